From an optimization exercise on the open Yosys and OpenROAD flow, aimed at small area and a short achievable clock period; shortcuts taken in it are not production practice. RTL that was checked went through simulation tests only; none was proved equivalent to the original. The runs stand in the order in which they began. Some may have run side by side, so a run need not build on the results above it, and the first need not be the original design. The series may have gaps, and a smaller design here may also do less where the tests do not look. No functional check of the RTL was part of runs 1, 3 to 9, 20, 24, 27 and 28. No driver is modelled on the clock port, so clock power and skew are understated where the tree is cut down; a real chip needs a root buffer or a tree. Power and IR drop assume default switching activity.

### design.v
module SPI_RAM(din,clk,rst_n,rx_valid,dout,tx_valid);
input [9:0] din;
input clk,rst_n,rx_valid;
output reg [7:0] dout;
output reg tx_valid;
parameter MEM_DEPTH=256;
parameter ADDR_SIZE=8;
reg [ADDR_SIZE-1:0] wr_addr;
reg [ADDR_SIZE-1:0] rd_addr;
reg [7:0] mem [MEM_DEPTH-1:0];
integer i;
always@(posedge clk or negedge rst_n)begin
    if(!rst_n)begin
        dout<=0;
        tx_valid<=0;
        wr_addr<=0;
        rd_addr<=0;
    end
    else if(rx_valid) begin
        case(din[9:8])
        'b00: wr_addr <= din[7:0];
        'b01: mem[wr_addr] <= din[7:0];
        'b10: rd_addr <= din[7:0];
        'b11: begin 
            dout<= mem[rd_addr];
            tx_valid <= 1;
        end
    endcase
    end
    else 
        tx_valid <= 0;
end
endmodule
module SPI_Slave(MOSI,clk,SS_n,tx_data,tx_valid,rst_n,MISO,rx_valid,rx_data);
    input MOSI,clk,SS_n;
    input [7:0] tx_data;
    input tx_valid,rst_n;
    output reg MISO,rx_valid;
    output reg [9:0] rx_data;
parameter IDLE     = 3'b000;
parameter CHK_CMD  = 3'b001;
parameter WRITE    = 3'b010;
parameter READ_DATA= 3'b011;
parameter READ_ADD = 3'b100;
reg [2:0] cs, ns;
reg read_ctrl;            
reg is_read_cmd;          
reg [3:0] bit_count;    
reg [9:0] rx_buffer;
reg flag;
always @(posedge clk) begin
    if (!rst_n) 
        cs <= IDLE;
    else 
        cs <= ns;
end
always @(*) begin
    case (cs)
        IDLE: begin
            ns = (!SS_n) ? CHK_CMD : IDLE;
        end
        CHK_CMD: begin
            if (SS_n) 
                ns = IDLE;
            else begin
                if(is_read_cmd)
                    ns = ((!read_ctrl) ? READ_ADD : READ_DATA);
                else 
                    ns = WRITE;
            end
        end
        WRITE: begin
            if (SS_n) 
                ns = IDLE;
            else if (bit_count < 10) 
                ns = cs;
            else 
                ns = IDLE;
        end
        READ_ADD: begin
            if (SS_n) 
                ns = IDLE;
            else if (bit_count < 10) 
                ns = cs;
            else 
                ns = IDLE ;
        end
        READ_DATA: begin
            if (SS_n) 
                ns = IDLE;
            else if (bit_count < 10) 
                ns = cs;
            else 
                ns = IDLE;
        end
        default: ns = IDLE;
    endcase
end
always @(posedge clk) begin
    if (!rst_n) begin
        rx_valid    <= 1'b0;
        rx_data     <= 10'b0;
        rx_buffer   <= 10'b0;
        MISO        <= 1'b0;
        bit_count   <= 4'b0;
        read_ctrl   <= 1'b0;
        is_read_cmd <= 1'b0;
        flag        <= 1'b0;
    end 
    else begin
        rx_valid <= 1'b0;
        if(tx_valid)
            flag<=1;
        case (cs)
            IDLE: begin
                bit_count <= 4'b0;
                MISO      <= 1'b0;
                rx_valid  <= 1'b0;
            end
            CHK_CMD: begin
                if (!SS_n) begin
                    is_read_cmd <= MOSI; 
                    bit_count   <= 4'b0;   
                end
            end
            WRITE: begin
                if (!SS_n) begin
                    if (bit_count < 10) begin
                        rx_buffer[9-bit_count] <= MOSI;
                        if (bit_count == 9) begin
                            rx_data<= rx_buffer;
                            rx_valid <= 1'b1;
                        end
                        else 
                            rx_valid <= 1'b0;
                        bit_count <= bit_count + 1;  
                    end
                end
            end
            READ_ADD: begin
                if (!SS_n && (bit_count < 10)) begin
                    rx_data[9-bit_count] <= MOSI;
                    if (bit_count == 9) begin  
                        rx_valid <= 1'b1;
                        read_ctrl <= 1'b1;
                         bit_count<=0;
                    end
                    else
                       rx_valid<=0;                    
                    bit_count <= bit_count + 1;
                end
            end
            READ_DATA: begin
                if (!SS_n && (bit_count < 10)) begin
                    rx_data[9-bit_count] <= MOSI;
                    if (flag && (bit_count < 8)) 
                        MISO <= tx_data[7-bit_count];
                    else 
                        MISO <= 1'b0;  
                    if (bit_count == 9) begin 
                        read_ctrl <= 1'b0;
                        flag<=0; 
                    end                    
                    bit_count <= bit_count + 1;
                end
                else
                    bit_count<=0;
            end
        endcase
    end
end
endmodule
module TopModule(MOSI,clk,SS_n,rst_n,MISO);
    input MOSI,clk,SS_n,rst_n;
    output MISO;
    wire [9:0] rx_data;
    wire rx_valid,tx_valid;
    wire [7:0] tx_data;
    SPI_Slave spi_slave (MOSI,clk,SS_n,tx_data,tx_valid,rst_n,MISO,rx_valid,rx_data);
    SPI_RAM ram(rx_data,clk,rst_n,rx_valid,tx_data,tx_valid);
endmodule
### run.sh
#!/bin/bash
# synth_recipe.tcl (not shown) runs the flow's synth.tcl, then flattens the netlist and writes it again
# the make line also repeats each setting of config.mk as NAME=value (left out here)
make -C /OpenROAD-flow-scripts/flow DESIGN_CONFIG=/design/flow/config.mk WORK_HOME=/design/flow/orfs CLKGATE_MAP_FILE= SYNTH_SCRIPT=/design/flow/synth_recipe.tcl finish
### config.mk
export PLATFORM = sky130hd
export DESIGN_NAME = TopModule
export DESIGN_NICKNAME = TopModule
export VERILOG_FILES = /design/flow/design.v
export SDC_FILE = /design/flow/constraint.sdc
export NUM_CORES = 8
export LEC_CHECK = 0
export CAP_MARGIN = 30
export CORE_MARGIN = 2
export CORE_UTILIZATION = 40
export SETUP_SLACK_MARGIN = 0.5
export SLEW_MARGIN = 20
### constraint.sdc
create_clock -name core_clock -period 7.0 [get_ports {clk}]
set_input_delay 1.4000 -clock core_clock [delete_from_list [all_inputs] [get_ports {clk}]]
set_output_delay 1.4000 -clock core_clock [all_outputs]
set_load 0.01 [all_outputs]
==> results of run 1 <==
[stage by stage]
step,instances,worst slack [ns],cell area [um2],util,hold WS (ns)
2_1_floorplan,5062,2.72,81000,-,0.440
3_3_place_gp,7726,1.05,86800,0.430,0.461
3_5_place_dp,7826,1.73,88600,0.439,0.456
4_1_cts,8237,1.72,95800,0.475,0.465
5_1_grt,8293,1.60,96400,0.478,0.483
6_report,8353,1.23,96600,0.479,0.464
[placed cells by master, fill, tap and decap left out, types with 127 or more instances in the layout]
cell type,Yosys,final
a22oi_1,451,449
a32oi_1,155,151
buf_4,12,382
clkbuf_16,0,223
edfxtp_1,2048,2048
nand3_1,339,332
nand4_1,127,127
nor2_1,407,224
nor2_2,1,136
o22ai_1,183,175
[registers in the layout, summed over array words and instances, names as in the netlist]
signal	cells
ram.mem	2048
spi_slave.rx_buffer	10
spi_slave.rx_data	10
ram.dout	8
ram.rd_addr	8
ram.wr_addr	8
spi_slave.bit_count	4
spi_slave.cs	3
ram.tx_valid	1
spi_slave.MISO	1
spi_slave.flag	1
spi_slave.is_read_cmd	1
spi_slave.read_ctrl	1
spi_slave.rx_valid	1
[cell type report]
type                            instances  area, um2  area share
Sequential cell                      2105      62800       0.650
Multi-Input combinational cell       2557      17800       0.184
Clock buffer                          259       5690      0.0590
Timing Repair Buffer                  524       5160      0.0534
Tap cell                             2672       3340      0.0346
Clock inverter                        152       1560      0.0161
Antenna cell                           73        183     0.00189
Inverter                               11       41.3    0.000428
[critical path, stage by stage (launching register included)]
cell and delay (ns):
dfrtp_2 0.96, buf_4 0.39, nor2_1 0.11, nand2_1 0.94, buf_4 0.33, o22ai_1 0.26, nor4_1 0.90, nand2_1 0.50
nor4_2 0.53, nand4b_1 0.43, o221a_2 0.26
[routing by layer]
| layer | up-vias | GRT usage | part of all wire |
|---|---|---|---|
| met5 | - | 0.0625 | 0.0032 |
| met4 | 64 | 0.470 | 0.11 |
| met3 | 2313 | 0.339 | 0.18 |
| met2 | 9126 | 0.729 | 0.38 |
| met1 | 34800 | 0.645 | 0.32 |
| li1 | 21800 | - | - |
[path summary, 6_finish.rpt]
kind / from / endpoint / slack, ns / cells after the start
setup / recovery: ram.rd_addr[2] / ram.dout[5] / 1.23 / 10
setup reg to reg: ram.rd_addr[2] / ram.dout[5] / 1.23 / 10
hold / removal: spi_slave.rx_buffer[8] / spi_slave.rx_buffer[8] / 0.46 / 2
min in group asynchronous: rst_n / ram.rd_addr[4] / 0.71 / 2
hold reg to reg: spi_slave.rx_buffer[8] / spi_slave.rx_buffer[8] / 0.46 / 2
max in group asynchronous: rst_n / ram.wr_addr[6] / 5.78 / 2
[kinds of logic after synthesis]
kind of cell | count (synthesis) | share of synthesized area
AOI/OAI and AO/OA | 1200 | 0.113
adders and majority gates | 13 | 0.00201
xor gates and xnor gates | 7 | 0.000757
buffers and inverters | 400 | 0.0217
DFF | 2105 | 0.775
and+or+nand+nor | 1305 | 0.0829
muxes | 32 | 0.00454
==> flow_metrics.py, run 1 <==
metrics = {
    "status": {
        "status": "complete, no violations",
    },
    "synth": {
        "synth_edf_count": 2048,
        "synth.net_count": 5079,
        "ys_types": 77,
        "synth_seq_cells": 2105,
        "netlist_instances": 5062,
        "yosysTopAreaCellShare": 0.760,
        "synth_area_um2": 81000,
        "avgSynthCellArea_um2": 16.0,
        "async_reset_ff_frac": 0.0119,
        "synth_top_cells_by_area": "edfxtp_1, a22oi_1, nand3_1, nor2_1, a32oi_1",
        "synth.most_common_cell": "edfxtp_1",
        "ys.flop_type": "edfxtp_1",
        "synthTopCellsByCount": "edfxtp_1, a22oi_1, nor2_1",
        "ys_warn_count": 3,
        "yosys.area.top_type": "edfxtp_1",
        "ys_seq_area_frac": 0.775,
    },
    "cells_and_area": {
        "num-fill-cells": 17200,
        "syn_to_final_growth_pct": 19.3,
        "drive_gt1_frac": 0.211,
        "finalNetCount": 5436,
    },
    "routing": {
        "drt-wirelength-per-cell_um": 70.3,
        "drc": 0,
        "ant_nets": 0,
        "routed_wl_um": 587000,
        "drt_iter0_markers": 17700,
        "vias": 68100,
        "vias_per_cell": 8.15,
        "dr.pass1.iters": 11,
    },
    "cts": {
        "cts_tree": "done",
        "cts_buffers": 220,
        "post_cts_buffers": 0,
        "cts.clk_slew.worst_paths_ns": 0.06,
        "clockBufferDepth": 3,
        "clock_latency_ns": 0.93,
        "cts_resized": 0,
        "cts_hold_buf": 0,
        "htree_levels": 4,
        "clockRootBuffer": "clkbuf_16",
        "cts_sinks": 2105,
    },
    "setup_path": {
        "cp.required_ns": 7.79,
        "critPathMaxFanout": 39,
        "arrival_ns": 6.56,
        "cp-end-kind": "register",
        "cp-start-kind": "register",
        "critical_path_class": "register to register",
    },
    "die": {
        "die_y_um": 454,
        "die_area_um2": 206000,
        "die_w_um": 454,
        "rows": 165,
        "core-area_um2": 202000,
        "ios": 5,
        "start_util": 0.401,
    },
    "grt": {
        "grt_pass1_wl_um": 715000,
        "grtUsageTotal": 0.562,
        "first_global_vias": 57000,
        "grt_overflow": 0,
        "antenna_found_initial": 95,
        "grt_max_degree": 131,
    },
    "sta": {
        "slew_viol_final": 0,
        "max_freq_mhz": 173,
        "rsz0062_at_grt": "no",
        "period_share": 0.824,
        "hold_viol_final": 0,
        "relSlewSlack": 0.0638,
        "setup_viol": 0,
        "fin_crit_ns": 5.77,
        "fin_skew_ns": 0.0727,
        "worst_slew_pin_slew_ns": 1.40,
        "finalSetupTns_ns": 0,
    },
    "place": {
        "gp_congestion": 1.17,
        "io_buffers": 4,
        "dp_hpwl_um": 405000,
    },
    "run": {
        "max-cap-violations": 0,
    },
    "hold_path": {
        "min_path_type": "register to register",
    },
}
Power of run 1 is not shown: the default activity estimate is doubtful for this run.
==> inputs of run 2 (changes only) <==
==> design.v (replaced) <==
module SPI_RAM(din,clk,rst_n,rx_valid,dout);
input [9:0] din;
input clk,rst_n,rx_valid;
output reg [7:0] dout;
reg [2:0] ph;             
reg [7:0] wr_addr;
reg wz;                   
reg [7:0] rd_addr;
reg wp;                   
reg wpz;                  
reg [7:0] wdata;
reg [7:0] rs;             
wire [7:0] wt = wpz ? 8'd0 : wr_addr;
wire wnow = wp && (ph == wt[2:0]);
wire [7:0] tap [0:31];
genvar r;
generate
    for (r = 0; r < 32; r = r + 1) begin : ring
        reg [63:0] q;     
        wire we = wnow && (wt[7:3] == r);
        always @(posedge clk)
            q <= {q[55:0], we ? wdata : q[63:56]};
        assign tap[r] = q[7:0];
    end
endgenerate
wire deliver = rx_valid && rst_n;
always @(posedge clk)
    ph <= ph + 3'd1;
always @(posedge clk) begin
    if (deliver && din[9:8] == 2'b01) begin
        wp    <= 1'b1;
        wpz   <= wz;
        wdata <= din[7:0];
    end else if (wnow)
        wp <= 1'b0;
    if (rx_valid && din[9:8] == 2'b00)
        wr_addr <= din[7:0];
    if (!rst_n)
        wz <= 1'b1;
    else if (rx_valid && din[9:8] == 2'b00)
        wz <= 1'b0;
    if (!rst_n)
        rd_addr <= 8'd0;
    else if (rx_valid && din[9:8] == 2'b10)
        rd_addr <= din[7:0];
    if (ph - 3'd1 == rd_addr[2:0])
        rs <= tap[rd_addr[7:3]];
    if (deliver && din[9:8] == 2'b11)
        dout <= rs;
end
endmodule
module SPI_Slave(MOSI,clk,SS_n,tx_data,rst_n,MISO,rx_valid,rx_data);
    input MOSI,clk,SS_n,rst_n;
    input [7:0] tx_data;
    output reg MISO,rx_valid;
    output [9:0] rx_data;
localparam IDLE  = 3'd0;
localparam CHK   = 3'd1;
localparam WRITE = 3'd2;
localparam RDATA = 3'd3;
localparam RADD  = 3'd4;
reg [2:0] cs;
reg [3:0] bit_count;
reg read_ctrl;            
reg is_read_cmd;          
reg flag;                 
reg b0;                   
reg [9:0] sh;             
wire wpath = (cs == WRITE);
assign rx_data = {sh[9:1], wpath ? b0 : sh[0]};
wire cap = rx_valid & rx_data[9] & rx_data[8];
always @(posedge clk)
    sh <= {sh[8:0], MOSI};
always @(posedge clk) begin
    if (!rst_n) begin
        cs          <= IDLE;
        rx_valid    <= 1'b0;
        MISO        <= 1'b0;
        read_ctrl   <= 1'b0;
        is_read_cmd <= 1'b0;
        flag        <= 1'b0;
        b0          <= 1'b0;
    end else begin
        rx_valid <= 1'b0;
        if (rx_valid && wpath)
            b0 <= sh[0];
        if (cap)
            flag <= 1'b1;
        case (cs)
            IDLE: begin
                MISO <= 1'b0;
                if (!SS_n) cs <= CHK;
            end
            CHK: begin
                if (SS_n)
                    cs <= IDLE;
                else begin
                    is_read_cmd <= MOSI;
                    cs <= is_read_cmd ? (read_ctrl ? RDATA : RADD) : WRITE;
                end
            end
            WRITE, RADD: begin
                if (SS_n || bit_count == 4'd10)
                    cs <= IDLE;
                else if (bit_count == 4'd9) begin
                    rx_valid <= 1'b1;
                    if (cs == RADD) read_ctrl <= 1'b1;
                end
            end
            RDATA: begin
                if (SS_n || bit_count == 4'd10)
                    cs <= IDLE;
                else begin
                    MISO <= flag && !bit_count[3] && tx_data[~bit_count[2:0]];
                    if (bit_count == 4'd9) begin
                        read_ctrl <= 1'b0;
                        flag <= 1'b0;
                    end
                end
            end
            default: cs <= IDLE;
        endcase
    end
end
always @(posedge clk) begin
    if (cs == CHK)
        bit_count <= 4'd0;
    else
        bit_count <= bit_count + 4'd1;
end
endmodule
module TopModule(MOSI,clk,SS_n,rst_n,MISO);
    input MOSI,clk,SS_n,rst_n;
    output MISO;
    wire [9:0] rx_data;
    wire rx_valid;
    wire [7:0] tx_data;
    SPI_Slave spi_slave (MOSI,clk,SS_n,tx_data,rst_n,MISO,rx_valid,rx_data);
    SPI_RAM ram(rx_data,clk,rst_n,rx_valid,tx_data);
endmodule
==> run 2 against run 1 <==
Effect of this change:
- still clean on timing, DRC and antenna
- clock skew down 0.043 ns
- synthesized area decreased by 39%
- final area fell by 40%
- synthesized cell count shrank 41%
- core utilization decreased by 0.99 points
- register-to-register slack better by 2.5 ns
- critical endpoint is now ram.rs[1]
==> flow_metrics.py, run 2 <==
metrics = {
    "cts": {
        "clockRootBuffer": "clkbuf_16",
        "clockBufferDepth": 3,
        "cts_buffers": 187,
        "htree_levels": 4,
        "clock_latency_ns": 0.77,
        "cts_sinks": 2117,
        "post_cts_buffers": 0,
        "cts.clk_slew.worst_paths_ns": 0.06,
        "cts_resized": 0,
        "cts_tree": "done",
        "cts_hold_buf": 0,
    },
    "routing": {
        "drc": 0,
        "dr.pass1.iters": 5,
        "ant_nets": 0,
        "drt-wirelength-per-cell_um": 20.1,
        "vias": 21600,
        "vias_per_cell": 4.39,
        "drt_iter0_markers": 1403,
        "routed_wl_um": 98500,
    },
    "sta": {
        "fin_crit_ns": 3.30,
        "worst_slew_pin_slew_ns": 1.02,
        "hold_viol_final": 0,
        "finalSetupTns_ns": 0,
        "hold_slack_ns": 0.300,
        "rsz0062_at_grt": "no",
        "slew_viol_final": 0,
        "max_freq_mhz": 303,
        "fin_skew_ns": 0.0294,
        "relSlewSlack": 0.305,
        "period_share": 0.472,
        "setup_viol": 0,
    },
    "synth": {
        "ys_seq_area_frac": 0.859,
        "avgSynthCellArea_um2": 16.6,
        "synthTopCellsByCount": "dfxtp_1, mux2_2, nand3_1",
        "synth_seq_cells": 2117,
        "synth.net_count": 2995,
        "async_reset_ff_frac": 0,
        "ys.flop_type": "dfxtp_1",
        "synth_edf_count": 33,
        "synth.most_common_cell": "dfxtp_1",
        "synth_top_cells_by_area": "dfxtp_1, mux2_2, edfxtp_1, and3_1, nand3_1",
        "synth_area_um2": 49700,
        "yosys.area.top_type": "dfxtp_1",
        "yosysTopAreaCellShare": 0.839,
        "netlist_instances": 2986,
        "ys_warn_count": 2,
        "ys_types": 71,
    },
    "grt": {
        "first_global_vias": 20900,
        "grtUsageTotal": 0.155,
        "grt_pass1_wl_um": 142000,
        "grt_overflow": 0,
        "antenna_found_initial": 6,
        "grt_max_degree": 61,
    },
    "cells_and_area": {
        "final_common_cell": "dfxtp_1",
        "top_register": "ram.ring.q",
        "finalNetCount": 3129,
        "layout_common_cells": "dfxtp_1, mux2_2, clkbuf_16",
        "fin_area_um2": 57900,
        "utilization": 0.469,
        "syn_to_final_growth_pct": 16.5,
        "largest_register_ffs": 2048,
        "reg.largest.list": "ram.ring.q: 2048 flops, spi_slave.sh: 10 flops",
        "drive_gt1_frac": 0.196,
    },
    "setup_path": {
        "rr_worst_depth": 6,
        "arrival_ns": 3.81,
        "slowest_stage": "a2111oi_0",
        "cp-end-kind": "register",
        "critPathMaxFanout": 60,
        "crit_buf_inv": 1,
        "cp.required_ns": 7.50,
        "cp_cell_sequence": "buf_4 -> and3b_1 -> and2_1 -> a2111oi_0 -> nand4_1 -> o32a_1",
        "rrSetupSlack_ns": 3.70,
        "slowest_delay_ns": 0.92,
        "critical_path_class": "register to register",
        "worstReg2RegStart": "ram.rd_addr[6]",
        "cp-start-kind": "register",
        "reg2reg_to": "ram.rs[1]",
        "cp_top_family": "compound AO/OA/AOI/OAI gates",
    },
    "die": {
        "rows": 129,
        "ios": 5,
        "core-area_um2": 123000,
        "die_w_um": 357,
        "die_area_um2": 127000,
        "start_util": 0.403,
        "die_y_um": 357,
    },
    "place": {
        "dp_hpwl_um": 63900,
        "placed_area_um2": 51600,
        "gp_congestion": 0.923,
        "io_buffers": 4,
    },
    "run": {
        "max-cap-violations": 0,
    },
    "status": {
        "status": "complete, no violations",
    },
    "hold_path": {
        "min_path_type": "register to register",
        "hp-start": "ram.ring[29].q[43]",
        "min_path_cells": 0,
        "holdPathEnd": "ram.ring[29].q[51]",
    },
}
[run 2: changes by cell type in the layout (fill, tap and decap cells not counted), moves of 244 or more]
cell and delta:
a22oi_1 -432, mux2_2 +244, nand3_1 -271, edfxtp_1 -2015, buf_4 -358, dfxtp_1 +2057
[run 2: how the worst max path moves through the flow]
stage                              start      endpoint  slack, ns  cells after the start
final                     ram.rd_addr[6]     ram.rs[1]       3.70                      6
after CTS                 ram.rd_addr[6]     ram.rs[2]       3.80                      6
after detailed placement  ram.rd_addr[6]     ram.rs[2]       3.81                      6
after global routing      ram.rd_addr[6]     ram.rs[1]       3.66                      6
after global placement    ram.rd_addr[3]     ram.rs[1]       3.83                      5
after floorplan                    rst_n  ram.wdata[0]       4.70                      2
[run 2: cell families (layout without fill, tap and decap cells)]
family                   Yosys count  in the layout  share of synthesized area
AO/OA/AOI/OAI                    129            129                     0.0199
XOR/XNOR                           9              9                    0.00159
adder cells (fa/ha/maj)            5              5                    0.00126
buffers and inverters            100            381                    0.00992
flip-flops                      2117           2117                      0.859
multiplexers                     292            292                     0.0660
other                              0              2                          0
AND/OR/NAND/NOR                  334            334                     0.0422
[run 2: final cells by class]
| type | instances | area [um2] |
|---|---|---|
| inverter | 13 | 48.8 |
| antenna | 2 | 5.00 |
| clock inverter | 54 | 682 |
| tap | 1637 | 2050 |
| clock buffer | 282 | 5580 |
| timing repair buffer | 32 | 265 |
| fill | 10500 | 65600 |
| sequential | 2117 | 42700 |
| multi-input combinational | 769 | 6560 |
[run 2: per-stage QoR]
step / worst slack (ns) / cells
after floorplan: 4.70 / 2986
after global placement: 3.83 / 4564
after detailed placement: 3.81 / 4568
after CTS: 3.80 / 4904
after global routing: 3.66 / 4904
final: 3.70 / 4906
[run 2: layer usage]
layer,GRT usage,part of all wire
met1,0.226,0.50
met3,0.0304,0.044
met2,0.231,0.43
met4,0.0548,0.027
met5,0,0
Power of run 2 is not shown: the default activity estimate is doubtful for this run.
==> inputs of run 3 (changes only) <==
--- a/design.v
+++ b/design.v
@@ -4,3 +4,3 @@
 output reg [7:0] dout;
-reg [2:0] ph;             
+reg [3:0] cnt;            
 reg [7:0] wr_addr;
@@ -12,4 +12,6 @@
 reg [7:0] rs;             
+reg wr, wr_n;             
 wire [7:0] wt = wpz ? 8'd0 : wr_addr;
-wire wnow = wp && (ph == wt[2:0]);
+wire [7:0] wd = wdata ^ {8{~cnt[3]}};
+wire [3:0] cntm1 = cnt - 4'd1;
 wire [7:0] tap [0:31];
@@ -19,5 +21,7 @@
         reg [63:0] q;     
-        wire we = wnow && (wt[7:3] == r);
+        wire sel = (wt[7:3] == r);
+        wire a = sel & wr;
+        wire b = ~sel | wr_n;
         always @(posedge clk)
-            q <= {q[55:0], we ? wdata : q[63:56]};
+            q <= {q[55:0], ~((q[63:56] | {8{a}}) & (wd | {8{b}}))};
         assign tap[r] = q[7:0];
@@ -26,11 +30,16 @@
 wire deliver = rx_valid && rst_n;
+wire put = deliver && din[9:8] == 2'b01;
+wire wp_nx = put | (wp & ~wr);
+wire wpz_nx = put ? wz : wpz;
+wire [2:0] wt_nx = wpz_nx ? 3'd0 : wr_addr[2:0];
+wire wr_nx = wp_nx && (cnt[2:0] + 3'd1 == wt_nx);
 always @(posedge clk)
-    ph <= ph + 3'd1;
+    cnt <= cnt + 4'd1;
 always @(posedge clk) begin
-    if (deliver && din[9:8] == 2'b01) begin
-        wp    <= 1'b1;
-        wpz   <= wz;
+    wp   <= wp_nx;
+    wpz  <= wpz_nx;
+    wr   <= wr_nx;
+    wr_n <= ~wr_nx;
+    if (put)
         wdata <= din[7:0];
-    end else if (wnow)
-        wp <= 1'b0;
     if (rx_valid && din[9:8] == 2'b00)
@@ -45,4 +54,4 @@
         rd_addr <= din[7:0];
-    if (ph - 3'd1 == rd_addr[2:0])
-        rs <= tap[rd_addr[7:3]];
+    if (cntm1[2:0] == rd_addr[2:0])
+        rs <= tap[rd_addr[7:3]] ^ {8{cntm1[3]}};
     if (deliver && din[9:8] == 2'b11)
--- a/config.mk
+++ b/config.mk
@@ -10,3 +10,3 @@
 export CORE_UTILIZATION = 40
-export SETUP_SLACK_MARGIN = 0.5
+export SETUP_SLACK_MARGIN = 4.5
 export SLEW_MARGIN = 20
==> run 3 against run 2 <==
Effect of this change:
- final cell count up 1.3%
- first-iteration DRC count up 29%
- via count up 5.8%
- synthesized cell count up 1.5%
- sequential cell count up 3
- still clean
- clock skew up 0.012 ns
- non-clock buffer count up 23
- sequential share of layout area up 0.79 points
- wire length up 14%
==> flow_metrics.py, run 3 <==
metrics = {
    "status": {
        "status": "complete, no violations",
    },
    "cells_and_area": {
        "largest_register_ffs": 2048,
        "reg.largest.list": "ram.ring.q: 2048 flops, spi_slave.sh: 10 flops",
        "finalNetCount": 3208,
        "multiInputGateArea_um2": 5470,
        "top_register": "ram.ring.q",
        "final_common_cell": "dfxtp_1",
        "drive_gt1_frac": 0.133,
        "seq_area_um2": 42800,
        "syn_to_final_growth_pct": 18.5,
        "layout_common_cells": "dfxtp_1, o22ai_1, clkbuf_16",
        "num-fill-cells": 10200,
    },
    "sta": {
        "fin_skew_ns": 0.0412,
        "hold_viol_final": 0,
        "max_freq_mhz": 384,
        "slew_viol_final": 0,
        "finalSetupTns_ns": 0,
        "worst_slew_pin_slew_ns": 1.06,
        "fin_crit_ns": 2.60,
        "rsz0062_at_grt": "yes",
        "period_share": 0.372,
        "relSlewSlack": 0.291,
        "setup_viol": 0,
    },
    "grt": {
        "grt_max_degree": 45,
        "antenna_found_initial": 9,
        "first_global_vias": 21900,
        "grt_overflow": 0,
        "grt_pass1_wl_um": 158000,
        "grtUsageTotal": 0.178,
    },
    "synth": {
        "ys.flop_type": "dfxtp_1",
        "synthTopCellsByCount": "dfxtp_1, o22ai_1, nor2_1",
        "synth_seq_cells": 2120,
        "synth_top_cells_by_area": "dfxtp_1, o22ai_1, edfxtp_1, nor2_1, nand3_1",
        "synth_area_um2": 48400,
        "synth_edf_count": 32,
        "yosysTopAreaCellShare": 0.863,
        "ys_warn_count": 2,
        "synth.net_count": 3040,
        "ys_types": 73,
        "ys_seq_area_frac": 0.883,
        "synth.most_common_cell": "dfxtp_1",
        "avgSynthCellArea_um2": 16.0,
        "async_reset_ff_frac": 0,
        "yosys.area.top_type": "dfxtp_1",
        "netlist_instances": 3031,
    },
    "hold_path": {
        "min_path_type": "register to register",
    },
    "cts": {
        "cts.clk_slew.worst_paths_ns": 0.07,
        "clock_latency_ns": 0.78,
        "cts_buffers": 185,
        "htree_levels": 4,
        "cts_sinks": 2120,
        "clockRootBuffer": "clkbuf_16",
        "clockBufferDepth": 3,
        "cts_tree": "done",
    },
    "routing": {
        "vias_per_cell": 4.59,
        "drc": 0,
        "routed_wl_um": 112000,
        "vias": 22800,
        "dr.pass1.iters": 5,
        "drt_iter0_markers": 1806,
        "drt-wirelength-per-cell_um": 22.5,
        "ant_nets": 0,
    },
    "die": {
        "die_w_um": 352,
        "start_util": 0.404,
        "die_area_um2": 124000,
        "die_y_um": 352,
        "rows": 127,
        "core-area_um2": 120000,
        "ios": 5,
    },
    "place": {
        "gp_congestion": 0.951,
        "dp_hpwl_um": 73600,
        "io_buffers": 4,
    },
    "setup_path": {
        "cp_top_family": "flip-flops",
        "arrival_ns": 1.20,
        "critPathMaxFanout": 2,
        "cp-start-kind": "register",
        "slowest_stage": "dfxtp_2",
        "cp-end-kind": "output pin",
        "slowest_delay_ns": 0.32,
        "crit_buf_inv": 1,
        "cp.required_ns": 5.60,
        "critical_path_class": "register to output pin",
        "cp_cell_sequence": "buf_6",
    },
    "run": {
        "max-cap-violations": 0,
    },
}
==> run 3: cell types whose count changed after synthesis, moves of 7 or more <==
cell and change:
nand3_1 -9, nand3_4 -9, a32oi_1 +8, nand2_1 +33
buf_2 -7, mux2_2 -253, nand3_2 -17, nor3_1 +13
a22o_1 +8, and3_1 -22, xnor2_1 +13, o22ai_1 +259
nor2_1 +43
==> run 3: layer usage <==
metal	up-vias	part of all wire	track usage
met2	620	0.43	0.264
met4	2	0.036	0.0720
met5	-	0.000089	0
met1	11300	0.49	0.256
li1	10700	-	-
met3	186	0.048	0.0327
==> run 3: final timing paths <==
kind	from	end	slack [ns]	cells after the start
setup / recovery	spi_slave.MISO	MISO	4.40	1
hold / removal	ram.ring[15].q[31]	ram.ring[15].q[39]	0.30	0
setup reg to reg	ram.rd_addr[7]	ram.rs[3]	4.50	8
hold reg to reg	ram.ring[15].q[31]	ram.ring[15].q[39]	0.30	0
==> run 3: kinds of logic (layout without fill, tap and decap cells) <==
family	Yosys count	in the layout	synth area share
compound gates	386	386	0.0542
xor+xnor	26	26	0.00470
fa+ha+maj	6	6	0.00150
buf+inv	89	414	0.00915
flops	2120	2120	0.883
mux	34	34	0.00788
other cells	0	3	0
simple gates	370	370	0.0394
==> run 3: cell type report <==
class,count,area share
antenna,3,0.000131
multi-input combinational,822,0.0953
inverter,15,0.000981
timing repair buffer,55,0.00933
clock buffer,267,0.0968
clock inverter,77,0.0167
tap,1612,0.0352
sequential,2120,0.746
==> run 3: what timing repair did <==
item / CTS / global route
endpoints found under the setup margin: 9 / 37
cloned: 1 / 0
pin swaps: 1 / 4
resized for setup: 43 / 20
setup buffers: 9 / 9
hold buffers: 0 / 0
==> run 3: per-stage QoR <==
step | setup slack, ns | hold WS (ns) | area [um2] | cells | util
after detailed placement | 3.73 | 0.312 | 50400 | 4605 | 0.421
after floorplan | 4.49 | 0.310 | 48400 | 3031 | -
after CTS | 4.35 | 0.295 | 57200 | 4959 | 0.477
after global routing | 4.35 | 0.307 | 57400 | 4968 | 0.478
final | 4.40 | 0.300 | 57400 | 4971 | 0.478
after global placement | 3.66 | 0.309 | 50400 | 4599 | 0.420
Power of run 3 is not shown: the default activity estimate is doubtful for this run.
==> inputs of run 4 (changes only) <==
--- a/config.mk
+++ b/config.mk
@@ -10,3 +10,3 @@
 export CORE_UTILIZATION = 40
-export SETUP_SLACK_MARGIN = 4.5
+export SETUP_SLACK_MARGIN = 0.5
 export SLEW_MARGIN = 20
==> run 4 against run 3 <==
Effect of this change:
- still clean
- sequential cell count did not move
- core utilization fell by 0.38 points
- register-to-register slack got worse by 0.80 ns
- wire length fell by 1.8%
- via count fell by 0.43%
- die area did not move
- clock-buffer cell count fell by 14
- worst hold slack improved by 0.0019 ns
- sequential share of layout area rose by 0.58 points
- clock skew barely moved
==> flow_metrics.py, run 4 <==
metrics = {
    "synth": {
        "synth.most_common_cell": "dfxtp_1",
        "muxShareOfSynthArea": 0.00788,
        "avgSynthCellArea_um2": 16.0,
        "synth_seq_cells": 2120,
        "synth_edf_count": 32,
        "ys_seq_area_frac": 0.883,
        "yosysTopAreaCellShare": 0.863,
        "synth.net_count": 3040,
        "synth_top_family_by_area": "compound AO/OA/AOI/OAI gates",
        "ys.flop_type": "dfxtp_1",
        "netlist_instances": 3031,
        "synthSimpleGateAreaFrac": 0.0394,
        "synth_fa_ha_area_frac": 0.00150,
        "ys_warn_count": 2,
        "synth_area_um2": 48400,
        "synth_compound_area_frac": 0.0542,
        "async_reset_ff_frac": 0,
        "ys_types": 73,
        "synthXorXnorAreaFrac": 0.00470,
        "yosys.area.top_type": "dfxtp_1",
        "synthTopCellsByCount": "dfxtp_1, o22ai_1, nor2_1",
        "synth_top_cells_by_area": "dfxtp_1, o22ai_1, edfxtp_1, nor2_1, nand3_1",
    },
    "cts": {
        "clock_latency_ns": 0.77,
        "cts_buffers": 184,
        "cts_sinks": 2120,
        "post_cts_buffers": 0,
        "cts_tree": "done",
        "clockBufferDepth": 3,
        "cts_resized": 0,
        "clockRootBuffer": "clkbuf_16",
        "cts.clk_slew.worst_paths_ns": 0.06,
        "cts_hold_buf": 0,
        "htree_levels": 4,
    },
    "sta": {
        "setup_viol": 0,
        "fin_skew_ns": 0.0411,
        "slew_viol_final": 0,
        "relSlewSlack": 0.308,
        "hold_viol_final": 0,
        "period_share": 0.471,
        "max_freq_mhz": 303,
        "rsz0062_at_grt": "no",
        "worst_slew_pin_slew_ns": 1.01,
        "finalSetupTns_ns": 0,
        "fin_crit_ns": 3.30,
    },
    "die": {
        "die_y_um": 352,
        "ios": 5,
        "die_w_um": 352,
        "rows": 127,
        "die_area_um2": 124000,
        "core-area_um2": 120000,
        "start_util": 0.404,
    },
    "cells_and_area": {
        "final_common_cell": "dfxtp_1",
        "layout_common_cells": "dfxtp_1, o22ai_1, clkbuf_16",
        "seq_area_um2": 42800,
        "largest_register_ffs": 2048,
        "drive_gt1_frac": 0.114,
        "reg.largest.list": "ram.ring.q: 2048 flops, spi_slave.sh: 10 flops",
        "multiInputGateArea_um2": 5300,
        "syn_to_final_growth_pct": 17.6,
        "finalNetCount": 3186,
        "top_register": "ram.ring.q",
        "num-fill-cells": 10100,
    },
    "grt": {
        "first_global_vias": 21700,
        "grtUsageTotal": 0.174,
        "grt.busiest_layer": "met2",
        "gr-usage-met2": 0.258,
        "grt_max_degree": 61,
        "grt.met1_usage": 0.251,
        "grt_pass1_wl_um": 154000,
        "grt_overflow": 0,
        "met3_usage": 0.0336,
        "antenna_found_initial": 7,
    },
    "routing": {
        "drt_iter0_markers": 1806,
        "dr.pass1.iters": 6,
        "drc": 0,
        "ant_nets": 0,
        "routed_wl_um": 110000,
        "drt-wirelength-per-cell_um": 22.2,
        "vias": 22700,
        "vias_per_cell": 4.59,
    },
    "setup_path": {
        "critical_path_class": "register to register",
        "cp-end-kind": "register",
        "crit_buf_inv": 1,
        "cp-start-kind": "register",
        "cp_cell_sequence": "buf_4 -> nand2_1 -> nor3_1 -> a221oi_1 -> nand4_1 -> o31ai_1 -> xor2_1",
        "slowest_stage": "nor3_1",
        "cp.required_ns": 7.46,
        "critPathMaxFanout": 42,
        "cp_top_family": "simple AND/OR/NAND/NOR gates",
        "arrival_ns": 3.75,
        "slowest_delay_ns": 0.85,
    },
    "hold_path": {
        "min_path_type": "register to register",
    },
    "status": {
        "status": "complete, no violations",
    },
    "place": {
        "dp_hpwl_um": 72300,
        "io_buffers": 4,
        "gp_congestion": 0.939,
    },
    "run": {
        "max-cap-violations": 0,
    },
}
[run 4: cell count changes in the layout (fill, tap and decap cells not counted), moves of 4 or more]
| cell | delta |
|---|---|
| buf_12 | -6 |
| clkinvlp_4 | -6 |
| clkbuf_1 | +6 |
| nor3_2 | -4 |
| nor2_1 | +5 |
| bufinv_16 | +11 |
| nor3_1 | +6 |
| a2111oi_0 | +6 |
| clkbuf_8 | -17 |
| buf_4 | -11 |
| a2111oi_2 | -6 |
[run 4: logic make-up (layout without fill, tap and decap cells)]
kind of cell               after synthesis  in the layout
xor gates and xnor gates                26             26
AOI/OAI and AO/OA                      386            386
muxes                                   34             34
adders and majority gates                6              6
buffers and inverters                   89            387
other                                    0              1
DFF                                   2120           2120
and+or+nand+nor                        370            370
[run 4: layout make-up]
class                           count  area share
Clock inverter                     85      0.0217
Timing Repair Buffer               34     0.00475
Clock buffer                      253      0.0926
Inverter                           15    0.000989
Multi-Input combinational cell    822      0.0931
Tap cell                         1612      0.0354
Antenna cell                        1   0.0000440
Sequential cell                  2120       0.751
[run 4: worst register-to-register path, stage by stage (launching register included)]
cell	delay [ns]
dfxtp_2	0.35
buf_4	0.49
nand2_1	0.49
nor3_1	0.86
a221oi_1	0.36
nand4_1	0.18
o31ai_1	0.12
xor2_1	0.16
[run 4: per-stage QoR]
step,hold slack (ns),setup slack [ns],util,std cells,instance area [um2]
after floorplan,0.310,4.45,-,3031,48400
after global placement,0.309,3.61,0.420,4600,50400
after detailed placement,0.312,3.66,0.420,4603,50400
after CTS,0.288,3.78,0.474,4941,56900
after global routing,0.295,3.63,0.474,4941,56900
final,0.301,3.70,0.474,4942,56900
[run 4: layer usage]
| metal | vias up | share of wire | routed length [um] |
|---|---|---|---|
| li1 | 10700 | - | - |
| met1 | 11300 | 0.48 | 53300 |
| met2 | 590 | 0.43 | 47200 |
| met3 | 187 | 0.051 | 5580 |
| met4 | 0 | 0.035 | 3820 |
| met5 | - | 0 | 0 |
[run 4: worst paths after layout]
kind                                         start            endpoint  slack (ns)  depth (start not counted)
worst max-delay path                ram.rd_addr[4]           ram.rs[3]        3.70                          7
worst max register to register      ram.rd_addr[4]           ram.rs[3]        3.70                          7
worst min-delay path            ram.ring[15].q[40]  ram.ring[15].q[48]        0.30                          0
worst min register to register  ram.ring[15].q[40]  ram.ring[15].q[48]        0.30                          0
Power of run 4 is not shown: the default activity estimate is doubtful for this run.
==> inputs of run 5 (changes only) <==
--- a/config.mk
+++ b/config.mk
@@ -9,4 +9,5 @@
 export CORE_MARGIN = 2
-export CORE_UTILIZATION = 40
-export SETUP_SLACK_MARGIN = 0.5
+export CORE_UTILIZATION = 65
+export PLACE_DENSITY = 0.75
+export SETUP_SLACK_MARGIN = 4.5
 export SLEW_MARGIN = 20
==> run 5 against run 4 <==
Effect of this change:
- sequential share of layout area is 0.63 points higher
- clock skew increased by 0.026 ns
- final area is 0.79% lower
- wire length increased by 19%
- sequential cell count unchanged
- worst hold slack worse by 0.032 ns
- largest cell class unchanged
- highest routed layer is now met5
==> flow_metrics.py, run 5 <==
metrics = {
    "die": {
        "start_util": 0.654,
        "rows": 100,
        "ios": 5,
        "core-area_um2": 74100,
        "die_area_um2": 76700,
        "die_y_um": 277,
        "die_w_um": 277,
    },
    "routing": {
        "dr.pass1.iters": 5,
        "drc": 0,
        "routed_wl_um": 131000,
        "vias": 24300,
        "ant_nets": 0,
        "drt-wirelength-per-cell_um": 30.4,
        "drt_iter0_markers": 1919,
        "vias_per_cell": 5.65,
    },
    "sta": {
        "slew_viol_final": 0,
        "worst_slew_pin_slew_ns": 0.936,
        "fin_crit_ns": 2.62,
        "period_share": 0.375,
        "setup_viol": 0,
        "setup_slack_ns": 4.38,
        "rsz0062_at_grt": "yes",
        "max_freq_mhz": 381,
        "hold_viol_final": 0,
        "finalSetupTns_ns": 0,
        "fin_skew_ns": 0.0667,
        "relSlewSlack": 0.373,
    },
    "synth": {
        "synth_top_cells_by_area": "dfxtp_1, o22ai_1, edfxtp_1, nor2_1, nand3_1",
        "ys.flop_type": "dfxtp_1",
        "ys_warn_count": 2,
        "async_reset_ff_frac": 0,
        "synth_edf_count": 32,
        "yosysTopAreaCellShare": 0.863,
        "synth.most_common_cell": "dfxtp_1",
        "synthTopCellsByCount": "dfxtp_1, o22ai_1, nor2_1",
        "synth_seq_cells": 2120,
        "netlist_instances": 3031,
        "avgSynthCellArea_um2": 16.0,
        "synth.net_count": 3040,
        "yosys.area.top_type": "dfxtp_1",
        "ys_seq_area_frac": 0.883,
        "synth_area_um2": 48400,
        "ys_types": 73,
    },
    "setup_path": {
        "cp_cell_sequence": "buf_6",
        "slowest_stage": "dfxtp_2",
        "critical_path_class": "register to output pin",
        "arrival_ns": 1.22,
        "worstReg2RegStart": "ram.wpz",
        "slowest_delay_ns": 0.32,
        "cp-end-kind": "output pin",
        "crit_start": "spi_slave.MISO",
        "crit_buf_inv": 1,
        "cp-start-kind": "register",
        "cp.required_ns": 5.60,
        "critPathMaxFanout": 2,
        "cp_top_family": "flip-flops",
    },
    "grt": {
        "antenna_found_initial": 4,
        "grt_pass1_wl_um": 186000,
        "first_global_vias": 25400,
        "grt_max_degree": 41,
        "grt_overflow": 0,
        "grtUsageTotal": 0.343,
    },
    "cells_and_area": {
        "final_common_cell": "dfxtp_1",
        "reg.largest.list": "ram.ring.q: 2048 flops, spi_slave.sh: 10 flops",
        "largest_register_ffs": 2048,
        "top_register": "ram.ring.q",
        "finalNetCount": 3197,
        "layout_common_cells": "dfxtp_1, o22ai_1, clkbuf_16",
        "syn_to_final_growth_pct": 16.6,
        "drive_gt1_frac": 0.132,
    },
    "cts": {
        "cts.clk_slew.worst_paths_ns": 0.06,
        "cts_buffers": 174,
        "cts_sinks": 2120,
        "clockRootBuffer": "clkbuf_16",
        "cts_tree": "done",
        "clockBufferDepth": 3,
        "htree_levels": 4,
        "clock_latency_ns": 0.80,
    },
    "hold_path": {
        "hp-start": "ram.ring[21].q[55]",
        "min_path_type": "register to register",
    },
    "run": {
        "max-cap-violations": 0,
    },
    "place": {
        "dp_hpwl_um": 77600,
        "gp_congestion": 1.00,
        "place_ws_ns": 3.57,
        "io_buffers": 4,
    },
    "status": {
        "status": "complete, no violations",
    },
}
## run 5: cell count changes in the layout (fill, tap and decap cells not counted), moves of 5 or more
| cell | previous run | this run |
|---|---|---|
| clkinv_2 | 35 | 27 |
| clkbuf_8 | 32 | 44 |
| buf_4 | 27 | 32 |
| inv_6 | 8 | 1 |
| nor3_1 | 27 | 21 |
| nor2_1 | 88 | 66 |
| dfxtp_4 | 0 | 5 |
| a2111oi_0 | 9 | 3 |
| clkbuf_16 | 188 | 177 |
| nor2_2 | 2 | 23 |
## run 5: repair_timing
item / in CTS / in global routing
pin swaps: 2 / 6
gates cloned: 2 / 3
endpoints found under the setup margin: 134 / 62
hold buffers: 0 / 0
resized for setup: 55 / 36
buffers inserted: 9 / 4
hold endpoints to repair: 0 / 0
## run 5: layer usage
| layer | track usage | part of all wire |
|---|---|---|
| met1 | 0.458 | 0.42 |
| met3 | 0.0702 | 0.065 |
| met2 | 0.547 | 0.47 |
| met4 | 0.157 | 0.051 |
| met5 | 0 | 0.00030 |
## run 5: final cells by class
type                            count  area [um2]
Tap cell                          969        1210
Timing Repair Buffer               53         572
Multi-Input combinational cell    824        5570
Fill cell                        3820       17600
Clock buffer                      251        5130
Inverter                           15        56.3
Clock inverter                     68        1150
Antenna cell                        3        7.51
Sequential cell                  2120       42800
## run 5: cells by family (layout without fill, tap and decap cells)
logic type,after synthesis,count (layout),share of synthesized area
simple gates,370,372,0.0394
compound gates,386,386,0.0542
other cells,0,3,0
fa+ha+maj,6,6,0.00150
xor+xnor,26,26,0.00470
flops,2120,2120,0.883
mux,34,34,0.00788
buf+inv,89,387,0.00915
## run 5: stage by stage
stage | area [um2] | hold WS [ns] | cells | utilization
2_1_floorplan | 48400 | 0.310 | 3031 | -
3_3_place_gp | 49600 | 0.310 | 3959 | 0.670
3_5_place_dp | 49600 | 0.312 | 3962 | 0.670
4_1_cts | 56200 | 0.259 | 4292 | 0.759
5_1_grt | 56500 | 0.262 | 4300 | 0.762
6_report | 56500 | 0.270 | 4303 | 0.762
## run 5: final timing paths
check                       endpoint  slack, ns  cells past startpoint
hold / removal    ram.ring[21].q[63]       0.27                      0
hold reg to reg   ram.ring[21].q[63]       0.27                      0
setup / recovery                MISO       4.38                      1
setup reg to reg   ram.ring[21].q[6]       4.42                      4
Power of run 5 is not shown: the default activity estimate is doubtful for this run.
==> inputs of run 6 (changes only) <==
--- a/config.mk
+++ b/config.mk
@@ -9,4 +9,5 @@
 export CORE_MARGIN = 2
-export CORE_UTILIZATION = 65
-export PLACE_DENSITY = 0.75
+export CORE_UTILIZATION = 40
+export CTS_BUF_LIST = sky130_fd_sc_hd__clkbuf_8
+export CTS_CLUSTER_SIZE = 20
 export SETUP_SLACK_MARGIN = 4.5
==> run 6 against run 5 <==
Effect of this change:
- still clean
- clock skew increased by 0.015 ns
- maximum frequency is 4.4% lower
- first-iteration DRC count grew 0.57%
- final area grew 1.4%
- critical path type unchanged
- largest cell class unchanged
==> flow_metrics.py, run 6 <==
metrics = {
    "cells_and_area": {
        "fin_cells": 5165,
        "utilization": 0.477,
        "final_common_cell": "dfxtp_1",
        "layout_common_cells": "dfxtp_1, clkbuf_8, o22ai_1",
        "finalNetCount": 3342,
        "largest_register_ffs": 2048,
        "syn_to_final_growth_pct": 18.3,
        "reg.largest.list": "ram.ring.q: 2048 flops, spi_slave.sh: 10 flops",
        "top_register": "ram.ring.q",
        "drive_gt1_frac": 0.165,
    },
    "routing": {
        "drt_iter0_markers": 1930,
        "vias_per_cell": 4.55,
        "ant_nets": 0,
        "dr_wl_met3_um": 6280,
        "wl_met2_um": 48400,
        "wl_met1_um": 54300,
        "drc": 0,
        "drt-wirelength-per-cell_um": 21.9,
        "routed_wl_um": 113000,
        "highest_layer": "met5",
        "vias": 23500,
        "dr.pass1.iters": 5,
    },
    "synth": {
        "synth_compound_area_frac": 0.0542,
        "yosys.area.top_type": "dfxtp_1",
        "ys_seq_area_frac": 0.883,
        "ys_warn_count": 2,
        "synth.net_count": 3040,
        "yosysTopAreaCellShare": 0.863,
        "synth_edf_count": 32,
        "ys_types": 73,
        "async_reset_ff_frac": 0,
        "netlist_instances": 3031,
        "synthSimpleGateAreaFrac": 0.0394,
        "synthTopCellsByCount": "dfxtp_1, o22ai_1, nor2_1",
        "synth_top_family_by_area": "compound AO/OA/AOI/OAI gates",
        "synth_area_um2": 48400,
        "synth_seq_cells": 2120,
        "synth.most_common_cell": "dfxtp_1",
        "avgSynthCellArea_um2": 16.0,
        "muxShareOfSynthArea": 0.00788,
        "ys.flop_type": "dfxtp_1",
        "synth_top_cells_by_area": "dfxtp_1, o22ai_1, edfxtp_1, nor2_1, nand3_1",
        "synth_fa_ha_area_frac": 0.00150,
        "synthXorXnorAreaFrac": 0.00470,
    },
    "place": {
        "gp_congestion": 0.951,
        "place_ws_ns": 3.73,
        "io_buffers": 4,
        "dpl.cell_count": 4605,
        "dp_hpwl_um": 73600,
    },
    "cts": {
        "cts.clk_slew.worst_paths_ns": 0.06,
        "cts_buffers": 326,
        "clockRootBuffer": "clkbuf_8",
        "cts_sinks": 2120,
        "htree_levels": 5,
        "cts_hold_buf": 0,
        "clockBufferDepth": 4,
        "clock_latency_ns": 0.94,
        "cts_tree": "done",
    },
    "die": {
        "ios": 5,
        "start_util": 0.404,
        "rows": 127,
        "die_w_um": 352,
        "die_y_um": 352,
        "core-area_um2": 120000,
        "die_area_um2": 124000,
    },
    "grt": {
        "grtUsageTotal": 0.181,
        "grt_max_degree": 45,
        "grt_overflow": 0,
        "grt_pass1_wl_um": 161000,
        "antenna_found_initial": 10,
        "first_global_vias": 23100,
    },
    "sta": {
        "rsz0062_at_grt": "yes",
        "fin_crit_ns": 2.74,
        "period_share": 0.392,
        "fin_skew_ns": 0.0814,
        "worst_slew_pin_slew_ns": 0.922,
        "setup_viol": 0,
        "hold_viol_final": 0,
        "max_freq_mhz": 365,
        "relSlewSlack": 0.384,
        "slew_viol_final": 0,
        "finalSetupTns_ns": 0,
        "setup_slack_ns": 4.26,
    },
    "setup_path": {
        "crit_buf_inv": 1,
        "critical_path_class": "register to output pin",
        "slowest_stage": "dfxtp_2",
        "critPathMaxFanout": 2,
        "cp-end-kind": "output pin",
        "cp-start-kind": "register",
        "slowest_delay_ns": 0.32,
        "cp_top_family": "flip-flops",
        "cp.required_ns": 5.60,
        "cp_cell_sequence": "buf_6",
        "arrival_ns": 1.34,
    },
    "run": {
        "max-cap-violations": 0,
    },
    "hold_path": {
        "min_path_type": "register to register",
    },
    "status": {
        "status": "complete, no violations",
    },
}
## run 6: what timing repair did
action,CTS,global route
pin swaps,2,5
resized for setup,45,32
gates cloned,1,0
endpoints found under the setup margin,10,34
buffers inserted,7,4
## run 6: layer usage
metal	vias up	track usage
met2	728	0.266
met3	219	0.0425
met4	2	0.0785
met5	-	0
li1	11000	-
met1	11600	0.254
## run 6: worst paths after layout
path                 startpoint                 end  slack, ns  cells past startpoint
max              spi_slave.MISO                MISO       4.26                      1
min          ram.ring[22].q[33]  ram.ring[22].q[41]       0.25                      0
max reg2reg      ram.rd_addr[5]           ram.rs[1]       4.46                      7
min reg2reg  ram.ring[22].q[33]  ram.ring[22].q[41]       0.25                      0
## run 6: worst reg2reg max path, delay by kind of cell (launching register included)
family / cells / cell delay (ns)
AND/OR/NAND/NOR: 3 / 1.06
AO/OA/AOI/OAI: 2 / 0.60
flip-flops: 1 / 0.33
XOR/XNOR: 1 / 0.12
buffers and inverters: 1 / 0.18
## run 6: area by class of cell
type                    count  area [um2]
diodes                      3        7.51
clock buffers             406        5590
clock inverters           139         801
fillers                 10200       62700
inverters                  15        56.3
multi-input cells         822        5530
flip-flops and latches   2120       42800
well taps                1612        2020
repair buffers             48         512
## run 6: logic make-up (layout without fill, tap and decap cells)
family / Yosys count / after routing
flops: 2120 / 2120
compound gates: 386 / 386
simple gates: 370 / 370
buf+inv: 89 / 608
mux: 34 / 34
xor+xnor: 26 / 26
fa+ha+maj: 6 / 6
other cells: 0 / 3
## run 6: through the flow
stage / hold WS [ns] / instance area (um2)
CTS: 0.248 / 57100
finish: 0.246 / 57300
floorplan: 0.310 / 48400
global placement: 0.309 / 50400
global route: 0.247 / 57300
detailed placement: 0.312 / 50400
Power of run 6 is not shown: the default activity estimate is doubtful for this run.
==> inputs of run 7 (changes only) <==
--- a/config.mk
+++ b/config.mk
@@ -10,4 +10,4 @@
 export CORE_UTILIZATION = 40
-export CTS_BUF_LIST = sky130_fd_sc_hd__clkbuf_8
-export CTS_CLUSTER_SIZE = 20
+export CTS_BUF_LIST = sky130_fd_sc_hd__clkbuf_16 sky130_fd_sc_hd__clkbuf_8 sky130_fd_sc_hd__clkbuf_4
+export CTS_CLUSTER_SIZE = 30
 export SETUP_SLACK_MARGIN = 4.5
==> run 7 against run 6 <==
Effect of this change:
- register-to-register slack gained 0.02 ns
- critical path type unchanged
- synthesized area did not move
- still clean
- maximum frequency increased by 5.5%
- largest cell class unchanged
==> flow_metrics.py, run 7 <==
metrics = {
    "routing": {
        "dr.pass1.iters": 5,
        "vias_per_cell": 4.57,
        "routed_wl_um": 112000,
        "drc": 0,
        "ant_nets": 0,
        "drt-wirelength-per-cell_um": 22.5,
        "vias": 22700,
        "drt_iter0_markers": 1898,
    },
    "sta": {
        "slew_viol_final": 0,
        "relSlewSlack": 0.302,
        "rsz0062_at_grt": "yes",
        "worst_slew_pin_slew_ns": 1.04,
        "max_freq_mhz": 385,
        "hold_viol_final": 0,
        "fin_crit_ns": 2.60,
        "setup_viol": 0,
        "fin_skew_ns": 0.0373,
        "hold_slack_ns": 0.302,
        "period_share": 0.371,
        "finalSetupTns_ns": 0,
    },
    "synth": {
        "synth_seq_cells": 2120,
        "synth_edf_count": 32,
        "async_reset_ff_frac": 0,
        "ys_warn_count": 2,
        "yosys.area.top_type": "dfxtp_1",
        "ys_types": 73,
        "synthTopCellsByCount": "dfxtp_1, o22ai_1, nor2_1",
        "ys_seq_area_frac": 0.883,
        "synth.net_count": 3040,
        "synth.most_common_cell": "dfxtp_1",
        "yosysTopAreaCellShare": 0.863,
        "avgSynthCellArea_um2": 16.0,
        "ys.flop_type": "dfxtp_1",
        "synth_area_um2": 48400,
        "synth_top_cells_by_area": "dfxtp_1, o22ai_1, edfxtp_1, nor2_1, nand3_1",
        "netlist_instances": 3031,
    },
    "grt": {
        "grt_overflow": 0,
        "antenna_found_initial": 9,
        "first_global_vias": 21900,
        "grt_max_degree": 45,
        "grtUsageTotal": 0.178,
        "grt_pass1_wl_um": 158000,
    },
    "cts": {
        "cts_tree": "done",
        "cts_buffers": 185,
        "cts_hold_buf": 0,
        "cts.clk_slew.worst_paths_ns": 0.06,
        "clock_latency_ns": 0.78,
        "htree_levels": 4,
        "clockRootBuffer": "clkbuf_16",
        "cts_sinks": 2120,
        "clockBufferDepth": 3,
    },
    "cells_and_area": {
        "layout_common_cells": "dfxtp_1, o22ai_1, clkbuf_16",
        "syn_to_final_growth_pct": 18.7,
        "num-fill-cells": 10100,
        "top_register": "ram.ring.q",
        "finalNetCount": 3208,
        "largest_register_ffs": 2048,
        "final_common_cell": "dfxtp_1",
        "utilization": 0.479,
        "reg.largest.list": "ram.ring.q: 2048 flops, spi_slave.sh: 10 flops",
        "drive_gt1_frac": 0.141,
    },
    "setup_path": {
        "rr_worst_depth": 7,
        "crit_buf_inv": 1,
        "cp.required_ns": 5.60,
        "slowest_delay_ns": 0.32,
        "path_depth": 1,
        "cp_cell_sequence": "buf_6",
        "critical_path_class": "register to output pin",
        "cp_top_family": "flip-flops",
        "slowest_stage": "dfxtp_2",
        "cp-end-kind": "output pin",
        "cp-start-kind": "register",
        "critPathMaxFanout": 2,
        "arrival_ns": 1.20,
    },
    "hold_path": {
        "min_path_cells": 0,
        "min_path_type": "register to register",
    },
    "die": {
        "die_y_um": 352,
        "die_w_um": 352,
        "core-area_um2": 120000,
        "rows": 127,
        "start_util": 0.404,
        "ios": 5,
        "die_area_um2": 124000,
    },
    "run": {
        "max-cap-violations": 0,
    },
    "place": {
        "gp_congestion": 0.951,
        "io_buffers": 4,
        "dp_hpwl_um": 73600,
    },
    "status": {
        "status": "complete, no violations",
    },
}
==> run 7: cell counts after synthesis <==
No cell type changed its count.
==> run 7: per-layer routing <==
metal | vias up | global-route usage | wire length [um]
met5 | - | 0 | 10
li1 | 10700 | - | -
met1 | 11200 | 0.256 | 54400
met3 | 183 | 0.0340 | 5600
met4 | 2 | 0.0705 | 3920
met2 | 616 | 0.265 | 48000
==> run 7: cells by family (layout without fill, tap and decap cells) <==
| family | after synthesis | in the layout | share of synthesized area |
|---|---|---|---|
| other | 0 | 2 | 0 |
| buffers and inverters | 89 | 414 | 0.00915 |
| muxes | 34 | 34 | 0.00788 |
| xor gates and xnor gates | 26 | 26 | 0.00470 |
| AOI/OAI and AO/OA | 386 | 386 | 0.0542 |
| adders and majority gates | 6 | 6 | 0.00150 |
| and+or+nand+nor | 370 | 370 | 0.0394 |
| DFF | 2120 | 2120 | 0.883 |
==> run 7: timing repair <==
action                                  CTS  global route
pin swaps                                 1             4
resized for setup                        43            20
gates cloned                              1             0
buffers inserted                          9             9
endpoints found under the setup margin    9            37
==> run 7: per-stage QoR <==
stage	worst slack (ns)	cells	instance area (um2)
5_1_grt	4.35	4968	57500
6_report	4.40	4970	57500
4_1_cts	4.35	4959	57300
2_1_floorplan	4.49	3031	48400
3_5_place_dp	3.73	4605	50400
3_3_place_gp	3.66	4599	50400
==> run 7: worst paths after layout <==
check	from	to	slack, ns
max	spi_slave.MISO	MISO	4.40
min	ram.ring[16].q[52]	ram.ring[16].q[60]	0.30
max reg2reg	ram.rd_addr[4]	ram.rs[4]	4.48
min reg2reg	ram.ring[16].q[52]	ram.ring[16].q[60]	0.30
==> run 7: area by class of cell <==
cell class / instances / area (um2) / area share
clock buffers: 267 / 5660 / 0.0984
well taps: 1612 / 2020 / 0.0351
multi-input cells: 822 / 5470 / 0.0951
clock inverters: 77 / 960 / 0.0167
flip-flops and latches: 2120 / 42800 / 0.744
repair buffers: 55 / 536 / 0.00932
inverters: 15 / 56.3 / 0.000980
diodes: 2 / 5.00 / 0.0000871
Power of run 7 is not shown: the default activity estimate is doubtful for this run.
==> inputs of run 8 (changes only) <==
--- a/config.mk
+++ b/config.mk
@@ -10,4 +10,4 @@
 export CORE_UTILIZATION = 40
-export CTS_BUF_LIST = sky130_fd_sc_hd__clkbuf_16 sky130_fd_sc_hd__clkbuf_8 sky130_fd_sc_hd__clkbuf_4
-export CTS_CLUSTER_SIZE = 30
+export CTS_CLUSTER_DIAMETER = 60
+export CTS_CLUSTER_SIZE = 25
 export SETUP_SLACK_MARGIN = 4.5
==> run 8 against run 7 <==
Effect of this change:
- highest routed layer is now met4
- final area down 5.6%
- clock-buffer cell count down 146
- core utilization down 2.7 points
- critical path depth unchanged
- first-iteration DRC count down 1.2%
- die area unchanged
- sequential share of layout area up 4.5 points
- clock skew up 0.0028 ns
- still clean on timing, DRC and antenna
- largest cell class unchanged
- via count down 3.2%
- critical endpoint unchanged
==> flow_metrics.py, run 8 <==
metrics = {
    "status": {
        "status": "complete, no violations",
    },
    "synth": {
        "avgSynthCellArea_um2": 16.0,
        "ys.flop_type": "dfxtp_1",
        "synth.most_common_cell": "dfxtp_1",
        "ys_warn_count": 2,
        "netlist_instances": 3031,
        "ys_seq_area_frac": 0.883,
        "ys_types": 73,
        "yosys.area.top_type": "dfxtp_1",
        "synth_area_um2": 48400,
        "synthTopCellsByCount": "dfxtp_1, o22ai_1, nor2_1",
        "yosysTopAreaCellShare": 0.863,
        "async_reset_ff_frac": 0,
        "synth_seq_cells": 2120,
        "synth.net_count": 3040,
        "synth_top_cells_by_area": "dfxtp_1, o22ai_1, edfxtp_1, nor2_1, nand3_1",
        "synth_edf_count": 32,
    },
    "grt": {
        "grt.busiest_layer": "met2",
        "grt_overflow": 0,
        "antenna_found_initial": 8,
        "grt_max_degree": 45,
        "met3_usage": 0.0280,
        "grt_pass1_wl_um": 153000,
        "grtUsageTotal": 0.173,
        "grt.met1_usage": 0.252,
        "first_global_vias": 20800,
        "gr-usage-met2": 0.258,
    },
    "place": {
        "dp_hpwl_um": 73600,
        "io_buffers": 4,
        "gp_congestion": 0.951,
        "place_ws_ns": 3.73,
    },
    "die": {
        "core-area_um2": 120000,
        "start_util": 0.404,
        "die_w_um": 352,
        "die_y_um": 352,
        "ios": 5,
        "die_area_um2": 124000,
        "rows": 127,
    },
    "routing": {
        "drt-wirelength-per-cell_um": 22.8,
        "dr.pass1.iters": 5,
        "vias_per_cell": 4.60,
        "drc": 0,
        "drt_iter0_markers": 1876,
        "routed_wl_um": 109000,
        "vias": 22000,
        "ant_nets": 0,
    },
    "sta": {
        "hold_viol_final": 0,
        "max_freq_mhz": 392,
        "finalSetupTns_ns": 0,
        "slew_viol_final": 0,
        "setup_viol": 0,
        "relSlewSlack": 0.292,
        "rsz0062_at_grt": "yes",
        "period_share": 0.364,
        "fin_skew_ns": 0.0402,
        "worst_slew_pin_slew_ns": 1.06,
        "setup_slack_ns": 4.45,
        "fin_crit_ns": 2.55,
    },
    "hold_path": {
        "min_path_type": "register to register",
        "holdPathEnd": "ram.ring[26].q[58]",
        "hp-start": "ram.ring[26].q[50]",
        "min_path_cells": 0,
    },
    "cts": {
        "clockRootBuffer": "clkbuf_16",
        "cts_buffers": 108,
        "cts_tree": "done",
        "cts_sinks": 2120,
        "cts.clk_slew.worst_paths_ns": 0.09,
        "clockBufferDepth": 3,
        "htree_levels": 3,
        "clock_latency_ns": 0.72,
    },
    "cells_and_area": {
        "reg.largest.list": "ram.ring.q: 2048 flops, spi_slave.sh: 10 flops",
        "syn_to_final_growth_pct": 12.0,
        "top_register": "ram.ring.q",
        "multiInputGateArea_um2": 5550,
        "finalNetCount": 3127,
        "drive_gt1_frac": 0.0924,
        "layout_common_cells": "dfxtp_1, o22ai_1, clkbuf_16",
        "seq_area_um2": 42800,
        "final_common_cell": "dfxtp_1",
        "num-fill-cells": 10500,
        "largest_register_ffs": 2048,
    },
    "setup_path": {
        "rr_worst_depth": 7,
        "critPathMaxFanout": 2,
        "slowest_delay_ns": 0.33,
        "worstReg2RegStart": "ram.rd_addr[4]",
        "cp-end-kind": "output pin",
        "cp_top_family": "flip-flops",
        "critical_path_class": "register to output pin",
        "cp_cell_sequence": "buf_6",
        "arrival_ns": 1.15,
        "crit_buf_inv": 1,
        "cp-start-kind": "register",
        "cp.required_ns": 5.60,
        "rrSetupSlack_ns": 4.48,
        "slowest_stage": "dfxtp_2",
        "reg2reg_to": "ram.rs[1]",
    },
    "run": {
        "max-cap-violations": 0,
    },
}
-- run 8: cell counts after synthesis --
No cell type changed its count.
-- run 8: per-layer routing --
metal  part of all wire  routed length, um  vias up
met3              0.049               5370      172
met4              0.036               3980        0
li1                   -                  -    10400
met5                  0                  0        -
met1               0.49              53200    10900
met2               0.43              46700      494
-- run 8: stage by stage --
stage | std cells | area, um2 | utilization | hold slack (ns)
2_1_floorplan | 3031 | 48400 | - | 0.310
3_3_place_gp | 4599 | 50400 | 0.420 | 0.309
3_5_place_dp | 4605 | 50400 | 0.421 | 0.312
4_1_cts | 4773 | 54000 | 0.450 | 0.306
5_1_grt | 4782 | 54200 | 0.452 | 0.301
6_report | 4783 | 54200 | 0.452 | 0.308
-- run 8: layout make-up --
type | instances | area share
Inverter | 15 | 0.00104
Multi-Input combinational cell | 822 | 0.102
Antenna cell | 1 | 0.0000462
Timing Repair Buffer | 51 | 0.00948
Clock inverter | 41 | 0.00900
Clock buffer | 121 | 0.0520
Tap cell | 1612 | 0.0372
Sequential cell | 2120 | 0.789
-- run 8: what timing repair did --
| action | 4_1_cts | 5_1_grt |
|---|---|---|
| hold buffers | 0 | 0 |
| cloned | 0 | 1 |
| setup buffers | 6 | 8 |
| pin swaps | 2 | 4 |
| endpoints found under the setup margin | 10 | 34 |
| resized for setup | 50 | 30 |
-- run 8: worst max path at each step --
stage               cells after the start        end  slack [ns]            from
finish                                  1       MISO        4.45  spi_slave.MISO
global route                            1       MISO        4.39  spi_slave.MISO
CTS                                     1       MISO        4.39  spi_slave.MISO
detailed placement                      7  ram.rs[5]        3.73  ram.rd_addr[6]
global placement                        7  ram.rs[5]        3.66  ram.rd_addr[7]
floorplan                               6     ram.wr        4.49           rst_n
-- run 8: logic make-up after synthesis --
kind of cell / after synthesis / synth area share
flip-flops: 2120 / 0.883
AO/OA/AOI/OAI: 386 / 0.0542
AND/OR/NAND/NOR: 370 / 0.0394
buffers and inverters: 89 / 0.00915
multiplexers: 34 / 0.00788
XOR/XNOR: 26 / 0.00470
adder cells (fa/ha/maj): 6 / 0.00150
Power of run 8 is not shown: the default activity estimate is doubtful for this run.
==> inputs of run 9 (changes only) <==
--- a/config.mk
+++ b/config.mk
@@ -10,4 +10,4 @@
 export CORE_UTILIZATION = 40
-export CTS_CLUSTER_DIAMETER = 60
-export CTS_CLUSTER_SIZE = 25
+export CTS_CLUSTER_DIAMETER = 80
+export CTS_CLUSTER_SIZE = 30
 export SETUP_SLACK_MARGIN = 4.5
==> run 9 against run 8 <==
Effect of this change:
- still clean
- critical path depth increased by 7
- worst setup slack got worse by 0.013 ns
- sequential share of layout area grew 1.2 points
- core utilization shrank 0.67 points
- final cell count is 1.1% lower
- synthesized area unchanged
- worst hold slack improved by 0.0034 ns
- first-iteration DRC count grew 9.1%
- via count decreased by 0.37%
- global-route usage shrank 0.098 points
- sequential cell count did not move
- critical path type is now register to register
==> flow_metrics.py, run 9 <==
metrics = {
    "synth": {
        "synth.net_count": 3040,
        "yosysTopAreaCellShare": 0.863,
        "netlist_instances": 3031,
        "yosys.area.top_type": "dfxtp_1",
        "ys_types": 73,
        "avgSynthCellArea_um2": 16.0,
        "ys_seq_area_frac": 0.883,
        "synth.most_common_cell": "dfxtp_1",
        "async_reset_ff_frac": 0,
        "synth_seq_cells": 2120,
        "ys.flop_type": "dfxtp_1",
        "synth_top_cells_by_area": "dfxtp_1, o22ai_1, edfxtp_1, nor2_1, nand3_1",
        "synth_edf_count": 32,
        "synthTopCellsByCount": "dfxtp_1, o22ai_1, nor2_1",
        "ys_warn_count": 2,
        "synth_area_um2": 48400,
    },
    "cells_and_area": {
        "largest_register_ffs": 2048,
        "drive_gt1_frac": 0.0773,
        "syn_to_final_growth_pct": 10.3,
        "top_register": "ram.ring.q",
        "finalNetCount": 3104,
        "layout_common_cells": "dfxtp_1, o22ai_1, clkbuf_16",
        "reg.largest.list": "ram.ring.q: 2048 flops, spi_slave.sh: 10 flops",
        "final_common_cell": "dfxtp_1",
    },
    "die": {
        "start_util": 0.404,
        "core-area_um2": 120000,
        "rows": 127,
        "die_y_um": 352,
        "ios": 5,
        "die_w_um": 352,
        "die_area_um2": 124000,
    },
    "place": {
        "io_buffers": 4,
        "dp_hpwl_um": 73600,
        "gp_congestion": 0.951,
    },
    "setup_path": {
        "cp.required_ns": 7.43,
        "critPathMaxFanout": 22,
        "critical_path_class": "register to register",
        "arrival_ns": 2.99,
        "cp-start-kind": "register",
        "cp-end-kind": "register",
    },
    "cts": {
        "cts_buffers": 85,
        "clock_latency_ns": 0.70,
        "cts_hold_buf": 0,
        "cts.clk_slew.worst_paths_ns": 0.11,
        "clockBufferDepth": 3,
        "cts_tree": "done",
        "clockRootBuffer": "clkbuf_16",
        "htree_levels": 3,
        "cts_sinks": 2120,
    },
    "routing": {
        "drt_iter0_markers": 2046,
        "vias": 21900,
        "dr.pass1.iters": 5,
        "vias_per_cell": 4.63,
        "ant_nets": 0,
        "drc": 0,
        "routed_wl_um": 110000,
        "drt-wirelength-per-cell_um": 23.2,
    },
    "grt": {
        "grt.busiest_layer": "met2",
        "first_global_vias": 20500,
        "antenna_found_initial": 10,
        "gr-usage-met2": 0.258,
        "grt.met1_usage": 0.252,
        "grt_pass1_wl_um": 152000,
        "grt_overflow": 0,
        "met3_usage": 0.0264,
        "grt_max_degree": 45,
        "grtUsageTotal": 0.172,
    },
    "sta": {
        "relSlewSlack": 0.262,
        "finalSetupTns_ns": 0,
        "hold_viol_final": 0,
        "period_share": 0.366,
        "slew_viol_final": 0,
        "max_freq_mhz": 390,
        "fin_skew_ns": 0.0283,
        "fin_crit_ns": 2.56,
        "worst_slew_pin_slew_ns": 1.10,
        "rsz0062_at_grt": "yes",
        "setup_viol": 0,
    },
    "run": {
        "max-cap-violations": 0,
    },
    "status": {
        "status": "complete, no violations",
    },
    "hold_path": {
        "min_path_type": "register to register",
    },
}
==> run 9: changes by cell type in the layout (fill, tap and decap cells not counted), sizes merged <==
cell      delta
clkinvlp     -4
buf          -1
bufinv       +1
inv         -10
clkbuf      -27
clkinv      -13
diode        +1
==> run 9: worst paths after layout <==
| kind | startpoint | to | slack [ns] | depth (start not counted) |
|---|---|---|---|---|
| setup / recovery | ram.rd_addr[4] | ram.rs[6] | 4.44 | 8 |
| hold / removal | ram.ring[23].q[30] | ram.ring[23].q[38] | 0.31 | 0 |
| setup reg to reg | ram.rd_addr[4] | ram.rs[6] | 4.44 | 8 |
| hold reg to reg | ram.ring[23].q[30] | ram.ring[23].q[38] | 0.31 | 0 |
==> run 9: repair_timing <==
item	4_1_cts	5_1_grt
cloned	0	2
endpoints found under the hold margin	0	0
buffers inserted	12	1
resized for setup	52	30
pin swaps	3	4
setup endpoints to repair	12	39
==> run 9: critical path: stages (launching register included) <==
cell and delay, ns:
dfxtp_2 0.48, buf_12 0.23, nor3b_2 0.13, buf_6 0.17, and3_1 0.19, a2111oi_2 0.37
nand4_1 0.31, o31ai_2 0.28, xor2_1 0.10
==> run 9: layout make-up <==
class / count / area, um2
timing repair buffer: 51 / 527
clock inverter: 15 / 258
sequential: 2120 / 42800
clock buffer: 93 / 2220
inverter: 15 / 56.3
antenna: 2 / 5.00
multi-input combinational: 822 / 5560
tap: 1612 / 2020
fill: 10600 / 66600
==> run 9: logic make-up after synthesis <==
kind of cell | share of synthesized area
XOR/XNOR | 0.00470
multiplexers | 0.00788
AO/OA/AOI/OAI | 0.0542
AND/OR/NAND/NOR | 0.0394
adder cells (fa/ha/maj) | 0.00150
buffers and inverters | 0.00915
flip-flops | 0.883
==> run 9: per-stage QoR <==
stage / std cells / hold WS [ns] / area (um2) / utilization / setup slack [ns]
global route: 4728 / 0.313 / 53400 / 0.445 / 4.42
detailed placement: 4605 / 0.312 / 50400 / 0.421 / 3.73
CTS: 4725 / 0.314 / 53200 / 0.444 / 4.42
finish: 4730 / 0.311 / 53400 / 0.445 / 4.44
global placement: 4599 / 0.309 / 50400 / 0.420 / 3.66
floorplan: 3031 / 0.310 / 48400 / - / 4.49
==> run 9: per-layer routing <==
layer	up-vias	wire [um]
met2	487	46500
li1	10400	-
met3	164	4780
met1	10900	54400
met5	-	10
met4	2	3950
Power of run 9 is not shown: the default activity estimate is doubtful for this run.
==> inputs of run 10 (changes only) <==
--- a/design.v
+++ b/design.v
@@ -9,9 +9,8 @@
 reg wp;                   
-reg wpz;                  
 reg [7:0] wdata;
+reg [7:0] rm;             
 reg [7:0] rs;             
 reg wr, wr_n;             
-wire [7:0] wt = wpz ? 8'd0 : wr_addr;
 wire [7:0] wd = wdata ^ {8{~cnt[3]}};
-wire [3:0] cntm1 = cnt - 4'd1;
+wire [3:0] cntm2 = cnt - 4'd2;
 wire [7:0] tap [0:31];
@@ -21,3 +20,3 @@
         reg [63:0] q;     
-        wire sel = (wt[7:3] == r);
+        wire sel = (wr_addr[7:3] == r);
         wire a = sel & wr;
@@ -32,5 +31,3 @@
 wire wp_nx = put | (wp & ~wr);
-wire wpz_nx = put ? wz : wpz;
-wire [2:0] wt_nx = wpz_nx ? 3'd0 : wr_addr[2:0];
-wire wr_nx = wp_nx && (cnt[2:0] + 3'd1 == wt_nx);
+wire wr_nx = wp_nx && (cnt[2:0] + 3'd1 == wr_addr[2:0]);
 always @(posedge clk)
@@ -39,3 +36,2 @@
     wp   <= wp_nx;
-    wpz  <= wpz_nx;
     wr   <= wr_nx;
@@ -46,2 +42,4 @@
         wr_addr <= din[7:0];
+    else if (wz && !wp)
+        wr_addr <= 8'd0;
     if (!rst_n)
@@ -54,4 +52,5 @@
         rd_addr <= din[7:0];
-    if (cntm1[2:0] == rd_addr[2:0])
-        rs <= tap[rd_addr[7:3]] ^ {8{cntm1[3]}};
+    rm <= tap[rd_addr[7:3]];
+    if (cntm2[2:0] == rd_addr[2:0])
+        rs <= rm ^ {8{cntm2[3]}};
     if (deliver && din[9:8] == 2'b11)
--- a/config.mk
+++ b/config.mk
@@ -10,4 +10,4 @@
 export CORE_UTILIZATION = 40
-export CTS_CLUSTER_DIAMETER = 80
-export CTS_CLUSTER_SIZE = 30
+export CTS_CLUSTER_DIAMETER = 60
+export CTS_CLUSTER_SIZE = 25
 export SETUP_SLACK_MARGIN = 4.5
==> run 10 against run 9 <==
Effect of this change:
- worst hold slack lost 0.0072 ns
- largest cell class unchanged
- register-to-register slack gained 0.02 ns
- non-clock buffer count fell by 9
- still clean on timing, DRC and antenna
- final area rose by 1.3%
- first-iteration DRC count shrank 18%
- wire length down 18%
- critical endpoint is now MISO
- global-route usage is 3.1 points lower
- die area is 0.65% higher
- core utilization hardly changed
- worst setup slack improved by 0.019 ns
==> flow_metrics.py, run 10 <==
metrics = {
    "setup_path": {
        "critPathMaxFanout": 2,
        "cp_cell_sequence": "buf_6",
        "crit_buf_inv": 1,
        "arrival_ns": 1.15,
        "slowest_stage": "dfxtp_2",
        "cp_top_family": "flip-flops",
        "cp-start-kind": "register",
        "rrSetupSlack_ns": 4.46,
        "slowest_delay_ns": 0.33,
        "critical_path_class": "register to output pin",
        "cp-end-kind": "output pin",
        "cp.required_ns": 5.60,
    },
    "sta": {
        "max_freq_mhz": 393,
        "slew_viol_final": 0,
        "fin_skew_ns": 0.0331,
        "finalSetupTns_ns": 0,
        "worst_slew_pin_slew_ns": 0.956,
        "setup_viol": 0,
        "relSlewSlack": 0.361,
        "fin_crit_ns": 2.55,
        "period_share": 0.364,
        "hold_viol_final": 0,
        "rsz0062_at_grt": "yes",
    },
    "cts": {
        "clockRootBuffer": "clkbuf_16",
        "cts_tree": "done",
        "clockBufferDepth": 3,
        "clock_latency_ns": 0.71,
        "cts_sinks": 2127,
        "cts_hold_buf": 0,
        "cts.clk_slew.worst_paths_ns": 0.09,
        "htree_levels": 3,
        "cts_buffers": 103,
    },
    "grt": {
        "grtUsageTotal": 0.141,
        "grt_overflow": 0,
        "grt_pass1_wl_um": 131000,
        "grt_max_degree": 54,
        "first_global_vias": 20400,
        "antenna_found_initial": 1,
    },
    "die": {
        "die_area_um2": 125000,
        "start_util": 0.401,
        "ios": 5,
        "die_w_um": 353,
        "rows": 128,
        "die_y_um": 353,
        "core-area_um2": 121000,
    },
    "place": {
        "dp_hpwl_um": 57200,
        "io_buffers": 4,
        "gp_congestion": 0.892,
    },
    "synth": {
        "ys.flop_type": "dfxtp_1",
        "synth_edf_count": 32,
        "ys_types": 64,
        "synth_area_um2": 48700,
        "ys_seq_area_frac": 0.880,
        "synthTopCellsByCount": "dfxtp_1, o22ai_1, nor2_1",
        "synth_compound_area_frac": 0.0488,
        "synthXorXnorAreaFrac": 0.00503,
        "synth.net_count": 3062,
        "synth_seq_cells": 2127,
        "avgSynthCellArea_um2": 16.0,
        "async_reset_ff_frac": 0,
        "yosysTopAreaCellShare": 0.861,
        "synth_top_cells_by_area": "dfxtp_1, o22ai_1, edfxtp_1, mux2i_1, nand3_1",
        "synth.most_common_cell": "dfxtp_1",
        "yosys.area.top_type": "dfxtp_1",
        "muxShareOfSynthArea": 0.0158,
        "netlist_instances": 3052,
        "synth_fa_ha_area_frac": 0.00154,
        "synthSimpleGateAreaFrac": 0.0386,
        "synth_top_family_by_area": "compound AO/OA/AOI/OAI gates",
        "ys_warn_count": 2,
    },
    "routing": {
        "routed_wl_um": 89700,
        "drt_iter0_markers": 1680,
        "dr.pass1.iters": 5,
        "drc": 0,
        "wl_met1_um": 43700,
        "wl_met2_um": 38300,
        "drt-wirelength-per-cell_um": 18.7,
        "ant_nets": 0,
        "vias_per_cell": 4.47,
        "dr_wl_met3_um": 4170,
        "vias": 21400,
        "highest_layer": "met4",
    },
    "cells_and_area": {
        "seq_area_um2": 42900,
        "layout_common_cells": "dfxtp_1, o22ai_1, clkbuf_16",
        "finalNetCount": 3124,
        "final_common_cell": "dfxtp_1",
        "largest_register_ffs": 2048,
        "drive_gt1_frac": 0.0785,
        "syn_to_final_growth_pct": 11.0,
        "top_register": "ram.ring.q",
        "num-fill-cells": 10700,
        "multiInputGateArea_um2": 5550,
        "n_antenna_cell": 0,
        "reg.largest.list": "ram.ring.q: 2048 flops, spi_slave.sh: 10 flops",
    },
    "status": {
        "status": "complete, no violations",
    },
    "hold_path": {
        "min_path_type": "register to register",
    },
    "run": {
        "max-cap-violations": 0,
    },
}
-- run 10: layer usage --
metal | vias up | global-route usage
met3 | 171 | 0.0255
met5 | - | 0
met2 | 496 | 0.213
met1 | 10400 | 0.201
met4 | 0 | 0.0560
li1 | 10400 | -
-- run 10: repair_timing --
| action | CTS | global route |
|---|---|---|
| gates resized for setup | 30 | 17 |
| buffers inserted | 0 | 7 |
| setup endpoints to repair | 59 | 50 |
| cloned | 0 | 0 |
-- run 10: layout make-up --
type                       count  share of cell area
clock buffer                 117              0.0498
timing repair buffer          42             0.00722
multi-input combinational    828               0.103
clock inverter                35             0.00858
inverter                      12            0.000833
sequential                  2127               0.793
tap                         1625              0.0376
-- run 10: kinds of logic (layout without fill, tap and decap cells) --
kind of cell	count (synthesis)	count (layout)
buf+inv	97	206
fa+ha+maj	6	6
simple gates	356	356
flops	2127	2127
compound gates	370	370
mux	68	68
xor+xnor	28	28
-- run 10: stage by stage --
stage | instance area [um2] | instances | util | setup WS (ns) | hold slack, ns
floorplan | 48700 | 3052 | - | 4.48 | 0.310
global placement | 50600 | 4618 | 0.417 | 3.55 | 0.309
detailed placement | 50600 | 4622 | 0.417 | 3.47 | 0.312
CTS | 53900 | 4774 | 0.444 | 4.38 | 0.317
global route | 54100 | 4786 | 0.446 | 4.40 | 0.319
finish | 54100 | 4786 | 0.446 | 4.45 | 0.304
-- run 10: final timing paths --
kind                           start            endpoint  depth (start not counted)
hold reg to reg   ram.ring[17].q[31]  ram.ring[17].q[39]                          0
hold / removal    ram.ring[17].q[31]  ram.ring[17].q[39]                          0
setup / recovery      spi_slave.MISO                MISO                          1
setup reg to reg      ram.rd_addr[3]           ram.rm[6]                          8
Power of run 10 is not shown: the default activity estimate is doubtful for this run.
==> inputs of run 11 (changes only) <==
==> flow/run.sh (new file) <==
#!/bin/bash
# The standard layout (standard.sh), with the clock tree built from smaller
# sink clusters and without dummy loads. make's output goes to make.log; each
# ORFS step keeps its own log under orfs/logs/.
set -euo pipefail
export CTS_ARGS="-sink_clustering_enable -repair_clock_nets -dont_use_dummy_load -buf_list {sky130_fd_sc_hd__clkbuf_16 sky130_fd_sc_hd__clkbuf_8 sky130_fd_sc_hd__clkbuf_4} -root_buf sky130_fd_sc_hd__clkbuf_16 -sink_clustering_buffer sky130_fd_sc_hd__clkbuf_16 -sink_buffer_max_cap_derate 1.0 -sink_clustering_size 30 -sink_clustering_max_diameter 80"
bash standard.sh finish > make.log 2>&1
==> standard.sh (new file) <==
#!/bin/bash
# synth_recipe.tcl (not shown) runs the flow's synth.tcl, then flattens the netlist and writes it again
# the make line also repeats each setting of config.mk as NAME=value (left out here)
make -C /OpenROAD-flow-scripts/flow DESIGN_CONFIG=/design/flow/config.mk WORK_HOME=/design/flow/orfs CLKGATE_MAP_FILE= SYNTH_SCRIPT=/design/flow/synth_recipe.tcl "${@:-finish}"
--- a/config.mk
+++ b/config.mk
@@ -10,4 +10,2 @@
 export CORE_UTILIZATION = 40
-export CTS_CLUSTER_DIAMETER = 60
-export CTS_CLUSTER_SIZE = 25
 export SETUP_SLACK_MARGIN = 4.5
removed: run.sh
==> run 11 against run 10 <==
Effect of this change:
- still clean on timing, DRC and antenna
- global-route usage decreased by 0.11 points
- clock-buffer cell count decreased by 35
- register-to-register slack got worse by 0.03 ns
- critical path depth increased by 6
- die area unchanged
- sequential share of layout area increased by 1.7 points
- via count decreased by 0.61%
- synthesized cell count unchanged
- critical path type is now register to register
- critical endpoint is now ram.rm[6]
- highest routed layer unchanged
==> flow_metrics.py, run 11 <==
metrics = {
    "die": {
        "die_w_um": 353,
        "die_y_um": 353,
        "rows": 128,
        "die_area_um2": 125000,
        "core-area_um2": 121000,
        "start_util": 0.401,
        "ios": 5,
    },
    "grt": {
        "grt_max_degree": 54,
        "grtUsageTotal": 0.140,
        "antenna_found_initial": 2,
        "grt_pass1_wl_um": 130000,
        "grt_overflow": 0,
        "first_global_vias": 20100,
    },
    "hold_path": {
        "min_path_cells": 0,
        "min_path_type": "register to register",
    },
    "cts": {
        "clock_latency_ns": 0.70,
        "htree_levels": 3,
        "clockRootBuffer": "clkbuf_16",
        "cts.clk_slew.worst_paths_ns": 0.11,
        "cts_sinks": 2127,
        "cts_tree": "done",
        "clockBufferDepth": 3,
        "cts_buffers": 82,
        "cts_hold_buf": 0,
    },
    "setup_path": {
        "arrival_ns": 3.15,
        "critPathMaxFanout": 32,
        "cp.required_ns": 7.57,
        "rr_worst_depth": 7,
        "cp-end-kind": "register",
        "cp-start-kind": "register",
        "critical_path_class": "register to register",
    },
    "routing": {
        "drt-wirelength-per-cell_um": 18.9,
        "drc": 0,
        "vias": 21300,
        "vias_per_cell": 4.51,
        "drt_iter0_markers": 1666,
        "routed_wl_um": 89100,
        "ant_nets": 0,
        "dr.pass1.iters": 7,
    },
    "synth": {
        "ys_warn_count": 2,
        "synth.net_count": 3062,
        "synth.most_common_cell": "dfxtp_1",
        "yosys.area.top_type": "dfxtp_1",
        "avgSynthCellArea_um2": 16.0,
        "synth_edf_count": 32,
        "ys_seq_area_frac": 0.880,
        "synth_seq_cells": 2127,
        "netlist_instances": 3052,
        "synth_top_cells_by_area": "dfxtp_1, o22ai_1, edfxtp_1, mux2i_1, nand3_1",
        "synthTopCellsByCount": "dfxtp_1, o22ai_1, nor2_1",
        "yosysTopAreaCellShare": 0.861,
        "async_reset_ff_frac": 0,
        "ys.flop_type": "dfxtp_1",
        "ys_types": 64,
        "synth_area_um2": 48700,
    },
    "sta": {
        "slew_viol_final": 0,
        "max_freq_mhz": 388,
        "fin_crit_ns": 2.57,
        "worst_slew_pin_slew_ns": 0.953,
        "rsz0062_at_grt": "yes",
        "relSlewSlack": 0.363,
        "setup_viol": 0,
        "hold_slack_ns": 0.247,
        "fin_skew_ns": 0.106,
        "finalSetupTns_ns": 0,
        "period_share": 0.368,
        "hold_viol_final": 0,
    },
    "run": {
        "max-cap-violations": 0,
    },
    "status": {
        "status": "complete, no violations",
    },
    "cells_and_area": {
        "syn_to_final_growth_pct": 8.69,
        "n_antenna_cell": 0,
        "layout_common_cells": "dfxtp_1, o22ai_1, clkbuf_16",
        "drive_gt1_frac": 0.0596,
        "reg.largest.list": "ram.ring.q: 2048 flops, spi_slave.sh: 10 flops",
        "fin_area_um2": 53000,
        "largest_register_ffs": 2048,
        "top_register": "ram.ring.q",
        "finalNetCount": 3101,
        "final_common_cell": "dfxtp_1",
    },
    "place": {
        "io_buffers": 4,
        "placed_area_um2": 50600,
        "gp_congestion": 0.892,
        "dp_hpwl_um": 57200,
    },
}
==> run 11: cell counts after synthesis <==
No cell type changed its count.
==> run 11: worst paths after layout <==
| check | slack, ns | startpoint | end |
|---|---|---|---|
| worst max-delay path | 4.43 | ram.rd_addr[7] | ram.rm[6] |
| worst min-delay path | 0.25 | ram.ring[4].q[17] | ram.ring[4].q[25] |
| worst max register to register | 4.43 | ram.rd_addr[7] | ram.rm[6] |
| worst min register to register | 0.25 | ram.ring[4].q[17] | ram.ring[4].q[25] |
==> run 11: stage by stage <==
stage               instances  worst slack, ns   util
floorplan                3052             4.48      -
global placement         4618             3.55  0.417
detailed placement       4622             3.47  0.417
CTS                      4705             4.37  0.435
global route             4714             4.38  0.436
finish                   4714             4.43  0.436
==> run 11: per-layer routing <==
metal	track usage	vias up	wire length, um
li1	-	10300	-
met1	0.203	10400	43800
met2	0.211	468	38200
met3	0.0233	163	3820
met4	0.0519	0	3290
met5	0	-	0
==> run 11: critical path: stages (launching register included) <==
cell and delay [ns]:
dfxtp_4 0.57, buf_12 0.29, mux2i_2 0.41, a2bb2oi_1 0.29
nand4_1 0.14, a2111oi_0 0.47, buf_4 0.22, a21oi_1 0.06
==> run 11: cells by family (layout without fill, tap and decap cells) <==
logic type,after synthesis,count (layout),share of synthesized area
XOR/XNOR,28,28,0.00503
AND/OR/NAND/NOR,356,356,0.0386
buffers and inverters,97,134,0.00991
multiplexers,68,68,0.0158
flip-flops,2127,2127,0.880
adder cells (fa/ha/maj),6,6,0.00154
AO/OA/AOI/OAI,370,370,0.0488
==> run 11: area by class of cell <==
class                      count  area [um2]
inverter                      12        45.0
fill                       10800       68400
multi-input combinational    828        5560
clock buffer                  82        2050
sequential                  2127       42900
timing repair buffer          40         364
tap                         1625        2030
==> run 11: what timing repair did <==
action | in CTS | in global routing
setup buffers | 1 | 4
resized for setup | 28 | 20
endpoints found under the hold margin | 0 | 0
endpoints found under the setup margin | 69 | 57
Power of run 11 is not shown: the default activity estimate is doubtful for this run.
==> inputs of run 12 (changes only) <==
--- a/config.mk
+++ b/config.mk
@@ -10,3 +10,3 @@
 export CORE_UTILIZATION = 40
-export SETUP_SLACK_MARGIN = 4.5
+export SETUP_SLACK_MARGIN = 5.0
 export SLEW_MARGIN = 20
==> run 12 against run 11 <==
Effect of this change:
- largest cell class unchanged
- critical path depth decreased by 6
- core utilization increased by 0.99 points
- wire length increased by 6.6%
- maximum frequency increased by 2.5%
- final area increased by 2.3%
- synthesized cell count unchanged
- final cell count increased by 0.87%
- highest routed layer unchanged
- register-to-register slack improved by 0.56 ns
- global-route usage increased by 0.63 points
- via count increased by 1.9%
- first-iteration DRC count increased by 23%
==> flow_metrics.py, run 12 <==
metrics = {
    "status": {
        "status": "complete, no violations",
    },
    "synth": {
        "synth_top_cells_by_area": "dfxtp_1, o22ai_1, edfxtp_1, mux2i_1, nand3_1",
        "synthTopCellsByCount": "dfxtp_1, o22ai_1, nor2_1",
        "yosysTopAreaCellShare": 0.861,
        "synth.most_common_cell": "dfxtp_1",
        "yosys.area.top_type": "dfxtp_1",
        "synth.net_count": 3062,
        "synth_seq_cells": 2127,
        "ys.flop_type": "dfxtp_1",
        "netlist_instances": 3052,
        "synth_area_um2": 48700,
        "ys_warn_count": 2,
        "async_reset_ff_frac": 0,
        "ys_types": 64,
        "synth_edf_count": 32,
        "ys_seq_area_frac": 0.880,
        "avgSynthCellArea_um2": 16.0,
    },
    "cts": {
        "htree_levels": 3,
        "clockBufferDepth": 3,
        "cts_buffers": 83,
        "cts.clk_slew.worst_paths_ns": 0.10,
        "cts_sinks": 2127,
        "cts_tree": "done",
        "clock_latency_ns": 0.68,
        "cts_hold_buf": 0,
        "clockRootBuffer": "clkbuf_16",
    },
    "run": {
        "max-cap-violations": 0,
    },
    "grt": {
        "antenna_found_initial": 1,
        "grt_overflow": 0,
        "grt_pass1_wl_um": 135000,
        "grtUsageTotal": 0.146,
        "grt_max_degree": 56,
        "first_global_vias": 20500,
    },
    "place": {
        "place_ws_ns": 3.79,
        "placed_area_um2": 50700,
        "gp_congestion": 0.885,
        "io_buffers": 4,
        "dp_hpwl_um": 59600,
    },
    "die": {
        "die_area_um2": 125000,
        "rows": 128,
        "ios": 5,
        "core-area_um2": 121000,
        "die_w_um": 353,
        "die_y_um": 353,
        "start_util": 0.401,
    },
    "routing": {
        "vias_per_cell": 4.56,
        "ant_nets": 0,
        "drc": 0,
        "routed_wl_um": 95000,
        "drt_iter0_markers": 2047,
        "drt-wirelength-per-cell_um": 20.0,
        "dr.pass1.iters": 6,
        "vias": 21700,
    },
    "cells_and_area": {
        "layout_common_cells": "dfxtp_1, o22ai_1, clkbuf_16",
        "reg.largest.list": "ram.ring.q: 2048 flops, spi_slave.sh: 10 flops",
        "final_common_cell": "dfxtp_1",
        "drive_gt1_frac": 0.104,
        "n_antenna_cell": 0,
        "syn_to_final_growth_pct": 11.1,
        "fin_area_um2": 54200,
        "finalNetCount": 3142,
        "largest_register_ffs": 2048,
        "top_register": "ram.ring.q",
    },
    "sta": {
        "hold_slack_ns": 0.231,
        "period_share": 0.359,
        "fin_crit_ns": 2.51,
        "max_freq_mhz": 398,
        "setup_slack_ns": 4.49,
        "relSlewSlack": 0.319,
        "fin_skew_ns": 0.0936,
        "setup_viol": 0,
        "worst_slew_pin_slew_ns": 1.02,
        "hold_viol_final": 0,
        "rsz0062_at_grt": "yes",
        "slew_viol_final": 0,
        "finalSetupTns_ns": 0,
    },
    "setup_path": {
        "critical_path_class": "register to output pin",
        "cp.required_ns": 5.60,
        "cp_top_family": "flip-flops",
        "slowest_stage": "dfxtp_2",
        "cp-end-kind": "output pin",
        "cp_cell_sequence": "buf_6",
        "slowest_delay_ns": 0.34,
        "crit_buf_inv": 1,
        "cp-start-kind": "register",
        "critPathMaxFanout": 2,
        "arrival_ns": 1.11,
    },
    "hold_path": {
        "min_path_type": "register to register",
    },
}
[run 12: changes by cell type in the layout (fill, tap and decap cells not counted), moves of 12 or more]
cell,delta
nand2_2,+17
buf_4,+16
nand2_1,-17
nor2_1,-26
nor2_4,+21
o21ai_0,-12
[run 12: kinds of logic after synthesis]
logic type	synth area share
fa+ha+maj	0.00154
compound gates	0.0488
buf+inv	0.00991
simple gates	0.0386
mux	0.0158
flops	0.880
xor+xnor	0.00503
[run 12: per-layer routing]
layer | up-vias | wire [um] | track usage
met1 | 10500 | 46400 | 0.213
li1 | 10400 | - | -
met2 | 600 | 40000 | 0.220
met3 | 229 | 4250 | 0.0195
met5 | - | 0 | 0
met4 | 0 | 4350 | 0.0603
[run 12: area by class of cell]
cell class / count / area, um2
Multi-Input combinational cell: 829 / 6170
Tap cell: 1625 / 2030
Clock buffer: 83 / 2080
Sequential cell: 2127 / 42900
Fill cell: 10700 / 67200
Timing Repair Buffer: 79 / 928
Inverter: 12 / 45.0
[run 12: what timing repair did]
| action | 4_1_cts | 5_1_grt |
|---|---|---|
| setup endpoints to repair | 303 | 156 |
| gates cloned | 2 | 7 |
| setup buffers | 26 | 15 |
| gates resized for setup | 142 | 76 |
| pin swaps | 5 | 36 |
[run 12: metrics by stage]
step / util / instances
finish: 0.446 / 4755
global route: 0.446 / 4755
CTS: 0.441 / 4732
detailed placement: 0.417 / 4621
global placement: 0.417 / 4613
floorplan: - / 3052
[run 12: final timing paths]
kind                 startpoint            endpoint  slack [ns]  cells after the start
max              spi_slave.MISO                MISO        4.49                      1
min          ram.ring[23].q[16]  ram.ring[23].q[24]        0.23                      0
max reg2reg      ram.rd_addr[6]           ram.rm[0]        4.99                      9
min reg2reg  ram.ring[23].q[16]  ram.ring[23].q[24]        0.23                      0
Power of run 12 is not shown: the default activity estimate is doubtful for this run.
==> inputs of run 13 (changes only) <==
==> run.sh (new file) <==
#!/bin/bash
# synth_recipe.tcl (not shown) runs the flow's synth.tcl, then flattens the netlist and writes it again
# the make line also repeats each setting of config.mk as NAME=value (left out here)
make -C /OpenROAD-flow-scripts/flow DESIGN_CONFIG=/design/flow/config.mk WORK_HOME=/design/flow/orfs CLKGATE_MAP_FILE= SYNTH_SCRIPT=/design/flow/synth_recipe.tcl finish
--- a/config.mk
+++ b/config.mk
@@ -10,2 +10,4 @@
 export CORE_UTILIZATION = 40
+export CTS_CLUSTER_DIAMETER = 60
+export CTS_CLUSTER_SIZE = 25
 export SETUP_SLACK_MARGIN = 5.0
removed: flow/run.sh
removed: standard.sh
==> run 13 against run 12 <==
Effect of this change:
- still clean on timing, DRC and antenna
- clock skew down 0.058 ns
- core utilization rose by 1.3 points
- worst setup slack worse by 0.039 ns
- global-route usage is 0.14 points higher
- critical path depth did not move
- maximum frequency fell by 1.5%
- final area is 2.8% higher
- worst hold slack better by 0.072 ns
- clock-buffer cell count grew 34
- largest cell class unchanged
==> flow_metrics.py, run 13 <==
metrics = {
    "status": {
        "status": "complete, no violations",
    },
    "setup_path": {
        "rrSetupSlack_ns": 4.88,
        "cp-start-kind": "register",
        "cp-end-kind": "output pin",
        "cp.required_ns": 5.60,
        "cp_top_family": "flip-flops",
        "slowest_delay_ns": 0.34,
        "path_depth": 1,
        "endpoint": "MISO",
        "critPathMaxFanout": 2,
        "crit_buf_inv": 1,
        "crit_start": "spi_slave.MISO",
        "worstReg2RegStart": "ram.rd_addr[7]",
        "critical_path_class": "register to output pin",
        "rr_worst_depth": 8,
        "cp_cell_sequence": "buf_6",
        "arrival_ns": 1.15,
        "slowest_stage": "dfxtp_2",
        "reg2reg_to": "ram.rm[2]",
    },
    "die": {
        "core-area_um2": 121000,
        "rows": 128,
        "die_y_um": 353,
        "die_area_um2": 125000,
        "die_w_um": 353,
        "ios": 5,
        "start_util": 0.401,
    },
    "synth": {
        "ys_types": 64,
        "async_reset_ff_frac": 0,
        "synth.net_count": 3062,
        "netlist_instances": 3052,
        "synthTopCellsByCount": "dfxtp_1, o22ai_1, nor2_1",
        "yosysTopAreaCellShare": 0.861,
        "avgSynthCellArea_um2": 16.0,
        "synth_area_um2": 48700,
        "ys_warn_count": 2,
        "ys.flop_type": "dfxtp_1",
        "synth_top_cells_by_area": "dfxtp_1, o22ai_1, edfxtp_1, mux2i_1, nand3_1",
        "synth.most_common_cell": "dfxtp_1",
        "synth_seq_cells": 2127,
        "ys_seq_area_frac": 0.880,
        "yosys.area.top_type": "dfxtp_1",
        "synth_edf_count": 32,
    },
    "cells_and_area": {
        "final_common_cell": "dfxtp_1",
        "top_register": "ram.ring.q",
        "seq_area_um2": 42900,
        "multiInputGateArea_um2": 6200,
        "finalNetCount": 3173,
        "layout_common_cells": "dfxtp_1, o22ai_1, clkbuf_16",
        "largest_register_ffs": 2048,
        "fin_area_um2": 55700,
        "num-fill-cells": 10500,
        "reg.largest.list": "ram.ring.q: 2048 flops, spi_slave.sh: 10 flops",
        "drive_gt1_frac": 0.126,
        "syn_to_final_growth_pct": 14.3,
        "n_antenna_cell": 0,
    },
    "routing": {
        "routed_wl_um": 96200,
        "drc": 0,
        "drt_iter0_markers": 1966,
        "drt-wirelength-per-cell_um": 19.9,
        "vias": 22100,
        "ant_nets": 0,
        "dr.pass1.iters": 5,
        "vias_per_cell": 4.58,
    },
    "cts": {
        "cts_buffers": 105,
        "clockBufferDepth": 3,
        "clockRootBuffer": "clkbuf_16",
        "htree_levels": 3,
        "cts_sinks": 2127,
        "cts.clk_slew.worst_paths_ns": 0.09,
        "clock_latency_ns": 0.73,
        "cts_hold_buf": 0,
        "cts_tree": "done",
    },
    "place": {
        "gp_congestion": 0.885,
        "placed_area_um2": 50700,
        "dp_hpwl_um": 59600,
        "io_buffers": 4,
    },
    "sta": {
        "finalSetupTns_ns": 0,
        "hold_slack_ns": 0.303,
        "rsz0062_at_grt": "yes",
        "relSlewSlack": 0.529,
        "slew_viol_final": 0,
        "fin_skew_ns": 0.0353,
        "fin_crit_ns": 2.55,
        "hold_viol_final": 0,
        "worst_slew_pin_slew_ns": 0.703,
        "max_freq_mhz": 392,
        "period_share": 0.364,
        "setup_viol": 0,
    },
    "grt": {
        "grtUsageTotal": 0.148,
        "grt.met1_usage": 0.215,
        "first_global_vias": 20800,
        "grt_overflow": 0,
        "grt_max_degree": 55,
        "grt_pass1_wl_um": 136000,
        "gr-usage-met2": 0.224,
        "met3_usage": 0.0208,
        "grt.busiest_layer": "met2",
        "antenna_found_initial": 1,
    },
    "run": {
        "max-cap-violations": 0,
    },
    "hold_path": {
        "min_path_type": "register to register",
    },
}
==> run 13: cell counts after synthesis <==
No cell type changed its count.
==> run 13: per-layer routing <==
| layer | part of all wire | routed length, um |
|---|---|---|
| met5 | 0 | 0 |
| met4 | 0.035 | 3410 |
| met3 | 0.051 | 4870 |
| met2 | 0.43 | 41300 |
| met1 | 0.48 | 46600 |
==> run 13: how the worst min path moves through the flow <==
| stage | to | slack, ns | cells past startpoint | start |
|---|---|---|---|---|
| floorplan | ram.ring[0].q[16] | 0.31 | 0 | ram.ring[0].q[8] |
| global placement | ram.ring[21].q[41] | 0.31 | 0 | ram.ring[21].q[33] |
| detailed placement | ram.ring[13].q[62] | 0.31 | 0 | ram.ring[13].q[54] |
| CTS | ram.ring[8].q[28] | 0.30 | 0 | ram.ring[8].q[20] |
| global route | ram.ring[8].q[28] | 0.32 | 0 | ram.ring[8].q[20] |
| finish | ram.ring[8].q[28] | 0.30 | 0 | ram.ring[8].q[20] |
==> run 13: cell families after synthesis <==
kind of cell,Yosys count,synth area share
xor gates and xnor gates,28,0.00503
and+or+nand+nor,356,0.0386
adders and majority gates,6,0.00154
AOI/OAI and AO/OA,370,0.0488
DFF,2127,0.880
buffers and inverters,97,0.00991
muxes,68,0.0158
==> run 13: layout make-up <==
cell class	count	area share
flip-flops and latches	2127	0.771
inverters	12	0.000809
multi-input cells	828	0.111
clock buffers	117	0.0491
repair buffers	89	0.0200
clock inverters	41	0.0117
well taps	1625	0.0365
==> run 13: metrics by stage <==
step                setup slack, ns  instances   util
floorplan                      4.85       3052      -
global placement               3.83       4613  0.417
detailed placement             3.79       4621  0.417
CTS                            4.41       4807  0.452
global route                   4.40       4839  0.459
finish                         4.45       4839  0.459
==> run 13: repair_timing <==
| action | in CTS | in global routing |
|---|---|---|
| endpoints found under the setup margin | 300 | 204 |
| cloned | 1 | 10 |
| buffers inserted | 27 | 21 |
| gates resized for setup | 155 | 83 |
| pin swaps | 7 | 34 |
Power of run 13 is not shown: the default activity estimate is doubtful for this run.
==> inputs of run 14 (changes only) <==
==> flow/run.sh (new file) <==
#!/bin/bash
# The standard layout (standard.sh) with two changes:
#  - synthesis maps the logic with an area-oriented ABC script (abc.script
#    here, in place of ORFS's abc_speed.script); every other synthesis step,
#    and so every register, is the standard synthesis's;
#  - the clock tree is built from larger sink clusters, without dummy loads.
# Each make run writes its output to a log here; each ORFS step keeps its
# own log under orfs/logs/.
set -euo pipefail
here=$(pwd)
rm -rf "$here/scripts_abc"
cp -r "$FLOW_HOME/scripts" "$here/scripts_abc"
cp "$here/flow/abc.script" "$here/scripts_abc/abc_speed.script"
bash standard.sh "SCRIPTS_DIR=$here/scripts_abc" synth > synth.log 2>&1
export CTS_ARGS="-sink_clustering_enable -repair_clock_nets -dont_use_dummy_load -buf_list {sky130_fd_sc_hd__clkbuf_16 sky130_fd_sc_hd__clkbuf_8 sky130_fd_sc_hd__clkbuf_4} -root_buf sky130_fd_sc_hd__clkbuf_16 -sink_clustering_buffer sky130_fd_sc_hd__clkbuf_16 -sink_buffer_max_cap_derate 1.0 -sink_clustering_size 30 -sink_clustering_max_diameter 80"
bash standard.sh finish > make.log 2>&1
==> flow/abc.script (new file) <==
&get -n
&st
&syn2
&dch -f
&nf -a -R 100
&st
&syn2
&dch -f
&nf -a -R 100
&put
buffer -c
topo
stime -c
upsize -c
dnsize -c
==> standard.sh (new file) <==
#!/bin/bash
# synth_recipe.tcl (not shown) runs the flow's synth.tcl, then flattens the netlist and writes it again
# the make line also repeats each setting of config.mk as NAME=value (left out here)
make -C /OpenROAD-flow-scripts/flow DESIGN_CONFIG=/design/flow/config.mk WORK_HOME=/design/flow/orfs CLKGATE_MAP_FILE= SYNTH_SCRIPT=/design/flow/synth_recipe.tcl "${@:-finish}"
--- a/config.mk
+++ b/config.mk
@@ -10,5 +10,3 @@
 export CORE_UTILIZATION = 40
-export CTS_CLUSTER_DIAMETER = 60
-export CTS_CLUSTER_SIZE = 25
-export SETUP_SLACK_MARGIN = 5.0
+export SETUP_SLACK_MARGIN = 4.8
 export SLEW_MARGIN = 20
removed: run.sh
==> run 14 against run 13 <==
Effect of this change:
- sequential cell count did not move
- largest cell class unchanged
- highest routed layer unchanged
- final area fell by 6.3%
- core utilization is 1.7 points lower
- register-to-register slack got worse by 0.15 ns
- sequential share of layout area rose by 5.2 points
- critical path depth unchanged
- critical endpoint unchanged
==> flow_metrics.py, run 14 <==
metrics = {
    "sta": {
        "finalSetupTns_ns": 0,
        "setup_viol": 0,
        "period_share": 0.352,
        "fin_crit_ns": 2.47,
        "rsz0062_at_grt": "yes",
        "fin_skew_ns": 0.0781,
        "slew_viol_final": 0,
        "worst_slew_pin_slew_ns": 1.05,
        "relSlewSlack": 0.300,
        "hold_viol_final": 0,
        "setup_slack_ns": 4.53,
        "max_freq_mhz": 405,
    },
    "place": {
        "dp_hpwl_um": 55900,
        "placed_area_um2": 49600,
        "io_buffers": 4,
        "place_ws_ns": 3.83,
        "gp_congestion": 0.873,
    },
    "cells_and_area": {
        "layout_common_cells": "dfxtp_1, o22ai_1, clkbuf_16",
        "drive_gt1_frac": 0.0768,
        "reg.largest.list": "ram.ring.q: 2048 flops, spi_slave.sh: 10 flops",
        "fin_area_um2": 52200,
        "largest_register_ffs": 2048,
        "num-fill-cells": 10300,
        "finalNetCount": 2966,
        "utilization": 0.442,
        "final_common_cell": "dfxtp_1",
        "top_register": "ram.ring.q",
        "n_antenna_cell": 0,
        "syn_to_final_growth_pct": 9.64,
    },
    "synth": {
        "synth.most_common_cell": "dfxtp_1",
        "ys_seq_area_frac": 0.901,
        "synth_edf_count": 32,
        "ys_types": 47,
        "ys_warn_count": 2,
        "synth_area_um2": 47600,
        "synthTopCellsByCount": "dfxtp_1, o22ai_1, nor2_1",
        "synth.net_count": 2895,
        "synth_seq_cells": 2127,
        "ys.flop_type": "dfxtp_1",
        "yosysTopAreaCellShare": 0.881,
        "yosys.area.top_type": "dfxtp_1",
        "netlist_instances": 2885,
        "synth_top_cells_by_area": "dfxtp_1, o22ai_1, edfxtp_1, a221oi_1, a22o_1",
        "async_reset_ff_frac": 0,
        "avgSynthCellArea_um2": 16.5,
    },
    "setup_path": {
        "slowest_stage": "dfxtp_2",
        "slowest_delay_ns": 0.33,
        "crit_buf_inv": 1,
        "cp.required_ns": 5.60,
        "rr_worst_depth": 3,
        "worstReg2RegStart": "ram.wr",
        "cp-start-kind": "register",
        "cp-end-kind": "output pin",
        "critPathMaxFanout": 2,
        "reg2reg_to": "ram.ring[16].q[4]",
        "rrSetupSlack_ns": 4.73,
        "cp_top_family": "flip-flops",
        "critical_path_class": "register to output pin",
        "arrival_ns": 1.07,
        "cp_cell_sequence": "buf_6",
    },
    "grt": {
        "antenna_found_initial": 2,
        "grt_max_degree": 33,
        "first_global_vias": 18900,
        "grtUsageTotal": 0.137,
        "grt_pass1_wl_um": 123000,
        "grt_overflow": 0,
    },
    "routing": {
        "drt-wirelength-per-cell_um": 18.9,
        "dr.pass1.iters": 6,
        "vias_per_cell": 4.51,
        "vias": 20200,
        "drt_iter0_markers": 1687,
        "routed_wl_um": 84800,
        "drc": 0,
        "ant_nets": 0,
    },
    "die": {
        "die_w_um": 349,
        "die_area_um2": 122000,
        "rows": 126,
        "die_y_um": 349,
        "core-area_um2": 118000,
        "ios": 5,
        "start_util": 0.403,
    },
    "hold_path": {
        "holdPathEnd": "ram.ring[25].q[52]",
        "hp-start": "ram.ring[25].q[44]",
        "min_path_type": "register to register",
        "min_path_cells": 0,
    },
    "cts": {
        "clockRootBuffer": "clkbuf_16",
        "clockBufferDepth": 3,
        "cts_buffers": 83,
        "cts_sinks": 2127,
        "htree_levels": 3,
        "cts_tree": "done",
        "cts.clk_slew.worst_paths_ns": 0.10,
        "clock_latency_ns": 0.67,
    },
    "run": {
        "max-cap-violations": 0,
    },
    "status": {
        "status": "complete, no violations",
    },
}
run 14: kinds of logic (layout without fill, tap and decap cells):
logic type	count (synthesis)	count (layout)	synth area share
AOI/OAI and AO/OA	411	411	0.0604
and+or+nand+nor	253	253	0.0252
buffers and inverters	56	125	0.00510
DFF	2127	2127	0.901
muxes	4	4	0.00137
adders and majority gates	6	6	0.00158
xor gates and xnor gates	28	28	0.00515
run 14: worst max path at each step:
stage	from	to	slack (ns)	depth (start not counted)
final	spi_slave.MISO	MISO	4.53	1
after global routing	spi_slave.MISO	MISO	4.50	1
after detailed placement	rst_n	spi_slave.flag	3.83	5
after CTS	spi_slave.MISO	MISO	4.49	1
after floorplan	SS_n	spi_slave.MISO	4.74	4
after global placement	rst_n	spi_slave.flag	3.83	5
run 14: metal layers:
metal,track usage,wire (um)
met1,0.209,43900
met2,0.195,34700
met3,0.0258,4050
met4,0.0453,2140
met5,0,0
run 14: layout make-up:
| type | instances | area, um2 | area share |
|---|---|---|---|
| Sequential cell | 2127 | 42900 | 0.822 |
| Multi-Input combinational cell | 702 | 4990 | 0.0955 |
| Clock buffer | 83 | 2080 | 0.0398 |
| Tap cell | 1536 | 1920 | 0.0368 |
| Timing Repair Buffer | 32 | 258 | 0.00494 |
| Inverter | 10 | 37.5 | 0.000719 |
run 14: worst reg2reg max path: stages, from the launching register on:
cell and delay, ns:
dfxtp_1 0.40, nand2_1 0.61, nor2_1 0.91, o22ai_1 0.20
run 14: through the flow:
stage          cells  hold slack, ns
2_1_floorplan   2885           0.310
3_3_place_gp    4396           0.310
3_5_place_dp    4398           0.312
4_1_cts         4484           0.236
5_1_grt         4490           0.247
6_report        4490           0.237
run 14: timing repair:
item	CTS	global route
setup endpoints to repair	91	95
buffers inserted	3	4
pin swaps	1	0
hold buffers	0	0
resized for setup	71	38
gates cloned	0	0
Power of run 14 is not shown: the default activity estimate is doubtful for this run.
==> inputs of run 15 (changes only) <==
--- a/config.mk
+++ b/config.mk
@@ -10,3 +10,3 @@
 export CORE_UTILIZATION = 40
-export SETUP_SLACK_MARGIN = 4.8
+export SETUP_SLACK_MARGIN = 4.6
 export SLEW_MARGIN = 20
==> run 15 against run 14 <==
Effect of this change:
- still clean
- clock-buffer cell count is 2 lower
- final cell count is 0.29% lower
- wire length is 1.5% lower
- maximum frequency hardly changed
- clock skew is 0.010 ns lower
- final area is 0.73% lower
- global-route usage is 0.20 points lower
- critical path depth stayed put
- synthesized area stayed put
- critical path type unchanged
- critical endpoint unchanged
- highest routed layer unchanged
==> flow_metrics.py, run 15 <==
metrics = {
    "sta": {
        "fin_crit_ns": 2.47,
        "setup_viol": 0,
        "hold_viol_final": 0,
        "relSlewSlack": 0.289,
        "finalSetupTns_ns": 0,
        "slew_viol_final": 0,
        "fin_skew_ns": 0.0681,
        "worst_slew_pin_slew_ns": 1.06,
        "max_freq_mhz": 405,
        "rsz0062_at_grt": "yes",
        "period_share": 0.353,
    },
    "routing": {
        "drt-wirelength-per-cell_um": 18.7,
        "vias_per_cell": 4.53,
        "ant_nets": 0,
        "drt_iter0_markers": 1661,
        "vias": 20300,
        "dr.pass1.iters": 5,
        "routed_wl_um": 83600,
        "drc": 0,
    },
    "synth": {
        "synth_compound_area_frac": 0.0604,
        "async_reset_ff_frac": 0,
        "synth.most_common_cell": "dfxtp_1",
        "synth_top_cells_by_area": "dfxtp_1, o22ai_1, edfxtp_1, a221oi_1, a22o_1",
        "muxShareOfSynthArea": 0.00137,
        "synth_top_family_by_area": "compound AO/OA/AOI/OAI gates",
        "synthTopCellsByCount": "dfxtp_1, o22ai_1, nor2_1",
        "synth.net_count": 2895,
        "ys_seq_area_frac": 0.901,
        "ys_types": 47,
        "synth_seq_cells": 2127,
        "netlist_instances": 2885,
        "yosysTopAreaCellShare": 0.881,
        "ys.flop_type": "dfxtp_1",
        "synthXorXnorAreaFrac": 0.00515,
        "yosys.area.top_type": "dfxtp_1",
        "synth_fa_ha_area_frac": 0.00158,
        "avgSynthCellArea_um2": 16.5,
        "ys_warn_count": 2,
        "synth_edf_count": 32,
        "synthSimpleGateAreaFrac": 0.0252,
        "synth_area_um2": 47600,
    },
    "setup_path": {
        "cp_top_family": "flip-flops",
        "rrSetupSlack_ns": 4.63,
        "critical_path_class": "register to output pin",
        "crit_buf_inv": 1,
        "cp-end-kind": "output pin",
        "cp_cell_sequence": "buf_6",
        "arrival_ns": 1.07,
        "slowest_delay_ns": 0.33,
        "slowest_stage": "dfxtp_2",
        "critPathMaxFanout": 2,
        "cp-start-kind": "register",
        "cp.required_ns": 5.60,
    },
    "cts": {
        "htree_levels": 3,
        "cts_tree": "done",
        "cts_sinks": 2127,
        "clock_latency_ns": 0.66,
        "cts_buffers": 81,
        "cts.clk_slew.worst_paths_ns": 0.10,
        "cts_hold_buf": 0,
        "clockBufferDepth": 3,
        "clockRootBuffer": "clkbuf_16",
    },
    "die": {
        "die_y_um": 349,
        "rows": 126,
        "die_w_um": 349,
        "core-area_um2": 118000,
        "die_area_um2": 122000,
        "start_util": 0.403,
        "ios": 5,
    },
    "cells_and_area": {
        "n_antenna_cell": 0,
        "top_register": "ram.ring.q",
        "finalNetCount": 2953,
        "drive_gt1_frac": 0.0595,
        "reg.largest.list": "ram.ring.q: 2048 flops, spi_slave.sh: 10 flops",
        "largest_register_ffs": 2048,
        "final_common_cell": "dfxtp_1",
        "syn_to_final_growth_pct": 8.84,
        "layout_common_cells": "dfxtp_1, o22ai_1, nor2_1",
    },
    "place": {
        "io_buffers": 4,
        "gp_congestion": 0.848,
        "dp_hpwl_um": 55200,
    },
    "status": {
        "status": "complete, no violations",
    },
    "grt": {
        "grtUsageTotal": 0.135,
        "grt_overflow": 0,
        "antenna_found_initial": 1,
        "first_global_vias": 18800,
        "grt_pass1_wl_um": 122000,
        "grt_max_degree": 33,
    },
    "hold_path": {
        "min_path_type": "register to register",
    },
    "run": {
        "max-cap-violations": 0,
    },
}
run 15: cell counts after synthesis:
No cell type changed its count.
run 15: cell families after synthesis:
family	after synthesis
muxes	4
and+or+nand+nor	253
AOI/OAI and AO/OA	411
xor gates and xnor gates	28
adders and majority gates	6
buffers and inverters	56
DFF	2127
run 15: metal layers:
metal  up-vias  track usage  part of all wire
met5         -            0                 0
met4         0       0.0418             0.027
met3       130       0.0253             0.047
met2       428        0.192              0.41
met1      9926        0.207              0.52
li1       9802            -                 -
run 15: what timing repair did:
| item | in CTS | in global routing |
|---|---|---|
| buffers inserted | 0 | 1 |
| endpoints found under the setup margin | 25 | 28 |
| pin swaps | 1 | 1 |
| gates resized for setup | 33 | 22 |
run 15: stage by stage:
stage | hold slack (ns) | std cells | cell area (um2) | utilization | setup slack, ns
after CTS | 0.290 | 4473 | 51700 | 0.438 | 4.49
after detailed placement | 0.312 | 4392 | 49500 | 0.419 | 3.64
after floorplan | 0.310 | 2885 | 47600 | - | 4.61
after global placement | 0.310 | 4391 | 49500 | 0.419 | 3.60
final | 0.288 | 4477 | 51800 | 0.439 | 4.53
after global routing | 0.281 | 4477 | 51800 | 0.439 | 4.48
run 15: area by class of cell:
| type | count | area (um2) |
|---|---|---|
| Fill cell | 10300 | 66300 |
| Clock buffer | 81 | 2030 |
| Inverter | 10 | 37.5 |
| Multi-Input combinational cell | 702 | 4760 |
| Sequential cell | 2127 | 42900 |
| Timing Repair Buffer | 21 | 165 |
| Tap cell | 1536 | 1920 |
run 15: worst paths after layout:
kind | start | endpoint | depth (start not counted)
setup / recovery | spi_slave.MISO | MISO | 1
hold reg to reg | ram.ring[1].q[52] | ram.ring[1].q[60] | 0
setup reg to reg | ram.rd_addr[4] | ram.rm[2] | 6
hold / removal | ram.ring[1].q[52] | ram.ring[1].q[60] | 0
Power of run 15 is not shown: the default activity estimate is doubtful for this run.
==> inputs of run 16 (changes only) <==
--- a/config.mk
+++ b/config.mk
@@ -7,3 +7,3 @@
 export LEC_CHECK = 0
-export CAP_MARGIN = 30
+export CAP_MARGIN = 0
 export CORE_MARGIN = 2
@@ -11,2 +11,2 @@
 export SETUP_SLACK_MARGIN = 4.6
-export SLEW_MARGIN = 20
+export SLEW_MARGIN = 0
==> run 16 against run 15 <==
Effect of this change:
- sequential share of layout area hardly changed
- maximum frequency is 0.40% higher
- final cell count hardly changed
- first-iteration DRC count is 1.1% lower
- core utilization hardly changed
- largest cell class unchanged
==> flow_metrics.py, run 16 <==
metrics = {
    "status": {
        "status": "complete, no violations",
    },
    "synth": {
        "synth_edf_count": 32,
        "synth_seq_cells": 2127,
        "synth_top_cells_by_area": "dfxtp_1, o22ai_1, edfxtp_1, a221oi_1, a22o_1",
        "ys_types": 47,
        "async_reset_ff_frac": 0,
        "yosysTopAreaCellShare": 0.881,
        "ys.flop_type": "dfxtp_1",
        "ys_warn_count": 2,
        "yosys.area.top_type": "dfxtp_1",
        "ys_seq_area_frac": 0.901,
        "synth_area_um2": 47600,
        "avgSynthCellArea_um2": 16.5,
        "synthTopCellsByCount": "dfxtp_1, o22ai_1, nor2_1",
        "synth.net_count": 2895,
        "synth.most_common_cell": "dfxtp_1",
        "netlist_instances": 2885,
    },
    "sta": {
        "hold_slack_ns": 0.283,
        "fin_crit_ns": 2.46,
        "rsz0062_at_grt": "yes",
        "slew_viol_final": 0,
        "setup_viol": 0,
        "fin_skew_ns": 0.0753,
        "relSlewSlack": 0.273,
        "finalSetupTns_ns": 0,
        "hold_viol_final": 0,
        "period_share": 0.351,
        "max_freq_mhz": 407,
        "worst_slew_pin_slew_ns": 1.08,
    },
    "hold_path": {
        "min_path_type": "register to register",
    },
    "grt": {
        "grt_pass1_wl_um": 123000,
        "gr-usage-met2": 0.194,
        "grt_max_degree": 33,
        "grt.met1_usage": 0.207,
        "grtUsageTotal": 0.136,
        "first_global_vias": 18900,
        "met3_usage": 0.0243,
        "grt.busiest_layer": "met1",
        "antenna_found_initial": 1,
        "grt_overflow": 0,
    },
    "place": {
        "dp_hpwl_um": 55200,
        "gp_congestion": 0.848,
        "placed_area_um2": 49500,
        "io_buffers": 4,
    },
    "setup_path": {
        "reg2reg_to": "ram.ring[1].q[3]",
        "critical_path_class": "register to output pin",
        "cp_top_family": "flip-flops",
        "crit_buf_inv": 1,
        "cp-end-kind": "output pin",
        "rr_worst_depth": 3,
        "cp.required_ns": 5.60,
        "path_depth": 1,
        "slowest_delay_ns": 0.33,
        "rrSetupSlack_ns": 4.61,
        "crit_start": "spi_slave.MISO",
        "critPathMaxFanout": 2,
        "slowest_stage": "dfxtp_2",
        "cp_cell_sequence": "buf_6",
        "worstReg2RegStart": "ram.wr_addr[7]",
        "cp-start-kind": "register",
        "endpoint": "MISO",
        "arrival_ns": 1.06,
    },
    "cells_and_area": {
        "utilization": 0.439,
        "fin_area_um2": 51800,
        "n_antenna_cell": 0,
        "layout_common_cells": "dfxtp_1, o22ai_1, clkbuf_16",
        "finalNetCount": 2952,
        "top_register": "ram.ring.q",
        "num-fill-cells": 10300,
        "syn_to_final_growth_pct": 8.84,
        "drive_gt1_frac": 0.0612,
        "largest_register_ffs": 2048,
        "final_common_cell": "dfxtp_1",
        "reg.largest.list": "ram.ring.q: 2048 flops, spi_slave.sh: 10 flops",
    },
    "routing": {
        "vias": 20300,
        "ant_nets": 0,
        "vias_per_cell": 4.53,
        "dr.pass1.iters": 5,
        "drt_iter0_markers": 1643,
        "drt-wirelength-per-cell_um": 18.7,
        "drc": 0,
        "routed_wl_um": 83700,
    },
    "cts": {
        "clock_latency_ns": 0.66,
        "cts_hold_buf": 0,
        "cts_buffers": 81,
        "cts_sinks": 2127,
        "cts.clk_slew.worst_paths_ns": 0.10,
        "clockRootBuffer": "clkbuf_16",
        "cts_tree": "done",
        "htree_levels": 3,
        "clockBufferDepth": 3,
    },
    "die": {
        "die_w_um": 349,
        "start_util": 0.403,
        "ios": 5,
        "die_area_um2": 122000,
        "die_y_um": 349,
        "core-area_um2": 118000,
        "rows": 126,
    },
    "run": {
        "max-cap-violations": 0,
    },
}
run 16: area by class of cell:
class                      count  area (um2)  share of cell area
sequential                  2127       42900               0.828
clock buffer                  81        2030              0.0391
tap                         1536        1920              0.0371
timing repair buffer          20         156             0.00302
inverter                      10        37.5            0.000724
multi-input combinational    702        4760              0.0920
run 16: what timing repair did:
item,CTS,global route
pin swaps,1,1
setup endpoints to repair,25,69
gates resized for setup,36,25
buffers inserted,0,3
run 16: worst min path at each step:
stage | from | to | cells past startpoint
6_report | ram.ring[12].q[10] | ram.ring[12].q[18] | 0
2_1_floorplan | ram.ring[0].q[8] | ram.ring[0].q[16] | 0
3_3_place_gp | ram.ring[30].q[37] | ram.ring[30].q[45] | 0
3_5_place_dp | ram.ring[6].q[51] | ram.ring[6].q[59] | 0
4_1_cts | ram.ring[1].q[11] | ram.ring[1].q[19] | 0
5_1_grt | ram.ring[1].q[53] | ram.ring[1].q[61] | 0
run 16: logic make-up (layout without fill, tap and decap cells):
family,count (synthesis),in the layout,synth area share
DFF,2127,2127,0.901
AOI/OAI and AO/OA,411,411,0.0604
and+or+nand+nor,253,253,0.0252
buffers and inverters,56,111,0.00510
xor gates and xnor gates,28,28,0.00515
adders and majority gates,6,6,0.00158
muxes,4,4,0.00137
run 16: per-layer routing:
metal  wire [um]  vias to the layer above
met5           0                        -
met4        2240                        0
met3        3910                      138
met2       34300                      417
met1       43200                     9904
li1            -                     9795
run 16: through the flow:
step                      std cells  setup WS, ns
final                          4476          4.54
after detailed placement       4392          3.62
after global placement         4391          3.60
after CTS                      4473          4.49
after floorplan                2885          4.61
after global routing           4476          4.48
Power of run 16 is not shown: the default activity estimate is doubtful for this run.
==> inputs of run 17 (changes only) <==
--- a/config.mk
+++ b/config.mk
@@ -7,6 +7,7 @@
 export LEC_CHECK = 0
-export CAP_MARGIN = 0
+export CAP_MARGIN = 30
 export CORE_MARGIN = 2
-export CORE_UTILIZATION = 40
+export CORE_UTILIZATION = 70
+export PLACE_DENSITY = 0.8
 export SETUP_SLACK_MARGIN = 4.6
-export SLEW_MARGIN = 0
+export SLEW_MARGIN = 20
==> run 17 against run 16 <==
Effect of this change:
- global-route usage increased by 13 points
- critical path depth did not move
- die area decreased by 42%
- worst hold slack worse by 0.028 ns
- final area fell by 1.6%
- synthesized area did not move
- via count up 7.1%
- first-iteration DRC count grew 35%
- largest cell class unchanged
==> flow_metrics.py, run 17 <==
metrics = {
    "setup_path": {
        "crit_buf_inv": 1,
        "cp-end-kind": "output pin",
        "critPathMaxFanout": 2,
        "slowest_stage": "dfxtp_2",
        "cp_top_family": "flip-flops",
        "rr_worst_depth": 3,
        "reg2reg_to": "ram.ring[12].q[3]",
        "critical_path_class": "register to output pin",
        "worstReg2RegStart": "ram.wr_addr[7]",
        "cp.required_ns": 5.60,
        "rrSetupSlack_ns": 4.51,
        "arrival_ns": 1.10,
        "cp-start-kind": "register",
        "slowest_delay_ns": 0.34,
        "cp_cell_sequence": "buf_6",
    },
    "cells_and_area": {
        "final_common_cell": "dfxtp_1",
        "syn_to_final_growth_pct": 7.09,
        "drive_gt1_frac": 0.0581,
        "largest_register_ffs": 2048,
        "layout_common_cells": "dfxtp_1, o22ai_1, clkbuf_16",
        "fin_area_um2": 51000,
        "num-fill-cells": 3560,
        "reg.largest.list": "ram.ring.q: 2048 flops, spi_slave.sh: 10 flops",
        "finalNetCount": 2954,
        "utilization": 0.758,
        "top_register": "ram.ring.q",
    },
    "routing": {
        "drc": 0,
        "vias": 21700,
        "dr.pass1.iters": 6,
        "ant_nets": 0,
        "vias_per_cell": 5.68,
        "routed_wl_um": 93600,
        "drt-wirelength-per-cell_um": 24.5,
        "drt_iter0_markers": 2210,
    },
    "synth": {
        "yosysTopAreaCellShare": 0.881,
        "synth.most_common_cell": "dfxtp_1",
        "ys_seq_area_frac": 0.901,
        "async_reset_ff_frac": 0,
        "netlist_instances": 2885,
        "ys_warn_count": 2,
        "synth_top_cells_by_area": "dfxtp_1, o22ai_1, edfxtp_1, a221oi_1, a22o_1",
        "synth_seq_cells": 2127,
        "synth_area_um2": 47600,
        "ys_types": 47,
        "synth.net_count": 2895,
        "ys.flop_type": "dfxtp_1",
        "avgSynthCellArea_um2": 16.5,
        "yosys.area.top_type": "dfxtp_1",
        "synth_edf_count": 32,
        "synthTopCellsByCount": "dfxtp_1, o22ai_1, nor2_1",
    },
    "die": {
        "rows": 95,
        "start_util": 0.708,
        "ios": 5,
        "die_w_um": 265,
        "die_y_um": 265,
        "die_area_um2": 70100,
        "core-area_um2": 67300,
    },
    "grt": {
        "first_global_vias": 21700,
        "grtUsageTotal": 0.264,
        "grt_max_degree": 33,
        "antenna_found_initial": 2,
        "grt_pass1_wl_um": 136000,
        "grt_overflow": 0,
    },
    "status": {
        "status": "complete, no violations",
    },
    "cts": {
        "cts_sinks": 2127,
        "htree_levels": 3,
        "cts_hold_buf": 0,
        "clockRootBuffer": "clkbuf_16",
        "cts_tree": "done",
        "clockBufferDepth": 3,
        "clock_latency_ns": 0.65,
        "cts_buffers": 81,
        "cts.clk_slew.worst_paths_ns": 0.10,
    },
    "sta": {
        "worst_slew_pin_slew_ns": 1.09,
        "fin_skew_ns": 0.0695,
        "relSlewSlack": 0.275,
        "max_freq_mhz": 401,
        "fin_crit_ns": 2.50,
        "slew_viol_final": 0,
        "finalSetupTns_ns": 0,
        "setup_viol": 0,
        "rsz0062_at_grt": "yes",
        "period_share": 0.357,
        "hold_slack_ns": 0.255,
        "hold_viol_final": 0,
    },
    "place": {
        "io_buffers": 4,
        "placed_area_um2": 48700,
        "gp_congestion": 0.960,
        "dp_hpwl_um": 57700,
    },
    "hold_path": {
        "holdPathEnd": "ram.ring[30].q[29]",
        "min_path_type": "register to register",
        "min_path_cells": 0,
        "hp-start": "ram.ring[30].q[21]",
    },
    "run": {
        "max-cap-violations": 0,
    },
}
## run 17: repair_timing
action                                  in CTS  in global routing
endpoints found under the setup margin      30                 99
pin swaps                                    0                  3
setup buffers                                2                  3
resized for setup                           23                 34
cloned                                       0                  0
## run 17: final cells by class
| type | count | area (um2) | share of cell area |
|---|---|---|---|
| Sequential cell | 2127 | 42900 | 0.842 |
| Multi-Input combinational cell | 702 | 4740 | 0.0929 |
| Clock buffer | 81 | 2030 | 0.0398 |
| Tap cell | 873 | 1090 | 0.0214 |
| Timing Repair Buffer | 22 | 175 | 0.00344 |
| Inverter | 10 | 37.5 | 0.000736 |
| Antenna cell | 1 | 2.50 | 0.0000491 |
## run 17: worst max-delay path by stage
stage / to / slack, ns / cells after the start / from
after floorplan: spi_slave.MISO / 4.61 / 4 / SS_n
after global placement: spi_slave.flag / 3.79 / 5 / rst_n
after detailed placement: spi_slave.flag / 3.76 / 5 / rst_n
after CTS: MISO / 4.47 / 1 / spi_slave.MISO
after global routing: MISO / 4.46 / 1 / spi_slave.MISO
final: MISO / 4.50 / 1 / spi_slave.MISO
## run 17: stage by stage
step                      instances  worst slack, ns
final                          3816             4.50
after detailed placement       3727             3.76
after floorplan                2885             4.61
after CTS                      3810             4.47
after global placement         3726             3.79
after global routing           3815             4.46
## run 17: kinds of logic (layout without fill, tap and decap cells)
kind of cell               Yosys count  in the layout  synth area share
AOI/OAI and AO/OA                  411            411            0.0604
adders and majority gates            6              6           0.00158
other                                0              1                 0
buffers and inverters               56            113           0.00510
xor gates and xnor gates            28             28           0.00515
muxes                                4              4           0.00137
DFF                               2127           2127             0.901
and+or+nand+nor                    253            253            0.0252
## run 17: per-layer routing
metal | wire, um | up-vias | GRT usage
li1 | - | 9782 | -
met1 | 39900 | 10600 | 0.364
met2 | 43100 | 987 | 0.416
met3 | 5760 | 276 | 0.0418
met4 | 4880 | 0 | 0.124
met5 | 0 | - | 0
Power of run 17 is not shown: the default activity estimate is doubtful for this run.
==> inputs of run 18 (changes only) <==
--- a/config.mk
+++ b/config.mk
@@ -9,4 +9,4 @@
 export CORE_MARGIN = 2
-export CORE_UTILIZATION = 70
-export PLACE_DENSITY = 0.8
+export CORE_UTILIZATION = 55
+export PLACE_DENSITY = 0.7
 export SETUP_SLACK_MARGIN = 4.6
==> run 18 against run 17 <==
Effect of this change:
- still clean
- sequential share of layout area fell by 0.53 points
- worst hold slack improved by 0.030 ns
- synthesized area did not move
- final cell count rose by 7.2%
- sequential cell count did not move
- final area rose by 0.63%
- worst setup slack improved by 0.0026 ns
- first-iteration DRC count fell by 27%
- global-route usage fell by 7.4 points
- clock skew fell by 0.015 ns
- synthesized cell count did not move
- die area rose by 27%
==> flow_metrics.py, run 18 <==
metrics = {
    "sta": {
        "rsz0062_at_grt": "yes",
        "worst_slew_pin_slew_ns": 1.01,
        "hold_viol_final": 0,
        "period_share": 0.356,
        "fin_crit_ns": 2.49,
        "setup_viol": 0,
        "max_freq_mhz": 401,
        "relSlewSlack": 0.325,
        "fin_skew_ns": 0.0544,
        "finalSetupTns_ns": 0,
        "slew_viol_final": 0,
    },
    "routing": {
        "wl_met2_um": 37800,
        "dr.pass1.iters": 5,
        "drt_iter0_markers": 1608,
        "highest_layer": "met4",
        "drc": 0,
        "vias": 20800,
        "ant_nets": 0,
        "routed_wl_um": 85600,
        "drt-wirelength-per-cell_um": 20.9,
        "vias_per_cell": 5.09,
        "wl_met1_um": 40100,
        "dr_wl_met3_um": 4650,
    },
    "setup_path": {
        "reg2reg_to": "ram.rm[0]",
        "cp.required_ns": 5.60,
        "rrSetupSlack_ns": 4.52,
        "crit_buf_inv": 1,
        "cp_top_family": "flip-flops",
        "cp-end-kind": "output pin",
        "cp_cell_sequence": "buf_6",
        "cp-start-kind": "register",
        "arrival_ns": 1.09,
        "slowest_delay_ns": 0.33,
        "critPathMaxFanout": 2,
        "rr_worst_depth": 6,
        "slowest_stage": "dfxtp_2",
        "worstReg2RegStart": "ram.rd_addr[6]",
        "critical_path_class": "register to output pin",
    },
    "hold_path": {
        "min_path_type": "register to register",
        "holdPathEnd": "ram.ring[27].q[58]",
        "min_path_cells": 0,
        "hp-start": "ram.ring[27].q[50]",
    },
    "cts": {
        "cts_hold_buf": 0,
        "clock_latency_ns": 0.66,
        "cts_buffers": 81,
        "clockBufferDepth": 3,
        "cts.clk_slew.worst_paths_ns": 0.10,
        "htree_levels": 3,
        "cts_sinks": 2127,
        "clockRootBuffer": "clkbuf_16",
        "cts_tree": "done",
    },
    "synth": {
        "async_reset_ff_frac": 0,
        "yosys.area.top_type": "dfxtp_1",
        "ys_warn_count": 2,
        "ys.flop_type": "dfxtp_1",
        "yosysTopAreaCellShare": 0.881,
        "synth.most_common_cell": "dfxtp_1",
        "synth.net_count": 2895,
        "synthTopCellsByCount": "dfxtp_1, o22ai_1, nor2_1",
        "ys_types": 47,
        "synth_top_cells_by_area": "dfxtp_1, o22ai_1, edfxtp_1, a221oi_1, a22o_1",
        "synth_seq_cells": 2127,
        "ys_seq_area_frac": 0.901,
        "avgSynthCellArea_um2": 16.5,
        "netlist_instances": 2885,
        "synth_area_um2": 47600,
        "synth_edf_count": 32,
    },
    "cells_and_area": {
        "largest_register_ffs": 2048,
        "n_antenna_cell": 0,
        "top_register": "ram.ring.q",
        "num-fill-cells": 6244,
        "finalNetCount": 2957,
        "layout_common_cells": "dfxtp_1, o22ai_1, nor2_1",
        "final_common_cell": "dfxtp_1",
        "syn_to_final_growth_pct": 7.76,
        "reg.largest.list": "ram.ring.q: 2048 flops, spi_slave.sh: 10 flops",
        "drive_gt1_frac": 0.0567,
    },
    "place": {
        "dp_hpwl_um": 56200,
        "gp_congestion": 0.934,
        "io_buffers": 4,
    },
    "die": {
        "die_y_um": 298,
        "die_w_um": 298,
        "core-area_um2": 85400,
        "die_area_um2": 88900,
        "rows": 107,
        "start_util": 0.557,
        "ios": 5,
    },
    "grt": {
        "first_global_vias": 20500,
        "grtUsageTotal": 0.190,
        "grt_overflow": 0,
        "grt_max_degree": 31,
        "grt_pass1_wl_um": 127000,
        "antenna_found_initial": 1,
    },
    "status": {
        "status": "complete, no violations",
    },
    "run": {
        "max-cap-violations": 0,
    },
}
==> run 18: cell counts after synthesis <==
Identical to the previous run, type by type.
==> run 18: logic make-up (layout without fill, tap and decap cells) <==
logic type               count (synthesis)  count (layout)  synth area share
adder cells (fa/ha/maj)                  6               6           0.00158
multiplexers                             4               4           0.00137
buffers and inverters                   56             116           0.00510
XOR/XNOR                                28              28           0.00515
AO/OA/AOI/OAI                          411             411            0.0604
flip-flops                            2127            2127             0.901
AND/OR/NAND/NOR                        253             253            0.0252
==> run 18: area by class of cell <==
type | instances | area, um2 | share of cell area
Tap cell | 1144 | 1430 | 0.0279
Multi-Input combinational cell | 702 | 4700 | 0.0916
Inverter | 10 | 37.5 | 0.000732
Sequential cell | 2127 | 42900 | 0.836
Clock buffer | 81 | 2030 | 0.0395
Timing Repair Buffer | 25 | 200 | 0.00390
==> run 18: worst max path at each step <==
stage,start,to,slack [ns],cells after the start
finish,spi_slave.MISO,MISO,4.51,1
global route,spi_slave.MISO,MISO,4.48,1
CTS,spi_slave.MISO,MISO,4.45,1
detailed placement,rst_n,spi_slave.flag,3.75,5
global placement,rst_n,spi_slave.flag,3.79,5
floorplan,SS_n,spi_slave.MISO,4.61,4
==> run 18: metal layers <==
metal | GRT usage | vias to the layer above
met1 | 0.274 | 10200
met4 | 0.0695 | 0
met5 | 0 | -
met2 | 0.293 | 623
met3 | 0.0288 | 173
li1 | - | 9814
==> run 18: what timing repair did <==
| action | 4_1_cts | 5_1_grt |
|---|---|---|
| endpoints found under the setup margin | 26 | 43 |
| pin swaps | 0 | 2 |
| setup buffers | 2 | 0 |
| gates resized for setup | 17 | 31 |
==> run 18: metrics by stage <==
| stage | setup WS [ns] | util | instances | hold slack, ns | instance area [um2] |
|---|---|---|---|---|---|
| after detailed placement | 3.75 | 0.574 | 4004 | 0.312 | 49100 |
| final | 4.51 | 0.601 | 4089 | 0.284 | 51300 |
| after CTS | 4.45 | 0.599 | 4087 | 0.288 | 51200 |
| after global placement | 3.79 | 0.574 | 4001 | 0.310 | 49000 |
| after floorplan | 4.61 | - | 2885 | 0.310 | 47600 |
| after global routing | 4.48 | 0.601 | 4089 | 0.296 | 51300 |
Power of run 18 is not shown: the default activity estimate is doubtful for this run.
==> inputs of run 19 (changes only) <==
==> design.v (replaced) <==
module SPI_RAM(din,clk,rst_n,rx_valid,dout);
input [9:0] din;
input clk,rst_n,rx_valid;
output reg [7:0] dout;
reg [3:0] cnt;            
reg [7:0] wr_addr;
reg wz;                   
reg [7:0] rd_addr;
reg wp;                   
reg [7:0] wdata;
reg [7:0] rm;             
reg [7:0] rs;             
reg wr, wr_n;             
wire [7:0] wd = wdata ^ {8{~cnt[3]}};
wire [3:0] cntm2 = cnt - 4'd2;
wire [7:0] tap [0:31];
genvar r;
generate
    for (r = 0; r < 32; r = r + 1) begin : ring
        reg [63:0] q;     
        wire sel = (wr_addr[7:3] == r);
        wire a = sel & wr;
        wire b = ~sel | wr_n;
        always @(posedge clk)
            q <= {q[55:0], ~((q[63:56] | {8{a}}) & (wd | {8{b}}))};
        assign tap[r] = q[7:0];
    end
endgenerate
wire put = rx_valid && din[9:8] == 2'b01;
wire at1 = (cnt[2:0] + 3'd1 == wr_addr[2:0]);
wire wp_nx = (rst_n & put) | (wp & ~wr);
wire wr_nx = (rst_n & put & at1) | (wp & ~wr & at1);
always @(posedge clk)
    cnt <= cnt + 4'd1;
always @(posedge clk) begin
    wp   <= wp_nx;
    wr   <= wr_nx;
    wr_n <= ~wr_nx;
    if (put)
        wdata <= din[7:0];
    if (rx_valid && din[9:8] == 2'b00)
        wr_addr <= din[7:0];
    else if (wz && !wp)
        wr_addr <= 8'd0;
    wz <= ~rst_n | (wz & ~(rx_valid && din[9:8] == 2'b00));
    rd_addr <= {8{rst_n}} & ((rx_valid && din[9:8] == 2'b10) ? din[7:0] : rd_addr);
    rm <= tap[rd_addr[7:3]];
    if (cntm2[2:0] == rd_addr[2:0])
        rs <= rm ^ {8{cntm2[3]}};
    if (rx_valid && din[9:8] == 2'b11)
        dout <= rs;
end
endmodule
module SPI_Slave(MOSI,clk,SS_n,tx_data,rst_n,MISO,rx_valid,rx_data);
    input MOSI,clk,SS_n,rst_n;
    input [7:0] tx_data;
    output reg MISO,rx_valid;
    output [9:0] rx_data;
localparam IDLE  = 3'd0;
localparam CHK   = 3'd1;
localparam WRITE = 3'd2;
localparam RDATA = 3'd3;
localparam RADD  = 3'd4;
reg [2:0] cs;
reg [3:0] bit_count;
reg read_ctrl;            
reg is_read_cmd;          
reg flag;                 
reg b0;                   
reg [9:0] sh;             
wire idle  = (cs == IDLE);
wire chk   = (cs == CHK);
wire wpath = (cs == WRITE);
wire rdata = (cs == RDATA);
wire radd  = (cs == RADD);
wire bc9   = (bit_count == 4'd9);
wire bc10  = (bit_count == 4'd10);
assign rx_data = {sh[9:1], wpath ? b0 : sh[0]};
wire cap = rx_valid & rx_data[9] & rx_data[8];
reg [2:0] cs_go;
always @* begin
    case (cs)
        IDLE:  cs_go = CHK;
        CHK:   cs_go = is_read_cmd ? (read_ctrl ? RDATA : RADD) : WRITE;
        WRITE, RADD, RDATA: cs_go = bc10 ? IDLE : cs;
        default: cs_go = IDLE;
    endcase
end
wire miso_go   = ~idle & ((rdata & ~bc10) ? (flag & ~bit_count[3] & tx_data[~bit_count[2:0]]) : MISO);
wire miso_hold = ~idle & MISO;
wire rc_go     = (radd & bc9) | (read_ctrl & ~(rdata & bc9));
wire fl_keep   = flag | cap;
wire fl_go     = fl_keep & ~(rdata & bc9);
wire rv_go     = (wpath | radd) & bc9;
always @(posedge clk)
    sh <= {sh[8:0], MOSI};
always @(posedge clk) begin
    cs          <= (rst_n & ~SS_n) ? cs_go : IDLE;
    MISO        <= rst_n & (SS_n ? miso_hold : miso_go);
    read_ctrl   <= rst_n & (SS_n ? read_ctrl : rc_go);
    flag        <= rst_n & (SS_n ? fl_keep : fl_go);
    rx_valid    <= rst_n & ~SS_n & rv_go;
    is_read_cmd <= rst_n & ((chk & ~SS_n) ? MOSI : is_read_cmd);
    b0          <= rst_n & ((rx_valid & wpath) ? sh[0] : b0);
end
always @(posedge clk) begin
    if (chk)
        bit_count <= 4'd0;
    else
        bit_count <= bit_count + 4'd1;
end
endmodule
module TopModule(MOSI,clk,SS_n,rst_n,MISO);
    input MOSI,clk,SS_n,rst_n;
    output MISO;
    wire [9:0] rx_data;
    wire rx_valid;
    wire [7:0] tx_data;
    SPI_Slave spi_slave (MOSI,clk,SS_n,tx_data,rst_n,MISO,rx_valid,rx_data);
    SPI_RAM ram(rx_data,clk,rst_n,rx_valid,tx_data);
endmodule
--- a/flow/run.sh
+++ b/flow/run.sh
@@ -1,3 +1,3 @@
 #!/bin/bash
-# The standard layout (standard.sh) with two changes:
+# The standard layout (standard.sh) with these changes:
 #  - synthesis maps the logic with an area-oriented ABC script (abc.script
@@ -5,3 +5,6 @@
 #    and so every register, is the standard synthesis's;
-#  - the clock tree is built from larger sink clusters, without dummy loads.
+#  - ports are buffered with buf_4 cells;
+#  - TritonCTS clusters the registers under leaf buffers, without dummy
+#    loads; clock_top.tcl then drives the leaves from four root buffers on
+#    the clock port and runs the post-CTS timing repair.
 # Each make run writes its output to a log here; each ORFS step keeps its
@@ -14,3 +17,6 @@
 bash standard.sh "SCRIPTS_DIR=$here/scripts_abc" synth > synth.log 2>&1
+export BUFFER_PORTS_ARGS="-buffer_cell sky130_fd_sc_hd__buf_4"
 export CTS_ARGS="-sink_clustering_enable -repair_clock_nets -dont_use_dummy_load -buf_list {sky130_fd_sc_hd__clkbuf_16 sky130_fd_sc_hd__clkbuf_8 sky130_fd_sc_hd__clkbuf_4} -root_buf sky130_fd_sc_hd__clkbuf_16 -sink_clustering_buffer sky130_fd_sc_hd__clkbuf_16 -sink_buffer_max_cap_derate 1.0 -sink_clustering_size 30 -sink_clustering_max_diameter 80"
+export SKIP_CTS_REPAIR_TIMING=1
+export POST_CTS_TCL="$here/flow/clock_top.tcl"
 bash standard.sh finish > make.log 2>&1
==> flow/clock_top.tcl (new file) <==
# Sourced by ORFS's cts.tcl after clock_tree_synthesis (POST_CTS_TCL, with
# SKIP_CTS_REPAIR_TIMING=1). TritonCTS clusters the registers under leaf
# buffers; this replaces the buffers above the leaves with four root buffers,
# each driven by the clock port and driving the leaves of one region, so
# every register's clock passes through two buffers. Then it legalizes and
# runs the post-CTS timing repair that cts.tcl skipped.

proc clock_top_rebuild {nroot rootcell} {
  set block [ord::get_db_block]
  set clknet [$block findNet clk]
  # walk down from the port; a clock buffer whose loads include a
  # non-buffer is a leaf, the others are upper levels
  set leaves {}
  set uppers {}
  set frontier [list $clknet]
  while {[llength $frontier]} {
    set next {}
    foreach net $frontier {
      foreach it [$net getITerms] {
        if {![$it isInputSignal]} continue
        set inst [$it getInst]
        if {![string match "sky130_fd_sc_hd__clkbuf*" [[$inst getMaster] getName]]} continue
        set onet [[$inst findITerm X] getNet]
        set isleaf 0
        foreach it2 [$onet getITerms] {
          if {[$it2 isInputSignal] && ![string match "sky130_fd_sc_hd__clkbuf*" [[[$it2 getInst] getMaster] getName]]} { set isleaf 1 }
        }
        if {$isleaf} { lappend leaves $inst } else { lappend uppers $inst; lappend next $onet }
      }
    }
    set frontier $next
  }
  puts "clock_top: [llength $leaves] leaf buffers, [llength $uppers] upper buffers removed"
  foreach inst $uppers {
    set onet [[$inst findITerm X] getNet]
    foreach it [$inst getITerms] { if {[$it getNet] ne "NULL"} { $it disconnect } }
    odb::dbInst_destroy $inst
    if {$onet ne "NULL" && [$onet getName] ne [$clknet getName]} { odb::dbNet_destroy $onet }
  }
  # group the leaves by location (k-means, nroot groups)
  set pts {}
  foreach l $leaves {
    set b [$l getBBox]
    lappend pts [list [expr {([$b xMin] + [$b xMax]) / 2.0}] [expr {([$b yMin] + [$b yMax]) / 2.0}]]
  }
  set die [$block getDieArea]
  set W [$die dx]
  set H [$die dy]
  set nx [expr {int(ceil(sqrt($nroot)))}]
  set ny [expr {int(ceil(double($nroot) / $nx))}]
  set centers {}
  for {set i 0} {$i < $nroot} {incr i} {
    lappend centers [list [expr {$W * (0.5 + $i % $nx) / $nx}] [expr {$H * (0.5 + $i / $nx) / $ny}]]
  }
  for {set iter 0} {$iter < 40} {incr iter} {
    set assign {}
    foreach p $pts {
      set best 0
      set bd 1e30
      for {set c 0} {$c < $nroot} {incr c} {
        set d [expr {abs([lindex $p 0] - [lindex $centers $c 0]) + abs([lindex $p 1] - [lindex $centers $c 1])}]
        if {$d < $bd} { set bd $d; set best $c }
      }
      lappend assign $best
    }
    set nc {}
    for {set c 0} {$c < $nroot} {incr c} {
      set sx 0
      set sy 0
      set n 0
      foreach p $pts a $assign {
        if {$a == $c} { set sx [expr {$sx + [lindex $p 0]}]; set sy [expr {$sy + [lindex $p 1]}]; incr n }
      }
      if {$n} { lappend nc [list [expr {$sx / $n}] [expr {$sy / $n}]] } else { lappend nc [lindex $centers $c] }
    }
    set centers $nc
  }
  set master [[ord::get_db] findMaster $rootcell]
  for {set c 0} {$c < $nroot} {incr c} {
    set inst [odb::dbInst_create $block $master "clkroot_$c"]
    $inst setLocation [expr {int([lindex $centers $c 0])}] [expr {int([lindex $centers $c 1])}]
    $inst setPlacementStatus PLACED
    set net [odb::dbNet_create $block "clknet_root_$c"]
    $net setSigType CLOCK
    [$inst findITerm A] connect $clknet
    [$inst findITerm X] connect $net
    set n 0
    foreach l $leaves a $assign {
      if {$a == $c} { [$l findITerm A] connect $net; incr n }
    }
    puts "clock_top: root $c drives $n leaves"
  }
}

clock_top_rebuild 4 sky130_fd_sc_hd__clkbuf_16
detailed_placement
estimate_parasitics -placement
report_clock_latency
repair_timing_helper
detailed_placement
check_placement -verbose
--- a/config.mk
+++ b/config.mk
@@ -9,4 +9,3 @@
 export CORE_MARGIN = 2
-export CORE_UTILIZATION = 55
-export PLACE_DENSITY = 0.7
+export CORE_UTILIZATION = 40
 export SETUP_SLACK_MARGIN = 4.6
==> run 19 against run 18 <==
Effect of this change:
- final cell count grew 9.6%
- clock skew grew 0.014 ns
- worst hold slack lost 0.0016 ns
- sequential cell count is the same
- final area grew 0.77%
- synthesized cell count grew 0.14%
- core utilization shrank 16 points
- highest routed layer unchanged
- still clean on timing, DRC and antenna
- critical path depth grew 5
- die area grew 37%
- critical path type is now register to register
- sequential share of layout area shrank 0.64 points
- largest cell class unchanged
- register-to-register slack gained 0.05 ns
==> flow_metrics.py, run 19 <==
metrics = {
    "routing": {
        "drt-wirelength-per-cell_um": 19.4,
        "vias": 20100,
        "dr.pass1.iters": 5,
        "highest_layer": "met4",
        "wl_met2_um": 36000,
        "drc": 0,
        "vias_per_cell": 4.48,
        "dr_wl_met3_um": 3530,
        "routed_wl_um": 86900,
        "wl_met1_um": 44500,
        "drt_iter0_markers": 1598,
        "ant_nets": 0,
    },
    "sta": {
        "slew_viol_final": 0,
        "period_share": 0.347,
        "fin_skew_ns": 0.0681,
        "hold_viol_final": 0,
        "relSlewSlack": 0.353,
        "setup_viol": 0,
        "finalSetupTns_ns": 0,
        "fin_crit_ns": 2.43,
        "max_freq_mhz": 411,
        "rsz0062_at_grt": "yes",
        "worst_slew_pin_slew_ns": 0.967,
    },
    "synth": {
        "ys_types": 47,
        "synth.net_count": 2899,
        "synth.most_common_cell": "dfxtp_1",
        "yosysTopAreaCellShare": 0.881,
        "synth_seq_cells": 2127,
        "yosys.area.top_type": "dfxtp_1",
        "async_reset_ff_frac": 0,
        "synth_edf_count": 32,
        "ys_warn_count": 2,
        "ys_seq_area_frac": 0.902,
        "netlist_instances": 2889,
        "ys.flop_type": "dfxtp_1",
        "synth_area_um2": 47600,
        "avgSynthCellArea_um2": 16.5,
        "synthTopCellsByCount": "dfxtp_1, o22ai_1, nor2_1",
        "synth_top_cells_by_area": "dfxtp_1, o22ai_1, edfxtp_1, a221oi_1, a22o_1",
    },
    "die": {
        "ios": 5,
        "die_y_um": 349,
        "start_util": 0.403,
        "core-area_um2": 118000,
        "rows": 126,
        "die_area_um2": 122000,
        "die_w_um": 349,
    },
    "grt": {
        "grt_max_degree": 33,
        "first_global_vias": 19100,
        "grt_pass1_wl_um": 126000,
        "grt_overflow": 0,
        "antenna_found_initial": 6,
        "grtUsageTotal": 0.141,
    },
    "place": {
        "dp_hpwl_um": 57300,
        "gp_congestion": 0.893,
        "dpl.cell_count": 4400,
        "io_buffers": 4,
    },
    "setup_path": {
        "cp.required_ns": 7.44,
        "cp-end-kind": "register",
        "arrival_ns": 2.87,
        "cp-start-kind": "register",
        "critPathMaxFanout": 8,
        "critical_path_class": "register to register",
    },
    "cells_and_area": {
        "fin_cells": 4480,
        "layout_common_cells": "dfxtp_1, o22ai_1, nor2_1",
        "final_common_cell": "dfxtp_1",
        "largest_register_ffs": 2048,
        "reg.largest.list": "ram.ring.q: 2048 flops, spi_slave.sh: 10 flops",
        "syn_to_final_growth_pct": 8.62,
        "top_register": "ram.ring.q",
        "finalNetCount": 2955,
        "num-fill-cells": 10300,
        "drive_gt1_frac": 0.0571,
    },
    "run": {
        "max-cap-violations": 0,
    },
    "power_and_ir_drop": {
        "max-vdd-ir-drop_v": 0.000227,
        "powerDensity_nw_per_um2": 343,
        "p_leak_nw": 19.7,
    },
    "cts": {
        "clock_latency_ns": 0.53,
        "cts_sinks": 2127,
        "cts.clk_slew.worst_paths_ns": 0.12,
    },
    "status": {
        "status": "complete, no violations",
    },
    "hold_path": {
        "min_path_type": "register to register",
    },
}
run 19: layout make-up, without the clock buffers:
class	instances	area, um2	area share
sequential	2127	42900	0.830
inverter	12	45.0	0.000871
tap	1536	1920	0.0372
timing repair buffer	24	179	0.00346
antenna	1	2.50	0.0000484
multi-input combinational	703	4710	0.0911
buffer	4	100	0.00194
run 19: worst max-delay path, cell delays in order, from the launching register on:
cell	delay (ns)
dfxtp_1	0.44
nand2b_2	0.30
nor2_1	0.23
a22o_1	0.30
a221oi_2	0.36
nand4_1	0.40
o22a_1	0.28
run 19: cells by family (layout without fill, tap and decap cells):
logic type      Yosys count  after routing  synth area share
buf+inv                  59            113           0.00528
mux                       4              4           0.00139
compound gates          411            411            0.0603
flops                  2127           2127             0.902
simple gates            254            254            0.0248
xor+xnor                 28             28           0.00515
other cells               0              1                 0
fa+ha+maj                 6              6           0.00158
run 19: per-stage QoR:
| step | hold WS, ns | area, um2 | setup WS [ns] | util | total power [mW] |
|---|---|---|---|---|---|
| detailed placement | 0.312 | 49500 | 4.34 | 0.419 | 12.8 |
| global route | 0.287 | 51700 | 4.53 | 0.438 | 18.3 |
| floorplan | 0.310 | 47600 | 4.91 | - | 12.7 |
| global placement | 0.310 | 49500 | 4.33 | 0.419 | 12.8 |
| finish | 0.283 | 51700 | 4.57 | 0.438 | 17.7 |
run 19: power by group:
group | internal (mW) | total, mW | switching, mW
clock network | 1.96 | 5.19 | 3.22
logic | 0.0624 | 0.167 | 0.104
registers | 12.3 | 12.4 | 0.102
total | 14.3 | 17.7 | 3.43
run 19: final timing paths:
kind                            from                  to  slack [ns]  depth (start not counted)
setup reg to reg      ram.rd_addr[5]           ram.rm[4]        4.57                          6
hold / removal    ram.ring[15].q[50]  ram.ring[15].q[58]        0.28                          0
setup / recovery      ram.rd_addr[5]           ram.rm[4]        4.57                          6
hold reg to reg   ram.ring[15].q[50]  ram.ring[15].q[58]        0.28                          0
run 19: routing by layer:
metal  vias to the layer above  track usage
met4                         0       0.0493
met1                      9748        0.211
li1                       9789            -
met5                         -            0
met3                       146       0.0185
met2                       399        0.208
==> inputs of run 20 (changes only) <==
--- a/design.v
+++ b/design.v
@@ -10,3 +10,3 @@
 reg [7:0] wdata;
-reg [7:0] rm;             
+reg [7:0] rma, rmb;       
 reg [7:0] rs;             
@@ -46,5 +46,6 @@
     rd_addr <= {8{rst_n}} & ((rx_valid && din[9:8] == 2'b10) ? din[7:0] : rd_addr);
-    rm <= tap[rd_addr[7:3]];
+    rma <= tap[{1'b0, rd_addr[6:3]}];
+    rmb <= tap[{1'b1, rd_addr[6:3]}];
     if (cntm2[2:0] == rd_addr[2:0])
-        rs <= rm ^ {8{cntm2[3]}};
+        rs <= (rd_addr[7] ? rmb : rma) ^ {8{cntm2[3]}};
     if (rx_valid && din[9:8] == 2'b11)
--- a/config.mk
+++ b/config.mk
@@ -10,3 +10,3 @@
 export CORE_UTILIZATION = 40
-export SETUP_SLACK_MARGIN = 4.6
+export SETUP_SLACK_MARGIN = 4.7
 export SLEW_MARGIN = 20
==> run 20 against run 19 <==
Effect of this change:
- largest cell class unchanged
- clock power barely moved
- first-iteration DRC count increased by 0.13%
- synthesized cell count rose by 4.8%
- final cell count is 4.5% higher
- wire length rose by 0.81%
- critical endpoint is now ram.ring[11].q[5]
- via count is 3.2% higher
==> flow_metrics.py, run 20 <==
metrics = {
    "sta": {
        "slew_viol_final": 0,
        "fin_crit_ns": 2.42,
        "worst_slew_pin_slew_ns": 1.13,
        "finalSetupTns_ns": 0,
        "max_freq_mhz": 414,
        "fin_skew_ns": 0.0894,
        "hold_viol_final": 0,
        "period_share": 0.345,
        "rsz0062_at_grt": "yes",
        "setup_viol": 0,
        "relSlewSlack": 0.243,
    },
    "synth": {
        "synth.net_count": 3039,
        "avgSynthCellArea_um2": 16.0,
        "ys_warn_count": 2,
        "ys.flop_type": "dfxtp_1",
        "netlist_instances": 3029,
        "synth.most_common_cell": "dfxtp_1",
        "synthTopCellsByCount": "dfxtp_1, o22ai_1, nor2_1",
        "ys_seq_area_frac": 0.889,
        "async_reset_ff_frac": 0,
        "synth_edf_count": 32,
        "ys_types": 49,
        "synth_area_um2": 48400,
        "yosysTopAreaCellShare": 0.869,
        "synth_seq_cells": 2135,
        "yosys.area.top_type": "dfxtp_1",
        "synth_top_cells_by_area": "dfxtp_1, o22ai_1, edfxtp_1, mux2i_1, nor2_1",
    },
    "power_and_ir_drop": {
        "max-vdd-ir-drop_v": 0.000231,
        "switching_share": 0.194,
        "combPwrFrac": 0.011,
        "p_int_mw": 14.4,
        "pwr-share-clk": 0.292,
        "powerDensity_nw_per_um2": 339,
        "p_leak_nw": 20.1,
        "power_frac_seq": 0.698,
        "power.switching_mw": 3.46,
    },
    "setup_path": {
        "slowest_stage": "nor2_1",
        "arrival_ns": 2.81,
        "critPathMaxFanout": 14,
        "critical_path_class": "register to register",
        "crit_buf_inv": 0,
        "cp-start-kind": "register",
        "cp_cell_sequence": "nor2b_1 -> nand3_1 -> nor2_1 -> o22ai_1",
        "cp_top_family": "simple AND/OR/NAND/NOR gates",
        "slowest_delay_ns": 0.72,
        "crit_start": "ram.wr_addr[6]",
        "cp.required_ns": 7.40,
        "cp-end-kind": "register",
        "worstReg2RegStart": "ram.wr_addr[6]",
    },
    "cells_and_area": {
        "n_antenna_cell": 0,
        "top_register": "ram.ring.q",
        "final_common_cell": "dfxtp_1",
        "drive_gt1_frac": 0.0531,
        "largest_register_ffs": 2048,
        "fin_cells": 4682,
        "reg.largest.list": "ram.ring.q: 2048 flops, spi_slave.sh: 10 flops",
        "syn_to_final_growth_pct": 8.46,
        "num-fill-cells": 10600,
        "seq_area_um2": 43100,
        "finalNetCount": 3082,
        "layout_common_cells": "dfxtp_1, o22ai_1, nand2_1",
        "multiInputGateArea_um2": 5080,
    },
    "grt": {
        "grt_pass1_wl_um": 126000,
        "grt_max_degree": 56,
        "grtUsageTotal": 0.136,
        "grt_overflow": 0,
        "first_global_vias": 19500,
        "antenna_found_initial": 0,
    },
    "cts": {
        "cts_sinks": 2135,
        "cts.clk_slew.worst_paths_ns": 0.11,
        "clock_latency_ns": 0.56,
    },
    "place": {
        "dp_hpwl_um": 55500,
        "io_buffers": 4,
        "gp_congestion": 0.861,
        "dpl.cell_count": 4592,
    },
    "status": {
        "status": "complete, no violations",
    },
    "routing": {
        "routed_wl_um": 87600,
        "drt-wirelength-per-cell_um": 18.7,
        "vias": 20700,
        "drt_iter0_markers": 1600,
        "drc": 0,
        "vias_per_cell": 4.43,
        "dr.pass1.iters": 6,
        "ant_nets": 0,
    },
    "die": {
        "die_y_um": 352,
        "start_util": 0.404,
        "ios": 5,
        "die_w_um": 352,
        "core-area_um2": 120000,
        "rows": 127,
        "die_area_um2": 124000,
    },
    "hold_path": {
        "hp-start": "ram.ring[6].q[20]",
        "min_path_type": "register to register",
    },
    "run": {
        "max-cap-violations": 0,
    },
}
==> run 20: cell types whose count changed in the layout (fill, tap and decap cells not counted), moves of 15 or more <==
cell and change:
mux2i_1 +76, a22o_1 -54, a21oi_1 +51, a221oi_1 -37, o22ai_1 +36, a221oi_2 -24
o21ai_0 +19, nand4_1 -17, nor2b_1 +17, nand2_1 +16, nor2_1 -15
==> run 20: through the flow <==
step	util	total power, mW	setup slack [ns]	hold WS (ns)	instance area [um2]
after detailed placement	0.420	12.9	3.96	0.312	50300
after global routing	0.438	18.4	4.57	0.282	52500
final	0.438	17.8	4.58	0.273	52500
after global placement	0.419	12.9	3.72	0.310	50300
after floorplan	-	12.8	4.83	0.310	48400
==> run 20: power by group through the flow <==
stage          registers, mW  clock network (mW)  logic (mW)
5_1_grt                 12.5                5.73       0.202
2_1_floorplan           12.7                   0       0.136
3_5_place_dp            12.7                   0       0.182
6_report                12.4                5.20       0.189
3_3_place_gp            12.7                   0       0.179
==> run 20: final cells by class, without the clock buffers <==
| class | count | area share |
|---|---|---|
| flip-flops and latches | 2135 | 0.820 |
| multi-input cells | 799 | 0.0968 |
| well taps | 1612 | 0.0384 |
| repair buffers | 37 | 0.00665 |
| plain buffers | 4 | 0.00191 |
| inverters | 22 | 0.00157 |
==> run 20: path summary, 6_finish.rpt <==
path         cells after the start                end  slack (ns)
max                              4  ram.ring[11].q[5]        4.58
min                              0  ram.ring[6].q[28]        0.27
max reg2reg                      4  ram.ring[11].q[5]        4.58
min reg2reg                      0  ram.ring[6].q[28]        0.27
==> run 20: per-layer routing <==
metal | GRT usage | wire (um) | vias to the layer above
met3 | 0.0223 | 3580 | 139
met2 | 0.199 | 36200 | 374
met5 | 0 | 0 | -
met1 | 0.204 | 44900 | 10100
li1 | - | - | 10100
met4 | 0.0453 | 2950 | 0
==> run 20: worst register-to-register path: stages (launching register included) <==
cell      delay, ns
edfxtp_1       0.67
nor2b_1        0.40
nand3_1        0.32
nor2_1         0.72
o22ai_1        0.21
==> run 20: kinds of logic (layout without fill, tap and decap cells) <==
kind of cell | after synthesis | in the layout | synth area share
flip-flops | 2135 | 2135 | 0.889
multiplexers | 79 | 79 | 0.0168
AND/OR/NAND/NOR | 268 | 268 | 0.0251
AO/OA/AOI/OAI | 419 | 419 | 0.0532
buffers and inverters | 95 | 136 | 0.00907
XOR/XNOR | 27 | 27 | 0.00504
adder cells (fa/ha/maj) | 6 | 6 | 0.00155
==> inputs of run 21 (changes only) <==
--- a/design.v
+++ b/design.v
@@ -10,3 +10,3 @@
 reg [7:0] wdata;
-reg [7:0] rma, rmb;       
+reg [7:0] rm;             
 reg [7:0] rs;             
@@ -46,6 +46,5 @@
     rd_addr <= {8{rst_n}} & ((rx_valid && din[9:8] == 2'b10) ? din[7:0] : rd_addr);
-    rma <= tap[{1'b0, rd_addr[6:3]}];
-    rmb <= tap[{1'b1, rd_addr[6:3]}];
+    rm <= tap[rd_addr[7:3]];
     if (cntm2[2:0] == rd_addr[2:0])
-        rs <= (rd_addr[7] ? rmb : rma) ^ {8{cntm2[3]}};
+        rs <= rm ^ {8{cntm2[3]}};
     if (rx_valid && din[9:8] == 2'b11)
--- a/config.mk
+++ b/config.mk
@@ -10,3 +10,3 @@
 export CORE_UTILIZATION = 40
-export SETUP_SLACK_MARGIN = 4.7
+export SETUP_SLACK_MARGIN = 4.75
 export SLEW_MARGIN = 20
==> run 21 against run 20 <==
Effect of this change:
- clock skew decreased by 0.023 ns
- worst hold slack improved by 0.010 ns
- register-to-register slack improved by 0.12 ns
- global-route usage increased by 0.48 points
- wire length decreased by 0.53%
- maximum frequency increased by 1.2%
- critical endpoint is now MISO
==> flow_metrics.py, run 21 <==
metrics = {
    "cells_and_area": {
        "drive_gt1_frac": 0.0669,
        "top_register": "ram.ring.q",
        "final_common_cell": "dfxtp_1",
        "largest_register_ffs": 2048,
        "syn_to_final_growth_pct": 8.95,
        "layout_common_cells": "dfxtp_1, o22ai_1, clkbuf_16",
        "multiInputGateArea_um2": 4850,
        "finalNetCount": 2957,
        "reg.largest.list": "ram.ring.q: 2048 flops, spi_slave.sh: 10 flops",
        "seq_area_um2": 42900,
        "num-fill-cells": 10300,
    },
    "status": {
        "status": "complete, no violations",
    },
    "synth": {
        "synth.net_count": 2899,
        "netlist_instances": 2889,
        "ys_warn_count": 2,
        "avgSynthCellArea_um2": 16.5,
        "synth_seq_cells": 2127,
        "yosysTopAreaCellShare": 0.881,
        "synthTopCellsByCount": "dfxtp_1, o22ai_1, nor2_1",
        "synth_edf_count": 32,
        "ys.flop_type": "dfxtp_1",
        "ys_seq_area_frac": 0.902,
        "yosys.area.top_type": "dfxtp_1",
        "synth_area_um2": 47600,
        "synth.most_common_cell": "dfxtp_1",
        "synth_top_cells_by_area": "dfxtp_1, o22ai_1, edfxtp_1, a221oi_1, a22o_1",
        "ys_types": 47,
        "async_reset_ff_frac": 0,
    },
    "sta": {
        "period_share": 0.341,
        "rsz0062_at_grt": "yes",
        "slew_viol_final": 0,
        "finalSetupTns_ns": 0,
        "relSlewSlack": 0.365,
        "max_freq_mhz": 419,
        "hold_viol_final": 0,
        "setup_slack_ns": 4.61,
        "fin_crit_ns": 2.39,
        "worst_slew_pin_slew_ns": 0.950,
        "setup_viol": 0,
        "fin_skew_ns": 0.0667,
    },
    "setup_path": {
        "cp-end-kind": "output pin",
        "cp_top_family": "flip-flops",
        "cp.required_ns": 5.60,
        "critical_path_class": "register to output pin",
        "worstReg2RegStart": "ram.rd_addr[4]",
        "crit_start": "spi_slave.MISO",
        "critPathMaxFanout": 2,
        "cp-start-kind": "register",
        "cp_cell_sequence": "buf_6",
        "slowest_stage": "dfxtp_2",
        "arrival_ns": 0.99,
        "slowest_delay_ns": 0.35,
        "crit_buf_inv": 1,
    },
    "power_and_ir_drop": {
        "max-vdd-ir-drop_v": 0.000228,
        "p_leak_nw": 19.7,
        "powerDensity_nw_per_um2": 343,
    },
    "routing": {
        "vias_per_cell": 4.49,
        "drt-wirelength-per-cell_um": 19.4,
        "drt_iter0_markers": 1652,
        "routed_wl_um": 87200,
        "dr.pass1.iters": 5,
        "vias": 20100,
        "ant_nets": 0,
        "drc": 0,
    },
    "die": {
        "die_y_um": 349,
        "die_w_um": 349,
        "core-area_um2": 118000,
        "rows": 126,
        "ios": 5,
        "start_util": 0.403,
        "die_area_um2": 122000,
    },
    "hold_path": {
        "min_path_type": "register to register",
        "hp-start": "ram.ring[15].q[50]",
    },
    "grt": {
        "grt_pass1_wl_um": 126000,
        "grt_max_degree": 33,
        "grt_overflow": 0,
        "grtUsageTotal": 0.141,
        "antenna_found_initial": 4,
        "first_global_vias": 19100,
    },
    "place": {
        "gp_congestion": 0.893,
        "dp_hpwl_um": 57300,
        "io_buffers": 4,
        "place_ws_ns": 4.34,
    },
    "cts": {
        "cts_sinks": 2127,
        "cts.clk_slew.worst_paths_ns": 0.10,
        "clock_latency_ns": 0.53,
    },
    "run": {
        "max-cap-violations": 0,
    },
}
## run 21: cell count changes in the layout (fill, tap and decap cells not counted), sizes merged, moves of 9 or more
cell,change
a22oi,-11
o21ai,-19
nor2b,-17
nor3,-9
a22o,+54
a221oi,+61
mux2i,-76
o22ai,-40
buf,-11
a21oi,-51
nand2,-16
inv,-10
nor2,+15
nand4,+17
## run 21: stage by stage
step	cells	hold slack [ns]	cell area [um2]	power, mW	utilization
3_5_place_dp	4400	0.312	49500	12.8	0.419
3_3_place_gp	4398	0.310	49500	12.8	0.419
5_1_grt	4481	0.287	51800	18.3	0.439
2_1_floorplan	2889	0.310	47600	12.7	-
6_report	4482	0.283	51800	17.8	0.439
## run 21: final timing paths
path	cells after the start	slack, ns	to
max	1	4.61	MISO
min	0	0.28	ram.ring[15].q[58]
max reg2reg	6	4.70	ram.rm[4]
min reg2reg	0	0.28	ram.ring[15].q[58]
## run 21: per-layer routing
layer / vias to the layer above / GRT usage / part of all wire
li1: 9786 / - / -
met1: 9794 / 0.211 / 0.51
met2: 394 / 0.208 / 0.41
met3: 147 / 0.0186 / 0.044
met4: 0 / 0.0493 / 0.033
met5: - / 0 / 0
## run 21: report_power, final
group          total [mW]  internal, mW  switching, mW
combinational       0.168        0.0628          0.105
clock                5.19          1.96           3.23
sequential           12.4          12.3          0.103
total                17.8          14.3           3.44
## run 21: cell type report, without the clock buffers
cell class / count / area share
plain buffers: 4 / 0.00193
diodes: 1 / 0.0000483
flip-flops and latches: 2127 / 0.828
repair buffers: 26 / 0.00374
multi-input cells: 703 / 0.0935
well taps: 1536 / 0.0371
inverters: 12 / 0.000869
## run 21: logic make-up (layout without fill, tap and decap cells)
kind of cell    Yosys count  count (layout)  share of synthesized area
compound gates          411             411                     0.0603
buf+inv                  59             115                    0.00528
xor+xnor                 28              28                    0.00515
fa+ha+maj                 6               6                    0.00158
simple gates            254             254                     0.0248
flops                  2127            2127                      0.902
mux                       4               4                    0.00139
other cells               0               1                          0
==> inputs of run 22 (changes only) <==
--- a/flow/run.sh
+++ b/flow/run.sh
@@ -6,5 +6,6 @@
 #  - ports are buffered with buf_4 cells;
-#  - TritonCTS clusters the registers under leaf buffers, without dummy
-#    loads; clock_top.tcl then drives the leaves from four root buffers on
-#    the clock port and runs the post-CTS timing repair.
+#  - TritonCTS builds the clock tree from larger sink clusters, without
+#    dummy loads; clock_top.tcl then replaces its root by four inverters on
+#    the clock port and its branch buffers by inverters, and runs the
+#    post-CTS timing repair.
 # Each make run writes its output to a log here; each ORFS step keeps its
==> flow/clock_top.tcl (replaced) <==
# Sourced by ORFS's cts.tcl after clock_tree_synthesis (POST_CTS_TCL, with
# SKIP_CTS_REPAIR_TIMING=1). TritonCTS builds a buffer tree: one root, a level
# of branch buffers, and leaf buffers that drive the registers. This replaces
# the root by four inverters driven by the clock port, each driving a group
# of branch buffers, and swaps the branch buffers for inverters, so the clock
# still reaches every register true, through three cells. Then it legalizes
# and runs the post-CTS timing repair that cts.tcl skipped.

set clock_top_root_cell sky130_fd_sc_hd__clkinv_16
set clock_top_branch_cell sky130_fd_sc_hd__clkinv_16
set clock_top_roots 4

proc clock_top_is_buf {inst} {
  return [string match "sky130_fd_sc_hd__clkbuf*" [[$inst getMaster] getName]]
}

# the clock buffers level by level from the port
proc clock_top_levels {clknet} {
  set levels {}
  set frontier [list $clknet]
  while {[llength $frontier]} {
    set next {}
    set lvl {}
    foreach net $frontier {
      foreach it [$net getITerms] {
        if {![$it isInputSignal]} continue
        set inst [$it getInst]
        if {![clock_top_is_buf $inst]} continue
        lappend lvl $inst
        lappend next [[$inst findITerm X] getNet]
      }
    }
    if {[llength $lvl]} { lappend levels $lvl }
    set frontier $next
  }
  return $levels
}

# replace buffer instances by inverters of the given master, in place
proc clock_top_to_inv {insts cell} {
  set block [ord::get_db_block]
  set master [[ord::get_db] findMaster $cell]
  set new {}
  foreach inst $insts {
    set innet [[$inst findITerm A] getNet]
    set onet [[$inst findITerm X] getNet]
    set loc [$inst getLocation]
    set name [$inst getName]
    foreach it [$inst getITerms] { if {[$it getNet] ne "NULL"} { $it disconnect } }
    odb::dbInst_destroy $inst
    set ni [odb::dbInst_create $block $master $name]
    $ni setLocation [lindex $loc 0] [lindex $loc 1]
    $ni setPlacementStatus PLACED
    if {$innet ne "NULL"} { [$ni findITerm A] connect $innet }
    [$ni findITerm Y] connect $onet
    lappend new $ni
  }
  return $new
}

# k-means of instance centres into k groups: {assignment centres}
proc clock_top_kmeans {insts k} {
  set pts {}
  foreach l $insts {
    set b [$l getBBox]
    lappend pts [list [expr {([$b xMin] + [$b xMax]) / 2.0}] [expr {([$b yMin] + [$b yMax]) / 2.0}]]
  }
  set n [llength $pts]
  set sorted [lsort -real -index 0 $pts]
  set centers {}
  for {set i 0} {$i < $k} {incr i} { lappend centers [lindex $sorted [expr {int(($i + 0.5) * $n / $k)}]] }
  for {set iter 0} {$iter < 50} {incr iter} {
    set assign {}
    foreach p $pts {
      set best 0
      set bd 1e30
      for {set c 0} {$c < $k} {incr c} {
        set d [expr {abs([lindex $p 0] - [lindex $centers $c 0]) + abs([lindex $p 1] - [lindex $centers $c 1])}]
        if {$d < $bd} { set bd $d; set best $c }
      }
      lappend assign $best
    }
    set nc {}
    for {set c 0} {$c < $k} {incr c} {
      set sx 0
      set sy 0
      set m 0
      foreach p $pts a $assign {
        if {$a == $c} { set sx [expr {$sx + [lindex $p 0]}]; set sy [expr {$sy + [lindex $p 1]}]; incr m }
      }
      if {$m} { lappend nc [list [expr {$sx / $m}] [expr {$sy / $m}]] } else { lappend nc [lindex $centers $c] }
    }
    set centers $nc
  }
  return [list $assign $centers]
}

proc clock_top_rebuild {} {
  global clock_top_root_cell clock_top_branch_cell clock_top_roots
  set block [ord::get_db_block]
  set clknet [$block findNet clk]
  set levels [clock_top_levels $clknet]
  puts "clock_top: buffers per level: [lmap l $levels {llength $l}]"
  if {[llength $levels] < 3 || [llength [lindex $levels 0]] != 1} {
    puts "clock_top: tree left as TritonCTS built it"
    return
  }
  set root [lindex $levels 0 0]
  set onet [[$root findITerm X] getNet]
  foreach it [$root getITerms] { if {[$it getNet] ne "NULL"} { $it disconnect } }
  odb::dbInst_destroy $root
  odb::dbNet_destroy $onet
  set branches [clock_top_to_inv [lindex $levels 1] $clock_top_branch_cell]
  set k [expr {min($clock_top_roots, [llength $branches])}]
  set r [clock_top_kmeans $branches $k]
  set master [[ord::get_db] findMaster $clock_top_root_cell]
  for {set c 0} {$c < $k} {incr c} {
    set inst [odb::dbInst_create $block $master "clkroot_$c"]
    $inst setLocation [expr {int([lindex $r 1 $c 0])}] [expr {int([lindex $r 1 $c 1])}]
    $inst setPlacementStatus PLACED
    set net [odb::dbNet_create $block "clknet_root_$c"]
    $net setSigType CLOCK
    [$inst findITerm A] connect $clknet
    [$inst findITerm Y] connect $net
    set n 0
    foreach b $branches a [lindex $r 0] {
      if {$a == $c} { [$b findITerm A] connect $net; incr n }
    }
    puts "clock_top: root $c drives $n branch inverters"
  }
}

clock_top_rebuild
detailed_placement
estimate_parasitics -placement
report_clock_latency
repair_timing_helper
detailed_placement
check_placement -verbose
--- a/config.mk
+++ b/config.mk
@@ -10,3 +10,3 @@
 export CORE_UTILIZATION = 40
-export SETUP_SLACK_MARGIN = 4.75
+export SETUP_SLACK_MARGIN = 4.8
 export SLEW_MARGIN = 20
==> run 22 against run 21 <==
Effect of this change:
- the flow now stops in clock tree synthesis
- synthesized cell count stayed put
- synthesized area stayed put
==> flow_metrics.py, run 22 <==
metrics = {
    "synth": {
        "synth.most_common_cell": "dfxtp_1",
        "synth_top_cells_by_area": "dfxtp_1, o22ai_1, edfxtp_1, a221oi_1, a22o_1",
        "ys_types": 47,
        "synth.net_count": 2899,
        "yosys.area.top_type": "dfxtp_1",
        "netlist_instances": 2889,
        "synthTopCellsByCount": "dfxtp_1, o22ai_1, nor2_1",
        "synth_edf_count": 32,
        "ys_seq_area_frac": 0.902,
        "ys.flop_type": "dfxtp_1",
        "ys_warn_count": 2,
        "synth_area_um2": 47600,
        "synth_seq_cells": 2127,
        "yosysTopAreaCellShare": 0.881,
        "async_reset_ff_frac": 0,
        "avgSynthCellArea_um2": 16.5,
    },
    "place": {
        "io_buffers": 4,
        "place_ws_ns": 4.34,
        "dp_hpwl_um": 57300,
        "gp_congestion": 0.893,
        "dpl.cell_count": 4400,
        "placed_area_um2": 49500,
    },
    "die": {
        "ios": 5,
        "start_util": 0.403,
        "die_y_um": 349,
        "die_w_um": 349,
        "rows": 126,
    },
    "status": {
        "status": "stopped before the end",
        "failing_step": "clock tree synthesis",
        "firstError": "Error: cts.tcl, 90 can't read \"clock_top_branch_cell\": no such variable",
    },
    "cts": {
        "cts_sinks": 2127,
    },
}
-- run 22: worst max-delay path by stage --
stage	depth (start not counted)	endpoint	from
floorplan	3	spi_slave.MISO	SS_n
detailed placement	6	ram.rm[4]	ram.rd_addr[5]
global placement	6	ram.rm[4]	ram.rd_addr[5]
-- run 22: cell families after synthesis --
family                     synth area share
xor gates and xnor gates            0.00515
muxes                               0.00139
adders and majority gates           0.00158
AOI/OAI and AO/OA                    0.0603
and+or+nand+nor                      0.0248
DFF                                   0.902
buffers and inverters               0.00528
-- run 22: power groups by stage --
stage	logic (mW)	clock network (mW)	registers (mW)
after detailed placement	0.162	0	12.7
after global placement	0.161	0	12.7
after floorplan	0.129	0	12.6
==> inputs of run 23 (changes only) <==
--- a/flow/clock_top.tcl
+++ b/flow/clock_top.tcl
@@ -8,5 +8,5 @@
 
-set clock_top_root_cell sky130_fd_sc_hd__clkinv_16
-set clock_top_branch_cell sky130_fd_sc_hd__clkinv_16
-set clock_top_roots 4
+set ::clock_top_root_cell sky130_fd_sc_hd__clkinv_16
+set ::clock_top_branch_cell sky130_fd_sc_hd__clkinv_16
+set ::clock_top_roots 4
 
==> run 23 against run 22 <==
Effect of this change:
- the run now finishes clean
- synthesized area did not move
- synthesized cell count did not move
==> flow_metrics.py, run 23 <==
metrics = {
    "sta": {
        "fin_skew_ns": 0.0557,
        "worst_slew_pin_slew_ns": 0.934,
        "slew_viol_final": 0,
        "setup_viol": 0,
        "setup_slack_ns": 4.77,
        "period_share": 0.319,
        "fin_crit_ns": 2.23,
        "finalSetupTns_ns": 0,
        "hold_slack_ns": 0.283,
        "rsz0062_at_grt": "yes",
        "hold_viol_final": 0,
        "relSlewSlack": 0.373,
        "max_freq_mhz": 448,
    },
    "synth": {
        "ys_warn_count": 2,
        "synth_seq_cells": 2127,
        "synthTopCellsByCount": "dfxtp_1, o22ai_1, nor2_1",
        "synth_top_cells_by_area": "dfxtp_1, o22ai_1, edfxtp_1, a221oi_1, a22o_1",
        "avgSynthCellArea_um2": 16.5,
        "synth_edf_count": 32,
        "synth.net_count": 2899,
        "ys_seq_area_frac": 0.902,
        "ys.flop_type": "dfxtp_1",
        "yosys.area.top_type": "dfxtp_1",
        "async_reset_ff_frac": 0,
        "synth.most_common_cell": "dfxtp_1",
        "yosysTopAreaCellShare": 0.881,
        "netlist_instances": 2889,
        "ys_types": 47,
        "synth_area_um2": 47600,
    },
    "cells_and_area": {
        "fin_cells": 4490,
        "drive_gt1_frac": 0.0752,
        "top_register": "ram.ring.q",
        "utilization": 0.442,
        "final_common_cell": "dfxtp_1",
        "n_antenna_cell": 0,
        "reg.largest.list": "ram.ring.q: 2048 flops, spi_slave.sh: 10 flops",
        "largest_register_ffs": 2048,
        "num-fill-cells": 10200,
        "fin_area_um2": 52200,
        "syn_to_final_growth_pct": 9.67,
        "layout_common_cells": "dfxtp_1, o22ai_1, clkbuf_16",
        "finalNetCount": 2966,
    },
    "grt": {
        "grt_pass1_wl_um": 127000,
        "antenna_found_initial": 6,
        "first_global_vias": 19200,
        "grtUsageTotal": 0.141,
        "grt_max_degree": 33,
        "grt_overflow": 0,
    },
    "setup_path": {
        "arrival_ns": 0.83,
        "cp-start-kind": "register",
        "rr_worst_depth": 6,
        "worstReg2RegStart": "ram.rd_addr[3]",
        "cp_top_family": "flip-flops",
        "critPathMaxFanout": 2,
        "crit_buf_inv": 1,
        "rrSetupSlack_ns": 4.78,
        "slowest_stage": "dfxtp_2",
        "cp-end-kind": "output pin",
        "slowest_delay_ns": 0.35,
        "cp.required_ns": 5.60,
        "cp_cell_sequence": "buf_6",
        "reg2reg_to": "ram.rm[0]",
        "critical_path_class": "register to output pin",
    },
    "hold_path": {
        "min_path_cells": 0,
        "hp-start": "ram.ring[15].q[50]",
        "holdPathEnd": "ram.ring[15].q[58]",
        "min_path_type": "register to register",
    },
    "die": {
        "core-area_um2": 118000,
        "die_area_um2": 122000,
        "ios": 5,
        "die_w_um": 349,
        "rows": 126,
        "start_util": 0.403,
        "die_y_um": 349,
    },
    "routing": {
        "ant_nets": 0,
        "drc": 0,
        "vias_per_cell": 4.51,
        "vias": 20200,
        "routed_wl_um": 87400,
        "drt-wirelength-per-cell_um": 19.5,
        "dr.pass1.iters": 5,
        "drt_iter0_markers": 1671,
    },
    "status": {
        "status": "complete, no violations",
    },
    "power_and_ir_drop": {
        "powerDensity_nw_per_um2": 345,
        "max-vdd-ir-drop_v": 0.000193,
        "p_leak_nw": 19.8,
        "p_total_mw": 18.0,
    },
    "cts": {
        "clock_latency_ns": 0.40,
        "cts_sinks": 2127,
        "cts.clk_slew.worst_paths_ns": 0.10,
    },
    "place": {
        "dp_hpwl_um": 57300,
        "io_buffers": 4,
        "dpl.cell_count": 4400,
        "placed_area_um2": 49500,
        "place_ws_ns": 4.34,
        "gp_congestion": 0.893,
    },
    "run": {
        "max-cap-violations": 0,
    },
}
## run 23: worst max-delay path by stage
stage | from | to | slack [ns] | depth (start not counted)
2_1_floorplan | SS_n | spi_slave.MISO | 4.91 | 3
3_3_place_gp | ram.rd_addr[5] | ram.rm[4] | 4.33 | 6
3_5_place_dp | ram.rd_addr[5] | ram.rm[4] | 4.34 | 6
5_1_grt | spi_slave.MISO | MISO | 4.72 | 1
6_report | spi_slave.MISO | MISO | 4.77 | 1
## run 23: routing by layer
| metal | up-vias | share of wire | global-route usage |
|---|---|---|---|
| met4 | 0 | 0.035 | 0.0503 |
| met5 | - | 0 | 0 |
| met2 | 392 | 0.41 | 0.209 |
| li1 | 9792 | - | - |
| met3 | 141 | 0.042 | 0.0192 |
| met1 | 9907 | 0.51 | 0.211 |
## run 23: cell type report, without the clock buffers
class | count | area, um2 | share of cell area
inverters | 24 | 405 | 0.00777
multi-input cells | 703 | 4920 | 0.0943
flip-flops and latches | 2127 | 42900 | 0.822
well taps | 1536 | 1920 | 0.0368
repair buffers | 27 | 201 | 0.00386
## run 23: report_power, final
| group | switching (mW) | leakage [nW] | internal, mW | total [mW] |
|---|---|---|---|---|
| clock network | 3.40 | 1.04 | 2.04 | 5.44 |
| registers | 0.103 | 17.5 | 12.3 | 12.4 |
| logic | 0.107 | 1.26 | 0.0629 | 0.170 |
## run 23: cell families after synthesis
logic type      after synthesis  synth area share
flops                      2127             0.902
simple gates                254            0.0248
compound gates              411            0.0603
buf+inv                      59           0.00528
xor+xnor                     28           0.00515
fa+ha+maj                     6           0.00158
mux                           4           0.00139
==> inputs of run 24 (changes only) <==
--- a/design.v
+++ b/design.v
@@ -28,2 +28,12 @@
 endgenerate
+wire [31:0] rsel;
+wire [255:0] taps;
+wire [7:0] rmux;
+generate
+    for (r = 0; r < 32; r = r + 1) begin : rdec
+        assign rsel[r] = (rd_addr[7:3] == r);
+        assign taps[8*r+7:8*r] = tap[r];
+    end
+endgenerate
+rdmux rd_mux(rsel, taps, rmux);
 wire put = rx_valid && din[9:8] == 2'b01;
@@ -46,3 +56,3 @@
     rd_addr <= {8{rst_n}} & ((rx_valid && din[9:8] == 2'b10) ? din[7:0] : rd_addr);
-    rm <= tap[rd_addr[7:3]];
+    rm <= rmux;
     if (cntm2[2:0] == rd_addr[2:0])
@@ -51,2 +61,19 @@
         dout <= rs;
+end
+endmodule
+module rdmux(sel,d,y);
+input [31:0] sel;
+input [255:0] d;
+output reg [7:0] y;
+integer g, b;
+reg [10:0] grp;
+always @* begin
+    for (b = 0; b < 8; b = b + 1) begin
+        for (g = 0; g < 10; g = g + 1)
+            grp[g] = ~((sel[3*g] & d[8*(3*g)+b]) |
+                       (sel[3*g+1] & d[8*(3*g+1)+b]) |
+                       (sel[3*g+2] & d[8*(3*g+2)+b]));
+        grp[10] = ~((sel[30] & d[8*30+b]) | (sel[31] & d[8*31+b]));
+        y[b] = ~&grp;
+    end
 end
--- a/flow/run.sh
+++ b/flow/run.sh
@@ -3,4 +3,6 @@
 #  - synthesis maps the logic with an area-oriented ABC script (abc.script
-#    here, in place of ORFS's abc_speed.script); every other synthesis step,
-#    and so every register, is the standard synthesis's;
+#    here, in place of ORFS's abc_speed.script), and maps the read mux
+#    (module rdmux, kept apart until the final flatten) with abc_mux.script;
+#    every other synthesis step, and so every register, is the standard
+#    synthesis's;
 #  - ports are buffered with buf_4 cells;
@@ -17,3 +19,7 @@
 cp "$here/flow/abc.script" "$here/scripts_abc/abc_speed.script"
-bash standard.sh "SCRIPTS_DIR=$here/scripts_abc" synth > synth.log 2>&1
+cp "$here/flow/abc_mux.script" "$here/scripts_abc/abc_mux.script"
+# the read mux (module rdmux) is kept apart and mapped without restructuring
+sed -i 's|^  log_cmd abc {\*}\$abc_args$|  log_cmd abc {*}[lreplace $abc_args 1 1 $::env(SCRIPTS_DIR)/abc_mux.script] rdmux\n  log_cmd abc {*}$abc_args $::env(DESIGN_NAME)|' "$here/scripts_abc/synth.tcl"
+grep -q abc_mux.script "$here/scripts_abc/synth.tcl"
+bash standard.sh "SCRIPTS_DIR=$here/scripts_abc" SYNTH_KEEP_MODULES=rdmux synth > synth.log 2>&1
 export BUFFER_PORTS_ARGS="-buffer_cell sky130_fd_sc_hd__buf_4"
==> flow/abc_mux.script (new file) <==
&get -n
&st
&nf -a -R 100
&put
buffer -c
topo
stime -c
upsize -c
dnsize -c
==> run 24 against run 23 <==
Effect of this change:
- synthesized cell count down 0.90%
- sequential share of layout area grew 0.18 points
- via count rose by 0.14%
- worst hold slack got worse by 0.038 ns
- final cell count shrank 0.40%
- sequential power about the same
- register-to-register slack lost 0.25 ns
- global-route usage fell by 0.45 points
- critical path depth rose by 5
- die area about the same
- final area fell by 0.19%
- synthesized area is essentially flat
- critical endpoint is now ram.rm[4]
==> flow_metrics.py, run 24 <==
metrics = {
    "status": {
        "status": "complete, no violations",
    },
    "power_and_ir_drop": {
        "p_leak_nw": 19.8,
        "max-vdd-ir-drop_v": 0.000213,
        "p_total_mw": 18.0,
        "powerDensity_nw_per_um2": 345,
    },
    "synth": {
        "ys_warn_count": 3,
        "synth.most_common_cell": "dfxtp_1",
        "synth_top_cells_by_area": "dfxtp_1, o22ai_1, edfxtp_1, a222oi_1, nor2_1",
        "synth_edf_count": 32,
        "yosysTopAreaCellShare": 0.882,
        "netlist_instances": 2863,
        "ys_types": 48,
        "synth.net_count": 2873,
        "ys_seq_area_frac": 0.902,
        "async_reset_ff_frac": 0,
        "ys.flop_type": "dfxtp_1",
        "yosys.area.top_type": "dfxtp_1",
        "avgSynthCellArea_um2": 16.6,
        "synth_area_um2": 47600,
        "synthTopCellsByCount": "dfxtp_1, o22ai_1, a222oi_1",
        "synth_seq_cells": 2127,
    },
    "die": {
        "start_util": 0.403,
        "rows": 126,
        "core-area_um2": 118000,
        "die_w_um": 349,
        "die_y_um": 349,
        "die_area_um2": 122000,
        "ios": 5,
    },
    "setup_path": {
        "cp-start-kind": "register",
        "slowest_stage": "a222oi_1",
        "crit_buf_inv": 0,
        "cp_cell_sequence": "nand2_1 -> nor2_4 -> a222oi_1 -> nand4_1 -> nor2_2 -> nand4_1",
        "cp.required_ns": 7.24,
        "cp_top_family": "simple AND/OR/NAND/NOR gates",
        "slowest_delay_ns": 0.72,
        "cp-end-kind": "register",
        "critPathMaxFanout": 8,
        "path_common_cell": "nand4_1",
        "arrival_ns": 2.71,
        "critical_path_class": "register to register",
    },
    "cts": {
        "cts_sinks": 2127,
        "clock_latency_ns": 0.36,
        "cts.clk_slew.worst_paths_ns": 0.11,
    },
    "cells_and_area": {
        "reg.largest.list": "ram.ring.q: 2048 flops, spi_slave.sh: 10 flops",
        "top_register": "ram.ring.q",
        "final_common_cell": "dfxtp_1",
        "fin_cells": 4472,
        "largest_register_ffs": 2048,
        "drive_gt1_frac": 0.0794,
        "layout_common_cells": "dfxtp_1, o22ai_1, a222oi_1",
        "syn_to_final_growth_pct": 9.52,
        "finalNetCount": 2947,
    },
    "place": {
        "io_buffers": 4,
        "place_ws_ns": 3.84,
        "dpl.cell_count": 4359,
        "dp_hpwl_um": 54800,
        "gp_congestion": 0.837,
    },
    "sta": {
        "setup_viol": 0,
        "max_freq_mhz": 405,
        "slew_viol_final": 0,
        "setup_slack_ns": 4.53,
        "hold_viol_final": 0,
        "hold_slack_ns": 0.245,
        "fin_crit_ns": 2.47,
        "relSlewSlack": 0.226,
        "period_share": 0.353,
        "finalSetupTns_ns": 0,
        "fin_skew_ns": 0.0709,
        "worst_slew_pin_slew_ns": 1.16,
        "rsz0062_at_grt": "yes",
    },
    "routing": {
        "dr.pass1.iters": 7,
        "drt_iter0_markers": 1758,
        "routed_wl_um": 84600,
        "vias": 20300,
        "drt-wirelength-per-cell_um": 18.9,
        "drc": 0,
        "vias_per_cell": 4.53,
        "ant_nets": 0,
    },
    "grt": {
        "first_global_vias": 19400,
        "antenna_found_initial": 0,
        "grt_overflow": 0,
        "grt_pass1_wl_um": 125000,
        "grtUsageTotal": 0.137,
        "grt_max_degree": 33,
    },
    "run": {
        "max-cap-violations": 0,
    },
    "hold_path": {
        "min_path_type": "register to register",
    },
}
-- run 24: changes by cell type after synthesis, sizes merged, moves of 4 or more --
cell	delta
nand4	+7
nand2	-15
a21oi	-4
a22o	-54
a221oi	-61
a222oi	+80
clkbuf	-24
and2b	+5
buf	+42
o22a	-6
a22oi	+4
nor3	+6
-- run 24: Yosys stat by module, one instance, submodules excluded --
module	cells inside	area [um2]
TopModule	2721	46400
rdmux	142	1160
-- run 24: area by class of cell, without the clock buffers --
class                   instances  area (um2)
flip-flops and latches       2127       42900
multi-input cells             659        4610
well taps                    1536        1920
fillers                     10300       65800
diodes                          1        2.50
inverters                      24         405
repair buffers                 52         400
-- run 24: path summary, 6_finish.rpt --
path | startpoint | endpoint | slack, ns | cells past startpoint
worst max-delay path | ram.rd_addr[5] | ram.rm[4] | 4.53 | 6
worst min-delay path | ram.ring[3].q[18] | ram.ring[3].q[26] | 0.25 | 0
worst max register to register | ram.rd_addr[5] | ram.rm[4] | 4.53 | 6
worst min register to register | ram.ring[3].q[18] | ram.ring[3].q[26] | 0.25 | 0
-- run 24: worst register-to-register path, delay by kind of cell (launching register included) --
kind | cells | cell delay [ns]
compound gates | 1 | 0.73
simple gates | 5 | 1.22
flops | 1 | 0.38
-- run 24: metrics by stage --
stage	util	cell area [um2]
after floorplan	-	47600
after global placement	0.419	49400
after detailed placement	0.419	49400
after global routing	0.442	52100
final	0.442	52100
-- run 24: logic make-up (layout without fill, tap and decap cells) --
kind of cell,Yosys count,count (layout),synth area share
AO/OA/AOI/OAI,370,370,0.0552
XOR/XNOR,28,28,0.00555
adder cells (fa/ha/maj),6,6,0.00158
buffers and inverters,77,149,0.00805
flip-flops,2127,2127,0.902
multiplexers,4,4,0.00153
other,0,1,0
AND/OR/NAND/NOR,251,251,0.0261
-- run 24: per-layer routing --
layer	track usage	wire, um	vias up	part of all wire
li1	-	-	9773	-
met1	0.203	42100	9934	0.50
met2	0.209	36200	424	0.43
met3	0.0158	3680	130	0.044
met4	0.0424	2620	0	0.031
met5	0	0	-	0
-- run 24: power breakdown --
part	total (mW)	leakage (nW)	switching [mW]	internal, mW
logic	0.184	1.29	0.115	0.0694
registers	12.4	17.5	0.0977	12.3
clock network	5.39	1.04	3.35	2.04
==> inputs of run 25 (changes only) <==
--- a/design.v
+++ b/design.v
@@ -28,12 +28,2 @@
 endgenerate
-wire [31:0] rsel;
-wire [255:0] taps;
-wire [7:0] rmux;
-generate
-    for (r = 0; r < 32; r = r + 1) begin : rdec
-        assign rsel[r] = (rd_addr[7:3] == r);
-        assign taps[8*r+7:8*r] = tap[r];
-    end
-endgenerate
-rdmux rd_mux(rsel, taps, rmux);
 wire put = rx_valid && din[9:8] == 2'b01;
@@ -56,3 +46,3 @@
     rd_addr <= {8{rst_n}} & ((rx_valid && din[9:8] == 2'b10) ? din[7:0] : rd_addr);
-    rm <= rmux;
+    rm <= tap[rd_addr[7:3]];
     if (cntm2[2:0] == rd_addr[2:0])
@@ -61,19 +51,2 @@
         dout <= rs;
-end
-endmodule
-module rdmux(sel,d,y);
-input [31:0] sel;
-input [255:0] d;
-output reg [7:0] y;
-integer g, b;
-reg [10:0] grp;
-always @* begin
-    for (b = 0; b < 8; b = b + 1) begin
-        for (g = 0; g < 10; g = g + 1)
-            grp[g] = ~((sel[3*g] & d[8*(3*g)+b]) |
-                       (sel[3*g+1] & d[8*(3*g+1)+b]) |
-                       (sel[3*g+2] & d[8*(3*g+2)+b]));
-        grp[10] = ~((sel[30] & d[8*30+b]) | (sel[31] & d[8*31+b]));
-        y[b] = ~&grp;
-    end
 end
--- a/flow/run.sh
+++ b/flow/run.sh
@@ -3,6 +3,4 @@
 #  - synthesis maps the logic with an area-oriented ABC script (abc.script
-#    here, in place of ORFS's abc_speed.script), and maps the read mux
-#    (module rdmux, kept apart until the final flatten) with abc_mux.script;
-#    every other synthesis step, and so every register, is the standard
-#    synthesis's;
+#    here, in place of ORFS's abc_speed.script); every other synthesis step,
+#    and so every register, is the standard synthesis's;
 #  - ports are buffered with buf_4 cells;
@@ -19,7 +17,3 @@
 cp "$here/flow/abc.script" "$here/scripts_abc/abc_speed.script"
-cp "$here/flow/abc_mux.script" "$here/scripts_abc/abc_mux.script"
-# the read mux (module rdmux) is kept apart and mapped without restructuring
-sed -i 's|^  log_cmd abc {\*}\$abc_args$|  log_cmd abc {*}[lreplace $abc_args 1 1 $::env(SCRIPTS_DIR)/abc_mux.script] rdmux\n  log_cmd abc {*}$abc_args $::env(DESIGN_NAME)|' "$here/scripts_abc/synth.tcl"
-grep -q abc_mux.script "$here/scripts_abc/synth.tcl"
-bash standard.sh "SCRIPTS_DIR=$here/scripts_abc" SYNTH_KEEP_MODULES=rdmux synth > synth.log 2>&1
+bash standard.sh "SCRIPTS_DIR=$here/scripts_abc" synth > synth.log 2>&1
 export BUFFER_PORTS_ARGS="-buffer_cell sky130_fd_sc_hd__buf_4"
--- a/config.mk
+++ b/config.mk
@@ -10,3 +10,3 @@
 export CORE_UTILIZATION = 40
-export SETUP_SLACK_MARGIN = 4.8
+export SETUP_SLACK_MARGIN = 4.77
 export SLEW_MARGIN = 20
removed: flow/abc_mux.script
==> run 25 against run 24 <==
Effect of this change:
- still clean
- power up 0.22%
- global-route usage increased by 0.44 points
- maximum frequency up 11%
- critical path type is now register to output pin
==> flow_metrics.py, run 25 <==
metrics = {
    "routing": {
        "drt-wirelength-per-cell_um": 19.5,
        "drt_iter0_markers": 1653,
        "vias": 20100,
        "routed_wl_um": 87400,
        "drc": 0,
        "vias_per_cell": 4.48,
        "ant_nets": 0,
        "dr.pass1.iters": 7,
    },
    "setup_path": {
        "critPathMaxFanout": 2,
        "rrSetupSlack_ns": 4.77,
        "crit_buf_inv": 1,
        "cp.required_ns": 5.60,
        "critical_path_class": "register to output pin",
        "cp_cell_sequence": "buf_6",
        "slowest_stage": "dfxtp_2",
        "cp-end-kind": "output pin",
        "arrival_ns": 0.83,
        "cp-start-kind": "register",
        "slowest_delay_ns": 0.35,
        "cp_top_family": "flip-flops",
    },
    "synth": {
        "async_reset_ff_frac": 0,
        "avgSynthCellArea_um2": 16.5,
        "ys_warn_count": 2,
        "synthTopCellsByCount": "dfxtp_1, o22ai_1, nor2_1",
        "synth_area_um2": 47600,
        "synth_edf_count": 32,
        "ys_types": 47,
        "synth.net_count": 2899,
        "netlist_instances": 2889,
        "synth_seq_cells": 2127,
        "synth_top_cells_by_area": "dfxtp_1, o22ai_1, edfxtp_1, a221oi_1, a22o_1",
        "yosysTopAreaCellShare": 0.881,
        "ys.flop_type": "dfxtp_1",
        "synth.most_common_cell": "dfxtp_1",
        "yosys.area.top_type": "dfxtp_1",
        "ys_seq_area_frac": 0.902,
    },
    "sta": {
        "hold_slack_ns": 0.284,
        "period_share": 0.319,
        "fin_skew_ns": 0.0517,
        "setup_viol": 0,
        "max_freq_mhz": 448,
        "hold_viol_final": 0,
        "rsz0062_at_grt": "yes",
        "worst_slew_pin_slew_ns": 0.933,
        "fin_crit_ns": 2.23,
        "finalSetupTns_ns": 0,
        "relSlewSlack": 0.374,
        "slew_viol_final": 0,
    },
    "grt": {
        "grt_pass1_wl_um": 127000,
        "grt_overflow": 0,
        "grt.busiest_layer": "met1",
        "gr-usage-met2": 0.209,
        "first_global_vias": 19200,
        "grtUsageTotal": 0.141,
        "antenna_found_initial": 6,
        "grt_max_degree": 33,
        "grt.met1_usage": 0.211,
        "met3_usage": 0.0194,
    },
    "place": {
        "dp_hpwl_um": 57300,
        "gp_congestion": 0.893,
        "dpl.cell_count": 4400,
        "io_buffers": 4,
    },
    "cells_and_area": {
        "layout_common_cells": "dfxtp_1, o22ai_1, clkbuf_16",
        "num-fill-cells": 10200,
        "drive_gt1_frac": 0.0725,
        "reg.largest.list": "ram.ring.q: 2048 flops, spi_slave.sh: 10 flops",
        "largest_register_ffs": 2048,
        "n_antenna_cell": 0,
        "final_common_cell": "dfxtp_1",
        "top_register": "ram.ring.q",
        "finalNetCount": 2964,
        "fin_cells": 4488,
        "syn_to_final_growth_pct": 9.58,
    },
    "cts": {
        "cts.clk_slew.worst_paths_ns": 0.10,
        "cts_sinks": 2127,
        "clock_latency_ns": 0.39,
    },
    "die": {
        "start_util": 0.403,
        "die_area_um2": 122000,
        "die_y_um": 349,
        "core-area_um2": 118000,
        "die_w_um": 349,
        "ios": 5,
        "rows": 126,
    },
    "run": {
        "max-cap-violations": 0,
    },
    "power_and_ir_drop": {
        "max-vdd-ir-drop_v": 0.000192,
        "p_leak_nw": 19.8,
        "p_total_mw": 18.0,
        "powerDensity_nw_per_um2": 345,
    },
    "hold_path": {
        "min_path_type": "register to register",
    },
    "status": {
        "status": "complete, no violations",
    },
}
run 25: cell families (layout without fill, tap and decap cells):
| logic type | after synthesis | after routing | synth area share |
|---|---|---|---|
| flops | 2127 | 2127 | 0.902 |
| xor+xnor | 28 | 28 | 0.00515 |
| buf+inv | 59 | 122 | 0.00528 |
| mux | 4 | 4 | 0.00139 |
| simple gates | 254 | 254 | 0.0248 |
| compound gates | 411 | 411 | 0.0603 |
| fa+ha+maj | 6 | 6 | 0.00158 |
run 25: worst paths after layout:
kind / startpoint / depth (start not counted) / endpoint
max reg2reg: ram.rd_addr[4] / 6 / ram.rm[3]
min reg2reg: ram.ring[15].q[50] / 0 / ram.ring[15].q[58]
max: spi_slave.MISO / 1 / MISO
min: ram.ring[15].q[50] / 0 / ram.ring[15].q[58]
run 25: area by class of cell, without the clock buffers:
type	instances	area (um2)	share of cell area
sequential	2127	42900	0.823
multi-input combinational	703	4890	0.0938
inverter	24	405	0.00777
tap	1536	1920	0.0369
timing repair buffer	25	186	0.00358
run 25: power by group:
part / switching, mW / internal, mW / total, mW / leakage, nW
clock: 3.40 / 2.04 / 5.44 / 1.04
sequential: 0.103 / 12.3 / 12.4 / 17.5
combinational: 0.105 / 0.0628 / 0.168 / 1.25
total: 3.61 / 14.4 / 18.0 / 19.8
run 25: per-stage QoR:
| step | setup WS [ns] | utilization | cell area [um2] |
|---|---|---|---|
| 2_1_floorplan | 4.91 | - | 47600 |
| 3_3_place_gp | 4.33 | 0.419 | 49500 |
| 3_5_place_dp | 4.34 | 0.419 | 49500 |
| 5_1_grt | 4.72 | 0.442 | 52100 |
| 6_report | 4.77 | 0.442 | 52100 |
run 25: routing by layer:
metal / vias to the layer above / share of wire
met2: 392 / 0.41
met5: - / 0
met4: 0 / 0.037
met3: 142 / 0.041
met1: 9757 / 0.51
li1: 9794 / -
==> inputs of run 26 (changes only) <==
--- a/flow/run.sh
+++ b/flow/run.sh
@@ -19,3 +19,3 @@
 export BUFFER_PORTS_ARGS="-buffer_cell sky130_fd_sc_hd__buf_4"
-export CTS_ARGS="-sink_clustering_enable -repair_clock_nets -dont_use_dummy_load -buf_list {sky130_fd_sc_hd__clkbuf_16 sky130_fd_sc_hd__clkbuf_8 sky130_fd_sc_hd__clkbuf_4} -root_buf sky130_fd_sc_hd__clkbuf_16 -sink_clustering_buffer sky130_fd_sc_hd__clkbuf_16 -sink_buffer_max_cap_derate 1.0 -sink_clustering_size 30 -sink_clustering_max_diameter 80"
+export CTS_ARGS="-sink_clustering_enable -repair_clock_nets -dont_use_dummy_load -buf_list {sky130_fd_sc_hd__clkbuf_16 sky130_fd_sc_hd__clkbuf_8 sky130_fd_sc_hd__clkbuf_4} -root_buf sky130_fd_sc_hd__clkbuf_16 -sink_clustering_buffer sky130_fd_sc_hd__clkbuf_16 -sink_buffer_max_cap_derate 1.0 -sink_clustering_size 34 -sink_clustering_max_diameter 80"
 export SKIP_CTS_REPAIR_TIMING=1
--- a/config.mk
+++ b/config.mk
@@ -10,3 +10,3 @@
 export CORE_UTILIZATION = 40
-export SETUP_SLACK_MARGIN = 4.77
+export SETUP_SLACK_MARGIN = 4.8
 export SLEW_MARGIN = 20
==> run 26 against run 25 <==
Effect of this change:
- worst hold slack improved by 0.0018 ns
- power is 1.3% lower
- synthesized area stayed put
- sequential share of layout area increased by 0.29 points
- highest routed layer unchanged
- wire length fell by 0.30%
- critical path depth grew 5
- final area is 0.35% lower
- first-iteration DRC count rose by 3.9%
==> flow_metrics.py, run 26 <==
metrics = {
    "grt": {
        "antenna_found_initial": 6,
        "grt_pass1_wl_um": 126000,
        "grt_overflow": 0,
        "grtUsageTotal": 0.141,
        "first_global_vias": 19100,
        "grt_max_degree": 35,
    },
    "synth": {
        "synth.net_count": 2899,
        "synth_edf_count": 32,
        "synth_area_um2": 47600,
        "synthTopCellsByCount": "dfxtp_1, o22ai_1, nor2_1",
        "muxShareOfSynthArea": 0.00139,
        "ys_seq_area_frac": 0.902,
        "synth_fa_ha_area_frac": 0.00158,
        "synth_top_family_by_area": "compound AO/OA/AOI/OAI gates",
        "synth.most_common_cell": "dfxtp_1",
        "yosys.area.top_type": "dfxtp_1",
        "synthSimpleGateAreaFrac": 0.0248,
        "synth_top_cells_by_area": "dfxtp_1, o22ai_1, edfxtp_1, a221oi_1, a22o_1",
        "synth_compound_area_frac": 0.0603,
        "synth_seq_cells": 2127,
        "async_reset_ff_frac": 0,
        "avgSynthCellArea_um2": 16.5,
        "yosysTopAreaCellShare": 0.881,
        "netlist_instances": 2889,
        "synthXorXnorAreaFrac": 0.00515,
        "ys_types": 47,
        "ys_warn_count": 2,
        "ys.flop_type": "dfxtp_1",
    },
    "setup_path": {
        "cp-end-kind": "register",
        "cp.required_ns": 7.29,
        "arrival_ns": 2.55,
        "cp-start-kind": "register",
        "rr_worst_depth": 6,
        "critPathMaxFanout": 9,
        "critical_path_class": "register to register",
    },
    "cells_and_area": {
        "largest_register_ffs": 2048,
        "fin_area_um2": 52000,
        "reg.largest.list": "ram.ring.q: 2048 flops, spi_slave.sh: 10 flops",
        "finalNetCount": 2956,
        "layout_common_cells": "dfxtp_1, o22ai_1, nor2_1",
        "syn_to_final_growth_pct": 9.19,
        "top_register": "ram.ring.q",
        "final_common_cell": "dfxtp_1",
        "drive_gt1_frac": 0.0686,
    },
    "status": {
        "status": "complete, no violations",
    },
    "sta": {
        "fin_crit_ns": 2.25,
        "hold_slack_ns": 0.285,
        "period_share": 0.322,
        "fin_skew_ns": 0.0714,
        "slew_viol_final": 0,
        "setup_viol": 0,
        "max_freq_mhz": 444,
        "worst_slew_pin_slew_ns": 0.947,
        "finalSetupTns_ns": 0,
        "rsz0062_at_grt": "yes",
        "hold_viol_final": 0,
        "relSlewSlack": 0.366,
    },
    "place": {
        "gp_congestion": 0.893,
        "dp_hpwl_um": 57300,
        "io_buffers": 4,
        "placed_area_um2": 49500,
    },
    "routing": {
        "drt-wirelength-per-cell_um": 19.4,
        "drt_iter0_markers": 1717,
        "vias": 20100,
        "dr.pass1.iters": 6,
        "ant_nets": 0,
        "routed_wl_um": 87100,
        "drc": 0,
        "vias_per_cell": 4.49,
    },
    "die": {
        "die_w_um": 349,
        "start_util": 0.403,
        "core-area_um2": 118000,
        "ios": 5,
        "die_y_um": 349,
        "rows": 126,
        "die_area_um2": 122000,
    },
    "cts": {
        "cts_sinks": 2127,
        "clock_latency_ns": 0.40,
        "cts.clk_slew.worst_paths_ns": 0.12,
    },
    "power_and_ir_drop": {
        "p_int_mw": 14.2,
        "power.switching_mw": 3.55,
        "max-vdd-ir-drop_v": 0.000182,
        "pwr-share-clk": 0.292,
        "p_leak_nw": 19.7,
        "combPwrFrac": 0.010,
        "powerDensity_nw_per_um2": 342,
        "power_frac_seq": 0.698,
        "switching_share": 0.200,
    },
    "hold_path": {
        "min_path_cells": 0,
        "min_path_type": "register to register",
    },
    "run": {
        "max-cap-violations": 0,
    },
}
-- run 26: area by class of cell, without the clock buffers --
class | count | area, um2
Fill cell | 10200 | 66100
Sequential cell | 2127 | 42900
Multi-Input combinational cell | 703 | 4910
Tap cell | 1536 | 1920
Inverter | 24 | 405
Timing Repair Buffer | 25 | 186
Antenna cell | 1 | 2.50
-- run 26: worst paths after layout --
check / start / to / slack, ns
setup / recovery: ram.rd_addr[3] / ram.rm[0] / 4.75
hold / removal: ram.ring[15].q[50] / ram.ring[15].q[58] / 0.29
setup reg to reg: ram.rd_addr[3] / ram.rm[0] / 4.75
hold reg to reg: ram.ring[15].q[50] / ram.ring[15].q[58] / 0.29
-- run 26: cells by family after synthesis --
kind of cell               count (synthesis)
and+or+nand+nor                          254
muxes                                      4
xor gates and xnor gates                  28
adders and majority gates                  6
AOI/OAI and AO/OA                        411
buffers and inverters                     59
DFF                                     2127
-- run 26: power by group through the flow --
stage	Clock (mW)	Combinational, mW	Sequential [mW]
final	5.19	0.169	12.4
after global routing	5.75	0.183	12.4
after detailed placement	0	0.162	12.7
after global placement	0	0.161	12.7
after floorplan	0	0.129	12.6
-- run 26: metrics by stage --
step | total power, mW | instances | worst slack [ns] | utilization
floorplan | 12.7 | 2889 | 4.91 | -
global placement | 12.8 | 4398 | 4.33 | 0.419
detailed placement | 12.8 | 4400 | 4.34 | 0.419
global route | 18.4 | 4480 | 4.66 | 0.440
finish | 17.8 | 4481 | 4.75 | 0.440
-- run 26: layer usage --
layer / routed length (um) / global-route usage / share of wire
met1: 44600 / 0.211 / 0.51
met2: 36100 / 0.209 / 0.41
met3: 3310 / 0.0168 / 0.038
met4: 3060 / 0.0502 / 0.035
met5: 0 / 0 / 0
-- run 26: critical path, cell delays in order, from the launching register on --
cell      delay, ns
dfxtp_2        0.39
or3b_4         0.33
nor2_4         0.10
a22o_1         0.24
a221oi_1       0.63
nand4_1        0.23
o22a_1         0.22
==> inputs of run 27 (changes only) <==
--- a/design.v
+++ b/design.v
@@ -29,2 +29,3 @@
 wire put = rx_valid && din[9:8] == 2'b01;
+wire wld = rx_valid && din[9:8] == 2'b00;
 wire at1 = (cnt[2:0] + 3'd1 == wr_addr[2:0]);
@@ -40,6 +41,3 @@
         wdata <= din[7:0];
-    if (rx_valid && din[9:8] == 2'b00)
-        wr_addr <= din[7:0];
-    else if (wz && !wp)
-        wr_addr <= 8'd0;
+    wr_addr <= {8{~(wz & ~wp) | wld}} & (wld ? din[7:0] : wr_addr);
     wz <= ~rst_n | (wz & ~(rx_valid && din[9:8] == 2'b00));
--- a/flow/run.sh
+++ b/flow/run.sh
@@ -19,3 +19,3 @@
 export BUFFER_PORTS_ARGS="-buffer_cell sky130_fd_sc_hd__buf_4"
-export CTS_ARGS="-sink_clustering_enable -repair_clock_nets -dont_use_dummy_load -buf_list {sky130_fd_sc_hd__clkbuf_16 sky130_fd_sc_hd__clkbuf_8 sky130_fd_sc_hd__clkbuf_4} -root_buf sky130_fd_sc_hd__clkbuf_16 -sink_clustering_buffer sky130_fd_sc_hd__clkbuf_16 -sink_buffer_max_cap_derate 1.0 -sink_clustering_size 34 -sink_clustering_max_diameter 80"
+export CTS_ARGS="-sink_clustering_enable -repair_clock_nets -dont_use_dummy_load -buf_list {sky130_fd_sc_hd__clkbuf_16 sky130_fd_sc_hd__clkbuf_8 sky130_fd_sc_hd__clkbuf_4} -root_buf sky130_fd_sc_hd__clkbuf_16 -sink_clustering_buffer sky130_fd_sc_hd__clkbuf_16 -sink_buffer_max_cap_derate 1.0 -sink_clustering_size 30 -sink_clustering_max_diameter 80"
 export SKIP_CTS_REPAIR_TIMING=1
==> run 27 against run 26 <==
Effect of this change:
- still clean on timing, DRC and antenna
- die area about the same
- final area increased by 0.45%
- synthesized cell count grew 0.14%
- register-to-register slack about the same
- maximum frequency is 0.32% higher
- worst hold slack improved by 0.0031 ns
- synthesized area is essentially flat
- final cell count up 0.27%
- wire length grew 1.4%
- core utilization increased by 0.26 points
- clock skew decreased by 0.032 ns
- via count grew 1.1%
- critical endpoint is now ram.rm[2]
==> flow_metrics.py, run 27 <==
metrics = {
    "cells_and_area": {
        "syn_to_final_growth_pct": 9.78,
        "layout_common_cells": "dfxtp_1, o22ai_1, clkbuf_16",
        "final_common_cell": "dfxtp_1",
        "num-fill-cells": 10300,
        "finalNetCount": 2969,
        "reg.largest.list": "ram.ring.q: 2048 flops, spi_slave.sh: 10 flops",
        "top_register": "ram.ring.q",
        "largest_register_ffs": 2048,
        "drive_gt1_frac": 0.0724,
        "n_antenna_cell": 0,
    },
    "setup_path": {
        "rrSetupSlack_ns": 4.75,
        "crit_start": "ram.rd_addr[4]",
        "cp_cell_sequence": "or3b_4 -> nor2_4 -> a22o_1 -> a221oi_1 -> nand4_1 -> o22a_1",
        "worstReg2RegStart": "ram.rd_addr[4]",
        "slowest_stage": "a221oi_1",
        "endpoint": "ram.rm[2]",
        "critical_path_class": "register to register",
        "cp-end-kind": "register",
        "slowest_delay_ns": 0.39,
        "cp-start-kind": "register",
        "cp.required_ns": 7.26,
        "reg2reg_to": "ram.rm[2]",
        "critPathMaxFanout": 9,
        "arrival_ns": 2.51,
        "rr_worst_depth": 6,
    },
    "grt": {
        "met3_usage": 0.0158,
        "first_global_vias": 19200,
        "antenna_found_initial": 0,
        "grt_max_degree": 33,
        "grt_pass1_wl_um": 128000,
        "grtUsageTotal": 0.143,
        "gr-usage-met2": 0.223,
        "grt.met1_usage": 0.209,
        "grt_overflow": 0,
        "grt.busiest_layer": "met2",
    },
    "sta": {
        "setup_viol": 0,
        "fin_crit_ns": 2.25,
        "rsz0062_at_grt": "yes",
        "finalSetupTns_ns": 0,
        "fin_skew_ns": 0.0390,
        "worst_slew_pin_slew_ns": 1.10,
        "max_freq_mhz": 445,
        "slew_viol_final": 0,
        "period_share": 0.321,
        "relSlewSlack": 0.268,
        "hold_viol_final": 0,
    },
    "die": {
        "die_w_um": 349,
        "die_y_um": 349,
        "start_util": 0.403,
        "core-area_um2": 118000,
        "rows": 126,
        "die_area_um2": 122000,
        "ios": 5,
    },
    "routing": {
        "drc": 0,
        "vias_per_cell": 4.52,
        "dr.pass1.iters": 6,
        "routed_wl_um": 88300,
        "vias": 20300,
        "ant_nets": 0,
        "drt-wirelength-per-cell_um": 19.7,
        "drt_iter0_markers": 1536,
    },
    "place": {
        "gp_congestion": 0.843,
        "io_buffers": 4,
        "dp_hpwl_um": 58200,
    },
    "synth": {
        "ys_warn_count": 2,
        "yosysTopAreaCellShare": 0.885,
        "ys.flop_type": "dfxtp_1",
        "synth_top_cells_by_area": "dfxtp_1, o22ai_1, edfxtp_1, a221oi_1, a22o_1",
        "ys_seq_area_frac": 0.901,
        "ys_types": 43,
        "synth_area_um2": 47500,
        "synthTopCellsByCount": "dfxtp_1, o22ai_1, nor2_1",
        "async_reset_ff_frac": 0,
        "synth.net_count": 2903,
        "synth_seq_cells": 2127,
        "avgSynthCellArea_um2": 16.4,
        "synth_edf_count": 24,
        "netlist_instances": 2893,
        "yosys.area.top_type": "dfxtp_1",
        "synth.most_common_cell": "dfxtp_1",
    },
    "cts": {
        "clock_latency_ns": 0.38,
        "cts_sinks": 2127,
        "cts.clk_slew.worst_paths_ns": 0.11,
    },
    "status": {
        "status": "complete, no violations",
    },
    "hold_path": {
        "min_path_cells": 0,
        "min_path_type": "register to register",
    },
    "run": {
        "max-cap-violations": 0,
    },
}
[run 27: changes by cell type in the layout (fill, tap and decap cells not counted), moves of 4 or more]
cell       change
mux2i_1        +9
o21ai_0        -4
clkbuf_16      +8
dfxtp_1        +9
and2_1         -6
edfxtp_1       -8
a221oi_2       -4
nor2_2         +4
nor2_4         +6
[run 27: stage by stage]
| stage | cells | cell area, um2 | hold slack (ns) | utilization | setup WS [ns] |
|---|---|---|---|---|---|
| 2_1_floorplan | 2893 | 47500 | 0.310 | - | 5.04 |
| 6_report | 4493 | 52200 | 0.288 | 0.443 | 4.75 |
| 5_1_grt | 4493 | 52200 | 0.295 | 0.443 | 4.67 |
| 3_3_place_gp | 4401 | 49500 | 0.310 | 0.419 | 3.97 |
| 3_5_place_dp | 4402 | 49500 | 0.312 | 0.419 | 3.95 |
[run 27: worst min path at each step]
stage | startpoint | endpoint | slack, ns
floorplan | ram.ring[0].q[8] | ram.ring[0].q[16] | 0.31
global placement | ram.ring[11].q[34] | ram.ring[11].q[42] | 0.31
detailed placement | ram.ring[18].q[55] | ram.ring[18].q[63] | 0.31
global route | ram.ring[21].q[16] | ram.ring[21].q[24] | 0.30
finish | ram.ring[21].q[16] | ram.ring[21].q[24] | 0.29
[run 27: critical path: cells and delay by family (launching register included)]
kind / cells / cell delay, ns
AND/OR/NAND/NOR: 3 / 0.79
flip-flops: 1 / 0.38
AO/OA/AOI/OAI: 3 / 0.95
[run 27: final cells by class, without the clock buffers]
type | count | area [um2] | share of cell area
Multi-Input combinational cell | 708 | 5010 | 0.0960
Sequential cell | 2127 | 42800 | 0.821
Tap cell | 1536 | 1920 | 0.0368
Timing Repair Buffer | 25 | 201 | 0.00386
Inverter | 24 | 405 | 0.00777
[run 27: kinds of logic (layout without fill, tap and decap cells)]
group,after synthesis,after routing,synth area share
flip-flops,2127,2127,0.901
AO/OA/AOI/OAI,404,404,0.0596
AND/OR/NAND/NOR,259,259,0.0249
buffers and inverters,58,122,0.00524
XOR/XNOR,27,27,0.00497
multiplexers,12,12,0.00305
adder cells (fa/ha/maj),6,6,0.00158
[run 27: metal layers]
metal	share of wire	vias up	wire length [um]
li1	-	9827	-
met1	0.50	9997	43800
met2	0.44	363	39200
met3	0.033	135	2930
met4	0.028	0	2460
met5	0	-	0
Power of run 27 is not shown: the default activity estimate is doubtful for this run.
==> inputs of run 28 (changes only) <==
--- a/design.v
+++ b/design.v
@@ -10,3 +10,3 @@
 reg [7:0] wdata;
-reg [7:0] rm;             
+reg [7:0] rma, rmb;       
 reg [7:0] rs;             
@@ -44,5 +44,6 @@
     rd_addr <= {8{rst_n}} & ((rx_valid && din[9:8] == 2'b10) ? din[7:0] : rd_addr);
-    rm <= tap[rd_addr[7:3]];
+    rma <= tap[{1'b0, rd_addr[6:3]}];
+    rmb <= tap[{1'b1, rd_addr[6:3]}];
     if (cntm2[2:0] == rd_addr[2:0])
-        rs <= rm ^ {8{cntm2[3]}};
+        rs <= (rd_addr[7] ? rmb : rma) ^ {8{cntm2[3]}};
     if (rx_valid && din[9:8] == 2'b11)
==> run 28 against run 27 <==
Effect of this change:
- critical path type is now register to output pin
- final area up 1.1%
- worst hold slack worse by 0.0079 ns
- critical endpoint is now MISO
- synthesized area grew 2.1%
- sequential share of layout area fell by 0.61 points
==> flow_metrics.py, run 28 <==
metrics = {
    "grt": {
        "first_global_vias": 20100,
        "antenna_found_initial": 0,
        "grtUsageTotal": 0.143,
        "grt_overflow": 0,
        "grt_max_degree": 37,
        "grt_pass1_wl_um": 133000,
    },
    "cells_and_area": {
        "final_common_cell": "dfxtp_1",
        "n_antenna_cell": 0,
        "top_register": "ram.ring.q",
        "reg.largest.list": "ram.ring.q: 2048 flops, spi_slave.sh: 10 flops",
        "multiInputGateArea_um2": 5190,
        "layout_common_cells": "dfxtp_1, o22ai_1, nor2_1",
        "syn_to_final_growth_pct": 8.79,
        "finalNetCount": 3094,
        "drive_gt1_frac": 0.0591,
        "seq_area_um2": 43000,
        "num-fill-cells": 10600,
        "fin_cells": 4694,
        "largest_register_ffs": 2048,
    },
    "run": {
        "max-cap-violations": 0,
    },
    "die": {
        "die_w_um": 352,
        "ios": 5,
        "start_util": 0.404,
        "die_y_um": 352,
        "rows": 127,
        "die_area_um2": 124000,
        "core-area_um2": 120000,
    },
    "synth": {
        "ys_warn_count": 2,
        "synth_edf_count": 24,
        "yosys.area.top_type": "dfxtp_1",
        "async_reset_ff_frac": 0,
        "netlist_instances": 3041,
        "synth_area_um2": 48500,
        "synth_seq_cells": 2135,
        "synth_top_cells_by_area": "dfxtp_1, o22ai_1, mux2i_1, edfxtp_1, nor2_1",
        "avgSynthCellArea_um2": 16.0,
        "synthTopCellsByCount": "dfxtp_1, o22ai_1, nor2_1",
        "ys.flop_type": "dfxtp_1",
        "yosysTopAreaCellShare": 0.871,
        "ys_seq_area_frac": 0.886,
        "ys_types": 49,
        "synth.most_common_cell": "dfxtp_1",
        "synth.net_count": 3051,
    },
    "sta": {
        "slew_viol_final": 0,
        "relSlewSlack": 0.451,
        "period_share": 0.315,
        "fin_crit_ns": 2.20,
        "worst_slew_pin_slew_ns": 0.824,
        "finalSetupTns_ns": 0,
        "fin_skew_ns": 0.0583,
        "hold_slack_ns": 0.281,
        "hold_viol_final": 0,
        "setup_viol": 0,
        "setup_slack_ns": 4.80,
        "max_freq_mhz": 454,
        "rsz0062_at_grt": "yes",
    },
    "routing": {
        "drt-wirelength-per-cell_um": 19.4,
        "wl_met2_um": 38900,
        "routed_wl_um": 91000,
        "ant_nets": 0,
        "wl_met1_um": 46400,
        "drt_iter0_markers": 1703,
        "drc": 0,
        "dr.pass1.iters": 5,
        "vias": 20800,
        "vias_per_cell": 4.43,
        "dr_wl_met3_um": 3230,
        "highest_layer": "met4",
    },
    "hold_path": {
        "holdPathEnd": "ram.ring[28].q[26]",
        "min_path_cells": 0,
        "hp-start": "ram.ring[28].q[18]",
        "min_path_type": "register to register",
    },
    "setup_path": {
        "slowest_stage": "dfxtp_2",
        "arrival_ns": 0.80,
        "critPathMaxFanout": 2,
        "cp_cell_sequence": "buf_6",
        "crit_buf_inv": 1,
        "worstReg2RegStart": "ram.rd_addr[6]",
        "slowest_delay_ns": 0.36,
        "cp-end-kind": "output pin",
        "reg2reg_to": "ram.rmb[7]",
        "critical_path_class": "register to output pin",
        "cp-start-kind": "register",
        "cp_top_family": "flip-flops",
        "rr_worst_depth": 7,
        "crit_start": "spi_slave.MISO",
        "rrSetupSlack_ns": 4.87,
        "cp.required_ns": 5.60,
    },
    "place": {
        "gp_congestion": 0.836,
        "place_ws_ns": 3.98,
        "io_buffers": 4,
        "dp_hpwl_um": 57300,
        "dpl.cell_count": 4600,
    },
    "cts": {
        "clock_latency_ns": 0.38,
        "cts.clk_slew.worst_paths_ns": 0.10,
        "cts_sinks": 2135,
    },
    "status": {
        "status": "complete, no violations",
    },
}
==> run 28: cell count changes after synthesis, sizes merged, moves of 27 or more <==
| cell | delta |
|---|---|
| mux2i | +76 |
| nor2 | +27 |
| a21oi | +51 |
| a22o | -54 |
| a221oi | -61 |
| buf | +31 |
| o22ai | +42 |
==> run 28: cell families after synthesis <==
kind of cell / count (synthesis) / share of synthesized area
xor gates and xnor gates: 28 / 0.00521
buffers and inverters: 95 / 0.00990
DFF: 2135 / 0.886
AOI/OAI and AO/OA: 406 / 0.0519
muxes: 89 / 0.0190
adders and majority gates: 6 / 0.00155
and+or+nand+nor: 282 / 0.0267
==> run 28: per-stage QoR <==
step	utilization	area, um2
finish	0.439	52800
global route	0.439	52800
detailed placement	0.419	50400
global placement	0.419	50400
floorplan	-	48500
==> run 28: worst register-to-register path: stages (launching register included) <==
cell and delay [ns]:
dfxtp_1 0.34, buf_6 0.33, nor2_1 0.14, nand2_2 0.37, o22ai_1 0.20, nor4_1 0.46, o21ai_1 0.13, o21a_1 0.12
==> run 28: area by class of cell, without the clock buffers <==
class | count | area share
sequential | 2135 | 0.815
multi-input combinational | 811 | 0.0984
tap | 1612 | 0.0382
inverter | 31 | 0.00818
timing repair buffer | 33 | 0.00659
==> run 28: how the worst max path moves through the flow <==
stage | slack [ns] | depth (start not counted) | endpoint
detailed placement | 3.98 | 8 | ram.rmb[4]
floorplan | 4.98 | 5 | spi_slave.MISO
global route | 4.75 | 1 | MISO
finish | 4.80 | 1 | MISO
global placement | 4.00 | 8 | ram.rmb[6]
==> run 28: metal layers <==
layer	vias to the layer above	GRT usage
li1	10100	-
met1	10100	0.213
met2	385	0.217
met3	150	0.0181
met4	0	0.0432
met5	-	0
Power of run 28 is not shown: the default activity estimate is doubtful for this run.
==> inputs of run 29 (changes only) <==
--- a/design.v
+++ b/design.v
@@ -10,3 +10,3 @@
 reg [7:0] wdata;
-reg [7:0] rma, rmb;       
+reg [7:0] rm;             
 reg [7:0] rs;             
@@ -29,3 +29,2 @@
 wire put = rx_valid && din[9:8] == 2'b01;
-wire wld = rx_valid && din[9:8] == 2'b00;
 wire at1 = (cnt[2:0] + 3'd1 == wr_addr[2:0]);
@@ -41,9 +40,11 @@
         wdata <= din[7:0];
-    wr_addr <= {8{~(wz & ~wp) | wld}} & (wld ? din[7:0] : wr_addr);
+    if (rx_valid && din[9:8] == 2'b00)
+        wr_addr <= din[7:0];
+    else if (wz && !wp)
+        wr_addr <= 8'd0;
     wz <= ~rst_n | (wz & ~(rx_valid && din[9:8] == 2'b00));
     rd_addr <= {8{rst_n}} & ((rx_valid && din[9:8] == 2'b10) ? din[7:0] : rd_addr);
-    rma <= tap[{1'b0, rd_addr[6:3]}];
-    rmb <= tap[{1'b1, rd_addr[6:3]}];
+    rm <= tap[rd_addr[7:3]];
     if (cntm2[2:0] == rd_addr[2:0])
-        rs <= (rd_addr[7] ? rmb : rma) ^ {8{cntm2[3]}};
+        rs <= rm ^ {8{cntm2[3]}};
     if (rx_valid && din[9:8] == 2'b11)
--- a/config.mk
+++ b/config.mk
@@ -9,3 +9,4 @@
 export CORE_MARGIN = 2
-export CORE_UTILIZATION = 40
+export CORE_UTILIZATION = 50
+export PLACE_DENSITY = 0.65
 export SETUP_SLACK_MARGIN = 4.8
==> run 29 against run 28 <==
Effect of this change:
- final cell count shrank 10%
- wire length shrank 0.63%
- sequential share of layout area grew 1.3 points
- clock skew grew 0.023 ns
- worst hold slack gained 0.0030 ns
- synthesized cell count shrank 5.0%
- final area shrank 1.7%
- core utilization grew 11 points
- highest routed layer unchanged
==> flow_metrics.py, run 29 <==
metrics = {
    "routing": {
        "drt_iter0_markers": 2050,
        "drc": 0,
        "ant_nets": 0,
        "dr_wl_met3_um": 4880,
        "routed_wl_um": 90400,
        "wl_met1_um": 42900,
        "wl_met2_um": 39500,
        "highest_layer": "met4",
        "dr.pass1.iters": 6,
        "vias_per_cell": 4.96,
        "vias": 20900,
        "drt-wirelength-per-cell_um": 21.5,
    },
    "power_and_ir_drop": {
        "pwr-share-clk": 0.301,
        "power.switching_mw": 3.61,
        "max-vdd-ir-drop_v": 0.000169,
        "p_int_mw": 14.4,
        "combPwrFrac": 0.010,
        "power_frac_seq": 0.689,
        "p_leak_nw": 19.8,
        "p_total_mw": 18.0,
        "switching_share": 0.200,
        "powerDensity_nw_per_um2": 347,
    },
    "setup_path": {
        "endpoint": "ram.ring[2].q[0]",
        "arrival_ns": 2.60,
        "reg2reg_to": "ram.ring[2].q[0]",
        "crit_start": "ram.wr_addr[7]",
        "cp-start-kind": "register",
        "cp.required_ns": 7.22,
        "cp-end-kind": "register",
        "critPathMaxFanout": 16,
        "rr_worst_depth": 3,
        "rrSetupSlack_ns": 4.62,
        "worstReg2RegStart": "ram.wr_addr[7]",
        "critical_path_class": "register to register",
    },
    "synth": {
        "synthTopCellsByCount": "dfxtp_1, o22ai_1, nor2_1",
        "synth_edf_count": 32,
        "netlist_instances": 2889,
        "yosysTopAreaCellShare": 0.881,
        "synth_seq_cells": 2127,
        "avgSynthCellArea_um2": 16.5,
        "ys_seq_area_frac": 0.902,
        "ys_types": 47,
        "yosys.area.top_type": "dfxtp_1",
        "ys_warn_count": 2,
        "ys.flop_type": "dfxtp_1",
        "synth_top_cells_by_area": "dfxtp_1, o22ai_1, edfxtp_1, a221oi_1, a22o_1",
        "synth.most_common_cell": "dfxtp_1",
        "synth.net_count": 2899,
        "async_reset_ff_frac": 0,
        "synth_area_um2": 47600,
    },
    "sta": {
        "setup_viol": 0,
        "max_freq_mhz": 420,
        "worst_slew_pin_slew_ns": 1.31,
        "rsz0062_at_grt": "yes",
        "period_share": 0.340,
        "slew_viol_final": 0,
        "relSlewSlack": 0.123,
        "fin_crit_ns": 2.38,
        "finalSetupTns_ns": 0,
        "fin_skew_ns": 0.0809,
        "setup_slack_ns": 4.62,
        "hold_viol_final": 0,
    },
    "grt": {
        "antenna_found_initial": 2,
        "first_global_vias": 20700,
        "grt_overflow": 0,
        "grt_max_degree": 33,
        "grt_pass1_wl_um": 133000,
        "grtUsageTotal": 0.182,
    },
    "cells_and_area": {
        "seq_area_um2": 42900,
        "fin_area_um2": 51900,
        "reg.largest.list": "ram.ring.q: 2048 flops, spi_slave.sh: 10 flops",
        "final_common_cell": "dfxtp_1",
        "multiInputGateArea_um2": 4970,
        "syn_to_final_growth_pct": 9.02,
        "layout_common_cells": "dfxtp_1, o22ai_1, clkbuf_16",
        "num-fill-cells": 7451,
        "largest_register_ffs": 2048,
        "finalNetCount": 2961,
        "top_register": "ram.ring.q",
        "drive_gt1_frac": 0.0726,
    },
    "die": {
        "rows": 113,
        "start_util": 0.502,
        "die_area_um2": 97700,
        "ios": 5,
        "die_w_um": 313,
        "core-area_um2": 94700,
        "die_y_um": 313,
    },
    "cts": {
        "clock_latency_ns": 0.39,
        "cts_sinks": 2127,
        "cts.clk_slew.worst_paths_ns": 0.12,
    },
    "place": {
        "dp_hpwl_um": 59100,
        "placed_area_um2": 49200,
        "place_ws_ns": 4.11,
        "gp_congestion": 0.967,
        "io_buffers": 4,
    },
    "status": {
        "status": "complete, no violations",
    },
    "hold_path": {
        "min_path_type": "register to register",
    },
    "run": {
        "max-cap-violations": 0,
    },
}
-- run 29: changes by cell type after synthesis, sizes merged, moves of 34 or more --
| cell | change |
|---|---|
| a221oi | +61 |
| a22o | +54 |
| o22ai | -42 |
| a21oi | -48 |
| nor2 | -34 |
| mux2i | -85 |
-- run 29: critical path, stage by stage, from the launching register on --
cell	delay, ns
edfxtp_1	0.44
nand2b_1	0.68
nor2_1	0.86
o22ai_1	0.21
-- run 29: per-stage QoR --
stage / hold WS (ns) / utilization / instances
finish: 0.284 / 0.548 / 4215
floorplan: 0.310 / - / 2889
detailed placement: 0.312 / 0.519 / 4126
global route: 0.283 / 0.548 / 4214
global placement: 0.310 / 0.519 / 4124
-- run 29: cell families (layout without fill, tap and decap cells) --
logic type | count (synthesis) | after routing | synth area share
flip-flops | 2127 | 2127 | 0.902
AO/OA/AOI/OAI | 411 | 411 | 0.0603
AND/OR/NAND/NOR | 254 | 254 | 0.0248
buffers and inverters | 59 | 119 | 0.00528
XOR/XNOR | 28 | 28 | 0.00515
adder cells (fa/ha/maj) | 6 | 6 | 0.00158
multiplexers | 4 | 4 | 0.00139
other | 0 | 1 | 0
-- run 29: worst min path at each step --
| stage | start | to | slack (ns) | depth (start not counted) |
|---|---|---|---|---|
| after global routing | ram.ring[6].q[31] | ram.ring[6].q[39] | 0.28 | 0 |
| after detailed placement | ram.ring[19].q[41] | ram.ring[19].q[49] | 0.31 | 0 |
| after global placement | ram.ring[30].q[36] | ram.ring[30].q[44] | 0.31 | 0 |
| final | ram.ring[21].q[34] | ram.ring[21].q[42] | 0.28 | 0 |
| after floorplan | ram.ring[0].q[8] | ram.ring[0].q[16] | 0.31 | 0 |
-- run 29: power groups by stage --
stage / combinational [mW] / sequential (mW) / clock (mW)
2_1_floorplan: 0.129 / 12.6 / 0
3_3_place_gp: 0.153 / 12.7 / 0
6_report: 0.175 / 12.4 / 5.42
5_1_grt: 0.186 / 12.4 / 5.95
3_5_place_dp: 0.161 / 12.7 / 0
-- run 29: layer usage --
metal  GRT usage  vias up
met5           0        -
met4      0.0583        0
met3      0.0224      158
met2       0.280      610
li1            -     9793
met1       0.270    10300
-- run 29: area by class of cell, without the clock buffers --
class / instances / area share
inverter: 24 / 0.00781
multi-input combinational: 703 / 0.0958
antenna: 1 / 0.0000482
timing repair buffer: 22 / 0.00340
sequential: 2127 / 0.827
tap: 1265 / 0.0305
==> inputs of run 30 (changes only) <==
--- a/config.mk
+++ b/config.mk
@@ -9,4 +9,4 @@
 export CORE_MARGIN = 2
-export CORE_UTILIZATION = 50
-export PLACE_DENSITY = 0.65
+export CORE_UTILIZATION = 40
+export PLACE_DENSITY = 0.75
 export SETUP_SLACK_MARGIN = 4.8
==> run 30 against run 29 <==
Effect of this change:
- final area grew 0.58%
- sequential share of layout area down 0.49 points
- first-iteration DRC count down 18%
- power fell by 0.34%
- core utilization down 11 points
- sequential cell count unchanged
- still clean
- highest routed layer unchanged
- clock skew is 0.020 ns lower
- die area is 25% higher
- sequential power about the same
- wire length is 5.1% lower
- critical path type unchanged
- register-to-register slack gained 0.14 ns
- final cell count is 6.4% higher
==> flow_metrics.py, run 30 <==
metrics = {
    "sta": {
        "rsz0062_at_grt": "yes",
        "relSlewSlack": 0.378,
        "setup_viol": 0,
        "period_share": 0.321,
        "setup_slack_ns": 4.76,
        "max_freq_mhz": 446,
        "slew_viol_final": 0,
        "fin_skew_ns": 0.0609,
        "hold_viol_final": 0,
        "finalSetupTns_ns": 0,
        "fin_crit_ns": 2.24,
        "worst_slew_pin_slew_ns": 0.926,
    },
    "cells_and_area": {
        "num-fill-cells": 9879,
        "seq_area_um2": 42900,
        "finalNetCount": 2960,
        "reg.largest.list": "ram.ring.q: 2048 flops, spi_slave.sh: 10 flops",
        "multiInputGateArea_um2": 4960,
        "final_common_cell": "dfxtp_1",
        "layout_common_cells": "dfxtp_1, o22ai_1, clkbuf_16",
        "n_antenna_cell": 0,
        "syn_to_final_growth_pct": 9.65,
        "fin_area_um2": 52200,
        "drive_gt1_frac": 0.0739,
        "utilization": 0.442,
        "largest_register_ffs": 2048,
        "top_register": "ram.ring.q",
    },
    "grt": {
        "grt.busiest_layer": "met2",
        "grt.met1_usage": 0.201,
        "grt_max_degree": 33,
        "grt_pass1_wl_um": 126000,
        "antenna_found_initial": 1,
        "grt_overflow": 0,
        "first_global_vias": 19900,
        "gr-usage-met2": 0.209,
        "grtUsageTotal": 0.137,
        "met3_usage": 0.0185,
    },
    "routing": {
        "routed_wl_um": 85800,
        "vias": 20600,
        "dr.pass1.iters": 5,
        "drc": 0,
        "drt_iter0_markers": 1674,
        "drt-wirelength-per-cell_um": 19.1,
        "vias_per_cell": 4.59,
        "ant_nets": 0,
    },
    "setup_path": {
        "slowest_delay_ns": 0.81,
        "cp_cell_sequence": "nand2b_1 -> nor2_1 -> o22ai_1",
        "critical_path_class": "register to register",
        "cp-end-kind": "register",
        "crit_start": "ram.wr_addr[7]",
        "crit_buf_inv": 0,
        "critPathMaxFanout": 16,
        "worstReg2RegStart": "ram.wr_addr[7]",
        "rrSetupSlack_ns": 4.76,
        "cp_top_family": "simple AND/OR/NAND/NOR gates",
        "reg2reg_to": "ram.ring[7].q[1]",
        "slowest_stage": "nor2_1",
        "cp.required_ns": 7.21,
        "arrival_ns": 2.46,
        "rr_worst_depth": 3,
        "cp-start-kind": "register",
    },
    "synth": {
        "ys_seq_area_frac": 0.902,
        "yosysTopAreaCellShare": 0.881,
        "yosys.area.top_type": "dfxtp_1",
        "async_reset_ff_frac": 0,
        "synth.most_common_cell": "dfxtp_1",
        "synth_seq_cells": 2127,
        "synth_area_um2": 47600,
        "synthTopCellsByCount": "dfxtp_1, o22ai_1, nor2_1",
        "ys.flop_type": "dfxtp_1",
        "synth_edf_count": 32,
        "ys_warn_count": 2,
        "synth_top_cells_by_area": "dfxtp_1, o22ai_1, edfxtp_1, a221oi_1, a22o_1",
        "ys_types": 47,
        "synth.net_count": 2899,
        "avgSynthCellArea_um2": 16.5,
        "netlist_instances": 2889,
    },
    "cts": {
        "cts.clk_slew.worst_paths_ns": 0.10,
        "cts_sinks": 2127,
        "clock_latency_ns": 0.40,
    },
    "place": {
        "gp_congestion": 0.926,
        "place_ws_ns": 4.26,
        "dp_hpwl_um": 54800,
        "io_buffers": 4,
        "placed_area_um2": 49500,
    },
    "die": {
        "core-area_um2": 118000,
        "die_y_um": 349,
        "die_w_um": 349,
        "start_util": 0.403,
        "ios": 5,
        "rows": 126,
        "die_area_um2": 122000,
    },
    "hold_path": {
        "holdPathEnd": "ram.ring[27].q[42]",
        "hp-start": "ram.ring[27].q[34]",
        "min_path_type": "register to register",
        "min_path_cells": 0,
    },
    "power_and_ir_drop": {
        "max-vdd-ir-drop_v": 0.000205,
        "pwr-share-clk": 0.300,
        "powerDensity_nw_per_um2": 344,
        "p_int_mw": 14.4,
        "power_frac_seq": 0.691,
        "switching_share": 0.199,
        "combPwrFrac": 0.009,
        "p_total_mw": 17.9,
        "p_leak_nw": 19.8,
        "power.switching_mw": 3.57,
    },
    "status": {
        "status": "complete, no violations",
    },
    "run": {
        "max-cap-violations": 0,
    },
}
run 30: cell counts after synthesis:
No cell type changed its count.
run 30: power by group through the flow:
stage	Clock (mW)	Sequential (mW)	Combinational, mW
final	5.38	12.4	0.160
after global routing	5.88	12.4	0.174
after global placement	0	12.7	0.144
after floorplan	0	12.6	0.129
after detailed placement	0	12.7	0.149
run 30: how the worst max path moves through the flow:
| stage | end | slack (ns) | cells past startpoint |
|---|---|---|---|
| 2_1_floorplan | spi_slave.MISO | 4.91 | 3 |
| 3_3_place_gp | ram.rm[2] | 4.27 | 6 |
| 3_5_place_dp | ram.rm[2] | 4.26 | 6 |
| 5_1_grt | ram.ring[11].q[5] | 4.65 | 3 |
| 6_report | ram.ring[7].q[1] | 4.76 | 3 |
run 30: logic make-up after synthesis:
group	share of synthesized area
flip-flops	0.902
AO/OA/AOI/OAI	0.0603
AND/OR/NAND/NOR	0.0248
buffers and inverters	0.00528
XOR/XNOR	0.00515
adder cells (fa/ha/maj)	0.00158
multiplexers	0.00139
run 30: area by class of cell, without the clock buffers:
| type | count | area share |
|---|---|---|
| Inverter | 24 | 0.00777 |
| Timing Repair Buffer | 22 | 0.00338 |
| Sequential cell | 2127 | 0.822 |
| Multi-Input combinational cell | 703 | 0.0951 |
| Tap cell | 1536 | 0.0368 |
run 30: stage by stage:
step	hold WS, ns	instances
5_1_grt	0.275	4484
3_3_place_gp	0.309	4393
2_1_floorplan	0.310	2889
3_5_place_dp	0.312	4394
6_report	0.276	4484
run 30: layer usage:
layer	wire length (um)	up-vias	share of wire
met1	42100	10100	0.49
li1	-	9811	-
met5	0	-	0
met3	3820	161	0.044
met4	2970	0	0.035
met2	36900	515	0.43
==> inputs of run 31 (changes only) <==
--- a/config.mk
+++ b/config.mk
@@ -10,4 +10,3 @@
 export CORE_UTILIZATION = 40
-export PLACE_DENSITY = 0.75
-export SETUP_SLACK_MARGIN = 4.8
+export SETUP_SLACK_MARGIN = 4.85
 export SLEW_MARGIN = 20
==> run 31 against run 30 <==
Effect of this change:
- still clean on timing, DRC and antenna
- sequential cell count is the same
- clock power up 0.9%
- wire length rose by 1.9%
- first-iteration DRC count shrank 1.7%
- power is 0.36% higher
- final area rose by 0.39%
- maximum frequency increased by 0.54%
- critical path depth shrank 2
- sequential power barely moved
- largest power group unchanged
==> flow_metrics.py, run 31 <==
metrics = {
    "setup_path": {
        "arrival_ns": 0.83,
        "cp-end-kind": "output pin",
        "worstReg2RegStart": "ram.rd_addr[5]",
        "critical_path_class": "register to output pin",
        "slowest_stage": "dfxtp_2",
        "critPathMaxFanout": 2,
        "cp_cell_sequence": "buf_6",
        "cp.required_ns": 5.60,
        "crit_buf_inv": 1,
        "cp_top_family": "flip-flops",
        "cp-start-kind": "register",
        "slowest_delay_ns": 0.35,
        "reg2reg_to": "ram.rm[6]",
        "rrSetupSlack_ns": 4.83,
        "rr_worst_depth": 6,
    },
    "die": {
        "rows": 126,
        "core-area_um2": 118000,
        "ios": 5,
        "die_y_um": 349,
        "start_util": 0.403,
        "die_area_um2": 122000,
        "die_w_um": 349,
    },
    "routing": {
        "routed_wl_um": 87400,
        "drt-wirelength-per-cell_um": 19.4,
        "dr.pass1.iters": 5,
        "drc": 0,
        "drt_iter0_markers": 1646,
        "vias_per_cell": 4.51,
        "vias": 20300,
        "ant_nets": 0,
    },
    "synth": {
        "synthTopCellsByCount": "dfxtp_1, o22ai_1, nor2_1",
        "yosysTopAreaCellShare": 0.881,
        "ys_warn_count": 2,
        "netlist_instances": 2889,
        "synth.net_count": 2899,
        "synth.most_common_cell": "dfxtp_1",
        "synth_seq_cells": 2127,
        "yosys.area.top_type": "dfxtp_1",
        "ys.flop_type": "dfxtp_1",
        "ys_seq_area_frac": 0.902,
        "avgSynthCellArea_um2": 16.5,
        "ys_types": 47,
        "synth_area_um2": 47600,
        "synth_edf_count": 32,
        "async_reset_ff_frac": 0,
        "synth_top_cells_by_area": "dfxtp_1, o22ai_1, edfxtp_1, a221oi_1, a22o_1",
    },
    "sta": {
        "period_share": 0.319,
        "worst_slew_pin_slew_ns": 0.932,
        "hold_viol_final": 0,
        "fin_crit_ns": 2.23,
        "setup_viol": 0,
        "max_freq_mhz": 448,
        "relSlewSlack": 0.374,
        "fin_skew_ns": 0.0538,
        "slew_viol_final": 0,
        "rsz0062_at_grt": "yes",
        "hold_slack_ns": 0.284,
        "finalSetupTns_ns": 0,
    },
    "cells_and_area": {
        "finalNetCount": 2974,
        "reg.largest.list": "ram.ring.q: 2048 flops, spi_slave.sh: 10 flops",
        "largest_register_ffs": 2048,
        "syn_to_final_growth_pct": 10.1,
        "top_register": "ram.ring.q",
        "drive_gt1_frac": 0.0834,
        "layout_common_cells": "dfxtp_1, o22ai_1, clkbuf_16",
        "final_common_cell": "dfxtp_1",
        "n_antenna_cell": 0,
        "fin_cells": 4498,
        "num-fill-cells": 10200,
    },
    "place": {
        "io_buffers": 4,
        "dpl.cell_count": 4400,
        "gp_congestion": 0.893,
        "dp_hpwl_um": 57300,
    },
    "cts": {
        "clock_latency_ns": 0.40,
        "cts.clk_slew.worst_paths_ns": 0.10,
        "cts_sinks": 2127,
    },
    "run": {
        "max-cap-violations": 0,
    },
    "grt": {
        "antenna_found_initial": 6,
        "grt_overflow": 0,
        "grt_max_degree": 33,
        "grtUsageTotal": 0.141,
        "grt_pass1_wl_um": 127000,
        "first_global_vias": 19300,
    },
    "power_and_ir_drop": {
        "p_leak_nw": 19.9,
        "max-vdd-ir-drop_v": 0.000192,
        "powerDensity_nw_per_um2": 344,
    },
    "hold_path": {
        "min_path_cells": 0,
        "holdPathEnd": "ram.ring[15].q[58]",
        "hp-start": "ram.ring[15].q[50]",
        "min_path_type": "register to register",
    },
    "status": {
        "status": "complete, no violations",
    },
}
[run 31: cell count changes in the layout (fill, tap and decap cells not counted), moves of 3 or more]
cell | previous run | this run
buf_4 | 18 | 32
a221oi_1 | 26 | 20
dfxtp_2 | 7 | 4
nor2_2 | 39 | 34
nor2_4 | 8 | 16
a221oi_2 | 29 | 36
dfxtp_4 | 0 | 3
nor2_1 | 57 | 54
[run 31: worst max-delay path by stage]
stage          cells past startpoint        endpoint      startpoint
2_1_floorplan                      3  spi_slave.MISO            SS_n
3_3_place_gp                       6       ram.rm[4]  ram.rd_addr[5]
3_5_place_dp                       6       ram.rm[4]  ram.rd_addr[5]
5_1_grt                            1            MISO  spi_slave.MISO
6_report                           1            MISO  spi_slave.MISO
[run 31: layout make-up, without the clock buffers]
| type | instances | area [um2] | area share |
|---|---|---|---|
| inverters | 24 | 405 | 0.00774 |
| multi-input cells | 703 | 5050 | 0.0964 |
| flip-flops and latches | 2127 | 42900 | 0.819 |
| well taps | 1536 | 1920 | 0.0367 |
| repair buffers | 35 | 262 | 0.00499 |
[run 31: logic make-up after synthesis]
| family | Yosys count | share of synthesized area |
|---|---|---|
| buf+inv | 59 | 0.00528 |
| fa+ha+maj | 6 | 0.00158 |
| xor+xnor | 28 | 0.00515 |
| mux | 4 | 0.00139 |
| simple gates | 254 | 0.0248 |
| compound gates | 411 | 0.0603 |
| flops | 2127 | 0.902 |
[run 31: per-layer routing]
| metal | track usage | vias to the layer above | wire length (um) |
|---|---|---|---|
| met4 | 0.0504 | 0 | 3080 |
| met3 | 0.0209 | 145 | 3850 |
| met2 | 0.209 | 409 | 36400 |
| met1 | 0.210 | 9899 | 44200 |
| met5 | 0 | - | 0 |
| li1 | - | 9823 | - |
[run 31: through the flow]
stage	utilization	worst slack, ns	power [mW]	instance area [um2]
after floorplan	-	4.91	12.7	47600
after global placement	0.419	4.33	12.8	49500
after detailed placement	0.419	4.34	12.8	49500
after global routing	0.444	4.72	18.6	52400
final	0.444	4.77	18.0	52400
[run 31: power breakdown]
part | internal (mW) | switching (mW) | leakage [nW]
Sequential | 12.3 | 0.105 | 17.5
Combinational | 0.0649 | 0.108 | 1.33
Clock | 2.04 | 3.40 | 1.04
==> inputs of run 32 (changes only) <==
--- a/flow/clock_top.tcl
+++ b/flow/clock_top.tcl
@@ -8,3 +8,3 @@
 
-set ::clock_top_root_cell sky130_fd_sc_hd__clkinv_16
+set ::clock_top_root_cell sky130_fd_sc_hd__clkinv_8
 set ::clock_top_branch_cell sky130_fd_sc_hd__clkinv_16
--- a/config.mk
+++ b/config.mk
@@ -10,3 +10,3 @@
 export CORE_UTILIZATION = 40
-export SETUP_SLACK_MARGIN = 4.85
+export SETUP_SLACK_MARGIN = 4.8
 export SLEW_MARGIN = 20
==> run 32 against run 31 <==
Effect of this change:
- still clean on timing, DRC and antenna
- clock power hardly changed
- wire length is 0.12% lower
- synthesized area stayed put
- first-iteration DRC count is 7.3% higher
- via count hardly changed
- final area is 0.48% lower
- global-route usage hardly changed
- critical endpoint unchanged
- largest power group unchanged
==> flow_metrics.py, run 32 <==
metrics = {
    "sta": {
        "finalSetupTns_ns": 0,
        "hold_viol_final": 0,
        "fin_crit_ns": 2.26,
        "relSlewSlack": 0.372,
        "fin_skew_ns": 0.0597,
        "rsz0062_at_grt": "yes",
        "max_freq_mhz": 442,
        "worst_slew_pin_slew_ns": 0.935,
        "setup_viol": 0,
        "period_share": 0.323,
        "slew_viol_final": 0,
    },
    "cells_and_area": {
        "fin_area_um2": 52100,
        "final_common_cell": "dfxtp_1",
        "reg.largest.list": "ram.ring.q: 2048 flops, spi_slave.sh: 10 flops",
        "syn_to_final_growth_pct": 9.55,
        "seq_area_um2": 42900,
        "largest_register_ffs": 2048,
        "finalNetCount": 2966,
        "n_antenna_cell": 0,
        "drive_gt1_frac": 0.0752,
        "multiInputGateArea_um2": 4920,
        "top_register": "ram.ring.q",
        "num-fill-cells": 10200,
        "layout_common_cells": "dfxtp_1, o22ai_1, clkbuf_16",
        "utilization": 0.442,
    },
    "place": {
        "placed_area_um2": 49500,
        "dp_hpwl_um": 57300,
        "io_buffers": 4,
        "gp_congestion": 0.893,
    },
    "setup_path": {
        "rr_worst_depth": 6,
        "cp_top_family": "flip-flops",
        "cp.required_ns": 5.60,
        "cp_cell_sequence": "buf_6",
        "cp-end-kind": "output pin",
        "crit_start": "spi_slave.MISO",
        "cp-start-kind": "register",
        "arrival_ns": 0.86,
        "worstReg2RegStart": "ram.rd_addr[3]",
        "slowest_delay_ns": 0.35,
        "critical_path_class": "register to output pin",
        "slowest_stage": "dfxtp_2",
        "path_depth": 1,
        "crit_buf_inv": 1,
        "critPathMaxFanout": 2,
    },
    "routing": {
        "drt-wirelength-per-cell_um": 19.5,
        "drt_iter0_markers": 1766,
        "drc": 0,
        "ant_nets": 0,
        "vias": 20300,
        "vias_per_cell": 4.51,
        "dr.pass1.iters": 7,
        "routed_wl_um": 87300,
    },
    "grt": {
        "first_global_vias": 19300,
        "antenna_found_initial": 6,
        "grtUsageTotal": 0.141,
        "grt_max_degree": 33,
        "grt_pass1_wl_um": 127000,
        "grt_overflow": 0,
    },
    "cts": {
        "cts_sinks": 2127,
        "cts.clk_slew.worst_paths_ns": 0.10,
        "clock_latency_ns": 0.43,
    },
    "die": {
        "die_y_um": 349,
        "die_area_um2": 122000,
        "ios": 5,
        "die_w_um": 349,
        "core-area_um2": 118000,
        "start_util": 0.403,
        "rows": 126,
    },
    "synth": {
        "ys_warn_count": 2,
        "synth_top_cells_by_area": "dfxtp_1, o22ai_1, edfxtp_1, a221oi_1, a22o_1",
        "ys_seq_area_frac": 0.902,
        "synth_seq_cells": 2127,
        "ys.flop_type": "dfxtp_1",
        "avgSynthCellArea_um2": 16.5,
        "synth.net_count": 2899,
        "netlist_instances": 2889,
        "synth_area_um2": 47600,
        "synth.most_common_cell": "dfxtp_1",
        "async_reset_ff_frac": 0,
        "yosysTopAreaCellShare": 0.881,
        "synth_edf_count": 32,
        "synthTopCellsByCount": "dfxtp_1, o22ai_1, nor2_1",
        "ys_types": 47,
        "yosys.area.top_type": "dfxtp_1",
    },
    "hold_path": {
        "hp-start": "ram.ring[15].q[50]",
        "min_path_cells": 0,
        "min_path_type": "register to register",
    },
    "status": {
        "status": "complete, no violations",
    },
    "run": {
        "max-cap-violations": 0,
    },
    "power_and_ir_drop": {
        "powerDensity_nw_per_um2": 345,
        "p_leak_nw": 19.8,
        "max-vdd-ir-drop_v": 0.000151,
    },
}
run 32: cell count changes in the layout (fill, tap and decap cells not counted), moves of 3 or more:
cell and change:
clkinv_8 +4, a221oi_1 +7, clkinv_16 -4, nor2_4 -4, nor2_1 +6, a221oi_2 -4
a221oi_4 -3, buf_4 -8
run 32: power breakdown:
| group | switching (mW) | leakage (nW) | internal [mW] |
|---|---|---|---|
| clock | 3.40 | 1.02 | 2.01 |
| sequential | 0.103 | 17.5 | 12.3 |
| combinational | 0.108 | 1.26 | 0.0630 |
run 32: layer usage:
layer  vias to the layer above  track usage  routed length (um)
met5                         -            0                   0
met4                         0       0.0521                3170
met3                       154       0.0193                3940
met2                       420        0.208               36000
met1                      9876        0.211               44200
li1                       9810            -                   -
run 32: cells by family (layout without fill, tap and decap cells):
kind of cell    Yosys count  count (layout)  share of synthesized area
compound gates          411             411                     0.0603
xor+xnor                 28              28                    0.00515
fa+ha+maj                 6               6                    0.00158
buf+inv                  59             124                    0.00528
flops                  2127            2127                      0.902
mux                       4               4                    0.00139
simple gates            254             254                     0.0248
run 32: final timing paths:
path                                           end  slack, ns
worst max-delay path                          MISO       4.74
worst min-delay path            ram.ring[15].q[58]       0.28
worst max register to register           ram.rm[0]       4.77
worst min register to register  ram.ring[15].q[58]       0.28
run 32: layout make-up, without the clock buffers:
| cell class | count | share of cell area |
|---|---|---|
| flip-flops and latches | 2127 | 0.823 |
| multi-input cells | 703 | 0.0944 |
| well taps | 1536 | 0.0369 |
| inverters | 24 | 0.00672 |
| repair buffers | 27 | 0.00386 |
run 32: through the flow:
stage          setup slack [ns]  cells  power, mW  hold WS, ns
2_1_floorplan              4.91   2889       12.7        0.310
3_3_place_gp               4.33   4398       12.8        0.310
3_5_place_dp               4.34   4400       12.8        0.312
5_1_grt                    4.69   4490       18.6        0.289
6_report                   4.74   4490       18.0        0.281
==> inputs of run 33 (changes only) <==
--- a/flow/clock_top.tcl
+++ b/flow/clock_top.tcl
@@ -8,3 +8,3 @@
 
-set ::clock_top_root_cell sky130_fd_sc_hd__clkinv_8
+set ::clock_top_root_cell sky130_fd_sc_hd__clkinv_16
 set ::clock_top_branch_cell sky130_fd_sc_hd__clkinv_16
--- a/config.mk
+++ b/config.mk
@@ -9,3 +9,3 @@
 export CORE_MARGIN = 2
-export CORE_UTILIZATION = 40
+export CORE_UTILIZATION = 35
 export SETUP_SLACK_MARGIN = 4.8
==> run 33 against run 32 <==
Effect of this change:
- die area is 14% higher
- worst setup slack worse by 0.0072 ns
- final area up 1.7%
- first-iteration DRC count fell by 17%
- sequential cell count is the same
- synthesized area did not move
- power down 0.21%
- sequential power about the same
==> flow_metrics.py, run 33 <==
metrics = {
    "sta": {
        "period_share": 0.324,
        "slew_viol_final": 0,
        "finalSetupTns_ns": 0,
        "relSlewSlack": 0.389,
        "hold_slack_ns": 0.293,
        "setup_slack_ns": 4.73,
        "max_freq_mhz": 440,
        "setup_viol": 0,
        "rsz0062_at_grt": "yes",
        "hold_viol_final": 0,
        "worst_slew_pin_slew_ns": 0.914,
        "fin_skew_ns": 0.0323,
        "fin_crit_ns": 2.27,
    },
    "place": {
        "dp_hpwl_um": 55200,
        "io_buffers": 4,
        "gp_congestion": 0.876,
        "place_ws_ns": 3.88,
        "placed_area_um2": 49800,
        "dpl.cell_count": 4640,
    },
    "synth": {
        "synth_edf_count": 32,
        "synth_top_cells_by_area": "dfxtp_1, o22ai_1, edfxtp_1, a221oi_1, a22o_1",
        "avgSynthCellArea_um2": 16.5,
        "ys_seq_area_frac": 0.902,
        "synth_seq_cells": 2127,
        "synth_fa_ha_area_frac": 0.00158,
        "synth_compound_area_frac": 0.0603,
        "ys_warn_count": 2,
        "netlist_instances": 2889,
        "synth_top_family_by_area": "compound AO/OA/AOI/OAI gates",
        "synth.most_common_cell": "dfxtp_1",
        "synthTopCellsByCount": "dfxtp_1, o22ai_1, nor2_1",
        "async_reset_ff_frac": 0,
        "ys.flop_type": "dfxtp_1",
        "muxShareOfSynthArea": 0.00139,
        "yosys.area.top_type": "dfxtp_1",
        "synth_area_um2": 47600,
        "synth.net_count": 2899,
        "yosysTopAreaCellShare": 0.881,
        "synthXorXnorAreaFrac": 0.00515,
        "ys_types": 47,
        "synthSimpleGateAreaFrac": 0.0248,
    },
    "setup_path": {
        "reg2reg_to": "ram.rm[6]",
        "rr_worst_depth": 7,
        "cp.required_ns": 7.23,
        "worstReg2RegStart": "ram.rd_addr[4]",
        "rrSetupSlack_ns": 4.73,
        "slowest_delay_ns": 0.48,
        "cp-end-kind": "register",
        "crit_start": "ram.rd_addr[4]",
        "arrival_ns": 2.50,
        "critPathMaxFanout": 8,
        "critical_path_class": "register to register",
        "slowest_stage": "a22oi_1",
        "cp_cell_sequence": "clkbuf_2 -> nand3_2 -> nor2_4 -> a22oi_1 -> nand4_1 -> nor3_2 -> nor2_1",
        "cp-start-kind": "register",
        "endpoint": "ram.rm[6]",
    },
    "grt": {
        "first_global_vias": 19300,
        "grt_pass1_wl_um": 125000,
        "met3_usage": 0.0144,
        "grt.met1_usage": 0.178,
        "grt_overflow": 0,
        "gr-usage-met2": 0.179,
        "grt.busiest_layer": "met2",
        "grt_max_degree": 33,
        "antenna_found_initial": 2,
        "grtUsageTotal": 0.120,
    },
    "power_and_ir_drop": {
        "switching_share": 0.199,
        "p_int_mw": 14.4,
        "p_total_mw": 17.9,
        "combPwrFrac": 0.010,
        "max-vdd-ir-drop_v": 0.000154,
        "powerDensity_nw_per_um2": 338,
        "power.switching_mw": 3.56,
        "power_frac_seq": 0.690,
        "pwr-share-clk": 0.300,
        "p_leak_nw": 20.0,
    },
    "cells_and_area": {
        "final_common_cell": "dfxtp_1",
        "largest_register_ffs": 2048,
        "drive_gt1_frac": 0.0899,
        "finalNetCount": 2994,
        "syn_to_final_growth_pct": 11.4,
        "n_antenna_cell": 0,
        "utilization": 0.392,
        "fin_area_um2": 53000,
        "fin_cells": 4763,
        "top_register": "ram.ring.q",
        "reg.largest.list": "ram.ring.q: 2048 flops, spi_slave.sh: 10 flops",
        "num-fill-cells": 12400,
        "layout_common_cells": "dfxtp_1, o22ai_1, clkbuf_16",
    },
    "routing": {
        "routed_wl_um": 85500,
        "dr.pass1.iters": 5,
        "ant_nets": 0,
        "drt_iter0_markers": 1473,
        "vias_per_cell": 4.27,
        "drc": 0,
        "vias": 20300,
        "drt-wirelength-per-cell_um": 18.0,
    },
    "die": {
        "die_area_um2": 139000,
        "start_util": 0.352,
        "die_y_um": 373,
        "die_w_um": 373,
        "rows": 135,
        "ios": 5,
        "core-area_um2": 135000,
    },
    "cts": {
        "cts_sinks": 2127,
        "cts.clk_slew.worst_paths_ns": 0.10,
        "clock_latency_ns": 0.39,
    },
    "run": {
        "max-cap-violations": 0,
    },
    "hold_path": {
        "min_path_type": "register to register",
    },
    "status": {
        "status": "complete, no violations",
    },
}
-- run 33: worst max-delay path: cells and delay by family, from the launching register on --
family          cells  cell delay [ns]
buf+inv             1             0.16
flops               1             0.39
compound gates      1             0.48
simple gates        5             1.09
-- run 33: power by group through the flow --
stage	clock (mW)	sequential, mW	combinational, mW
final	5.38	12.4	0.177
after global placement	0	12.7	0.157
after global routing	5.95	12.4	0.195
after floorplan	0	12.6	0.129
after detailed placement	0	12.7	0.158
-- run 33: layer usage --
layer / share of wire / vias up
met5: 0 / -
li1: - / 9879
met4: 0.032 / 0
met3: 0.040 / 128
met1: 0.51 / 9950
met2: 0.42 / 369
-- run 33: how the worst min path moves through the flow --
stage | startpoint | cells after the start | slack, ns | to
final | ram.ring[25].q[40] | 0 | 0.29 | ram.ring[25].q[48]
after global routing | ram.ring[25].q[33] | 0 | 0.29 | ram.ring[25].q[41]
after detailed placement | ram.ring[25].q[38] | 0 | 0.31 | ram.ring[25].q[46]
after global placement | ram.ring[30].q[28] | 0 | 0.31 | ram.ring[30].q[36]
after floorplan | ram.ring[0].q[8] | 0 | 0.31 | ram.ring[0].q[16]
-- run 33: area by class of cell, without the clock buffers --
type                            instances  area (um2)  share of cell area
Sequential cell                      2127       42900               0.809
Tap cell                             1781        2230              0.0420
Inverter                               24         405             0.00765
Multi-Input combinational cell        703        5200              0.0980
Timing Repair Buffer                   56         470             0.00887
-- run 33: kinds of logic (layout without fill, tap and decap cells) --
| logic type | after synthesis | in the layout |
|---|---|---|
| AO/OA/AOI/OAI | 411 | 411 |
| multiplexers | 4 | 4 |
| buffers and inverters | 59 | 152 |
| XOR/XNOR | 28 | 28 |
| flip-flops | 2127 | 2127 |
| AND/OR/NAND/NOR | 254 | 254 |
| adder cells (fa/ha/maj) | 6 | 6 |
==> inputs of run 34 (changes only) <==
--- a/config.mk
+++ b/config.mk
@@ -9,3 +9,4 @@
 export CORE_MARGIN = 2
-export CORE_UTILIZATION = 35
+export CORE_UTILIZATION = 40
+export PLACE_DENSITY = 0.5
 export SETUP_SLACK_MARGIN = 4.8
==> run 34 against run 33 <==
Effect of this change:
- sequential share of layout area up 0.27 points
- final area decreased by 0.34%
- highest routed layer unchanged
- via count barely moved
- wire length increased by 10%
- synthesized area unchanged
- clock skew grew 0.0060 ns
- sequential cell count stayed put
==> flow_metrics.py, run 34 <==
metrics = {
    "power_and_ir_drop": {
        "p_leak_nw": 20.1,
        "p_total_mw": 18.1,
        "powerDensity_nw_per_um2": 342,
        "max-vdd-ir-drop_v": 0.000189,
    },
    "setup_path": {
        "arrival_ns": 2.53,
        "cp-end-kind": "register",
        "cp-start-kind": "register",
        "critical_path_class": "register to register",
        "critPathMaxFanout": 6,
        "cp.required_ns": 7.29,
    },
    "sta": {
        "slew_viol_final": 0,
        "hold_viol_final": 0,
        "finalSetupTns_ns": 0,
        "rsz0062_at_grt": "yes",
        "period_share": 0.320,
        "relSlewSlack": 0.418,
        "hold_slack_ns": 0.296,
        "setup_viol": 0,
        "max_freq_mhz": 447,
        "fin_crit_ns": 2.24,
        "fin_skew_ns": 0.0384,
        "worst_slew_pin_slew_ns": 0.871,
    },
    "cells_and_area": {
        "finalNetCount": 2988,
        "reg.largest.list": "ram.ring.q: 2048 flops, spi_slave.sh: 10 flops",
        "largest_register_ffs": 2048,
        "fin_area_um2": 52800,
        "top_register": "ram.ring.q",
        "syn_to_final_growth_pct": 11.1,
        "drive_gt1_frac": 0.0924,
        "num-fill-cells": 10100,
        "layout_common_cells": "dfxtp_1, o22ai_1, clkbuf_16",
        "n_antenna_cell": 0,
        "final_common_cell": "dfxtp_1",
    },
    "cts": {
        "clock_latency_ns": 0.39,
        "cts_sinks": 2127,
        "cts.clk_slew.worst_paths_ns": 0.11,
    },
    "synth": {
        "synthSimpleGateAreaFrac": 0.0248,
        "synth_compound_area_frac": 0.0603,
        "ys.flop_type": "dfxtp_1",
        "netlist_instances": 2889,
        "synthTopCellsByCount": "dfxtp_1, o22ai_1, nor2_1",
        "synth.net_count": 2899,
        "synth_top_family_by_area": "compound AO/OA/AOI/OAI gates",
        "avgSynthCellArea_um2": 16.5,
        "yosysTopAreaCellShare": 0.881,
        "synth_seq_cells": 2127,
        "synth_edf_count": 32,
        "ys_seq_area_frac": 0.902,
        "synth_top_cells_by_area": "dfxtp_1, o22ai_1, edfxtp_1, a221oi_1, a22o_1",
        "yosys.area.top_type": "dfxtp_1",
        "muxShareOfSynthArea": 0.00139,
        "synthXorXnorAreaFrac": 0.00515,
        "synth.most_common_cell": "dfxtp_1",
        "synth_area_um2": 47600,
        "async_reset_ff_frac": 0,
        "ys_types": 47,
        "synth_fa_ha_area_frac": 0.00158,
        "ys_warn_count": 2,
    },
    "die": {
        "start_util": 0.403,
        "rows": 126,
        "die_w_um": 349,
        "ios": 5,
        "core-area_um2": 118000,
        "die_y_um": 349,
        "die_area_um2": 122000,
    },
    "routing": {
        "drt-wirelength-per-cell_um": 20.8,
        "drc": 0,
        "drt_iter0_markers": 1316,
        "vias_per_cell": 4.51,
        "ant_nets": 0,
        "routed_wl_um": 94100,
        "dr.pass1.iters": 5,
        "vias": 20300,
    },
    "grt": {
        "antenna_found_initial": 2,
        "grt_overflow": 0,
        "first_global_vias": 20300,
        "grtUsageTotal": 0.152,
        "grt_pass1_wl_um": 137000,
        "grt_max_degree": 33,
    },
    "run": {
        "max-cap-violations": 0,
    },
    "place": {
        "placed_area_um2": 49500,
        "io_buffers": 4,
        "dp_hpwl_um": 60100,
        "gp_congestion": 0.810,
    },
    "hold_path": {
        "min_path_type": "register to register",
    },
    "status": {
        "status": "complete, no violations",
    },
}
-- run 34: cell counts after synthesis --
Identical to the previous run, type by type.
-- run 34: per-layer routing --
metal  global-route usage  wire length [um]  up-vias
li1                     -                 -     9863
met1                0.226             47300    10000
met2                0.235             41100      354
met3               0.0168              2790      114
met4               0.0458              2840        0
met5                    0                 0        -
-- run 34: where the power goes --
group          switching [mW]  internal, mW  leakage, nW
clock network            3.45          2.04         1.04
registers              0.0950          12.3         17.5
logic                   0.120        0.0642         1.52
-- run 34: path summary, 6_finish.rpt --
kind                 startpoint            endpoint  slack, ns  cells after the start
min reg2reg  ram.ring[26].q[41]  ram.ring[26].q[49]       0.30                      0
min          ram.ring[26].q[41]  ram.ring[26].q[49]       0.30                      0
max reg2reg      ram.rd_addr[4]           ram.rm[1]       4.76                      7
max              ram.rd_addr[4]           ram.rm[1]       4.76                      7
-- run 34: cells by family after synthesis --
family / after synthesis
compound gates: 411
xor+xnor: 28
fa+ha+maj: 6
buf+inv: 59
flops: 2127
mux: 4
simple gates: 254
-- run 34: area by class of cell, without the clock buffers --
class | instances | area [um2] | share of cell area
inverters | 24 | 405 | 0.00767
flip-flops and latches | 2127 | 42900 | 0.812
well taps | 1536 | 1920 | 0.0364
multi-input cells | 703 | 5350 | 0.101
repair buffers | 49 | 422 | 0.00798
-- run 34: critical path, cell delays in order (launching register included) --
cell and delay (ns):
dfxtp_4 0.39, buf_4 0.14, or3b_4 0.26, nor2_4 0.10, buf_4 0.18, a221oi_4 0.38
nand4_1 0.38, o22a_1 0.30
-- run 34: per-stage QoR --
stage	setup slack, ns	util	std cells
2_1_floorplan	4.91	-	2889
3_3_place_gp	3.70	0.419	4397
3_5_place_dp	3.68	0.419	4399
5_1_grt	4.76	0.448	4512
6_report	4.76	0.448	4512
==> inputs of run 35 (changes only) <==
--- a/flow/run.sh
+++ b/flow/run.sh
@@ -19,3 +19,3 @@
 export BUFFER_PORTS_ARGS="-buffer_cell sky130_fd_sc_hd__buf_4"
-export CTS_ARGS="-sink_clustering_enable -repair_clock_nets -dont_use_dummy_load -buf_list {sky130_fd_sc_hd__clkbuf_16 sky130_fd_sc_hd__clkbuf_8 sky130_fd_sc_hd__clkbuf_4} -root_buf sky130_fd_sc_hd__clkbuf_16 -sink_clustering_buffer sky130_fd_sc_hd__clkbuf_16 -sink_buffer_max_cap_derate 1.0 -sink_clustering_size 30 -sink_clustering_max_diameter 80"
+export CTS_ARGS="-sink_clustering_enable -repair_clock_nets -dont_use_dummy_load -buf_list {sky130_fd_sc_hd__clkbuf_16 sky130_fd_sc_hd__clkbuf_8 sky130_fd_sc_hd__clkbuf_4} -root_buf sky130_fd_sc_hd__clkbuf_16 -sink_clustering_buffer sky130_fd_sc_hd__clkbuf_16 -sink_buffer_max_cap_derate 1.0 -sink_clustering_size 25 -sink_clustering_max_diameter 70"
 export SKIP_CTS_REPAIR_TIMING=1
--- a/config.mk
+++ b/config.mk
@@ -10,3 +10,2 @@
 export CORE_UTILIZATION = 40
-export PLACE_DENSITY = 0.5
 export SETUP_SLACK_MARGIN = 4.8
==> run 35 against run 34 <==
Effect of this change:
- clock skew fell by 0.0060 ns
- global-route usage is 1.0 points lower
- synthesized area did not move
- synthesized cell count unchanged
- final area decreased by 0.60%
- via count decreased by 0.10%
- critical endpoint is now ram.rm[6]
- largest cell class unchanged
==> flow_metrics.py, run 35 <==
metrics = {
    "place": {
        "gp_congestion": 0.893,
        "dp_hpwl_um": 57300,
        "dpl.cell_count": 4400,
        "io_buffers": 4,
    },
    "grt": {
        "grtUsageTotal": 0.142,
        "grt_overflow": 0,
        "grt_pass1_wl_um": 127000,
        "grt_max_degree": 33,
        "first_global_vias": 19500,
        "antenna_found_initial": 5,
    },
    "sta": {
        "fin_skew_ns": 0.0324,
        "max_freq_mhz": 433,
        "relSlewSlack": 0.347,
        "rsz0062_at_grt": "yes",
        "finalSetupTns_ns": 0,
        "period_share": 0.330,
        "hold_slack_ns": 0.308,
        "fin_crit_ns": 2.31,
        "hold_viol_final": 0,
        "slew_viol_final": 0,
        "worst_slew_pin_slew_ns": 0.976,
        "setup_viol": 0,
    },
    "synth": {
        "avgSynthCellArea_um2": 16.5,
        "async_reset_ff_frac": 0,
        "ys_warn_count": 2,
        "synth_fa_ha_area_frac": 0.00158,
        "yosysTopAreaCellShare": 0.881,
        "ys_seq_area_frac": 0.902,
        "ys_types": 47,
        "netlist_instances": 2889,
        "muxShareOfSynthArea": 0.00139,
        "synth_area_um2": 47600,
        "synth_compound_area_frac": 0.0603,
        "synth_seq_cells": 2127,
        "synth_top_family_by_area": "compound AO/OA/AOI/OAI gates",
        "synthTopCellsByCount": "dfxtp_1, o22ai_1, nor2_1",
        "ys.flop_type": "dfxtp_1",
        "synth.most_common_cell": "dfxtp_1",
        "synthXorXnorAreaFrac": 0.00515,
        "synth_edf_count": 32,
        "synthSimpleGateAreaFrac": 0.0248,
        "synth_top_cells_by_area": "dfxtp_1, o22ai_1, edfxtp_1, a221oi_1, a22o_1",
        "synth.net_count": 2899,
        "yosys.area.top_type": "dfxtp_1",
    },
    "power_and_ir_drop": {
        "p_int_mw": 14.8,
        "combPwrFrac": 0.009,
        "pwr-share-clk": 0.319,
        "powerDensity_nw_per_um2": 351,
        "power.switching_mw": 3.66,
        "power_frac_seq": 0.672,
        "max-vdd-ir-drop_v": 0.000202,
        "switching_share": 0.199,
        "p_leak_nw": 20.0,
    },
    "routing": {
        "drt_iter0_markers": 1664,
        "routed_wl_um": 87600,
        "drt-wirelength-per-cell_um": 19.5,
        "ant_nets": 0,
        "dr.pass1.iters": 5,
        "vias": 20300,
        "drc": 0,
        "vias_per_cell": 4.51,
    },
    "cells_and_area": {
        "reg.largest.list": "ram.ring.q: 2048 flops, spi_slave.sh: 10 flops",
        "finalNetCount": 2979,
        "syn_to_final_growth_pct": 10.4,
        "final_common_cell": "dfxtp_1",
        "num-fill-cells": 10200,
        "largest_register_ffs": 2048,
        "n_antenna_cell": 0,
        "drive_gt1_frac": 0.0768,
        "top_register": "ram.ring.q",
        "fin_cells": 4503,
        "layout_common_cells": "dfxtp_1, o22ai_1, clkbuf_16",
    },
    "setup_path": {
        "endpoint": "ram.rm[6]",
        "arrival_ns": 2.55,
        "reg2reg_to": "ram.rm[6]",
        "critical_path_class": "register to register",
        "rrSetupSlack_ns": 4.69,
        "cp-end-kind": "register",
        "rr_worst_depth": 7,
        "cp.required_ns": 7.24,
        "crit_start": "ram.rd_addr[4]",
        "cp-start-kind": "register",
        "critPathMaxFanout": 9,
        "worstReg2RegStart": "ram.rd_addr[4]",
    },
    "cts": {
        "cts.clk_slew.worst_paths_ns": 0.10,
        "clock_latency_ns": 0.38,
        "cts_sinks": 2127,
    },
    "die": {
        "die_area_um2": 122000,
        "die_y_um": 349,
        "rows": 126,
        "start_util": 0.403,
        "ios": 5,
        "core-area_um2": 118000,
        "die_w_um": 349,
    },
    "status": {
        "status": "complete, no violations",
    },
    "hold_path": {
        "min_path_type": "register to register",
    },
    "run": {
        "max-cap-violations": 0,
    },
}
## run 35: cell counts after synthesis
No cell type changed its count.
## run 35: logic make-up (layout without fill, tap and decap cells)
logic type,Yosys count,after routing
flip-flops,2127,2127
AO/OA/AOI/OAI,411,411
AND/OR/NAND/NOR,254,254
buffers and inverters,59,137
XOR/XNOR,28,28
adder cells (fa/ha/maj),6,6
multiplexers,4,4
## run 35: worst min-delay path by stage
| stage | start | to | slack, ns | cells past startpoint |
|---|---|---|---|---|
| after floorplan | ram.ring[0].q[8] | ram.ring[0].q[16] | 0.31 | 0 |
| final | ram.ring[21].q[19] | ram.ring[21].q[27] | 0.31 | 0 |
| after global placement | ram.ring[0].q[22] | ram.ring[0].q[30] | 0.31 | 0 |
| after global routing | ram.ring[17].q[33] | ram.ring[17].q[41] | 0.31 | 0 |
| after detailed placement | ram.ring[10].q[12] | ram.ring[10].q[20] | 0.31 | 0 |
## run 35: layout make-up, without the clock buffers
cell class	count	area, um2	area share
flip-flops and latches	2127	42900	0.817
multi-input cells	703	4880	0.0930
well taps	1536	1920	0.0366
inverters	24	405	0.00772
repair buffers	24	179	0.00341
## run 35: critical path, stage by stage, from the launching register on
cell,delay [ns]
dfxtp_2,0.42
nand3b_1,0.25
nor2_1,0.21
a22o_1,0.22
a221oi_1,0.40
nand4_1,0.21
nor3_2,0.35
nor2_1,0.14
## run 35: layer usage
metal	track usage	wire length [um]	vias up
li1	-	-	9836
met1	0.210	44400	9889
met2	0.209	36100	433
met3	0.0180	3680	163
met4	0.0606	3480	0
met5	0	0	-
## run 35: through the flow
stage          area [um2]  setup WS (ns)  power [mW]   util
6_report            52500           4.69        18.4  0.445
2_1_floorplan       47600           4.91        12.7      -
3_3_place_gp        49500           4.33        12.8  0.419
5_1_grt             52500           4.67        19.1  0.445
3_5_place_dp        49500           4.34        12.8  0.419
## run 35: power by group through the flow
stage | clock network (mW) | registers [mW] | logic (mW)
detailed placement | 0 | 12.7 | 0.162
finish | 5.88 | 12.4 | 0.170
floorplan | 0 | 12.6 | 0.129
global route | 6.47 | 12.4 | 0.184
global placement | 0 | 12.7 | 0.161

==> port drivers added, routing unchanged <==
The results above use ideal ports. As a check the final layouts listed here were re-extracted and re-timed, cells and wires unchanged. Step 1, drivers: a clkbuf_16 drives clk and a buf_2 each remaining input, both assumed. Step 2 also shifts input and output timing later by t, the mid clock arrival at the registers, as if the neighbouring blocks saw the same clock. Slacks: ideal ports / drivers / drivers and shift; pairs: ideal ports / drivers.
run	t, ns	setup slack, ns	worst setup path at the end	slew at the worst register clock pin (ns)	worst slew at a driven data input, ns
run 1	0.994	1.230 / 1.230 / 1.230	register to register	0.07 / 0.07	0.06
run 2	0.829	3.698 / 3.698 / 3.698	register to register	0.07 / 0.07	0.06
run 3	0.828	4.398 / 4.330 / 3.779	input to register	0.07 / 0.07	0.03
run 4	0.830	3.701 / 3.701 / 3.638	input to register	0.07 / 0.07	0.03
run 5	0.835	4.378 / 4.305 / 3.753	input to register	0.08 / 0.08	0.04
run 6	0.971	4.258 / 4.192 / 3.729	input to register	0.07 / 0.07	0.03
run 7	0.829	4.401 / 4.333 / 3.784	input to register	0.07 / 0.07	0.03
run 8	0.772	4.449 / 4.376 / 3.829	input to register	0.09 / 0.09	0.03
run 9	0.750	4.436 / 4.403 / 3.889	input to register	0.11 / 0.11	0.03
run 10	0.763	4.455 / 4.387 / 3.925	input to register	0.09 / 0.09	0.03
run 11	0.722	4.425 / 4.390 / 3.917	input to register	0.12 / 0.12	0.03
run 12	0.709	4.488 / 4.416 / 4.401	input to register	0.11 / 0.11	0.03
run 13	0.778	4.450 / 4.382 / 4.366	input to register	0.09 / 0.09	0.03
run 14	0.709	4.534 / 4.461 / 4.428	input to register	0.11 / 0.11	0.07
run 15	0.708	4.532 / 4.464 / 4.057	input to register	0.11 / 0.11	0.09
run 16	0.706	4.542 / 4.475 / 4.054	input to register	0.11 / 0.11	0.09
run 17	0.695	4.504 / 4.436 / 3.983	input to register	0.12 / 0.12	0.04
run 18	0.699	4.507 / 4.441 / 4.019	input to register	0.11 / 0.11	0.03
run 19	0.647	4.569 / 4.471 / 4.567	input to register	0.12 / 0.12	0.03
run 20	0.652	4.585 / 4.465 / 4.570	input to register	0.11 / 0.11	0.03
run 21	0.647	4.612 / 4.471 / 4.567	input to register	0.12 / 0.12	0.03
run 23	0.610	4.767 / 4.517 / 4.559	input to register	0.12 / 0.12	0.03
run 24	0.586	4.531 / 4.531 / 4.531	register to register	0.11 / 0.11	0.03
run 25	0.609	4.767 / 4.517 / 4.560	input to register	0.12 / 0.12	0.03
run 26	0.611	4.745 / 4.535 / 4.540	input to register	0.13 / 0.13	0.03
run 27	0.616	4.753 / 4.514 / 4.580	input to register	0.11 / 0.11	0.07
run 28	0.609	4.795 / 4.535 / 4.706	input to register	0.11 / 0.11	0.05
run 29	0.596	4.618 / 4.546 / 4.616	register to register	0.12 / 0.12	0.04
run 30	0.624	4.755 / 4.538 / 4.519	input to register	0.11 / 0.11	0.07
run 31	0.610	4.767 / 4.517 / 4.559	input to register	0.12 / 0.12	0.03
run 32	0.579	4.736 / 4.547 / 4.561	input to register	0.12 / 0.12	0.03
run 33	0.621	4.729 / 4.531 / 4.617	input to register	0.11 / 0.11	0.04
run 34	0.609	4.762 / 4.549 / 4.509	input to register	0.11 / 0.11	0.03
run 35	0.627	4.689 / 4.547 / 4.526	input to register	0.10 / 0.10	0.03
After both steps every run listed still meets setup and hold. For run 5, which loses most, drivers alone change the setup slack by -0.073 ns; drivers and shift together by -0.625 ns.
